This design comes from an exercise in tuning for small area on the open sky130 flow, not from production work.
Only simulation tests tie the RTL to the original design; equivalence was not proved.
The runs stand in the order in which they began. Some may have run side by side, so a run need not build on the results above it, and the first need not be the original design.
Not every run is shown, and edits may drop behaviour that the tests do not exercise.
Power is estimated from default activity; no workload was simulated.

===== flow/design.v =====
`default_nettype none
module fp_add (
    input  var logic        clk,
    input  var logic        rst,
    input  var logic        valid_i,
    input  var logic [31:0] num_a_i,
    input  var logic [31:0] num_b_i,
    output var logic [31:0] num_o,
    output var logic        valid_o
);
localparam int unsigned W_MANT     = 23;
localparam int unsigned W_MANT_EXT = W_MANT + 1;
localparam int unsigned W_EXP      = 8;
localparam int unsigned W_MANT_IDX = $clog2(W_MANT_EXT + 1);
logic                  sign_a;
logic                  sign_b;
logic [W_EXP-1:0]      exponent_a;
logic [W_EXP-1:0]      exponent_b;
logic [W_MANT-1:0]     mantissa_a;
logic [W_MANT-1:0]     mantissa_b;
logic [W_MANT_EXT-1:0] mantissa_ext_a;
logic [W_MANT_EXT-1:0] mantissa_ext_b;
logic [W_MANT_EXT-1:0] mantissa_aligned_a;
logic [W_MANT_EXT-1:0] mantissa_aligned_b;
logic [W_EXP-1:0]      exponent_diff;
logic                  shift_align_num;
logic                  valid_p1;
logic                  sign_a_p1;
logic                  sign_b_p1;
logic                  overflow;
logic                  res_sign;
logic [W_MANT_EXT-1:0] add_result;
logic [W_EXP-1:0]      exponent_a_p1;
logic [W_EXP-1:0]      exponent_b_p1;
logic [W_MANT_EXT-1:0] mantissa_aligned_a_p1;
logic [W_MANT_EXT-1:0] mantissa_aligned_b_p1;
logic                  shift_align_num_p1;
logic                  valid_p2;
logic [W_MANT_EXT-1:0] add_result_p2;
logic                  overflow_p2;
logic                  res_sign_p2;
logic [W_EXP-1:0]      exponent_a_p2;
logic [W_EXP-1:0]      exponent_b_p2;
logic                  shift_align_num_p2;
logic [W_MANT_EXT-1:0] pri_onehot;
logic                  prev_ones;
logic [W_MANT_IDX-1:0] normalize_shamt;
logic [W_MANT_EXT-1:0] add_result_p3;
logic                  overflow_p3;
logic                  res_sign_p3;
logic [W_EXP-1:0]      exponent_a_p3;
logic [W_EXP-1:0]      exponent_b_p3;
logic [W_EXP-1:0]      res_exponent;
logic [W_EXP-1:0]      higher_exponent;
logic [W_MANT-1:0]     mantissa_normalized;
logic                  shift_align_num_p3;
logic [W_MANT_IDX-1:0] normalize_shamt_p3;
always_comb begin
    { sign_a, exponent_a, mantissa_a } = num_a_i;
    { sign_b, exponent_b, mantissa_b } = num_b_i;
    if (exponent_a != '0)
        mantissa_ext_a = { 1'b1, mantissa_a };
    else
        mantissa_ext_a = { 1'b0, mantissa_a };
    if (exponent_b != '0)
        mantissa_ext_b = { 1'b1, mantissa_b };
    else
        mantissa_ext_b = { 1'b0, mantissa_b };
    if (exponent_a == '0)
        exponent_a = 8'd1;
    if (exponent_b == '0)
        exponent_b = 8'd1;
    if (exponent_a > exponent_b) begin
        exponent_diff   = exponent_a - exponent_b;
        shift_align_num = '0;
    end else begin
        exponent_diff   = exponent_b - exponent_a;
        shift_align_num = '1;
    end
    if (shift_align_num) begin
        mantissa_aligned_a = mantissa_ext_a >> exponent_diff;
        mantissa_aligned_b = mantissa_ext_b;
    end else begin
        mantissa_aligned_a = mantissa_ext_a;
        mantissa_aligned_b = mantissa_ext_b >> exponent_diff;
    end
end
always_ff @(posedge clk) begin
    sign_a_p1             <= sign_a;
    sign_b_p1             <= sign_b;
    mantissa_aligned_a_p1 <= mantissa_aligned_a;
    mantissa_aligned_b_p1 <= mantissa_aligned_b;
    exponent_a_p1         <= exponent_a;
    exponent_b_p1         <= exponent_b;
    shift_align_num_p1    <= shift_align_num;
end
always_ff @(posedge clk)
    if (rst)
        valid_p1 <= '0;
    else
        valid_p1 <= valid_i;
always_comb begin
    if (sign_a_p1 != sign_b_p1) begin
        overflow = '0;
        if (sign_a_p1)
            { res_sign, add_result } = mantissa_aligned_b_p1 - mantissa_aligned_a_p1;
        else
            { res_sign, add_result } = mantissa_aligned_a_p1 - mantissa_aligned_b_p1;
        if (res_sign)
            add_result = -add_result;
    end else begin
        { overflow, add_result } = mantissa_aligned_a_p1 + mantissa_aligned_b_p1;
        res_sign = sign_a_p1;
    end
end
always_ff @(posedge clk) begin
    add_result_p2      <= add_result;
    overflow_p2        <= overflow;
    res_sign_p2        <= res_sign;
    exponent_a_p2      <= exponent_a_p1;
    exponent_b_p2      <= exponent_b_p1;
    shift_align_num_p2 <= shift_align_num_p1;
end
always_ff @(posedge clk)
    if (rst)
        valid_p2 <= '0;
    else
        valid_p2 <= valid_p1;
always_comb begin
    for (int i = W_MANT_EXT-1; i >= 0; i--) begin
        prev_ones = '0;
        for (int j = W_MANT_EXT-1; j > i; j--)
            prev_ones |= add_result_p2[j];
        pri_onehot[i] = add_result_p2[i] && !prev_ones;
    end
    normalize_shamt = '0;
    for (int unsigned i = 0; i < W_MANT_EXT; i++)
        if (pri_onehot[W_MANT_EXT-1-i])
            normalize_shamt |= W_MANT_IDX'(i);
end
always_ff @(posedge clk) begin
    add_result_p3      <= add_result_p2;
    overflow_p3        <= overflow_p2;
    res_sign_p3        <= res_sign_p2;
    exponent_a_p3      <= exponent_a_p2;
    exponent_b_p3      <= exponent_b_p2;
    shift_align_num_p3 <= shift_align_num_p2;
    normalize_shamt_p3 <= normalize_shamt;
end
always_ff @(posedge clk)
    if (rst)
        valid_o <= '0;
    else
        valid_o <= valid_p2;
always_comb begin
    if (shift_align_num_p3)
        higher_exponent = exponent_b_p3;
    else
        higher_exponent = exponent_a_p3;
    if (overflow_p3) begin
        if (higher_exponent != 8'b11111110) begin
            res_exponent        = higher_exponent + 1'b1;
            mantissa_normalized = W_MANT'(add_result_p3 >> 1);
        end else begin
            res_exponent        = higher_exponent;
            mantissa_normalized = '1;
        end
    end else begin
        if (add_result_p3 == '0)
            res_exponent = '0;
        else
            res_exponent = higher_exponent - 8'(normalize_shamt_p3);
        mantissa_normalized = W_MANT'(add_result_p3 << normalize_shamt_p3);
    end
    num_o = { res_sign_p3, res_exponent, mantissa_normalized };
end
endmodule
`resetall

===== flow/run.sh =====
#!/bin/bash
# synth_recipe.tcl (not shown) runs the flow's synth.tcl, then flattens the netlist and writes it again
# the make line also repeats each setting of config.mk as NAME=value (left out here)
make -C /OpenROAD-flow-scripts/flow DESIGN_CONFIG=/design/flow/config.mk WORK_HOME=/design/flow/orfs CLKGATE_MAP_FILE= SYNTH_SCRIPT=/design/flow/synth_recipe.tcl finish

===== flow/config.mk =====
export PLATFORM = sky130hd
export DESIGN_NAME = fp_add
export DESIGN_NICKNAME = fp_add
export VERILOG_FILES = /design/flow/design.v
export SDC_FILE = /design/flow/constraint.sdc
export NUM_CORES = 4
export LEC_CHECK = 0
export CAP_MARGIN = 20
export CORE_MARGIN = 2
export CORE_UTILIZATION = 40
export SLEW_MARGIN = 20

===== flow/constraint.sdc =====
create_clock -name core_clock -period 4.7 [get_ports {clk}]
set_input_delay 0.9400 -clock core_clock [delete_from_list [all_inputs] [get_ports {clk}]]
set_output_delay 0.9400 -clock core_clock [all_outputs]
set_load 0.01 [all_outputs]

==> results.cfg, run 1 <==
[routing]
antenna_left = 0
wl_met3_um = 1940
post_drt_wl_per_cell_um = 18.5
drt-pass1-iter-count = 5
wirelength_um = 40900
drc = 0
vias = 12600
top_layer_used = met4
met2_length_um = 19400
wl_met1_um = 18300
drt_iter0_drc = 860
routed_via_density = 5.68

[synthesis]
synth_seq_cells = 161
netlist.area_leader.share_pct = 24.5
syn_inst = 1618
synth_area_sq_mm = 0.0132
ys_seq_area_share_pct = 24.5
synth_area_per_cell_sq_um = 8.14
synth-edff-count = 0
yosys.area.top_type = dfxtp_1
ys_top_cells_by_area = dfxtp_1 24%, ha_1 9.0%, mux4_2 6.8%, mux2i_1 5.2%, a21oi_1 4.4%
synth_warnings = 1
postSynth.asyncResetShare_pct = 0
synth_nets = 1786
synth_ff_type = dfxtp_1
synth_cell_type_count = 87

[global_route]
grt_pass1_wl_um = 64600
grt_usage_pct = 23.8
grt.overflow.total = 0
grt_pass1_vias = 12000
grt_max_degree = 56
antenna_found_initial = 0

[critical_path]
reg2reg_depth = 12
path_max_fanout = 9
crit_path_cell_trace = clkdlybuf4s50_1 > nor4_1 > nand2_1 > nand2b_1 > ha_2 > inv_1 > fa_2 > a21o_1 > a21oi_2 > o211a_4 > o21ai_1 > a311o_1 > a22oi_2 > xor2_2 > and3_4 > buf_6 > buf_12 > a32o_1 > or3_1
worstSetupEndpointType = flop
rrSetupSlack_ns = 0.62
cp.arrival_ns = 4.90
r2r_start = mantissa_aligned_a_p1[1]
slowest_delay_ns = 0.42
start_kind = input pin
reg2reg_to = add_result_p2[19]
worstSetupPathType = input pin to flop
crit_required_ns = 5.02
critPathSlowestCell = clkdlybuf4s50_1

[sta]
finalHoldViolCount = 0
period_share_pct = 97.5
max_clock_freq_mhz = 218
relSlewSlack_pct = 43.6
rsz0062_at_grt = yes
skew_ns = 0.00872
drv_slew = 0
period_needed_ns = 4.58
worstMarginPinSlew_ns = 0.846
setup_violations = 0
worst_hold_slack_ns = 0.325
setup_slack_ns = 0.119

[floorplanning]
coreArea_sq_mm = 0.0325
die_h_um = 185
dieArea_sq_mm = 0.0344
die_x_um = 185
start_util_pct = 40.6
num_io_pins = 100
rows = 66

[clocking]
cts.sinks = 161
ctsRootBufferMaster = clkbuf_16
h-tree-depth = 4
cts_hold_buf = 0
clk_pin_slew_worst_paths_ns = 0.07
cts_tree = done
clk_path_buf_depth = 2
cts_buffers = 17
clock_latency_ns = 0.44

[pwr]
ir_drop_mv = 0.285
p_per_area_mw_per_mm2 = 501
p_leak_nw = 6.67

[hold_path]
hold_end = exponent_b_p2[3]
worstHoldPathType = flop to flop
holdCritStartpoint = exponent_b_p1[3]
hold_path_depth = 0

[final_layout]
drive_gt1_share_pct = 16.0
instances_no_fill = 2216
layout_commonest_cell = dfxtp_1
insertedDiodeCount = 0
final_net_count = 1930
layout_common_cells = 160 x dfxtp_1, 152 x nand2_1, 130 x nor2_1, 124 x buf_4, 115 x a21oi_1
fin_util_pct = 49.5
area_growth_pct = 21.9
final_cell_area_sq_mm = 0.0161

[status]
outcome = complete, no violations

[placement]
dp_slack_ns = -0.378
place.port_buffers = 99
placedInstanceArea_sq_mm = 0.0153
dpl.hpwl_um = 32900
place_inst = 2179
gp_congestion = 0.947

[run]
maxCapViolCount = 0
-- cells in the mapped netlist (all sizes together), types with 31 or more instances --
| cell type | number |
|---|---|
| a21oi | 119 |
| nor3 | 31 |
| nand3 | 38 |
| ha | 95 |
| o21ai | 116 |
| nor2 | 131 |
| nand2 | 153 |
| dfxtp | 161 |
| inv | 108 |
| clkbuf | 75 |
| mux4 | 40 |
| xnor2 | 42 |
| mux2i | 68 |
| buf | 32 |
-- how the worst max path moves through the flow --
| stage | from | endpoint | slack [ns] | cells past startpoint |
|---|---|---|---|---|
| 2_1_floorplan | num_a_i[23] | mantissa_aligned_a_p1[9] | 0.32 | 17 |
| 3_5_place_dp | num_b_i[28] | mantissa_aligned_b_p1[0] | -0.38 | 19 |
| 4_1_cts | num_b_i[28] | mantissa_aligned_b_p1[0] | 0.07 | 19 |
| 3_3_place_gp | num_b_i[28] | mantissa_aligned_a_p1[6] | -0.24 | 18 |
| 5_1_grt | num_a_i[28] | mantissa_aligned_b_p1[18] | -0.03 | 19 |
| 6_report | num_b_i[30] | mantissa_aligned_a_p1[6] | 0.12 | 19 |
-- kinds of logic after synthesis --
| family | count (synthesis) | synth area share (%) |
|---|---|---|
| xor+xnor | 61 | 4.06 |
| flops | 161 | 24.5 |
| buf+inv | 216 | 6.69 |
| mux | 128 | 13.7 |
| simple gates | 497 | 18.5 |
| compound gates | 454 | 22.7 |
| fa+ha+maj | 101 | 9.93 |
-- registers in the layout, summed over array words and instances (netlist names), 5 cells and up --
signal                 flops
exponent_a_p1              8
mantissa_aligned_b_p1     24
exponent_b_p3              8
exponent_a_p3              8
normalize_shamt_p3         5
exponent_b_p2              8
mantissa_aligned_a_p1     24
add_result_p3             24
add_result_p2             24
exponent_b_p1              8
exponent_a_p2              8
-- power breakdown --
part | leakage (nW) | internal, W | switching, W
Sequential | 1.35 | 0.00168 | 0.000297
Clock | 0.280 | 0.000704 | 0.000622
Combinational | 5.04 | 0.00216 | 0.00258
-- cell type report --
cell class	count	area [sq um]
Tap cell	442	553
Multi-Input combinational cell	1241	9220
Fill cell	3156	16400
Sequential cell	161	3220
Clock inverter	14	145
Inverter	109	409
Timing Repair Buffer	232	2090
Clock buffer	17	425
-- per-layer routing --
metal / track usage [%] / up-vias
li1: - / 6184
met1: 30.9 / 5947
met2: 40.4 / 401
met3: 3.46 / 60
met4: 8.13 / 0
met5: 0 / -
-- per-stage QoR --
step           total power (W)  TNS (ns)
2_1_floorplan          0.00496         0
3_3_place_gp           0.00663     -6.75
3_5_place_dp           0.00665    -11.40
4_1_cts                0.00800         0
5_1_grt                0.00861   -0.0747
6_report               0.00805         0
-- critical path: cells and delay by family --
family,cells,cell delay [ns]
xor gates and xnor gates,1,0.12
adders and majority gates,2,0.55
AOI/OAI and AO/OA,7,1.44
and+or+nand+nor,5,1.10
buffers and inverters,4,0.74
-- what timing repair did --
item | CTS | global route
buffers inserted | 0 | 5
gates resized for setup | 0 | 21
setup endpoints to repair | 0 | 46
==> run 2, diff against run 1 <==
==> flow/design.v (replaced) <==
`default_nettype none
module fp_add (
    input  var logic        clk,
    input  var logic        rst,
    input  var logic        valid_i,
    input  var logic [31:0] num_a_i,
    input  var logic [31:0] num_b_i,
    output var logic [31:0] num_o,
    output var logic        valid_o
);
logic        sa, sb;
logic [7:0]  ea, eb;
logic        a_gt_b;       
logic        sx;
logic [7:0]  ex, ey, xx, xy, d;
logic [22:0] fx, fy;
logic [23:0] mx, my, my_sh;
logic        sub;
logic [24:0] sum;
always_comb begin
    sa = num_a_i[31];
    sb = num_b_i[31];
    ea = num_a_i[30:23];
    eb = num_b_i[30:23];
    a_gt_b = { num_a_i[30:0], ~sa } > { num_b_i[30:0], ~sb };
    sx = a_gt_b ? sa : sb;
    ex = a_gt_b ? ea : eb;
    ey = a_gt_b ? eb : ea;
    fx = a_gt_b ? num_a_i[22:0] : num_b_i[22:0];
    fy = a_gt_b ? num_b_i[22:0] : num_a_i[22:0];
    xx = (ex == '0) ? 8'd1 : ex;
    xy = (ey == '0) ? 8'd1 : ey;
    d  = xx - xy;
    mx = { ex != '0, fx };
    my = { ey != '0, fy };
    my_sh = my >> d;
    sub = sa ^ sb;
    if (sub)
        sum = { 1'b0, mx - my_sh };
    else
        sum = { 1'b0, mx } + { 1'b0, my_sh };
end
logic [23:0] r_q;
logic        c_q;
logic        s_q;
logic [7:0]  h_q;
always_ff @(posedge clk) begin
    r_q <= sum[23:0];
    c_q <= sum[24];
    s_q <= sx;
    h_q <= xx;
end
always_ff @(posedge clk)
    if (rst)
        valid_o <= '0;
    else
        valid_o <= valid_i;
logic [4:0]  lz;
logic [23:0] r_n;
logic [7:0]  e_o;
logic [22:0] m_o;
always_comb begin
    lz = '0;
    for (int i = 0; i < 24; i++)
        if (r_q[i])
            lz = 5'(23 - i);
    r_n = r_q << lz;
    if (c_q) begin
        if (h_q != 8'd254) begin
            e_o = h_q + 8'd1;
            m_o = r_q[23:1];
        end else begin
            e_o = h_q;
            m_o = '1;
        end
    end else begin
        e_o = (r_q == '0) ? 8'd0 : h_q - 8'(lz);
        m_o = r_n[22:0];
    end
    num_o = { s_q, e_o, m_o };
end
endmodule
`resetall
==> results.cfg, run 2 <==
[status]
outcome = complete, but fails checks
violations = setup timing

[sta]
relSlewSlack_pct = 55.1
period_share_pct = 169
worstMarginPinSlew_ns = 0.672
drv_slew = 0
setup_violations = 26
max_clock_freq_mhz = 126
setup_slack_ns = -3.24
period_needed_ns = 7.94
rsz0062_at_grt = yes
fin_setup_tns_ns = -62.61
finalHoldViolCount = 0

[critical_path]
cp.arrival_ns = 8.15
slowest_delay_ns = 0.52
start_kind = input pin
worstSetupEndpointType = flop
critPathSlowestCell = or4b_4
worstSetupPathType = input pin to flop
crit_required_ns = 4.91
path_max_fanout = 5

[global_route]
grt_max_degree = 53
grt.overflow.total = 0
antenna_found_initial = 0
grt_pass1_wl_um = 46900
grt_pass1_vias = 9453
grt_usage_pct = 26.3

[synthesis]
ys_top_cells_by_area = ha_1 14%, mux2i_1 9.7%, dfxtp_1 8.6%, mux4_2 5.8%, mux2_2 5.4%
synth_nets = 1226
netlist.area_leader.share_pct = 14.0
synth_ff_type = dfxtp_1
syn_inst = 1064
synth_most_common_cell = ha_1
ys_top_cells_by_count = 91 x ha_1, 83 x a21oi_1, 83 x inv_1, 82 x nand2_1, 79 x mux2i_1
yosys.area.top_type = ha_1
postSynth.asyncResetShare_pct = 0
synth-edff-count = 0
synth_area_sq_mm = 0.00816
synth_area_per_cell_sq_um = 7.67
synth_seq_cells = 35
synth_warnings = 1
synth_cell_type_count = 85
ys_seq_area_share_pct = 8.59

[routing]
vias = 9572
drt-pass1-iter-count = 5
drc = 0
drt_iter0_drc = 440
antenna_left = 0
post_drt_wl_per_cell_um = 17.1
wirelength_um = 29600
routed_via_density = 5.51

[final_layout]
drive_gt1_share_pct = 46.0
instances_no_fill = 1738
layout_commonest_cell = buf_4
fillCellCount = 1633
insertedDiodeCount = 0
largest_reg_flops = 24
area_growth_pct = 62.8
layout_common_cells = 331 x buf_4, 78 x nand2_1, 69 x nor2_1, 69 x mux2i_1, 58 x a21oi_1
fin_util_pct = 66.1
top_regs = r_q (24), h_q (8)
top_register = r_q
final_net_count = 1630

[clocking]
h-tree-depth = 2
clk_path_buf_depth = 2
cts_hold_buf = 0
ctsRootBufferMaster = clkbuf_16
clk_pin_slew_worst_paths_ns = 0.05
cts_tree = done
cts_buffers = 5
cts.sinks = 35

[hold_path]
hold_path_depth = 2
holdCritStartpoint = num_b_i[31]
worstHoldPathType = input pin to flop
hold_end = s_q

[pwr]
p_per_area_mw_per_mm2 = 386
p_leak_nw = 5.94
ir_drop_mv = 0.188

[run]
maxCapViolCount = 0

[floorplanning]
dieArea_sq_mm = 0.0216
num_io_pins = 100
die_h_um = 147
die_x_um = 147
start_util_pct = 40.6
coreArea_sq_mm = 0.0201
rows = 52

[placement]
gp_congestion = 0.974
dpl.hpwl_um = 23000
place_inst = 1665
place.port_buffers = 99
-- run 2: cell types whose count changed after synthesis, sizes merged, moves of 25 or more --
cell,delta
dfxtp,-126
clkbuf,-41
inv,-25
nor2,-56
nand2,-70
o21ai,-39
a21oi,-36
-- run 2: what timing repair did --
item,CTS,global route
endpoints found under the setup margin,29,36
cloned,1,0
buffers inserted,49,17
pin swaps,107,61
gates resized for setup,370,99
-- run 2: worst max path at each step --
stage           startpoint  endpoint  slack (ns)  cells past startpoint
3_3_place_gp   num_b_i[14]   r_q[23]       -4.07                     38
5_1_grt        num_b_i[28]   r_q[21]       -3.57                     40
4_1_cts         num_b_i[8]   r_q[21]       -3.07                     38
2_1_floorplan  num_b_i[26]   r_q[21]       -3.40                     40
3_5_place_dp   num_b_i[14]   r_q[23]       -4.22                     40
6_report        num_b_i[2]   r_q[21]       -3.24                     39
-- run 2: stage by stage --
| stage | hold slack (ns) | worst slack (ns) | cell area (sq um) | total power (W) |
|---|---|---|---|---|
| finish | 0.925 | -3.24 | 13300 | 0.00513 |
| global route | 0.948 | -3.57 | 13300 | 0.00547 |
| global placement | 1.47 | -4.07 | 11600 | 0.00417 |
| floorplan | 1.01 | -3.40 | 8360 | 0.00258 |
| detailed placement | 1.48 | -4.22 | 11600 | 0.00420 |
| CTS | 1.03 | -3.07 | 12800 | 0.00485 |
-- run 2: routing by layer --
metal,vias to the layer above,GRT usage [%],wire length [um]
met1,4491,34.5,13300
li1,4741,-,-
met3,64,1.46,934
met2,276,45.5,14400
met4,0,10.4,1070
met5,-,0,0
-- run 2: cells by family after synthesis --
group,count (synthesis),synth area share [%]
AO/OA/AOI/OAI,315,25.2
adder cells (fa/ha/maj),96,15.1
buffers and inverters,143,7.27
flip-flops,35,8.58
multiplexers,140,21.1
XOR/XNOR,38,4.31
AND/OR/NAND/NOR,297,18.4
-- run 2: cell type report --
type	instances	area (sq um)	area share, %
clock buffers	6	139	1.05
clock inverters	1	5.00	0.0377
inverters	84	342	2.57
multi-input cells	886	8050	60.6
flip-flops and latches	35	702	5.28
well taps	270	338	2.54
repair buffers	456	3710	27.9
-- run 2: critical path: cells and delay by family --
family	cells	cell delay, ns
and+or+nand+nor	11	2.00
xor gates and xnor gates	1	0.13
buffers and inverters	6	0.75
AOI/OAI and AO/OA	17	3.20
adders and majority gates	4	1.10
-- run 2: where the power goes --
group          total (W)  leakage [nW]  switching, W  internal [W]
Sequential      0.000547         0.295      0.000145      0.000402
Clock           0.000322        0.0727      0.000115      0.000206
Combinational    0.00426          5.57       0.00206       0.00221
==> run 3, diff against run 2 <==
==> flow/design.v (replaced) <==
`default_nettype none
module fp_add (
    input  var logic        clk,
    input  var logic        rst,
    input  var logic        valid_i,
    input  var logic [31:0] num_a_i,
    input  var logic [31:0] num_b_i,
    output var logic [31:0] num_o,
    output var logic        valid_o
);
logic        sa, sb;
logic [7:0]  ea, eb, xa, xb;
logic        a_gt_b;       
logic [8:0]  dab, dba;
logic [7:0]  d;
logic [23:0] ma, mb, my, my_sh;
always_comb begin
    sa = num_a_i[31];
    sb = num_b_i[31];
    ea = num_a_i[30:23];
    eb = num_b_i[30:23];
    xa = (ea == '0) ? 8'd1 : ea;
    xb = (eb == '0) ? 8'd1 : eb;
    ma = { ea != '0, num_a_i[22:0] };
    mb = { eb != '0, num_b_i[22:0] };
    a_gt_b = { num_a_i[30:0], ~sa } > { num_b_i[30:0], ~sb };
    dab = { 1'b0, xa } - { 1'b0, xb };
    dba = { 1'b0, xb } - { 1'b0, xa };
    d   = dab[8] ? dba[7:0] : dab[7:0];
    my    = a_gt_b ? mb : ma;
    my_sh = my >> d;
end
logic        valid_p1;
logic        sx_p1;
logic        sub_p1;
logic [7:0]  h_p1;
logic [23:0] mx_p1;
logic [23:0] my_p1;
always_ff @(posedge clk) begin
    sx_p1  <= a_gt_b ? sa : sb;
    sub_p1 <= sa ^ sb;
    h_p1   <= a_gt_b ? xa : xb;
    mx_p1  <= a_gt_b ? ma : mb;
    my_p1  <= my_sh;
end
always_ff @(posedge clk)
    if (rst)
        valid_p1 <= '0;
    else
        valid_p1 <= valid_i;
logic [24:0] sum;
always_comb begin
    if (sub_p1)
        sum = { 1'b0, mx_p1 - my_p1 };
    else
        sum = { 1'b0, mx_p1 } + { 1'b0, my_p1 };
end
logic [23:0] r_p2;
logic        c_p2;
logic        s_p2;
logic [7:0]  h_p2;
always_ff @(posedge clk) begin
    r_p2 <= sum[23:0];
    c_p2 <= sum[24];
    s_p2 <= sx_p1;
    h_p2 <= h_p1;
end
always_ff @(posedge clk)
    if (rst)
        valid_o <= '0;
    else
        valid_o <= valid_p1;
logic [4:0]  lz;
logic [23:0] r_n;
logic [7:0]  e_o;
logic [22:0] m_o;
always_comb begin
    lz = '0;
    for (int i = 0; i < 24; i++)
        if (r_p2[i])
            lz = 5'(23 - i);
    r_n = r_p2 << lz;
    if (c_p2) begin
        if (h_p2 != 8'd254) begin
            e_o = h_p2 + 8'd1;
            m_o = r_p2[23:1];
        end else begin
            e_o = h_p2;
            m_o = '1;
        end
    end else begin
        e_o = (r_p2 == '0) ? 8'd0 : h_p2 - 8'(lz);
        m_o = r_n[22:0];
    end
    num_o = { s_p2, e_o, m_o };
end
endmodule
`resetall
--- a/flow/config.mk
+++ b/flow/config.mk
@@ -5,6 +5,7 @@
 export SDC_FILE = /design/flow/constraint.sdc
 export NUM_CORES = 4
 export LEC_CHECK = 0
+export ABC_AREA = 1
 export CAP_MARGIN = 20
 export CORE_MARGIN = 2
 export CORE_UTILIZATION = 40
==> results.cfg, run 3 <==
[critical_path]
reg2reg_to = r_p2[22]
worstSetupEndpointType = primary output
rrSetupSlack_ns = 1.25
slowest_delay_ns = 0.57
r2r_start = mx_p1[0]
cp.depth = 30
cp.arrival_ns = 3.47
critPathSlowestCell = clkdlybuf4s50_1
cpMostUsedCell = nand2_1
crit_required_ns = 3.76
crit_buf_inv = 3
path_max_fanout = 22
start_kind = flop
cp_top_family = simple AND/OR/NAND/NOR gates
reg2reg_depth = 16
worstSetupPathType = flop to primary output

[synthesis]
ys_top_cells_by_area = dfxtp_1 20%, nand2_1 16%, ha_1 14%, nand3_1 11%, inv_1 7.6%
netlist.area_leader.share_pct = 19.9
postSynth.asyncResetShare_pct = 0
synth_seq_cells = 94
synth_cell_type_count = 47
synth_warnings = 1
synth_nets = 1715
ys_top_cells_by_count = 392 x nand2_1, 203 x nand3_1, 193 x inv_1, 139 x o21ai_0, 103 x ha_1
synth_area_sq_mm = 0.00947
ys_seq_area_share_pct = 19.9
synth_ff_type = dfxtp_1
synth-edff-count = 0
syn_inst = 1540
synth_most_common_cell = nand2_1
synth_area_per_cell_sq_um = 6.15
yosys.area.top_type = dfxtp_1

[run]
maxCapViolCount = 0

[placement]
place.port_buffers = 99
placedInstanceArea_sq_mm = 0.0110
gp_congestion = 0.954
dpl.hpwl_um = 22400

[pwr]
power.switching_w = 0.00256
p_per_area_mw_per_mm2 = 480
p_seq_share_pct = 22.6
combPwrFrac_pct = 64.3
ir_drop_mv = 0.206
p_clk_share_pct = 13.1
power_w = 0.00544
power.internal_w = 0.00289
p_leak_nw = 5.64
netSwitchingFraction_pct = 47.0

[sta]
worstMarginPinSlew_ns = 0.714
period_share_pct = 93.8
period_needed_ns = 4.41
relSlewSlack_pct = 52.4
finalHoldViolCount = 0
drv_slew = 0
setup_violations = 0
max_clock_freq_mhz = 227
skew_ns = 0.00725
rsz0062_at_grt = yes

[global_route]
grt_max_degree = 40
grt_pass1_wl_um = 44600
grt.overflow.total = 0
grt_pass1_vias = 9257
grt_usage_pct = 21.8
antenna_found_initial = 0

[final_layout]
insertedDiodeCount = 0
final_cell_area_sq_mm = 0.0113
final_net_count = 1801
regArea_sq_mm = 0.00189
layout_common_cells = 391 x nand2_1, 203 x nand3_1, 193 x inv_1, 137 x o21ai_0, 103 x ha_1
top_regs = mx_p1 (24), my_p1 (24), r_p2 (24)
multiInputGateArea_sq_mm = 0.00654
drive_gt1_share_pct = 6.13
layout_commonest_cell = nand2_1
area_growth_pct = 19.6
fillCellCount = 2450

[routing]
wirelength_um = 26800
drt_iter0_drc = 520
drc = 0
post_drt_wl_per_cell_um = 13.7
drt-pass1-iter-count = 5
routed_via_density = 5.08
vias = 9911
antenna_left = 0

[clocking]
cts.sinks = 94
clk_pin_slew_worst_paths_ns = 0.06
h-tree-depth = 3
clk_path_buf_depth = 2
cts_setup_buffers = 0
cts_buffers = 9
clock_latency_ns = 0.34
ctsRootBufferMaster = clkbuf_16
cts_tree = done

[floorplanning]
dieArea_sq_mm = 0.0249
num_io_pins = 100
die_x_um = 158
start_util_pct = 40.6
die_h_um = 158
rows = 56
coreArea_sq_mm = 0.0233

[hold_path]
hold_path_depth = 0
holdCritStartpoint = h_p1[1]
worstHoldPathType = flop to flop
hold_end = h_p2[1]

[status]
outcome = complete, no violations
[run 3: cell count changes after synthesis, sizes merged, moves of 16 or more]
| cell | before | now |
|---|---|---|
| xnor2 | 27 | 5 |
| mux4 | 21 | 0 |
| mux2i | 80 | 2 |
| inv | 83 | 198 |
| nand2 | 83 | 397 |
| dfxtp | 35 | 94 |
| xor2 | 11 | 32 |
| o21ai | 77 | 164 |
| nand3 | 21 | 203 |
| clkbuf | 34 | 58 |
| mux2 | 39 | 0 |
| a21o | 21 | 5 |
[run 3: power by group through the flow]
| stage | Combinational (W) | Sequential (W) | Clock [W] |
|---|---|---|---|
| 2_1_floorplan | 0.00230 | 0.00115 | 0 |
| 3_3_place_gp | 0.00343 | 0.00124 | 0 |
| 3_5_place_dp | 0.00344 | 0.00125 | 0 |
| 4_1_cts | 0.00346 | 0.00123 | 0.000731 |
| 5_1_grt | 0.00394 | 0.00126 | 0.000763 |
| 6_report | 0.00350 | 0.00123 | 0.000713 |
[run 3: metal layers]
layer	vias to the layer above	GRT usage, %	share of wire (%)	routed length (um)
li1	5254	-	-	-
met3	44	1.92	3.4	921
met1	4380	29.3	48	12900
met5	-	0	0	0
met2	233	36.8	46	12300
met4	0	7.14	2.6	695
[run 3: worst register-to-register path: cells and delay by family (launching register included)]
family	cells	cell delay (ns)
fa+ha+maj	2	0.61
compound gates	11	2.11
flops	1	0.33
buf+inv	1	0.04
xor+xnor	1	0.15
simple gates	1	0.08
[run 3: metrics by stage]
stage,hold WS [ns],cells,TNS (ns),worst slack [ns],utilization (%)
2_1_floorplan,0.310,1540,0,0.863,-
3_3_place_gp,0.313,1934,0,0.0700,47.0
3_5_place_dp,0.312,1934,0,0.0245,47.0
4_1_cts,0.327,1950,0,0.0673,48.3
5_1_grt,0.332,1950,-0.0558,-0.0216,48.6
6_report,0.326,1950,0,0.289,48.6
[run 3: cells by family after synthesis]
family	after synthesis	synth area share [%]
AO/OA/AOI/OAI	316	18.4
XOR/XNOR	37	3.50
adder cells (fa/ha/maj)	108	14.7
buffers and inverters	280	11.6
flip-flops	94	19.9
multiplexers	2	0.211
AND/OR/NAND/NOR	703	31.7
[run 3: timing repair]
| action | in CTS | in global routing |
|---|---|---|
| gates cloned | 0 | 0 |
| hold buffers | 0 | 0 |
| gates resized for setup | 7 | 20 |
| endpoints found under the setup margin | 3 | 25 |
[run 3: worst max path at each step]
stage,startpoint,endpoint,slack [ns]
finish,r_p2[1],num_o[6],0.29
global route,r_p2[1],num_o[19],-0.02
CTS,r_p2[1],num_o[27],0.07
detailed placement,num_b_i[28],my_p1[4],0.02
global placement,num_a_i[23],my_p1[4],0.07
floorplan,r_p2[1],num_o[29],0.86
[run 3: final cells by class]
class | count | area share (%)
clock buffer | 11 | 2.05
inverter | 201 | 6.66
clock inverter | 5 | 0.574
tap | 319 | 3.52
sequential | 94 | 16.6
timing repair buffer | 154 | 12.9
multi-input combinational | 1166 | 57.7
==> run 4, diff against run 3 <==
--- a/flow/config.mk
+++ b/flow/config.mk
@@ -5,7 +5,6 @@
 export SDC_FILE = /design/flow/constraint.sdc
 export NUM_CORES = 4
 export LEC_CHECK = 0
-export ABC_AREA = 1
 export CAP_MARGIN = 20
 export CORE_MARGIN = 2
 export CORE_UTILIZATION = 40
==> results.cfg, run 4 <==
[status]
outcome = complete, no violations

[placement]
dpl.hpwl_um = 25900
place.port_buffers = 99
gp_congestion = 0.973
place_inst = 1736
placedInstanceArea_sq_mm = 0.0120

[sta]
skew_ns = 0.00620
worstMarginPinSlew_ns = 0.782
setup_violations = 0
period_needed_ns = 4.62
drv_slew = 0
period_share_pct = 98.3
relSlewSlack_pct = 47.8
finalHoldViolCount = 0
worst_hold_slack_ns = 0.327
max_clock_freq_mhz = 217
rsz0062_at_grt = yes

[final_layout]
top_regs = mx_p1 (24), my_p1 (24), r_p2 (24)
area_growth_pct = 27.3
drive_gt1_share_pct = 17.2
insertedDiodeCount = 0
layout_commonest_cell = buf_4
layout_common_cells = 132 x buf_4, 117 x nand2_1, 115 x inv_1, 110 x o21ai_0, 103 x ha_1
fin_util_pct = 51.9
final_cell_area_sq_mm = 0.0127
final_net_count = 1618
instances_no_fill = 1772

[clocking]
cts_buffers = 9
clk_pin_slew_worst_paths_ns = 0.07
clk_path_buf_depth = 2
clock_latency_ns = 0.34
cts.sinks = 94
ctsRootBufferMaster = clkbuf_16
cts_tree = done
h-tree-depth = 3

[global_route]
grt_pass1_vias = 9632
grt_pass1_wl_um = 50000
antenna_found_initial = 0
grt_usage_pct = 23.8
grt.overflow.total = 0
grt_max_degree = 49

[synthesis]
synth_ff_type = dfxtp_1
synth_cell_type_count = 82
ys_seq_area_share_pct = 18.9
synth_warnings = 1
synth_most_common_cell = nand2_1
yosys.area.top_type = dfxtp_1
synth_area_per_cell_sq_um = 7.86
syn_inst = 1266
netlist.area_leader.share_pct = 18.9
synth_seq_cells = 94
synth-edff-count = 0
ys_top_cells_by_count = 117 x nand2_1, 115 x inv_1, 113 x o21ai_0, 103 x ha_1, 94 x dfxtp_1
ys_top_cells_by_area = dfxtp_1 19%, ha_1 13%, mux2i_1 7.0%, o21ai_0 5.7%, mux4_2 5.4%
synth_nets = 1441
synth_area_sq_mm = 0.00995
postSynth.asyncResetShare_pct = 0

[pwr]
ir_drop_mv = 0.237
p_leak_nw = 5.59
p_per_area_mw_per_mm2 = 384
power_w = 0.00487

[floorplanning]
num_io_pins = 100
dieArea_sq_mm = 0.0262
die_x_um = 162
rows = 57
start_util_pct = 40.8
coreArea_sq_mm = 0.0244
die_h_um = 162

[hold_path]
worstHoldPathType = flop to flop

[routing]
post_drt_wl_per_cell_um = 17.9
drc = 0
antenna_left = 0
drt-pass1-iter-count = 8
vias = 10100
wirelength_um = 31600
routed_via_density = 5.71
drt_iter0_drc = 893

[critical_path]
slowest_delay_ns = 0.60
cp.arrival_ns = 3.68
crit_path_cell_trace = or3_1 > a221oi_4 > o31ai_4 > buf_4 > mux2i_1 > mux2_2 > o22ai_1 > a2111oi_0 > a221oi_1 > clkdlybuf4s50_1
critPathSlowestCell = clkdlybuf4s50_1
crit_required_ns = 3.76
path_max_fanout = 7
crit_buf_inv = 2
start_kind = flop
worstSetupEndpointType = primary output
cp_top_family = compound AO/OA/AOI/OAI gates
worstSetupPathType = flop to primary output

[run]
maxCapViolCount = 0
run 4: repair_timing:
action | CTS | global route
gates cloned | 0 | 1
resized for setup | 16 | 55
endpoints found under the setup margin | 25 | 40
pin swaps | 7 | 16
buffers inserted | 5 | 14
hold buffers | 0 | 0
run 4: path summary, 6_finish.rpt:
kind,depth (start not counted),to,slack (ns),start
worst max-delay path,10,num_o[21],0.08,r_p2[11]
worst min-delay path,0,h_p2[4],0.33,h_p1[4]
worst max register to register,12,r_p2[22],1.63,my_p1[0]
worst min register to register,0,h_p2[4],0.33,h_p1[4]
run 4: routing by layer:
layer  GRT usage, %  share of wire, %
met1           30.9                45
met2           40.4                46
met3           2.30               4.3
met4           10.1               4.4
met5              0                 0
run 4: report_power, final:
| group | switching, W | total (W) | internal, W |
|---|---|---|---|
| Clock | 0.000314 | 0.000744 | 0.000429 |
| Sequential | 0.000230 | 0.00119 | 0.000958 |
| Combinational | 0.00151 | 0.00293 | 0.00143 |
| Total | 0.00205 | 0.00487 | 0.00281 |
run 4: area by class of cell:
type / count / area [sq um]
clock buffer: 10 / 239
multi-input combinational: 981 / 7510
tap: 324 / 405
fill: 2395 / 11700
sequential: 94 / 1890
inverter: 120 / 450
clock inverter: 6 / 70.1
timing repair buffer: 237 / 2100
run 4: kinds of logic after synthesis:
kind of cell / count (synthesis) / synth area share (%)
mux: 102 / 13.4
compound gates: 378 / 25.5
fa+ha+maj: 108 / 14.0
xor+xnor: 36 / 3.51
flops: 94 / 18.9
simple gates: 357 / 17.0
buf+inv: 191 / 7.72
run 4: stage by stage:
stage	worst slack, ns	TNS (ns)
4_1_cts	-0.0179	-0.0233
3_5_place_dp	-0.595	-8.88
5_1_grt	-0.0512	-0.0881
2_1_floorplan	0.377	0
3_3_place_gp	-0.526	-8.27
6_report	0.0821	0
run 4: worst register-to-register path: cells and delay by family, from the launching register on:
| kind | cells | cell delay, ns |
|---|---|---|
| adders and majority gates | 2 | 0.60 |
| buffers and inverters | 1 | 0.06 |
| xor gates and xnor gates | 1 | 0.20 |
| and+or+nand+nor | 1 | 0.19 |
| DFF | 1 | 0.38 |
| AOI/OAI and AO/OA | 7 | 1.57 |
==> run 5, diff against run 4 <==
--- a/flow/design.v
+++ b/flow/design.v
@@ -8,10 +8,37 @@
     output var logic [31:0] num_o,
     output var logic        valid_o
 );
+function automatic logic [24:0] add24(input logic [23:0] a, input logic [23:0] b, input logic ci);
+    logic [24:0] c;
+    logic [23:0] s;
+    c[0] = ci;
+    for (int i = 0; i < 24; i++) begin
+        s[i]   = a[i] ^ b[i] ^ c[i];
+        c[i+1] = (a[i] & b[i]) | ((a[i] ^ b[i]) & c[i]);
+    end
+    add24 = { c[24], s };
+endfunction
+function automatic logic [8:0] add8(input logic [7:0] a, input logic [7:0] b, input logic ci);
+    logic [8:0] c;
+    logic [7:0] s;
+    c[0] = ci;
+    for (int i = 0; i < 8; i++) begin
+        s[i]   = a[i] ^ b[i] ^ c[i];
+        c[i+1] = (a[i] & b[i]) | ((a[i] ^ b[i]) & c[i]);
+    end
+    add8 = { c[8], s };
+endfunction
+function automatic logic gt32(input logic [31:0] a, input logic [31:0] b);
+    logic g;
+    g = 1'b0;
+    for (int i = 0; i < 32; i++)
+        g = (a[i] & ~b[i]) | (~(a[i] ^ b[i]) & g);
+    gt32 = g;
+endfunction
 logic        sa, sb;
-logic [7:0]  ea, eb, xa, xb;
+logic [7:0]  ea, eb, xa, xb, xx, xy;
 logic        a_gt_b;       
-logic [8:0]  dab, dba;
+logic [8:0]  dd;
 logic [7:0]  d;
 logic [23:0] ma, mb, my, my_sh;
 always_comb begin
@@ -23,10 +50,11 @@
     xb = (eb == '0) ? 8'd1 : eb;
     ma = { ea != '0, num_a_i[22:0] };
     mb = { eb != '0, num_b_i[22:0] };
-    a_gt_b = { num_a_i[30:0], ~sa } > { num_b_i[30:0], ~sb };
-    dab = { 1'b0, xa } - { 1'b0, xb };
-    dba = { 1'b0, xb } - { 1'b0, xa };
-    d   = dab[8] ? dba[7:0] : dab[7:0];
+    a_gt_b = gt32({ num_a_i[30:0], ~sa }, { num_b_i[30:0], ~sb });
+    xx = a_gt_b ? xa : xb;
+    xy = a_gt_b ? xb : xa;
+    dd = add8(xx, ~xy, 1'b1);
+    d  = dd[7:0];
     my    = a_gt_b ? mb : ma;
     my_sh = my >> d;
 end
@@ -39,7 +67,7 @@
 always_ff @(posedge clk) begin
     sx_p1  <= a_gt_b ? sa : sb;
     sub_p1 <= sa ^ sb;
-    h_p1   <= a_gt_b ? xa : xb;
+    h_p1   <= xx;
     mx_p1  <= a_gt_b ? ma : mb;
     my_p1  <= my_sh;
 end
@@ -50,10 +78,8 @@
         valid_p1 <= valid_i;
 logic [24:0] sum;
 always_comb begin
-    if (sub_p1)
-        sum = { 1'b0, mx_p1 - my_p1 };
-    else
-        sum = { 1'b0, mx_p1 } + { 1'b0, my_p1 };
+    sum = add24(mx_p1, my_p1 ^ {24{sub_p1}}, sub_p1);
+    sum[24] = sum[24] & ~sub_p1;
 end
 logic [23:0] r_p2;
 logic        c_p2;
@@ -72,6 +98,7 @@
         valid_o <= valid_p1;
 logic [4:0]  lz;
 logic [23:0] r_n;
+logic [8:0]  hm;
 logic [7:0]  e_o;
 logic [22:0] m_o;
 always_comb begin
@@ -80,16 +107,17 @@
         if (r_p2[i])
             lz = 5'(23 - i);
     r_n = r_p2 << lz;
+    hm  = add8(h_p2, ~{3'b000, lz}, 1'b1);
     if (c_p2) begin
         if (h_p2 != 8'd254) begin
-            e_o = h_p2 + 8'd1;
+            e_o = add8(h_p2, 8'd0, 1'b1);
             m_o = r_p2[23:1];
         end else begin
             e_o = h_p2;
             m_o = '1;
         end
     end else begin
-        e_o = (r_p2 == '0) ? 8'd0 : h_p2 - 8'(lz);
+        e_o = (r_p2 == '0) ? 8'd0 : hm[7:0];
         m_o = r_n[22:0];
     end
     num_o = { s_p2, e_o, m_o };
--- a/flow/config.mk
+++ b/flow/config.mk
@@ -5,6 +5,7 @@
 export SDC_FILE = /design/flow/constraint.sdc
 export NUM_CORES = 4
 export LEC_CHECK = 0
+export ABC_AREA = 1
 export CAP_MARGIN = 20
 export CORE_MARGIN = 2
 export CORE_UTILIZATION = 40
==> results.cfg, run 5 <==
[status]
outcome = complete, but fails checks
violations = setup timing

[final_layout]
layout_common_cells = 255 x nand2_1, 184 x inv_1, 140 x buf_4, 91 x dfxtp_1, 61 x clkdlybuf4s50_1
final_net_count = 1604
insertedDiodeCount = 0
layout_commonest_cell = nand2_1
fin_util_pct = 66.2
drive_gt1_share_pct = 36.5
instances_no_fill = 1731
top_regs = mx_p1 (24), my_p1 (24), r_p2 (24)
area_growth_pct = 63.1

[pwr]
p_leak_nw = 6.14
ir_drop_mv = 0.245
p_per_area_mw_per_mm2 = 593

[synthesis]
synth_compound_area_share_pct = 12.5
yosys.area_share.xor_xnor_pct = 3.13
synth_nets = 1364
synth_cell_type_count = 39
syn_inst = 1221
synth_area_sq_mm = 0.00785
synth_seq_cells = 94
postSynth.asyncResetShare_pct = 0
synth_top_family_by_area = simple AND/OR/NAND/NOR gates
synth_warnings = 1
ys_seq_area_share_pct = 24.0
synthAdderAreaFrac_pct = 15.3
ys_top_cells_by_count = 326 x nand2_1, 200 x inv_1, 144 x nand3_1, 131 x o21ai_0, 94 x dfxtp_1
yosys.area.top_type = dfxtp_1
synth.area.mux_share_pct = 0.128
synth_most_common_cell = nand2_1
ys_top_cells_by_area = dfxtp_1 24%, nand2_1 16%, inv_1 9.6%, nand3_1 9.2%, fa_1 8.4%
synth_area_per_cell_sq_um = 6.43
yosys.area_share.simple_pct = 31.9
synth-edff-count = 0
synth_ff_type = dfxtp_1
netlist.area_leader.share_pct = 24.0

[placement]
dpl.hpwl_um = 18400
place_inst = 1674
gp_congestion = 0.936
place.port_buffers = 99

[hold_path]
worstHoldPathType = flop to flop
hold_path_depth = 0

[global_route]
grt.overflow.total = 0
grt_pass1_vias = 7743
grt_pass1_wl_um = 37100
grt_max_degree = 70
antenna_found_initial = 0
grt_usage_pct = 22.3

[sta]
rsz0062_at_grt = yes
max_clock_freq_mhz = 106
worst_hold_slack_ns = 0.327
period_needed_ns = 9.39
setup_violations = 75
fin_setup_tns_ns = -137.90
skew_ns = 0.00545
period_share_pct = 200
setup_slack_ns = -4.69
worstMarginPinSlew_ns = 0.826
finalHoldViolCount = 0
drv_slew = 0
relSlewSlack_pct = 44.7

[critical_path]
start_kind = flop
path_max_fanout = 2
crit_required_ns = 4.93
reg2reg_depth = 25
worstSetupPathType = flop to flop
cp.arrival_ns = 9.63
worstSetupEndpointType = flop

[routing]
post_drt_wl_per_cell_um = 15.2
drt_iter0_drc = 475
vias = 8830
wirelength_um = 26300
top_layer_used = met4
drc = 0
wl_met3_um = 1050
routed_via_density = 5.10
antenna_left = 0
drt-pass1-iter-count = 7
wl_met1_um = 10900
met2_length_um = 13300

[floorplanning]
dieArea_sq_mm = 0.0207
num_io_pins = 100
start_util_pct = 40.6
rows = 51
coreArea_sq_mm = 0.0193
die_x_um = 144
die_h_um = 144

[clocking]
clock_latency_ns = 0.33
ctsRootBufferMaster = clkbuf_16
cts.sinks = 94
cts_buffers = 9
clk_path_buf_depth = 2
clk_pin_slew_worst_paths_ns = 0.06
cts_tree = done
h-tree-depth = 3

[run]
maxCapViolCount = 0
[run 5: changes by cell type after synthesis, moves of 16 or more]
| cell | before | now |
|---|---|---|
| o21ai_0 | 113 | 131 |
| fa_1 | 5 | 33 |
| mux2i_1 | 70 | 1 |
| nor2_1 | 81 | 54 |
| nor3_1 | 29 | 3 |
| inv_1 | 115 | 200 |
| mux4_2 | 24 | 0 |
| a21oi_1 | 71 | 24 |
| nor2b_1 | 21 | 0 |
| ha_1 | 103 | 43 |
| nand3_1 | 27 | 144 |
| o22ai_1 | 16 | 0 |
| nand2_1 | 117 | 326 |
[run 5: critical path, cell delays in order (launching register included)]
cell	delay, ns
dfxtp_2	0.33
mux2i_2	0.16
fa_2	0.38
fa_2	0.37
fa_2	0.38
fa_2	0.38
fa_2	0.38
fa_2	0.37
fa_2	0.37
fa_2	0.37
fa_2	0.38
fa_2	0.39
fa_2	0.38
fa_2	0.37
fa_2	0.37
fa_2	0.38
fa_2	0.37
fa_2	0.37
fa_2	0.37
fa_2	0.37
fa_2	0.37
fa_2	0.37
fa_2	0.37
fa_2	0.37
fa_1	0.50
inv_1	0.04
[run 5: cell type report]
| type | count | area, sq um |
|---|---|---|
| Clock buffer | 9 | 225 |
| Timing Repair Buffer | 290 | 2830 |
| Multi-Input combinational cell | 860 | 6630 |
| Fill cell | 1653 | 6540 |
| Sequential cell | 94 | 1890 |
| Inverter | 206 | 795 |
| Tap cell | 265 | 332 |
| Clock inverter | 7 | 95.1 |
[run 5: repair_timing]
item,CTS,global route
hold endpoints to repair,0,0
gates resized for setup,171,357
gates cloned,3,8
hold buffers,0,0
buffers inserted,6,29
pin swaps,55,121
setup endpoints to repair,99,99
[run 5: cells by family after synthesis]
group	Yosys count
adders and majority gates	76
xor gates and xnor gates	28
DFF	94
muxes	1
and+or+nand+nor	575
buffers and inverters	267
AOI/OAI and AO/OA	180
[run 5: routing by layer]
metal	vias up	global-route usage (%)
met3	98	1.46
met2	291	39.7
met1	4052	28.5
met4	0	8.20
met5	-	0
li1	4389	-
[run 5: metrics by stage]
| stage | instance area (sq um) | setup slack [ns] | total power, W |
|---|---|---|---|
| floorplan | 8180 | -4.72 | 0.00382 |
| global placement | 10400 | -4.69 | 0.00558 |
| detailed placement | 10400 | -4.75 | 0.00561 |
| CTS | 11300 | -4.76 | 0.00674 |
| global route | 12800 | -4.97 | 0.00820 |
| finish | 12800 | -4.69 | 0.00758 |
[run 5: power by group]
group | total [W] | leakage, nW | internal [W] | switching [W]
registers | 0.00115 | 0.787 | 0.00104 | 0.000113
clock network | 0.000753 | 0.156 | 0.000467 | 0.000286
logic | 0.00568 | 5.20 | 0.00245 | 0.00323
[run 5: final timing paths]
check	from	endpoint	slack, ns
max reg2reg	my_p1[0]	r_p2[23]	-4.69
max	my_p1[0]	r_p2[23]	-4.69
min reg2reg	h_p1[7]	h_p2[7]	0.33
min	h_p1[7]	h_p2[7]	0.33
==> run 6, diff against run 5 <==
==> flow/design.v (replaced) <==
`default_nettype none
module fp_add (
    input  var logic        clk,
    input  var logic        rst,
    input  var logic        valid_i,
    input  var logic [31:0] num_a_i,
    input  var logic [31:0] num_b_i,
    output var logic [31:0] num_o,
    output var logic        valid_o
);
function automatic logic [24:0] add24(input logic [23:0] a, input logic [23:0] b, input logic ci);
    logic [23:0] g, p, gg, pp;
    logic [24:0] c;
    g  = a & b;
    p  = a ^ b;
    gg = g;
    pp = p;
    gg[0] = g[0] | (p[0] & ci);
    for (int d = 1; d < 24; d = d * 2)
        for (int i = 2 * d - 1; i < 24; i = i + 2 * d) begin
            gg[i] = gg[i] | (pp[i] & gg[i-d]);
            pp[i] = pp[i] & pp[i-d];
        end
    for (int d = 8; d >= 1; d = d / 2)
        for (int i = 3 * d - 1; i < 24; i = i + 2 * d) begin
            gg[i] = gg[i] | (pp[i] & gg[i-d]);
            pp[i] = pp[i] & pp[i-d];
        end
    c[0] = ci;
    for (int i = 0; i < 24; i++)
        c[i+1] = gg[i];
    add24 = { c[24], p ^ c[23:0] };
endfunction
logic        sa, sb;
logic [7:0]  ea, eb, xa, xb;
logic        za, zb;
logic        a_big;        
logic [8:0]  dab;
logic [7:0]  dba, d;
logic        sat;
logic [23:0] ma, mb, my, my_sh;
always_comb begin
    sa = num_a_i[31];
    sb = num_b_i[31];
    ea = num_a_i[30:23];
    eb = num_b_i[30:23];
    za = ea == '0;
    zb = eb == '0;
    xa = { ea[7:1], ea[0] | za };
    xb = { eb[7:1], eb[0] | zb };
    ma = { ~za, num_a_i[22:0] };
    mb = { ~zb, num_b_i[22:0] };
    a_big = { xa, sb } > { xb, 1'b0 };
    dab = { 1'b0, xa } - { 1'b0, xb };
    dba = xb - xa;
    d   = dab[8] ? dba : dab[7:0];
    sat = (d[7:5] != '0) || (d[4:3] == 2'b11);
    my    = a_big ? mb : ma;
    my_sh = sat ? '0 : my >> d[4:0];
end
logic        valid_p1;
logic        sx_p1;
logic        sub_p1;
logic [7:0]  h_p1;
logic [23:0] mx_p1;
logic [23:0] my_p1;
always_ff @(posedge clk) begin
    sx_p1  <= a_big ? sa : sb;
    sub_p1 <= sa ^ sb;
    h_p1   <= a_big ? xa : xb;
    mx_p1  <= a_big ? ma : mb;
    my_p1  <= my_sh;
end
always_ff @(posedge clk)
    if (rst)
        valid_p1 <= '0;
    else
        valid_p1 <= valid_i;
logic [24:0] sum;
logic        neg;          
logic [23:0] below;        
logic [23:0] r;
always_comb begin
    sum = add24(mx_p1, my_p1 ^ {24{sub_p1}}, sub_p1);
    neg = sub_p1 & ~sum[24];
    below[0] = 1'b0;
    for (int i = 1; i < 24; i++)
        below[i] = below[i-1] | sum[i-1];
    r = sum[23:0] ^ (below & {24{neg}});
end
logic [23:0] r_p2;
logic        c_p2;
logic        s_p2;
logic [7:0]  h_p2;
always_ff @(posedge clk) begin
    r_p2 <= r;
    c_p2 <= sum[24] & ~sub_p1;
    s_p2 <= sx_p1 ^ neg;
    h_p2 <= h_p1;
end
always_ff @(posedge clk)
    if (rst)
        valid_o <= '0;
    else
        valid_o <= valid_p1;
logic [4:0]  lz;
logic [23:0] r_n;
logic [7:0]  e_o;
logic [22:0] m_o;
always_comb begin
    lz = '0;
    for (int i = 0; i < 24; i++)
        if (r_p2[i])
            lz = 5'(23 - i);
    r_n = r_p2 << lz;
    if (c_p2) begin
        if (h_p2 != 8'd254) begin
            e_o = h_p2 + 8'd1;
            m_o = r_p2[23:1];
        end else begin
            e_o = h_p2;
            m_o = '1;
        end
    end else begin
        e_o = (r_p2 == '0) ? 8'd0 : h_p2 - 8'(lz);
        m_o = r_n[22:0];
    end
    num_o = { s_p2, e_o, m_o };
end
endmodule
`resetall
==> results.cfg, run 6 <==
[global_route]
grt_pass1_vias = 7892
grt_usage_pct = 21.4
grt.overflow.total = 0
antenna_found_initial = 0
grt_max_degree = 32
grt_pass1_wl_um = 38500

[clocking]
h-tree-depth = 3
ctsRootBufferMaster = clkbuf_16
cts.sinks = 94
clk_pin_slew_worst_paths_ns = 0.06
clock_latency_ns = 0.34
cts_hold_buf = 0
cts_buffers = 9
clk_path_buf_depth = 2
cts_tree = done

[final_layout]
area_growth_pct = 25.2
instances_no_fill = 1672
final_net_count = 1525
layout_common_cells = 308 x nand2_1, 150 x inv_1, 145 x nand3_1, 111 x o21ai_0, 92 x dfxtp_1
fillCellCount = 2068
layout_commonest_cell = nand2_1
regArea_sq_mm = 0.00189
insertedDiodeCount = 0
multiInputGateArea_sq_mm = 0.00560
top_regs = mx_p1 (24), my_p1 (24), r_p2 (24)
drive_gt1_share_pct = 11.8
fin_util_pct = 51.2

[pwr]
ir_drop_mv = 0.242
p_leak_nw = 5.03
power_w = 0.00586
power.internal_w = 0.00309
power.switching_w = 0.00277
p_clk_share_pct = 12.3
p_per_area_mw_per_mm2 = 563
p_seq_share_pct = 20.2
netSwitchingFraction_pct = 47.3
combPwrFrac_pct = 67.5

[critical_path]
crit_required_ns = 4.98
r2r_start = sub_p1
worstSetupPathType = input pin to flop
cp.depth = 26
worstSetupEndpointType = flop
reg2reg_to = r_p2[23]
cp.arrival_ns = 4.72
cp_top_family = buffers and inverters
start_kind = input pin
slowest_delay_ns = 0.44
path_max_fanout = 21
cpMostUsedCell = inv_1
reg2reg_depth = 21
rrSetupSlack_ns = 0.85
crit_buf_inv = 9
critPathSlowestCell = clkdlybuf4s50_1

[synthesis]
ys_top_cells_by_count = 308 x nand2_1, 151 x inv_1, 148 x nand3_1, 119 x o21ai_0, 94 x dfxtp_1
synth_ff_type = dfxtp_1
synth_nets = 1398
synth_area_per_cell_sq_um = 6.54
synth_area_sq_mm = 0.00831
synth_seq_cells = 94
synth_most_common_cell = nand2_1
syn_inst = 1270
ys_top_cells_by_area = dfxtp_1 23%, nand2_1 14%, nand3_1 8.9%, o21ai_0 7.2%, ha_1 6.9%
synth_cell_type_count = 52
synth_warnings = 1
postSynth.asyncResetShare_pct = 0
yosys.area.top_type = dfxtp_1
netlist.area_leader.share_pct = 22.7
ys_seq_area_share_pct = 22.7
synth-edff-count = 0

[sta]
period_share_pct = 94.5
rsz0062_at_grt = no
finalHoldViolCount = 0
worstMarginPinSlew_ns = 0.623
skew_ns = 0.0114
period_needed_ns = 4.44
max_clock_freq_mhz = 225
fin_setup_tns_ns = 0
setup_violations = 0
relSlewSlack_pct = 58.3
drv_slew = 0

[run]
maxCapViolCount = 0

[floorplanning]
start_util_pct = 40.9
coreArea_sq_mm = 0.0203
die_x_um = 148
dieArea_sq_mm = 0.0219
die_h_um = 148
rows = 52
num_io_pins = 100

[routing]
drt-pass1-iter-count = 5
vias = 8409
drt_iter0_drc = 518
antenna_left = 0
routed_via_density = 5.03
post_drt_wl_per_cell_um = 14.1
wirelength_um = 23600
drc = 0

[hold_path]
worstHoldPathType = flop to flop
hold_path_depth = 0
hold_end = h_p2[1]
holdCritStartpoint = h_p1[1]

[placement]
gp_congestion = 0.960
place_inst = 1656
dpl.hpwl_um = 19400
place.port_buffers = 99

[status]
outcome = complete, no violations
[run 6: cell types whose count changed in the layout (fill, tap and decap cells not counted), sizes merged, moves of 10 or more]
cell,previous run,this run
a21oi,24,41
buf,197,75
clkdlybuf4s50,61,89
fa,33,15
inv,203,161
nand2,331,317
nand4,22,11
nor2,56,66
nor3,3,13
o21ai,131,161
xor2,3,45
[run 6: repair_timing]
action / 4_1_cts / 5_1_grt
gates resized for setup: 5 / 46
buffers inserted: 0 / 0
pin swaps: 0 / 5
setup endpoints to repair: 4 / 50
[run 6: worst max-delay path by stage]
stage	startpoint	to	slack [ns]
3_3_place_gp	num_b_i[25]	my_p1[2]	0.01
2_1_floorplan	num_b_i[25]	my_p1[12]	0.76
6_report	num_b_i[29]	my_p1[4]	0.26
3_5_place_dp	num_b_i[25]	my_p1[2]	-0.09
4_1_cts	r_p2[1]	num_o[27]	0.04
5_1_grt	r_p2[1]	num_o[29]	0.02
[run 6: metal layers]
metal,vias up,wire length (um),global-route usage [%]
li1,4390,-,-
met1,3758,10800,27.8
met2,219,11300,37.7
met3,42,792,1.60
met4,0,687,7.38
met5,-,0,0
[run 6: worst reg2reg max path: cells and delay by family (launching register included)]
kind / cells / cell delay (ns)
AO/OA/AOI/OAI: 2 / 0.31
adder cells (fa/ha/maj): 2 / 0.82
flip-flops: 1 / 0.47
XOR/XNOR: 1 / 0.14
buffers and inverters: 3 / 0.47
AND/OR/NAND/NOR: 13 / 1.58
[run 6: logic make-up (layout without fill, tap and decap cells)]
logic type	count (synthesis)	after routing	synth area share [%]
buf+inv	221	353	10.7
xor+xnor	75	75	8.32
compound gates	244	244	16.6
flops	94	94	22.7
fa+ha+maj	61	61	10.5
mux	8	8	0.964
simple gates	567	567	30.2
[run 6: power groups by stage]
stage | registers (W) | clock network (W) | logic (W)
after floorplan | 0.00111 | 0 | 0.00257
after global placement | 0.00119 | 0 | 0.00387
after detailed placement | 0.00119 | 0 | 0.00388
after CTS | 0.00118 | 0.000740 | 0.00389
after global routing | 0.00121 | 0.000768 | 0.00441
final | 0.00119 | 0.000719 | 0.00395
[run 6: per-stage QoR]
stage / hold WS (ns) / cell area (sq um) / setup slack, ns
after floorplan: 0.310 / 8310 / 0.756
after global routing: 0.330 / 10400 / 0.0163
after global placement: 0.311 / 9970 / 0.0104
after detailed placement: 0.312 / 9970 / -0.0873
final: 0.327 / 10400 / 0.260
after CTS: 0.328 / 10300 / 0.0428
[run 6: layout make-up]
type	instances	share of cell area (%)
multi-input combinational	955	53.9
sequential	94	18.1
timing repair buffer	174	16.0
inverter	163	5.88
tap	270	3.25
clock buffer	11	2.33
clock inverter	5	0.553
==> run 7, diff against run 6 <==
==> flow/flow/run.sh (new file) <==
#!/bin/bash
# Standard ORFS layout, with plain buf_1 cells as the port buffers.
set -euo pipefail
export BUFFER_PORTS_ARGS="-buffer_cell sky130_fd_sc_hd__buf_1"
bash standard.sh > standard.log 2>&1
==> flow/standard.sh (new file) <==
#!/bin/bash
# synth_recipe.tcl (not shown) runs the flow's synth.tcl, then flattens the netlist and writes it again
# the make line also repeats each setting of config.mk as NAME=value (left out here)
make -C /OpenROAD-flow-scripts/flow DESIGN_CONFIG=/design/flow/config.mk WORK_HOME=/design/flow/orfs CLKGATE_MAP_FILE= SYNTH_SCRIPT=/design/flow/synth_recipe.tcl "${@:-finish}"
removed: flow/run.sh
==> results.cfg, run 7 <==
[status]
outcome = complete, no violations

[critical_path]
cp.arrival_ns = 3.44
rrSetupSlack_ns = 0.84
cp_top_family = simple AND/OR/NAND/NOR gates
cpMostUsedCell = nand2_1
reg2reg_depth = 17
reg2reg_to = r_p2[23]
critPathSlowestCell = fa_1
crit_required_ns = 3.76
start_kind = flop
worstSetupPathType = flop to primary output
slowest_delay_ns = 0.43
crit_buf_inv = 3
worstSetupEndpointType = primary output
path_max_fanout = 3
r2r_start = sub_p1

[sta]
drv_slew = 0
relSlewSlack_pct = 49.4
period_share_pct = 93.2
worstMarginPinSlew_ns = 0.758
max_clock_freq_mhz = 228
setup_violations = 0
period_needed_ns = 4.38
fin_setup_tns_ns = 0
rsz0062_at_grt = no
skew_ns = 0.00645
finalHoldViolCount = 0

[synthesis]
synth_most_common_cell = nand2_1
synth_area_per_cell_sq_um = 6.54
synth_ff_type = dfxtp_1
syn_inst = 1270
synth_warnings = 1
synth_compound_area_share_pct = 16.6
yosys.area_share.simple_pct = 30.3
yosys.area_share.xor_xnor_pct = 8.32
synthAdderAreaFrac_pct = 10.5
synth_top_family_by_area = simple AND/OR/NAND/NOR gates
ys_top_cells_by_area = dfxtp_1 23%, nand2_1 14%, nand3_1 8.9%, o21ai_0 7.2%, ha_1 6.9%
synth_nets = 1398
synth-edff-count = 0
ys_top_cells_by_count = 308 x nand2_1, 151 x inv_1, 148 x nand3_1, 119 x o21ai_0, 94 x dfxtp_1
synth_cell_type_count = 52
synth_area_sq_mm = 0.00831
yosys.area.top_type = dfxtp_1
ys_seq_area_share_pct = 22.7
netlist.area_leader.share_pct = 22.7
synth_seq_cells = 94
postSynth.asyncResetShare_pct = 0
synth.area.mux_share_pct = 0.964

[floorplanning]
rows = 52
start_util_pct = 40.9
num_io_pins = 100
coreArea_sq_mm = 0.0203
die_h_um = 148
dieArea_sq_mm = 0.0219
die_x_um = 148

[clocking]
ctsRootBufferMaster = clkbuf_16
cts_setup_buffers = 0
clk_path_buf_depth = 2
cts.sinks = 94
cts_tree = done
clock_latency_ns = 0.34
clk_pin_slew_worst_paths_ns = 0.07
cts_buffers = 9
h-tree-depth = 3

[placement]
place.port_buffers = 99
dpl.hpwl_um = 18300
gp_congestion = 0.917
placedInstanceArea_sq_mm = 0.00899

[hold_path]
worstHoldPathType = flop to flop
hold_end = h_p2[2]
hold_path_depth = 0
holdCritStartpoint = h_p1[2]

[final_layout]
layout_commonest_cell = nand2_1
area_growth_pct = 12.0
top_regs = mx_p1 (24), my_p1 (24), r_p2 (24)
layout_common_cells = 308 x nand2_1, 151 x inv_1, 148 x nand3_1, 116 x o21ai_0, 99 x buf_1
final_net_count = 1478
insertedDiodeCount = 0
drive_gt1_share_pct = 7.60
final_cell_area_sq_mm = 0.00930

[global_route]
grt_pass1_vias = 7583
grt_max_degree = 33
grt_usage_pct = 20.3
grt.overflow.total = 0
grt_pass1_wl_um = 36600
antenna_found_initial = 0

[pwr]
p_per_area_mw_per_mm2 = 573
p_leak_nw = 4.40
ir_drop_mv = 0.262
power_w = 0.00533

[routing]
antenna_left = 0
vias = 8280
routed_via_density = 5.10
wirelength_um = 22300
drt-pass1-iter-count = 5
drt_iter0_drc = 582
post_drt_wl_per_cell_um = 13.7
drc = 0

[run]
maxCapViolCount = 0
-- run 7: cell counts after synthesis --
No cell type changed its count.
-- run 7: repair_timing --
item / 4_1_cts / 5_1_grt
endpoints found under the setup margin: 0 / 2
hold buffers: 0 / 0
gates resized for setup: 0 / 3
hold endpoints to repair: 0 / 0
-- run 7: how the worst max path moves through the flow --
stage / from / endpoint / slack (ns) / depth (start not counted)
final: r_p2[1] / num_o[29] / 0.32 / 31
after floorplan: num_b_i[25] / my_p1[12] / 0.76 / 27
after CTS: r_p2[1] / num_o[30] / 0.24 / 32
after detailed placement: num_a_i[27] / my_p1[1] / 0.08 / 26
after global routing: r_p2[1] / num_o[29] / 0.001 / 31
after global placement: num_b_i[28] / my_p1[1] / 0.05 / 28
-- run 7: routing by layer --
layer	GRT usage, %	vias to the layer above	wire length [um]
met3	2.09	37	1130
met4	6.62	0	573
met2	34.7	242	10500
li1	-	4311	-
met5	0	-	0
met1	27.0	3690	10100
-- run 7: through the flow --
stage	worst slack (ns)	hold WS [ns]	std cells	util, %
final	0.320	0.321	1625	45.8
after global routing	0.000965	0.321	1625	45.8
after CTS	0.241	0.321	1625	45.8
after detailed placement	0.0812	0.314	1609	44.3
after global placement	0.0547	0.311	1609	44.3
after floorplan	0.756	0.310	1270	-
-- run 7: cells by family (layout without fill, tap and decap cells) --
family / count (synthesis) / in the layout
adders and majority gates: 61 / 61
buffers and inverters: 221 / 306
and+or+nand+nor: 567 / 567
DFF: 94 / 94
AOI/OAI and AO/OA: 244 / 244
muxes: 8 / 8
xor gates and xnor gates: 75 / 75
-- run 7: cell type report --
| type | count | area [sq um] |
|---|---|---|
| Inverter | 163 | 612 |
| Tap cell | 270 | 338 |
| Fill cell | 2193 | 11000 |
| Clock buffer | 10 | 239 |
| Multi-Input combinational cell | 955 | 5540 |
| Sequential cell | 94 | 1880 |
| Timing Repair Buffer | 127 | 619 |
| Clock inverter | 6 | 67.6 |
-- run 7: report_power, final --
part / switching, W / leakage [nW] / internal, W
sequential: 0.000203 / 0.784 / 0.000985
combinational: 0.00220 / 3.47 / 0.00119
clock: 0.000311 / 0.145 / 0.000429
total: 0.00272 / 4.40 / 0.00261
==> run 8, diff against run 7 <==
--- a/flow/config.mk
+++ b/flow/config.mk
@@ -9,4 +9,5 @@
 export CAP_MARGIN = 20
 export CORE_MARGIN = 2
 export CORE_UTILIZATION = 40
+export CTS_BUF_LIST = sky130_fd_sc_hd__clkbuf_8
 export SLEW_MARGIN = 20
==> results.cfg, run 8 <==
[run]
maxCapViolCount = 0

[pwr]
p_per_area_mw_per_mm2 = 558
p_clk_share_pct = 10.8
p_leak_nw = 4.36
netSwitchingFraction_pct = 52.4
ir_drop_mv = 0.257
p_seq_share_pct = 23.1
power_w = 0.00513
power.switching_w = 0.00269
combPwrFrac_pct = 66.1
power.internal_w = 0.00244

[synthesis]
postSynth.asyncResetShare_pct = 0
yosys.area.top_type = dfxtp_1
syn_inst = 1270
synth_area_per_cell_sq_um = 6.54
synth_ff_type = dfxtp_1
synth_cell_type_count = 52
ys_seq_area_share_pct = 22.7
synth-edff-count = 0
netlist.area_leader.share_pct = 22.7
synth_warnings = 1
synth_seq_cells = 94
synth_nets = 1398
ys_top_cells_by_count = 308 x nand2_1, 151 x inv_1, 148 x nand3_1, 119 x o21ai_0, 94 x dfxtp_1
synth_most_common_cell = nand2_1
ys_top_cells_by_area = dfxtp_1 23%, nand2_1 14%, nand3_1 8.9%, o21ai_0 7.2%, ha_1 6.9%
synth_area_sq_mm = 0.00831

[sta]
period_needed_ns = 4.42
drv_slew = 0
worstMarginPinSlew_ns = 0.753
setup_slack_ns = 0.284
max_clock_freq_mhz = 226
fin_setup_tns_ns = 0
finalHoldViolCount = 0
skew_ns = 0.0141
rsz0062_at_grt = no
relSlewSlack_pct = 49.8
period_share_pct = 94.0
setup_violations = 0
worst_hold_slack_ns = 0.319

[critical_path]
crit_buf_inv = 3
worstSetupEndpointType = primary output
start_kind = flop
cp_top_family = simple AND/OR/NAND/NOR gates
critPathSlowestCell = fa_1
cp.arrival_ns = 3.48
cpMostUsedCell = nand2_1
path_max_fanout = 5
slowest_delay_ns = 0.42
worstSetupPathType = flop to primary output
crit_required_ns = 3.76

[routing]
drt-pass1-iter-count = 5
vias = 8262
routed_via_density = 5.08
drc = 0
antenna_left = 0
drt_iter0_drc = 482
post_drt_wl_per_cell_um = 13.7
wirelength_um = 22300

[clocking]
clk_path_buf_depth = 2
clock_latency_ns = 0.37
ctsRootBufferMaster = clkbuf_8
cts_tree = done
cts.sinks = 94
clk_pin_slew_worst_paths_ns = 0.10
h-tree-depth = 3
cts_buffers = 9

[global_route]
grt_usage_pct = 20.4
grt.overflow.total = 0
grt_pass1_vias = 7541
grt_pass1_wl_um = 36600
antenna_found_initial = 0
grt_max_degree = 33

[floorplanning]
dieArea_sq_mm = 0.0219
die_h_um = 148
die_x_um = 148
start_util_pct = 40.9
rows = 52
coreArea_sq_mm = 0.0203
num_io_pins = 100

[final_layout]
insertedDiodeCount = 0
instances_no_fill = 1625
final_net_count = 1478
area_growth_pct = 10.8
layout_commonest_cell = nand2_1
drive_gt1_share_pct = 7.68
top_regs = mx_p1 (24), my_p1 (24), r_p2 (24)
layout_common_cells = 308 x nand2_1, 151 x inv_1, 148 x nand3_1, 116 x o21ai_0, 99 x buf_1

[placement]
gp_congestion = 0.917
place_inst = 1609
dp_slack_ns = 0.0812
dpl.hpwl_um = 18300
place.port_buffers = 99

[status]
outcome = complete, no violations

[hold_path]
worstHoldPathType = flop to flop
run 8: through the flow:
stage / utilization, % / instance area [sq um]
3_3_place_gp: 44.3 / 8990
6_report: 45.3 / 9200
2_1_floorplan: - / 8310
5_1_grt: 45.3 / 9200
3_5_place_dp: 44.3 / 8990
4_1_cts: 45.3 / 9200
run 8: worst reg2reg max path, stage by stage (launching register included):
cell and delay, ns:
dfxtp_1 0.62, buf_4 0.26, xnor2_1 0.20, inv_1 0.08, ha_1 0.28, nand2_1 0.09
inv_1 0.05, a221oi_2 0.37, nor3_1 0.08, nor2_1 0.20, o21a_1 0.19, o21a_2 0.17
inv_1 0.06, a21oi_1 0.21, o31ai_1 0.12, fa_1 0.54, o21ai_2 0.08, xor2_1 0.15
run 8: final timing paths:
kind	start	endpoint	slack, ns	cells past startpoint
worst max-delay path	r_p2[2]	num_o[29]	0.28	30
worst min-delay path	h_p1[4]	h_p2[4]	0.32	0
worst max register to register	sub_p1	r_p2[23]	0.85	17
worst min register to register	h_p1[4]	h_p2[4]	0.32	0
run 8: final cells by class:
class	instances	area [sq um]
fill	2203	11100
multi-input combinational	955	5540
sequential	94	1880
timing repair buffer	127	619
inverter	163	612
tap	270	338
clock buffer	10	138
clock inverter	6	67.6
run 8: per-layer routing:
layer  part of all wire [%]  GRT usage [%]  up-vias
met1                     46           27.2     3680
met2                     47           34.7      238
met4                    2.5           6.57        0
met5                      0              0        -
met3                    4.7           1.93       37
li1                       -              -     4307
run 8: what timing repair did:
| item | 4_1_cts | 5_1_grt |
|---|---|---|
| setup endpoints to repair | 0 | 2 |
| gates resized for setup | 0 | 4 |
| hold buffers | 0 | 0 |
| setup buffers | 0 | 0 |
| endpoints found under the hold margin | 0 | 0 |
run 8: kinds of logic (layout without fill, tap and decap cells):
logic type / count (synthesis) / after routing / share of synthesized area (%)
AND/OR/NAND/NOR: 567 / 567 / 30.2
AO/OA/AOI/OAI: 244 / 244 / 16.6
buffers and inverters: 221 / 306 / 10.7
flip-flops: 94 / 94 / 22.7
XOR/XNOR: 75 / 75 / 8.32
adder cells (fa/ha/maj): 61 / 61 / 10.5
multiplexers: 8 / 8 / 0.964
run 8: power groups by stage:
stage / Combinational (W) / Clock (W) / Sequential [W]
global route: 0.00385 / 0.000604 / 0.00121
detailed placement: 0.00338 / 0 / 0.00120
CTS: 0.00339 / 0.000570 / 0.00118
finish: 0.00339 / 0.000553 / 0.00119
global placement: 0.00336 / 0 / 0.00120
floorplan: 0.00257 / 0 / 0.00111
==> run 9, diff against run 8 <==
--- a/flow/design.v
+++ b/flow/design.v
@@ -30,6 +30,17 @@
     for (int i = 0; i < 24; i++)
         c[i+1] = gg[i];
     add24 = { c[24], p ^ c[23:0] };
+endfunction
+function automatic logic [23:0] or_below(input logic [23:0] v);
+    logic [23:0] o;
+    o = v;
+    for (int d = 1; d < 24; d = d * 2)
+        for (int i = 2 * d - 1; i < 24; i = i + 2 * d)
+            o[i] = o[i] | o[i-d];
+    for (int d = 8; d >= 1; d = d / 2)
+        for (int i = 3 * d - 1; i < 24; i = i + 2 * d)
+            o[i] = o[i] | o[i-d];
+    or_below = { o[22:0], 1'b0 };
 endfunction
 logic        sa, sb;
 logic [7:0]  ea, eb, xa, xb;
@@ -80,52 +91,45 @@
 logic        neg;          
 logic [23:0] below;        
 logic [23:0] r;
+logic        cout;
+logic        top;          
 always_comb begin
-    sum = add24(mx_p1, my_p1 ^ {24{sub_p1}}, sub_p1);
-    neg = sub_p1 & ~sum[24];
-    below[0] = 1'b0;
-    for (int i = 1; i < 24; i++)
-        below[i] = below[i-1] | sum[i-1];
+    sum  = add24(mx_p1, my_p1 ^ {24{sub_p1}}, sub_p1);
+    neg  = sub_p1 & ~sum[24];
+    cout = sum[24] & ~sub_p1;
+    top  = cout & (h_p1 == 8'd254);
+    below = or_below(mx_p1 ^ my_p1);
     r = sum[23:0] ^ (below & {24{neg}});
 end
 logic [23:0] r_p2;
 logic        c_p2;
 logic        s_p2;
-logic [7:0]  h_p2;
+logic [7:0]  h1_p2;        
 always_ff @(posedge clk) begin
-    r_p2 <= r;
-    c_p2 <= sum[24] & ~sub_p1;
-    s_p2 <= sx_p1 ^ neg;
-    h_p2 <= h_p1;
+    r_p2  <= r | {24{top}};
+    c_p2  <= cout & ~top;
+    s_p2  <= sx_p1 ^ neg;
+    h1_p2 <= h_p1 + 8'd1;
 end
 always_ff @(posedge clk)
     if (rst)
         valid_o <= '0;
     else
         valid_o <= valid_p1;
+logic [24:0] w, w_n;
 logic [4:0]  lz;
-logic [23:0] r_n;
+logic        zero;
 logic [7:0]  e_o;
-logic [22:0] m_o;
 always_comb begin
+    w = { c_p2, r_p2 };
     lz = '0;
-    for (int i = 0; i < 24; i++)
-        if (r_p2[i])
-            lz = 5'(23 - i);
-    r_n = r_p2 << lz;
-    if (c_p2) begin
-        if (h_p2 != 8'd254) begin
-            e_o = h_p2 + 8'd1;
-            m_o = r_p2[23:1];
-        end else begin
-            e_o = h_p2;
-            m_o = '1;
-        end
-    end else begin
-        e_o = (r_p2 == '0) ? 8'd0 : h_p2 - 8'(lz);
-        m_o = r_n[22:0];
-    end
-    num_o = { s_p2, e_o, m_o };
+    for (int i = 0; i < 25; i++)
+        if (w[i])
+            lz = 5'(24 - i);
+    zero = w == '0;
+    w_n  = w << lz;
+    e_o  = zero ? 8'd0 : h1_p2 - 8'(lz);
+    num_o = { s_p2, e_o, w_n[23:1] };
 end
 endmodule
 `resetall
==> flow/flow/run.sh (replaced) <==
#!/bin/bash
# Layout flow: the standard synthesis, then the combinational logic is
# re-mapped by ABC with an area-recovering script (flip-flops are kept as
# blackboxes, so every register keeps its name and cell), then the standard
# ORFS layout with plain buf_1 cells as the port buffers.
set -euo pipefail
here=$(pwd)
res=$here/orfs/results/$FLOW_PLATFORM/fp_add/base
log=$here/orfs/logs/$FLOW_PLATFORM/fp_add/base
lib=$FLOW_HOME/platforms/$FLOW_PLATFORM/lib/sky130_fd_sc_hd__tt_025C_1v80.lib

bash standard.sh synth > standard_synth.log 2>&1

# the same don't-use list the standard synthesis gave abc
dont_use=$(grep -o -- '-dont_use [A-Za-z0-9_]*' $log/1_2_yosys.log | sort -u | tr '\n' ' ')
cp $res/1_2_yosys.v $here/standard_1_2_yosys.v
cat > $here/remap.ys <<EOT
read_liberty -ignore_miss_func $lib
read_verilog $here/standard_1_2_yosys.v
hierarchy -top $FLOW_TOP
blackbox sky130_fd_sc_hd__df* sky130_fd_sc_hd__dl* sky130_fd_sc_hd__sdf* sky130_fd_sc_hd__edf*
flatten
opt_clean
techmap
opt -fast
abc -script $here/flow/remap.abc -liberty $lib $dont_use
opt_clean -purge
stat -liberty $lib
write_verilog -noattr -noexpr -nohex -nodec $res/1_2_yosys.v
EOT
yosys -l $here/remap.log -q $here/remap.ys > /dev/null 2>&1
rm -f $res/1_synth.odb $res/1_synth.sdc

export BUFFER_PORTS_ARGS="-buffer_cell sky130_fd_sc_hd__buf_1"
bash standard.sh > standard_finish.log 2>&1
==> flow/flow/remap.abc (new file) <==
&get -n
&st
&dch
&nf -p {D}
&put
buffer -c
topo
upsize -c
dnsize -c
==> results.cfg, run 9 <==
[global_route]
grt_usage_pct = 17.6
grt_pass1_wl_um = 28900
antenna_found_initial = 0
grt_max_degree = 48
grt.overflow.total = 0
grt_pass1_vias = 6089

[sta]
rsz0062_at_grt = yes
max_clock_freq_mhz = 222
period_share_pct = 95.7
setup_violations = 0
worstMarginPinSlew_ns = 0.753
finalHoldViolCount = 0
setup_slack_ns = 0.200
drv_slew = 0
relSlewSlack_pct = 49.8
skew_ns = 0.0107
period_needed_ns = 4.50

[clocking]
cts_buffers = 9
h-tree-depth = 3
clock_latency_ns = 0.36
clk_pin_slew_worst_paths_ns = 0.08
cts.sinks = 94
ctsRootBufferMaster = clkbuf_8
cts_tree = done
clk_path_buf_depth = 2
cts_hold_buf = 0

[critical_path]
worstSetupEndpointType = primary output
reg2reg_depth = 15
worstSetupPathType = flop to primary output
start_kind = flop
cp.arrival_ns = 3.56
path_max_fanout = 31
crit_required_ns = 3.76
rrSetupSlack_ns = 0.46

[floorplanning]
start_util_pct = 40.5
rows = 50
die_h_um = 141
dieArea_sq_mm = 0.0199
coreArea_sq_mm = 0.0185
die_x_um = 141
num_io_pins = 100

[hold_path]
worstHoldPathType = flop to flop
hold_path_depth = 1

[pwr]
p_per_area_mw_per_mm2 = 572
ir_drop_mv = 0.208
p_leak_nw = 3.46

[final_layout]
area_growth_pct = 13.1
final_cell_area_sq_mm = 0.00848
layout_commonest_cell = buf_1
insertedDiodeCount = 0
fillCellCount = 1942
top_regs = mx_p1 (24), my_p1 (24), r_p2 (24)
final_net_count = 1096
drive_gt1_share_pct = 10.7
layout_common_cells = 98 x buf_1, 97 x nand2_1, 97 x mux2i_1, 90 x dfxtp_1, 75 x nor2_1

[placement]
dpl.hpwl_um = 14700
gp_congestion = 0.870
placedInstanceArea_sq_mm = 0.00821
dp_slack_ns = 0.127
place.port_buffers = 99

[synthesis]
synth_nets = 1001
syn_inst = 934
synth_warnings = 1
synth_area_sq_mm = 0.00750
synth_area_per_cell_sq_um = 8.03

[routing]
wirelength_um = 17700
routed_via_density = 5.22
antenna_left = 0
drt_iter0_drc = 249
drc = 0
post_drt_wl_per_cell_um = 14.0
drt-pass1-iter-count = 4
vias = 6618

[run]
maxCapViolCount = 0

[status]
outcome = complete, no violations
-- run 9: timing repair --
item,in CTS,in global routing
endpoints found under the hold margin,0,0
setup endpoints to repair,1,22
setup buffers,0,2
pin swaps,0,3
gates resized for setup,2,24
-- run 9: metal layers --
metal,global-route usage [%],vias to the layer above,wire length (um)
met5,0,-,0
met4,5.84,0,331
met3,2.00,22,596
met2,29.0,137,7910
met1,24.1,2901,8860
li1,-,3558,-
-- run 9: worst max-delay path, stage by stage, from the launching register on --
cell and delay [ns]:
dfxtp_4 0.37, nand2b_1 0.10, a21oi_1 0.07, o21bai_1 0.12, a21oi_1 0.08, o21bai_1 0.14, a21oi_1 0.09, o21bai_1 0.14
a21oi_1 0.08, o21bai_1 0.18, a21oi_2 0.10, o31ai_4 0.31, buf_12 0.25, mux2i_2 0.28, mux2i_1 0.14, mux2_2 0.30
a221o_1 0.31, buf_1 0.13
-- run 9: final timing paths --
| kind | startpoint | end |
|---|---|---|
| max | r_p2[2] | num_o[19] |
| min | sx_p1 | s_p2 |
| max reg2reg | sub_p1 | r_p2[23] |
| min reg2reg | sx_p1 | s_p2 |
-- run 9: report_power, final --
group          switching (W)  internal (W)  total (W)
logic                0.00180       0.00135    0.00315
clock network       0.000263      0.000204   0.000468
registers           0.000235      0.000997    0.00123
-- run 9: final cells by class --
class                   instances  area [sq um]  area share [%]
repair buffers                123           578            6.82
flip-flops and latches         94          1890            22.3
inverters                      14          52.6           0.620
clock inverters                 5          33.8           0.399
multi-input cells             787          5490            64.8
clock buffers                  10           138            1.62
well taps                     234           293            3.45
-- run 9: stage by stage --
stage | power (W) | std cells | util (%) | setup TNS (ns) | hold WS [ns]
2_1_floorplan | 0.00345 | 934 | - | 0 | 0.414
6_report | 0.00485 | 1267 | 45.8 | 0 | 0.436
3_3_place_gp | 0.00423 | 1250 | 44.3 | 0 | 0.418
3_5_place_dp | 0.00425 | 1250 | 44.3 | 0 | 0.429
5_1_grt | 0.00529 | 1267 | 45.8 | -0.0522 | 0.460
4_1_cts | 0.00473 | 1265 | 45.3 | 0 | 0.441
==> run 10, diff against run 9 <==
==> flow/flow/run.sh (replaced) <==
#!/bin/bash
# Standard ORFS layout, with plain buf_1 cells as the port buffers.
set -euo pipefail
export BUFFER_PORTS_ARGS="-buffer_cell sky130_fd_sc_hd__buf_1"
bash standard.sh > standard.log 2>&1
removed: flow/flow/remap.abc
==> results.cfg, run 10 <==
[critical_path]
critPathSlowestCell = fa_2
cp_top_family = simple AND/OR/NAND/NOR gates
crit_buf_inv = 2
cp.arrival_ns = 3.34
start_kind = flop
rrSetupSlack_ns = 0.84
worstSetupEndpointType = primary output
r2r_start = sub_p1
reg2reg_depth = 15
crit_required_ns = 3.76
worstSetupPathType = flop to primary output
cpMostUsedCell = nand2_1
path_max_fanout = 3
slowest_delay_ns = 0.37
reg2reg_to = r_p2[14]

[routing]
wirelength_um = 20400
post_drt_wl_per_cell_um = 12.3
drc = 0
routed_via_density = 4.83
vias = 8021
drt-pass1-iter-count = 5
antenna_left = 0
drt_iter0_drc = 390

[hold_path]
worstHoldPathType = flop to flop
holdCritStartpoint = valid_p1
hold_end = valid_o
hold_path_depth = 2

[floorplanning]
dieArea_sq_mm = 0.0219
rows = 52
die_x_um = 148
num_io_pins = 100
die_h_um = 148
start_util_pct = 40.9
coreArea_sq_mm = 0.0203

[final_layout]
final_net_count = 1512
insertedDiodeCount = 0
drive_gt1_share_pct = 6.61
top_regs = mx_p1 (24), my_p1 (24), r_p2 (24)
layout_commonest_cell = nand2_1
layout_common_cells = 343 x nand2_1, 170 x inv_1, 137 x nand3_1, 115 x o21ai_0, 98 x buf_1
fillCellCount = 2225
area_growth_pct = 11.3
instances_no_fill = 1661

[pwr]
p_per_area_mw_per_mm2 = 556
ir_drop_mv = 0.153
p_leak_nw = 4.47

[run]
maxCapViolCount = 0

[synthesis]
ys_top_cells_by_count = 343 x nand2_1, 169 x inv_1, 137 x nand3_1, 116 x o21ai_0, 94 x dfxtp_1
synth_area_sq_mm = 0.00831
synth_most_common_cell = nand2_1
synth_cell_type_count = 49
ys_seq_area_share_pct = 22.7
synth_nets = 1428
synth-edff-count = 0
synth_ff_type = dfxtp_1
synth_seq_cells = 94
syn_inst = 1302
yosys.area.top_type = dfxtp_1
netlist.area_leader.share_pct = 22.7
postSynth.asyncResetShare_pct = 0
synth_area_per_cell_sq_um = 6.38
ys_top_cells_by_area = dfxtp_1 23%, nand2_1 16%, nand3_1 8.3%, inv_1 7.6%, o21ai_0 7.0%
synth_warnings = 1

[sta]
period_needed_ns = 4.28
rsz0062_at_grt = no
worstMarginPinSlew_ns = 0.726
max_clock_freq_mhz = 234
period_share_pct = 91.0
drv_slew = 0
setup_violations = 0
setup_slack_ns = 0.424
skew_ns = 0.0147
finalHoldViolCount = 0
relSlewSlack_pct = 51.5
fin_setup_tns_ns = 0

[placement]
dp_slack_ns = 0.218
place.port_buffers = 99
dpl.hpwl_um = 17300
place_inst = 1645
gp_congestion = 0.932

[clocking]
cts_tree = done
h-tree-depth = 3
cts.sinks = 94
clk_path_buf_depth = 2
cts_setup_buffers = 0
clock_latency_ns = 0.37
clk_pin_slew_worst_paths_ns = 0.08
cts_buffers = 9
ctsRootBufferMaster = clkbuf_8

[global_route]
grt_pass1_vias = 7424
grt.overflow.total = 0
grt_max_degree = 73
antenna_found_initial = 0
grt_pass1_wl_um = 34700
grt_usage_pct = 19.0

[status]
outcome = complete, no violations
==> run 10: worst max path at each step <==
stage | slack [ns] | to | start | cells after the start
final | 0.42 | num_o[29] | r_p2[2] | 32
after global routing | 0.008 | num_o[29] | r_p2[2] | 32
after CTS | 0.1 | num_o[30] | r_p2[1] | 20
after detailed placement | 0.22 | my_p1[15] | num_b_i[23] | 25
after global placement | 0.23 | my_p1[8] | num_b_i[23] | 25
after floorplan | 0.63 | num_o[29] | r_p2[2] | 32
==> run 10: cell type report <==
class / instances / area, sq um / area share, %
sequential: 94 / 1880 / 20.4
multi-input combinational: 978 / 5580 / 60.4
inverter: 175 / 657 / 7.11
tap: 270 / 338 / 3.66
clock buffer: 10 / 138 / 1.49
clock inverter: 6 / 45.0 / 0.487
timing repair buffer: 128 / 603 / 6.53
==> run 10: per-layer routing <==
metal  wire length (um)  track usage (%)  vias to the layer above
met5                  0                0                        -
met3                757             1.78                       18
met2               9380             32.2                      180
li1                   -                -                     4377
met4                355             5.19                        0
met1               9950             25.8                     3446
==> run 10: kinds of logic after synthesis <==
group           count (synthesis)  synth area share [%]
simple gates                  629                  33.5
buf+inv                       230                  10.6
compound gates                210                  14.3
flops                          94                  22.7
xor+xnor                       73                  7.79
fa+ha+maj                      59                  10.2
mux                             7                 0.844
==> run 10: per-stage QoR <==
step | instance area [sq um] | util (%) | total power (W) | hold slack (ns)
3_3_place_gp | 9020 | 44.4 | 0.00462 | 0.389
3_5_place_dp | 9020 | 44.4 | 0.00465 | 0.400
6_report | 9240 | 45.5 | 0.00513 | 0.406
5_1_grt | 9240 | 45.5 | 0.00574 | 0.434
4_1_cts | 9210 | 45.4 | 0.00515 | 0.412
2_1_floorplan | 8310 | - | 0.00372 | 0.388
==> run 10: repair_timing <==
item                                    in CTS  in global routing
cloned                                       0                  0
hold buffers                                 0                  0
endpoints found under the setup margin       1                  3
gates resized for setup                      1                 10
pin swaps                                    0                  1
==> run 10: worst reg2reg max path, stage by stage, from the launching register on <==
cell     delay [ns]
dfxtp_1        0.52
xor2_1         0.19
ha_1           0.28
nand2_1        0.08
nand2_1        0.05
a31oi_1        0.29
inv_1          0.11
a221o_1        0.35
a21oi_1        0.26
o21a_1         0.21
o21ai_0        0.19
nand3_1        0.13
and3_1         0.53
o21ai_0        0.21
or2_2          0.31
nand3_1        0.06
==> run 10: power by group <==
group	switching [W]	leakage [nW]	internal (W)
combinational	0.00219	3.59	0.00127
clock	0.000283	0.0907	0.000209
sequential	0.000185	0.784	0.000995
total	0.00266	4.47	0.00247
==> run 11, diff against run 10 <==
==> flow/flow/run.sh (replaced) <==
#!/bin/bash
# Layout flow: the standard synthesis, then the combinational logic is
# re-mapped by ABC with an area-recovering script (flip-flops are kept as
# blackboxes, so every register keeps its name and cell), then the standard
# ORFS layout with plain buf_1 cells as the port buffers.
set -euo pipefail
here=$(pwd)
res=$here/orfs/results/$FLOW_PLATFORM/fp_add/base
log=$here/orfs/logs/$FLOW_PLATFORM/fp_add/base
lib=$FLOW_HOME/platforms/$FLOW_PLATFORM/lib/sky130_fd_sc_hd__tt_025C_1v80.lib

bash standard.sh synth > standard_synth.log 2>&1

# the same don't-use list the standard synthesis gave abc
dont_use=$(grep -o -- '-dont_use [A-Za-z0-9_]*' $log/1_2_yosys.log | sort -u | tr '\n' ' ')
cp $res/1_2_yosys.v $here/standard_1_2_yosys.v
cat > $here/remap.ys <<EOT
read_liberty -ignore_miss_func $lib
read_verilog $here/standard_1_2_yosys.v
hierarchy -top $FLOW_TOP
blackbox sky130_fd_sc_hd__df* sky130_fd_sc_hd__dl* sky130_fd_sc_hd__sdf* sky130_fd_sc_hd__edf*
flatten
opt_clean
techmap
opt -fast
abc -script $here/flow/remap.abc -liberty $lib $dont_use
opt_clean -purge
stat -liberty $lib
write_verilog -noattr -noexpr -nohex -nodec $res/1_2_yosys.v
EOT
yosys -l $here/remap.log -q $here/remap.ys > /dev/null 2>&1
rm -f $res/1_synth.odb $res/1_synth.sdc

export BUFFER_PORTS_ARGS="-buffer_cell sky130_fd_sc_hd__buf_1"
bash standard.sh > standard_finish.log 2>&1
==> flow/flow/remap.abc (new file) <==
&get -n
&st
&dch
&nf -p {D}
&put
buffer -c
topo
upsize -c
dnsize -c
--- a/flow/config.mk
+++ b/flow/config.mk
@@ -8,6 +8,6 @@
 export ABC_AREA = 1
 export CAP_MARGIN = 20
 export CORE_MARGIN = 2
-export CORE_UTILIZATION = 40
+export CORE_UTILIZATION = 60
 export CTS_BUF_LIST = sky130_fd_sc_hd__clkbuf_8
 export SLEW_MARGIN = 20
==> results.cfg, run 11 <==
[clocking]
ctsRootBufferMaster = clkbuf_8
clock_latency_ns = 0.39
clk_path_buf_depth = 2
cts_hold_buf = 0
cts_buffers = 9
h-tree-depth = 3
cts.sinks = 94
clk_pin_slew_worst_paths_ns = 0.09
cts_tree = done

[final_layout]
insertedDiodeCount = 0
area_growth_pct = 13.0
final_cell_area_sq_mm = 0.00847
final_net_count = 1106
instances_no_fill = 1212
layout_common_cells = 103 x mux2i_1, 98 x buf_1, 97 x nand2_1, 90 x dfxtp_1, 75 x nor2_1
drive_gt1_share_pct = 10.9
layout_commonest_cell = mux2i_1
top_regs = mx_p1 (24), my_p1 (24), r_p2 (24)

[hold_path]
worstHoldPathType = flop to flop

[sta]
max_clock_freq_mhz = 221
setup_violations = 0
skew_ns = 0.0158
relSlewSlack_pct = 51.9
drv_slew = 0
finalHoldViolCount = 0
worst_hold_slack_ns = 0.448
period_needed_ns = 4.52
setup_slack_ns = 0.178
worstMarginPinSlew_ns = 0.722
period_share_pct = 96.2

[routing]
post_drt_wl_per_cell_um = 15.3
drt_iter0_drc = 344
drt-pass1-iter-count = 5
antenna_left = 0
wirelength_um = 18600
vias = 7095
routed_via_density = 5.85
drc = 0

[critical_path]
worstSetupEndpointType = primary output
worstSetupPathType = flop to primary output
crit_buf_inv = 2
crit_path_cell_trace = nor3_1 > nor3_1 > nor3_1 > nor3_1 > nor3_1 > o31ai_1 > a211oi_1 > nor3_1 > or3_1 > and2_4 > o311ai_2 > buf_4 > a311oi_4 > o31a_1 > a311oi_1 > buf_2
cp.arrival_ns = 3.58
path_max_fanout = 7
cpMostUsedCell = nor3_1
cp_top_family = simple AND/OR/NAND/NOR gates
critPathSlowestCell = or3_1
slowest_delay_ns = 0.38
start_kind = flop
crit_required_ns = 3.76

[placement]
dpl.hpwl_um = 15300
dp_slack_ns = 0.136
placedInstanceArea_sq_mm = 0.00819
place.port_buffers = 99
gp_congestion = 0.990
place_inst = 1191

[floorplanning]
rows = 40
dieArea_sq_mm = 0.0134
die_h_um = 116
start_util_pct = 61.9
die_x_um = 116
num_io_pins = 100
coreArea_sq_mm = 0.0121

[global_route]
antenna_found_initial = 0
grt_pass1_wl_um = 30000
grt_pass1_vias = 6426
grt_max_degree = 35
grt.overflow.total = 0
grt_usage_pct = 28.0

[pwr]
power_w = 0.00488
p_leak_nw = 3.52
ir_drop_mv = 0.237
p_per_area_mw_per_mm2 = 576

[synthesis]
synth_area_sq_mm = 0.00750
synth_warnings = 1
synth_area_per_cell_sq_um = 8.03
synth_nets = 1001
syn_inst = 934

[run]
maxCapViolCount = 0

[status]
outcome = complete, no violations
==> run 11: routing by layer <==
| metal | share of wire [%] | global-route usage (%) | vias up |
|---|---|---|---|
| met2 | 48 | 49.5 | 231 |
| met4 | 2.9 | 10.7 | 0 |
| met1 | 43 | 33.6 | 3221 |
| li1 | - | - | 3598 |
| met5 | 0 | 0 | - |
| met3 | 5.7 | 5.44 | 45 |
==> run 11: final timing paths <==
kind / start / to / slack, ns / depth (start not counted)
setup / recovery: r_p2[4] / num_o[30] / 0.18 / 16
hold / removal: sx_p1 / s_p2 / 0.45 / 1
setup reg to reg: sub_p1 / r_p2[23] / 0.31 / 15
hold reg to reg: sx_p1 / s_p2 / 0.45 / 1
==> run 11: where the power goes <==
group / total (W) / internal [W] / switching, W
Sequential: 0.00121 / 0.000996 / 0.000214
Combinational: 0.00317 / 0.00135 / 0.00182
Clock: 0.000500 / 0.000200 / 0.000300
Total: 0.00488 / 0.00255 / 0.00233
==> run 11: final cells by class <==
type	instances	area [sq um]
Clock buffer	9	124
Inverter	14	52.6
Fill cell	1051	3640
Sequential cell	94	1890
Tap cell	168	210
Clock inverter	7	57.6
Timing Repair Buffer	133	666
Multi-Input combinational cell	787	5470
==> run 11: worst register-to-register path: stages, from the launching register on <==
cell and delay [ns]:
dfxtp_1 0.64, mux2i_1 0.22, maj3_1 0.42, o211ai_1 0.25, a32oi_1 0.17, o211ai_2 0.15
a31oi_1 0.20, a31o_2 0.31, o311a_1 0.39, nor4b_1 0.47, nor2_1 0.15, o21bai_1 0.23
maj3_1 0.23, xor2_1 0.20, o21ai_0 0.13, o311ai_0 0.11
==> run 11: stage by stage <==
stage               util (%)  setup TNS (ns)
floorplan                  -               0
global placement        67.6               0
detailed placement      67.6               0
CTS                     69.3               0
global route            69.9         -0.0980
finish                  69.9               0
==> run 11: what timing repair did <==
action                                 4_1_cts  5_1_grt
pin swaps                                    2        8
setup endpoints to repair                    2       15
buffers inserted                             1        4
endpoints found under the hold margin        0        0
resized for setup                            5       12
==> run 12, diff against run 11 <==
==> flow/flow/remap.abc (replaced) <==
&get -n
&st
&dch -f
&nf -p {D}
&put
buffer -c
topo
upsize -c
dnsize -c
--- a/flow/config.mk
+++ b/flow/config.mk
@@ -8,6 +8,6 @@
 export ABC_AREA = 1
 export CAP_MARGIN = 20
 export CORE_MARGIN = 2
-export CORE_UTILIZATION = 60
+export CORE_UTILIZATION = 40
 export CTS_BUF_LIST = sky130_fd_sc_hd__clkbuf_8
 export SLEW_MARGIN = 20
==> results.cfg, run 12 <==
[critical_path]
reg2reg_to = r_p2[4]
start_kind = flop
worstSetupPathType = flop to primary output
cp.arrival_ns = 3.50
rrSetupSlack_ns = 0.48
r2r_start = my_p1[0]
worstSetupEndpointType = primary output
path_max_fanout = 6
crit_required_ns = 3.76
reg2reg_depth = 12

[pwr]
p_clk_share_pct = 12.2
combPwrFrac_pct = 63.1
power.switching_w = 0.00225
power.internal_w = 0.00260
p_leak_nw = 3.47
netSwitchingFraction_pct = 46.3
p_per_area_mw_per_mm2 = 571
ir_drop_mv = 0.179
p_seq_share_pct = 24.7

[sta]
skew_ns = 0.0171
relSlewSlack_pct = 52.6
setup_violations = 0
max_clock_freq_mhz = 225
drv_slew = 0
finalHoldViolCount = 0
fin_setup_tns_ns = 0
setup_slack_ns = 0.260
period_share_pct = 94.5
worstMarginPinSlew_ns = 0.709
rsz0062_at_grt = yes
period_needed_ns = 4.44

[clocking]
cts_buffers = 9
h-tree-depth = 3
clk_pin_slew_worst_paths_ns = 0.09
cts.sinks = 94
clk_path_buf_depth = 2
cts_tree = done
ctsRootBufferMaster = clkbuf_8
clock_latency_ns = 0.38

[final_layout]
fin_util_pct = 46.8
drive_gt1_share_pct = 10.9
final_net_count = 1088
insertedDiodeCount = 0
layout_common_cells = 106 x mux2i_1, 97 x buf_1, 92 x dfxtp_1, 91 x nand2_1, 78 x nor2_1
top_regs = mx_p1 (24), my_p1 (24), r_p2 (24)
instances_no_fill = 1255
final_cell_area_sq_mm = 0.00850
layout_commonest_cell = mux2i_1
area_growth_pct = 13.7

[synthesis]
synth_area_sq_mm = 0.00748
synth_area_per_cell_sq_um = 8.07
syn_inst = 926
synth_warnings = 1
synth_nets = 993

[floorplanning]
dieArea_sq_mm = 0.0198
die_x_um = 141
rows = 49
start_util_pct = 41.2
die_h_um = 141
coreArea_sq_mm = 0.0181
num_io_pins = 100

[placement]
place_inst = 1236
place.port_buffers = 99
gp_congestion = 0.898
dp_slack_ns = 0.119
placedInstanceArea_sq_mm = 0.00820
dpl.hpwl_um = 14300

[global_route]
grt_pass1_wl_um = 29000
antenna_found_initial = 0
grt.overflow.total = 0
grt_usage_pct = 17.7
grt_pass1_vias = 5958
grt_max_degree = 50

[run]
maxCapViolCount = 0

[hold_path]
hold_end = valid_o
worstHoldPathType = flop to flop
holdCritStartpoint = valid_p1
hold_path_depth = 1

[status]
outcome = complete, no violations

[routing]
drt_iter0_drc = 314
wirelength_um = 17500
routed_via_density = 5.21
antenna_left = 0
post_drt_wl_per_cell_um = 14.0
vias = 6543
drt-pass1-iter-count = 5
drc = 0
==> run 12: worst max-delay path by stage <==
stage                      from        end  slack, ns
floorplan               r_p2[2]  num_o[16]       0.40
global placement    num_a_i[28]   my_p1[8]        0.1
detailed placement  num_a_i[28]   my_p1[8]       0.12
CTS                     r_p2[2]  num_o[30]       0.02
global route            r_p2[2]  num_o[30]      -0.03
finish                  r_p2[2]  num_o[30]       0.26
==> run 12: through the flow <==
step	hold WS [ns]	total power, W
after floorplan	0.414	0.00338
after global placement	0.417	0.00415
after detailed placement	0.433	0.00416
after CTS	0.456	0.00476
after global routing	0.489	0.00528
final	0.448	0.00485
==> run 12: layout make-up <==
cell class              count  area [sq um]
fillers                  1828          9650
multi-input cells         781          5450
flip-flops and latches     94          1880
repair buffers            124           617
well taps                 229           287
clock buffers               9           124
clock inverters             7          97.6
inverters                  11          41.3
==> run 12: worst max-delay path, stage by stage, from the launching register on <==
cell and delay [ns]:
dfxtp_2 0.35, nand2b_1 0.14, a21oi_1 0.13, o21bai_1 0.07
a21oi_1 0.17, o21bai_1 0.08, a21oi_1 0.15, o21bai_1 0.08
a21oi_1 0.16, o21bai_1 0.08, a21oi_1 0.25, o31ai_4 0.13
buf_4 0.19, o311ai_4 0.32, a311oi_4 0.16, or3_1 0.36
a21oi_1 0.15, clkbuf_2 0.15
==> run 12: power groups by stage <==
stage | registers, W | logic, W | clock network, W
floorplan | 0.00116 | 0.00222 | 0
global placement | 0.00121 | 0.00294 | 0
detailed placement | 0.00122 | 0.00294 | 0
CTS | 0.00120 | 0.00295 | 0.000608
global route | 0.00123 | 0.00341 | 0.000637
finish | 0.00120 | 0.00306 | 0.000591
==> run 12: routing by layer <==
layer,vias to the layer above,GRT usage [%],part of all wire [%]
met5,-,0,0
met4,0,5.68,1.7
met3,23,2.28,3.8
met2,141,27.4,42
met1,2862,25.5,52
li1,3517,-,-
==> run 12: what timing repair did <==
item	CTS	global route
gates resized for setup	0	10
endpoints found under the setup margin	0	21
hold buffers	0	0
setup buffers	0	2
==> run 13, diff against run 12 <==
==> flow/flow/remap.abc (replaced) <==
&get -n
&st
&dch
&nf -p -R 50 {D}
&put
buffer -c
topo
upsize -c
dnsize -c
==> results.cfg, run 13 <==
[status]
outcome = complete, but fails checks
violations = setup timing

[routing]
wirelength_um = 18000
vias = 6685
post_drt_wl_per_cell_um = 13.9
routed_via_density = 5.16
antenna_left = 0
drt_iter0_drc = 288
drc = 0
drt-pass1-iter-count = 21

[critical_path]
r2r_start = sub_p1
start_kind = flop
rrSetupSlack_ns = 0.45
cp.depth = 22
crit_required_ns = 3.76
reg2reg_to = r_p2[10]
slowest_delay_ns = 0.33
cp_top_family = compound AO/OA/AOI/OAI gates
critPathSlowestCell = dfxtp_2
critPathCapture = num_o[29]
cp.arrival_ns = 3.92
worstSetupEndpointType = primary output
critPathLaunch = r_p2[2]
worstSetupPathType = flop to primary output
path_max_fanout = 3
reg2reg_depth = 22
crit_buf_inv = 1
crit_path_cell_trace = nand2b_1 > a21oi_2 > o21bai_1 > a21oi_1 > o21bai_1 > a21oi_1 > o21bai_1 > a21oi_1 > o21bai_1 > a21oi_1 > o21a_1 > nor2_2 > or2_4 > maj3_2 > a22o_1 > and2_4 > o21ai_2 > nand2_2 > nor3_4 > nor2_1 > a211oi_1 > buf_2

[floorplanning]
coreArea_sq_mm = 0.0181
start_util_pct = 40.9
num_io_pins = 100
rows = 49
die_x_um = 140
die_h_um = 140
dieArea_sq_mm = 0.0196

[final_layout]
fin_util_pct = 47.9
layout_commonest_cell = nand2_1
drive_gt1_share_pct = 15.7
area_growth_pct = 17.1
instances_no_fill = 1296
regArea_sq_mm = 0.00189
top_regs = mx_p1 (24), my_p1 (24), r_p2 (24)
fillCellCount = 1828
insertedDiodeCount = 0
layout_common_cells = 132 x nand2_1, 95 x buf_1, 90 x dfxtp_1, 87 x nor2_1, 85 x mux2i_1
multiInputGateArea_sq_mm = 0.00544
final_net_count = 1129

[placement]
gp_congestion = 0.872
place.port_buffers = 99
dpl.hpwl_um = 14700
place_inst = 1272

[global_route]
grt-busiest-layer = met2
grt_pass1_vias = 6161
grt_usage_pct = 18.2
antenna_found_initial = 0
grt_use_met2_pct = 29.6
grt_pass1_wl_um = 29500
grt_max_degree = 46
grt.overflow.total = 0
met3_usage_pct = 1.74
grtUsageMet1_pct = 25.2

[sta]
period_share_pct = 103
fin_setup_tns_ns = -0.367
finalHoldViolCount = 0
max_clock_freq_mhz = 206
drv_slew = 0
setup_violations = 3
relSlewSlack_pct = 54.8
rsz0062_at_grt = yes
setup_slack_ns = -0.160
worstMarginPinSlew_ns = 0.679
period_needed_ns = 4.86
skew_ns = 0.0169

[pwr]
power_w = 0.00499
p_leak_nw = 3.53
p_per_area_mw_per_mm2 = 575
ir_drop_mv = 0.211

[clocking]
cts.sinks = 94
cts_buffers = 9
h-tree-depth = 3
clk_path_buf_depth = 2
cts_tree = done
clock_latency_ns = 0.37
clk_pin_slew_worst_paths_ns = 0.10
ctsRootBufferMaster = clkbuf_8

[synthesis]
syn_inst = 942
synth_area_per_cell_sq_um = 7.86
synth_warnings = 1
synth_area_sq_mm = 0.00740
synth_nets = 1009

[hold_path]
worstHoldPathType = flop to flop

[run]
maxCapViolCount = 0
[run 13: cell count changes in the layout (fill, tap and decap cells not counted), sizes merged, moves of 5 or more]
cell	change
nor2	+11
inv	-6
nand2b	-10
nand2	+44
mux2i	-22
o311ai	-5
buf	+26
nor3	+19
o21ai	-9
[run 13: routing by layer]
layer  part of all wire (%)  vias to the layer above  wire (um)
met5                      0                        -          0
li1                       -                     3587          -
met2                     44                      133       7870
met1                     51                     2943       9150
met4                    2.0                        0        353
met3                    3.3                       22        584
[run 13: what timing repair did]
action,4_1_cts,5_1_grt
pin swaps,11,2
setup endpoints to repair,4,30
hold buffers,0,0
cloned,0,0
setup buffers,7,3
resized for setup,19,14
[run 13: where the power goes]
part	internal, W	leakage, nW	total, W	switching [W]
logic	0.00136	2.62	0.00313	0.00177
clock network	0.000371	0.127	0.000658	0.000286
registers	0.000990	0.784	0.00120	0.000207
[run 13: metrics by stage]
stage | worst slack [ns] | hold slack (ns) | cell area, sq um
floorplan | 0.0820 | 0.414 | 7400
global placement | 0.0580 | 0.415 | 8250
detailed placement | 0.0205 | 0.424 | 8250
CTS | -0.0836 | 0.436 | 8620
global route | -0.378 | 0.451 | 8670
finish | -0.160 | 0.426 | 8670
[run 13: how the worst min path moves through the flow]
stage,start,to,slack [ns],cells past startpoint
after global routing,sx_p1,s_p2,0.45,1
final,sx_p1,s_p2,0.43,1
after CTS,sx_p1,s_p2,0.44,1
after floorplan,valid_p1,valid_o,0.41,1
after detailed placement,sx_p1,s_p2,0.42,1
after global placement,valid_p1,valid_o,0.42,1
[run 13: final cells by class]
type	count	share of cell area (%)
clock buffers	10	1.59
well taps	229	3.31
flip-flops and latches	94	21.8
repair buffers	148	8.91
clock inverters	6	1.34
multi-input cells	802	62.8
inverters	7	0.303
==> run 14, diff against run 13 <==
==> flow/flow/remap.abc (replaced) <==
&get -n
&st
&dch
&nf -p {D}
&put
buffer -c
topo
upsize -c
dnsize -c
--- a/flow/config.mk
+++ b/flow/config.mk
@@ -6,8 +6,8 @@
 export NUM_CORES = 4
 export LEC_CHECK = 0
 export ABC_AREA = 1
-export CAP_MARGIN = 20
+export CAP_MARGIN = 0
 export CORE_MARGIN = 2
 export CORE_UTILIZATION = 40
 export CTS_BUF_LIST = sky130_fd_sc_hd__clkbuf_8
-export SLEW_MARGIN = 20
+export SLEW_MARGIN = 0
==> results.cfg, run 14 <==
[sta]
finalHoldViolCount = 0
rsz0062_at_grt = yes
setup_violations = 0
drv_slew = 0
worstMarginPinSlew_ns = 0.753
setup_slack_ns = 0.200
max_clock_freq_mhz = 222
period_share_pct = 95.7
relSlewSlack_pct = 49.8
period_needed_ns = 4.50
skew_ns = 0.0107

[clocking]
clk_path_buf_depth = 2
clock_latency_ns = 0.36
ctsRootBufferMaster = clkbuf_8
cts_buffers = 9
cts.sinks = 94
clk_pin_slew_worst_paths_ns = 0.08
cts_tree = done
h-tree-depth = 3

[synthesis]
synth_warnings = 1
synth_area_sq_mm = 0.00750
synth_area_per_cell_sq_um = 8.03
synth_nets = 1001
syn_inst = 934

[hold_path]
hold_path_depth = 1
worstHoldPathType = flop to flop
holdCritStartpoint = sx_p1
hold_end = s_p2

[pwr]
p_leak_nw = 3.46
p_per_area_mw_per_mm2 = 572
ir_drop_mv = 0.208

[placement]
dpl.hpwl_um = 14700
dp_slack_ns = 0.127
gp_congestion = 0.870
place.port_buffers = 99
place_inst = 1250

[final_layout]
final_net_count = 1096
insertedDiodeCount = 0
drive_gt1_share_pct = 10.7
instances_no_fill = 1267
area_growth_pct = 13.1
layout_commonest_cell = buf_1
top_regs = mx_p1 (24), my_p1 (24), r_p2 (24)
layout_common_cells = 98 x buf_1, 97 x nand2_1, 97 x mux2i_1, 90 x dfxtp_1, 75 x nor2_1

[global_route]
grt_pass1_wl_um = 28900
grt_max_degree = 48
grt_usage_pct = 17.6
antenna_found_initial = 0
grt.overflow.total = 0
grt_pass1_vias = 6089

[routing]
routed_via_density = 5.22
drc = 0
drt_iter0_drc = 249
post_drt_wl_per_cell_um = 14.0
antenna_left = 0
wirelength_um = 17700
vias = 6618
drt-pass1-iter-count = 4

[critical_path]
start_kind = flop
cp.arrival_ns = 3.56
rrSetupSlack_ns = 0.46
path_max_fanout = 31
worstSetupEndpointType = primary output
crit_required_ns = 3.76
worstSetupPathType = flop to primary output
r2r_start = sub_p1
reg2reg_to = r_p2[23]
reg2reg_depth = 15

[run]
maxCapViolCount = 0

[floorplanning]
start_util_pct = 40.5
die_h_um = 141
num_io_pins = 100
die_x_um = 141
coreArea_sq_mm = 0.0185
dieArea_sq_mm = 0.0199
rows = 50

[status]
outcome = complete, no violations
run 14: cell count changes in the layout (fill, tap and decap cells not counted), sizes merged, moves of 7 or more:
cell   previous run  this run
mux2i            86       103
nor2             91        77
buf             147       123
nand2           136        97
nor3             38        25
mux2             40        33
inv               8        17
run 14: worst max path at each step:
stage,startpoint,cells past startpoint,slack (ns),to
detailed placement,num_b_i[24],14,0.13,my_p1[16]
floorplan,sub_p1,14,0.37,r_p2[23]
CTS,r_p2[2],17,0.03,num_o[19]
global route,r_p2[4],16,-0.04,num_o[30]
global placement,num_b_i[24],14,0.21,my_p1[8]
finish,r_p2[2],17,0.20,num_o[19]
run 14: timing repair:
item                                    4_1_cts  5_1_grt
endpoints found under the setup margin        1       22
cloned                                        0        0
gates resized for setup                       2       24
hold buffers                                  0        0
pin swaps                                     0        3
buffers inserted                              0        2
run 14: routing by layer:
layer	up-vias	global-route usage (%)	share of wire [%]
met2	137	29.0	45
met1	2901	24.1	50
met3	22	2.00	3.4
li1	3558	-	-
met4	0	5.84	1.9
met5	-	0	0
run 14: stage by stage:
stage	hold slack [ns]	util, %	total power, W	instance area [sq um]	TNS, ns
4_1_cts	0.441	45.3	0.00473	8380	0
2_1_floorplan	0.414	-	0.00345	7500	0
3_3_place_gp	0.418	44.3	0.00423	8210	0
3_5_place_dp	0.429	44.3	0.00425	8210	0
6_report	0.436	45.8	0.00485	8480	0
5_1_grt	0.460	45.8	0.00529	8480	-0.0522
run 14: final cells by class:
class	instances	area (sq um)
Clock buffer	10	138
Clock inverter	5	33.8
Fill cell	1942	10000
Inverter	14	52.6
Multi-Input combinational cell	787	5490
Sequential cell	94	1890
Tap cell	234	293
Timing Repair Buffer	123	578
run 14: worst max-delay path, stage by stage, from the launching register on:
cell and delay [ns]:
dfxtp_4 0.37, nand2b_1 0.10, a21oi_1 0.07, o21bai_1 0.12, a21oi_1 0.08, o21bai_1 0.14, a21oi_1 0.09, o21bai_1 0.14
a21oi_1 0.08, o21bai_1 0.18, a21oi_2 0.10, o31ai_4 0.31, buf_12 0.25, mux2i_2 0.28, mux2i_1 0.14, mux2_2 0.30
a221o_1 0.31, buf_1 0.13
run 14: report_power, final:
group,internal (W),switching [W]
clock,0.000204,0.000263
sequential,0.000997,0.000235
combinational,0.00135,0.00180
==> run 15, diff against run 14 <==
--- a/flow/config.mk
+++ b/flow/config.mk
@@ -6,8 +6,10 @@
 export NUM_CORES = 4
 export LEC_CHECK = 0
 export ABC_AREA = 1
-export CAP_MARGIN = 0
+export CAP_MARGIN = 20
 export CORE_MARGIN = 2
 export CORE_UTILIZATION = 40
 export CTS_BUF_LIST = sky130_fd_sc_hd__clkbuf_8
-export SLEW_MARGIN = 0
+export CTS_CLUSTER_DIAMETER = 100
+export CTS_CLUSTER_SIZE = 32
+export SLEW_MARGIN = 20
==> results.cfg, run 15 <==
[global_route]
grt_use_met2_pct = 29.0
grt_pass1_vias = 6089
grt_usage_pct = 17.6
met3_usage_pct = 2.00
grt.overflow.total = 0
grt_pass1_wl_um = 28900
grt-busiest-layer = met2
antenna_found_initial = 0
grtUsageMet1_pct = 24.1
grt_max_degree = 48

[critical_path]
worstSetupEndpointType = primary output
r2r_start = sub_p1
start_kind = flop
slowest_delay_ns = 0.37
crit_required_ns = 3.76
reg2reg_depth = 15
path_max_fanout = 31
critPathSlowestCell = dfxtp_4
worstSetupPathType = flop to primary output
cp.arrival_ns = 3.56
rrSetupSlack_ns = 0.46
critPathLaunch = r_p2[2]
crit_path_cell_trace = nand2b_1 > a21oi_1 > o21bai_1 > a21oi_1 > o21bai_1 > a21oi_1 > o21bai_1 > a21oi_1 > o21bai_1 > a21oi_2 > o31ai_4 > buf_12 > mux2i_2 > mux2i_1 > mux2_2 > a221o_1 > buf_1
reg2reg_to = r_p2[23]
critPathCapture = num_o[19]

[placement]
place.port_buffers = 99
dp_slack_ns = 0.127
placedInstanceArea_sq_mm = 0.00821
place_inst = 1250
gp_congestion = 0.870
dpl.hpwl_um = 14700

[floorplanning]
dieArea_sq_mm = 0.0199
coreArea_sq_mm = 0.0185
die_h_um = 141
die_x_um = 141
num_io_pins = 100
rows = 50
start_util_pct = 40.5

[sta]
worstMarginPinSlew_ns = 0.753
period_needed_ns = 4.50
skew_ns = 0.0107
setup_violations = 0
max_clock_freq_mhz = 222
relSlewSlack_pct = 49.8
period_share_pct = 95.7
finalHoldViolCount = 0
setup_slack_ns = 0.200
rsz0062_at_grt = yes
worst_hold_slack_ns = 0.436
drv_slew = 0

[pwr]
ir_drop_mv = 0.208
p_per_area_mw_per_mm2 = 572
p_leak_nw = 3.46

[synthesis]
syn_inst = 934
synth_warnings = 1
synth_area_sq_mm = 0.00750
synth_area_per_cell_sq_um = 8.03
synth_nets = 1001

[routing]
antenna_left = 0
wirelength_um = 17700
routed_via_density = 5.22
drt_iter0_drc = 249
post_drt_wl_per_cell_um = 14.0
drc = 0
vias = 6618
drt-pass1-iter-count = 4

[clocking]
clk_path_buf_depth = 2
cts_tree = done
h-tree-depth = 3
cts_buffers = 9
clk_pin_slew_worst_paths_ns = 0.08
ctsRootBufferMaster = clkbuf_8
clock_latency_ns = 0.36
cts.sinks = 94

[final_layout]
instances_no_fill = 1267
drive_gt1_share_pct = 10.7
regArea_sq_mm = 0.00189
top_regs = mx_p1 (24), my_p1 (24), r_p2 (24)
fin_util_pct = 45.8
layout_commonest_cell = buf_1
final_cell_area_sq_mm = 0.00848
final_net_count = 1096
fillCellCount = 1942
layout_common_cells = 98 x buf_1, 97 x nand2_1, 97 x mux2i_1, 90 x dfxtp_1, 75 x nor2_1
multiInputGateArea_sq_mm = 0.00549
area_growth_pct = 13.1
insertedDiodeCount = 0

[run]
maxCapViolCount = 0

[hold_path]
worstHoldPathType = flop to flop

[status]
outcome = complete, no violations
[run 15: cell counts in the layout (fill, tap and decap cells not counted)]
No cell type changed its count.
[run 15: stage by stage]
| stage | power, W | TNS (ns) |
|---|---|---|
| after floorplan | 0.00345 | 0 |
| after global routing | 0.00529 | -0.0522 |
| after CTS | 0.00473 | 0 |
| final | 0.00485 | 0 |
| after detailed placement | 0.00425 | 0 |
| after global placement | 0.00423 | 0 |
[run 15: worst min-delay path by stage]
stage	startpoint	end	slack, ns	cells after the start
2_1_floorplan	valid_p1	valid_o	0.41	1
6_report	sx_p1	s_p2	0.44	1
5_1_grt	valid_p1	valid_o	0.46	1
3_3_place_gp	valid_p1	valid_o	0.42	1
3_5_place_dp	sx_p1	s_p2	0.43	1
4_1_cts	sx_p1	s_p2	0.44	1
[run 15: where the power goes]
| part | internal, W | leakage, nW | switching [W] | total, W |
|---|---|---|---|---|
| Clock | 0.000204 | 0.0903 | 0.000263 | 0.000468 |
| Sequential | 0.000997 | 0.785 | 0.000235 | 0.00123 |
| Combinational | 0.00135 | 2.58 | 0.00180 | 0.00315 |
[run 15: critical path, delay by kind of cell (launching register included)]
family	cells	cell delay [ns]
DFF	1	0.37
muxes	3	0.72
buffers and inverters	2	0.38
and+or+nand+nor	1	0.10
AOI/OAI and AO/OA	11	1.62
[run 15: final cells by class]
cell class                 instances  share of cell area (%)
clock buffer                      10                    1.62
clock inverter                     5                   0.399
inverter                          14                   0.620
sequential                        94                    22.3
tap                              234                    3.45
multi-input combinational        787                    64.8
timing repair buffer             123                    6.82
[run 15: routing by layer]
metal / up-vias / wire [um]
met1: 2901 / 8860
met3: 22 / 596
met4: 0 / 331
li1: 3558 / -
met5: - / 0
met2: 137 / 7910
[run 15: timing repair]
| item | in CTS | in global routing |
|---|---|---|
| setup endpoints to repair | 1 | 22 |
| hold endpoints to repair | 0 | 0 |
| pin swaps | 0 | 3 |
| hold buffers | 0 | 0 |
| gates cloned | 0 | 0 |
| resized for setup | 2 | 24 |
| setup buffers | 0 | 2 |
==> run 16, diff against run 15 <==
--- a/flow/design.v
+++ b/flow/design.v
@@ -65,9 +65,14 @@
     dab = { 1'b0, xa } - { 1'b0, xb };
     dba = xb - xa;
     d   = dab[8] ? dba : dab[7:0];
-    sat = (d[7:5] != '0) || (d[4:3] == 2'b11);
+    sat = d[7:5] != '0;    
     my    = a_big ? mb : ma;
-    my_sh = sat ? '0 : my >> d[4:0];
+    my_sh = my;
+    if (d[0]) my_sh = { 1'b0, my_sh[23:1] };
+    if (d[1]) my_sh = { 2'b0, my_sh[23:2] };
+    if (d[2]) my_sh = { 4'b0, my_sh[23:4] };
+    if (d[3]) my_sh = { 8'b0, my_sh[23:8] };
+    if (d[4] | sat) my_sh = { 16'b0, my_sh[23:16] & {8{~sat}} };
 end
 logic        valid_p1;
 logic        sx_p1;
@@ -127,7 +132,12 @@
         if (w[i])
             lz = 5'(24 - i);
     zero = w == '0;
-    w_n  = w << lz;
+    w_n  = w;
+    if (lz[4]) w_n = { w_n[8:0], 16'b0 };
+    if (lz[3]) w_n = { w_n[16:0], 8'b0 };
+    if (lz[2]) w_n = { w_n[20:0], 4'b0 };
+    if (lz[1]) w_n = { w_n[22:0], 2'b0 };
+    if (lz[0]) w_n = { w_n[23:0], 1'b0 };
     e_o  = zero ? 8'd0 : h1_p2 - 8'(lz);
     num_o = { s_p2, e_o, w_n[23:1] };
 end
--- a/flow/config.mk
+++ b/flow/config.mk
@@ -10,6 +10,4 @@
 export CORE_MARGIN = 2
 export CORE_UTILIZATION = 40
 export CTS_BUF_LIST = sky130_fd_sc_hd__clkbuf_8
-export CTS_CLUSTER_DIAMETER = 100
-export CTS_CLUSTER_SIZE = 32
 export SLEW_MARGIN = 20
==> results.cfg, run 16 <==
[sta]
drv_slew = 0
worst_hold_slack_ns = 0.458
setup_violations = 0
fin_setup_tns_ns = 0
period_share_pct = 93.8
worstMarginPinSlew_ns = 0.644
finalHoldViolCount = 0
max_clock_freq_mhz = 227
skew_ns = 0.0177
relSlewSlack_pct = 56.7
period_needed_ns = 4.41

[global_route]
grt_pass1_wl_um = 31000
grt_pass1_vias = 6258
grt_max_degree = 41
grt.overflow.total = 0
antenna_found_initial = 0
grt_usage_pct = 19.0

[pwr]
p_leak_nw = 3.37
p_seq_share_pct = 27.9
p_per_area_mw_per_mm2 = 526
power.internal_w = 0.00231
netSwitchingFraction_pct = 47.3
ir_drop_mv = 0.510
combPwrFrac_pct = 60.4
power.switching_w = 0.00207
p_clk_share_pct = 11.7
power_w = 0.00438

[critical_path]
reg2reg_to = r_p2[1]
start_kind = flop
worstSetupEndpointType = primary output
crit_required_ns = 3.76
path_max_fanout = 6
critPathSlowestCell = dfxtp_1
critPathLaunch = r_p2[3]
critPathCapture = num_o[29]
cp_top_family = compound AO/OA/AOI/OAI gates
crit_path_cell_trace = inv_1 > a21oi_1 > o21bai_1 > a21oi_1 > o21bai_1 > a21oi_1 > o21bai_1 > a21oi_1 > o21bai_1 > a21oi_1 > o21bai_1 > a21o_1 > o311ai_2 > a311oi_2 > or2_2 > a21oi_1 > buf_1
worstSetupPathType = flop to primary output
rrSetupSlack_ns = 0.40
cp.arrival_ns = 3.47
crit_buf_inv = 2
slowest_delay_ns = 0.45
cp.depth = 17
r2r_start = sub_p1
reg2reg_depth = 15
cpMostUsedCell = a21oi_1

[clocking]
h-tree-depth = 3
clk_path_buf_depth = 2
ctsRootBufferMaster = clkbuf_8
cts_hold_buf = 0
clk_pin_slew_worst_paths_ns = 0.09
clock_latency_ns = 0.38
cts_buffers = 9
cts_tree = done
cts.sinks = 94

[routing]
drt-pass1-iter-count = 7
antenna_left = 0
post_drt_wl_per_cell_um = 14.5
drt_iter0_drc = 372
vias = 6673
wirelength_um = 18500
drc = 0
routed_via_density = 5.23

[placement]
gp_congestion = 0.955
placedInstanceArea_sq_mm = 0.00813
place_inst = 1260
dpl.hpwl_um = 15300
place.port_buffers = 99

[floorplanning]
dieArea_sq_mm = 0.0196
die_x_um = 140
start_util_pct = 41.0
num_io_pins = 100
rows = 49
coreArea_sq_mm = 0.0180
die_h_um = 140

[final_layout]
layout_commonest_cell = nand2_1
drive_gt1_share_pct = 10.9
fillCellCount = 1901
top_regs = mx_p1 (24), my_p1 (24), r_p2 (24)
regArea_sq_mm = 0.00188
final_net_count = 1109
instances_no_fill = 1276
area_growth_pct = 12.7
layout_common_cells = 104 x nand2_1, 99 x buf_1, 94 x dfxtp_1, 90 x mux2i_1, 88 x nor2_1
multiInputGateArea_sq_mm = 0.00529
final_cell_area_sq_mm = 0.00833
insertedDiodeCount = 0

[synthesis]
synth_area_sq_mm = 0.00739
synth_nets = 1014
synth_warnings = 1
synth_area_per_cell_sq_um = 7.80
syn_inst = 947

[run]
maxCapViolCount = 0

[hold_path]
worstHoldPathType = flop to flop

[status]
outcome = complete, no violations
-- run 16: how the worst min path moves through the flow --
stage | from | endpoint | slack (ns) | cells after the start
floorplan | valid_p1 | valid_o | 0.41 | 1
global placement | valid_p1 | valid_o | 0.42 | 1
detailed placement | valid_p1 | valid_o | 0.45 | 1
finish | valid_p1 | valid_o | 0.46 | 1
global route | valid_p1 | valid_o | 0.49 | 1
CTS | valid_p1 | valid_o | 0.46 | 1
-- run 16: layout make-up --
cell class	instances	share of cell area (%)
clock buffers	9	1.49
repair buffers	129	7.47
multi-input cells	793	63.6
well taps	229	3.44
clock inverters	7	0.736
inverters	15	0.676
flip-flops and latches	94	22.6
-- run 16: metal layers --
layer	track usage, %	vias to the layer above	part of all wire (%)
li1	-	3554	-
met1	26.2	2936	49
met2	31.1	154	45
met3	2.15	29	3.5
met4	6.47	0	2.3
met5	0	-	0
-- run 16: through the flow --
stage	worst slack (ns)	utilization [%]
finish	0.290	46.2
global placement	0.283	45.1
CTS	0.0360	46.1
detailed placement	0.273	45.1
floorplan	0.00123	-
global route	-0.00917	46.2
-- run 16: power by group through the flow --
stage	Clock, W	Combinational (W)	Sequential [W]
3_5_place_dp	0	0.00263	0.00124
4_1_cts	0.000526	0.00264	0.00122
5_1_grt	0.000554	0.00296	0.00125
6_report	0.000512	0.00265	0.00122
2_1_floorplan	0	0.00201	0.00115
3_3_place_gp	0	0.00262	0.00124
-- run 16: what timing repair did --
action                     4_1_cts  5_1_grt
buffers inserted                 0        0
setup endpoints to repair        0        5
gates resized for setup          0        3
==> run 17, diff against run 16 <==
--- a/flow/design.v
+++ b/flow/design.v
@@ -31,21 +31,11 @@
         c[i+1] = gg[i];
     add24 = { c[24], p ^ c[23:0] };
 endfunction
-function automatic logic [23:0] or_below(input logic [23:0] v);
-    logic [23:0] o;
-    o = v;
-    for (int d = 1; d < 24; d = d * 2)
-        for (int i = 2 * d - 1; i < 24; i = i + 2 * d)
-            o[i] = o[i] | o[i-d];
-    for (int d = 8; d >= 1; d = d / 2)
-        for (int i = 3 * d - 1; i < 24; i = i + 2 * d)
-            o[i] = o[i] | o[i-d];
-    or_below = { o[22:0], 1'b0 };
-endfunction
 logic        sa, sb;
 logic [7:0]  ea, eb, xa, xb;
 logic        za, zb;
 logic        a_big;        
+logic        b_first;      
 logic [8:0]  dab;
 logic [7:0]  dba, d;
 logic        sat;
@@ -61,10 +51,11 @@
     xb = { eb[7:1], eb[0] | zb };
     ma = { ~za, num_a_i[22:0] };
     mb = { ~zb, num_b_i[22:0] };
-    a_big = { xa, sb } > { xb, 1'b0 };
     dab = { 1'b0, xa } - { 1'b0, xb };
     dba = xb - xa;
+    a_big = ~dab[8];
     d   = dab[8] ? dba : dab[7:0];
+    b_first = (xa == xb) && ({ ma, ~sa } < { mb, ~sb });
     sat = d[7:5] != '0;    
     my    = a_big ? mb : ma;
     my_sh = my;
@@ -77,12 +68,14 @@
 logic        valid_p1;
 logic        sx_p1;
 logic        sub_p1;
+logic        bf_p1;
 logic [7:0]  h_p1;
 logic [23:0] mx_p1;
 logic [23:0] my_p1;
 always_ff @(posedge clk) begin
     sx_p1  <= a_big ? sa : sb;
     sub_p1 <= sa ^ sb;
+    bf_p1  <= b_first;
     h_p1   <= a_big ? xa : xb;
     mx_p1  <= a_big ? ma : mb;
     my_p1  <= my_sh;
@@ -93,27 +86,21 @@
     else
         valid_p1 <= valid_i;
 logic [24:0] sum;
-logic        neg;          
-logic [23:0] below;        
-logic [23:0] r;
 logic        cout;
 logic        top;          
 always_comb begin
-    sum  = add24(mx_p1, my_p1 ^ {24{sub_p1}}, sub_p1);
-    neg  = sub_p1 & ~sum[24];
+    sum  = add24(mx_p1 ^ {24{sub_p1 & bf_p1}}, my_p1 ^ {24{sub_p1 & ~bf_p1}}, sub_p1);
     cout = sum[24] & ~sub_p1;
     top  = cout & (h_p1 == 8'd254);
-    below = or_below(mx_p1 ^ my_p1);
-    r = sum[23:0] ^ (below & {24{neg}});
 end
 logic [23:0] r_p2;
 logic        c_p2;
 logic        s_p2;
 logic [7:0]  h1_p2;        
 always_ff @(posedge clk) begin
-    r_p2  <= r | {24{top}};
+    r_p2  <= sum[23:0] | {24{top}};
     c_p2  <= cout & ~top;
-    s_p2  <= sx_p1 ^ neg;
+    s_p2  <= sx_p1 ^ (sub_p1 & bf_p1);
     h1_p2 <= h_p1 + 8'd1;
 end
 always_ff @(posedge clk)
==> results.cfg, run 17 <==
[status]
outcome = complete, no violations

[critical_path]
start_kind = flop
critPathSlowestCell = dfxtp_1
slowest_delay_ns = 0.57
crit_path_cell_trace = nor2b_4 > xnor2_1 > a221oi_2 > o2111ai_1 > and2_4 > or3b_4 > o31ai_4 > a41oi_2 > o21ai_2 > a221oi_2 > nor3_2 > a22oi_2 > o21ai_2 > nand2_2 > a211o_4 > nand2b_1
cp_top_family = compound AO/OA/AOI/OAI gates
cp.depth = 16
worstSetupEndpointType = flop
worstSetupPathType = flop to flop
crit_buf_inv = 0
crit_required_ns = 5.01
reg2reg_depth = 16
cp.arrival_ns = 4.63
path_max_fanout = 24

[final_layout]
fillCellCount = 1886
layout_common_cells = 132 x nand2_1, 100 x nor2_1, 99 x buf_1, 94 x dfxtp_1, 88 x mux2i_1
area_growth_pct = 13.1
final_net_count = 1161
drive_gt1_share_pct = 8.92
fin_util_pct = 45.9
instances_no_fill = 1333
final_cell_area_sq_mm = 0.00853
insertedDiodeCount = 0
top_regs = mx_p1 (24), my_p1 (24), r_p2 (24)
layout_commonest_cell = nand2_1

[sta]
max_clock_freq_mhz = 231
skew_ns = 0.0114
period_needed_ns = 4.33
worstMarginPinSlew_ns = 0.807
period_share_pct = 92.0
worst_hold_slack_ns = 0.443
drv_slew = 0
setup_violations = 0
fin_setup_tns_ns = 0
rsz0062_at_grt = no
relSlewSlack_pct = 46.2
finalHoldViolCount = 0

[routing]
drc = 0
post_drt_wl_per_cell_um = 13.4
drt-pass1-iter-count = 5
antenna_left = 0
drt_iter0_drc = 324
routed_via_density = 5.16
wirelength_um = 17900
vias = 6874

[synthesis]
synth_nets = 1066
synth_warnings = 1
syn_inst = 999
synth_area_per_cell_sq_um = 7.55
synth_area_sq_mm = 0.00754

[floorplanning]
die_x_um = 141
rows = 50
start_util_pct = 40.6
coreArea_sq_mm = 0.0186
num_io_pins = 100
dieArea_sq_mm = 0.0200
die_h_um = 141

[pwr]
p_per_area_mw_per_mm2 = 506
p_leak_nw = 3.60
ir_drop_mv = 0.173

[placement]
gp_congestion = 0.893
placedInstanceArea_sq_mm = 0.00828
dpl.hpwl_um = 14800
place_inst = 1316
place.port_buffers = 99

[clocking]
clk_path_buf_depth = 2
cts_tree = done
h-tree-depth = 3
clk_pin_slew_worst_paths_ns = 0.09
cts.sinks = 95
clock_latency_ns = 0.37
ctsRootBufferMaster = clkbuf_8
cts_buffers = 9

[global_route]
grt.overflow.total = 0
grt_pass1_vias = 6124
antenna_found_initial = 0
grt_pass1_wl_um = 29500
grt_max_degree = 38
grt_usage_pct = 17.8

[hold_path]
hold_path_depth = 1
worstHoldPathType = flop to flop

[run]
maxCapViolCount = 0
[run 17: power by group]
group | leakage (nW) | switching, W | internal, W
Clock | 0.122 | 0.000286 | 0.000355
Combinational | 2.69 | 0.00143 | 0.00104
Sequential | 0.792 | 0.000206 | 0.00100
Total | 3.60 | 0.00192 | 0.00240
[run 17: stage by stage]
step                      total power [W]  setup WS (ns)
final                             0.00432          0.374
after global routing              0.00469       0.000368
after CTS                         0.00433          0.224
after detailed placement          0.00369         0.0977
after global placement            0.00368          0.201
after floorplan                   0.00301          0.517
[run 17: area by class of cell]
type | instances | area, sq um | share of cell area (%)
flip-flops and latches | 95 | 1900 | 22.3
clock buffers | 9 | 124 | 1.45
repair buffers | 131 | 637 | 7.47
well taps | 234 | 293 | 3.43
inverters | 29 | 109 | 1.28
multi-input cells | 828 | 5340 | 62.7
clock inverters | 7 | 119 | 1.39
[run 17: worst paths after layout]
kind	startpoint	end	slack (ns)
max	sub_p1	r_p2[2]	0.37
min	valid_p1	valid_o	0.44
max reg2reg	sub_p1	r_p2[2]	0.37
min reg2reg	valid_p1	valid_o	0.44
[run 17: repair_timing]
item / 4_1_cts / 5_1_grt
setup endpoints to repair: 0 / 3
hold buffers: 0 / 0
resized for setup: 0 / 2
setup buffers: 0 / 1
[run 17: per-layer routing]
layer / vias to the layer above / GRT usage [%] / wire length (um)
li1: 3678 / - / -
met1: 3001 / 24.7 / 8720
met2: 174 / 29.5 / 8190
met3: 21 / 2.23 / 740
met4: 0 / 4.47 / 270
met5: - / 0 / 0
==> run 18, diff against run 17 <==
==> flow/flow/remap.abc (replaced) <==
strash
dch
map -D 3500
topo
buffer -c
upsize -c -D 3500
dnsize -c -D 3500
==> results.cfg, run 18 <==
[floorplanning]
rows = 50
coreArea_sq_mm = 0.0188
dieArea_sq_mm = 0.0205
die_h_um = 143
die_x_um = 143
start_util_pct = 41.1
num_io_pins = 100

[global_route]
grt_usage_pct = 21.1
antenna_found_initial = 0
grt_max_degree = 56
grt_pass1_vias = 7203
grt_pass1_wl_um = 34800
grt.overflow.total = 0

[run]
maxCapViolCount = 0

[clocking]
ctsRootBufferMaster = clkbuf_8
clk_pin_slew_worst_paths_ns = 0.11
clk_path_buf_depth = 2
cts_tree = done
clock_latency_ns = 0.38
cts_hold_buf = 0
h-tree-depth = 3
cts_buffers = 9
cts.sinks = 95

[critical_path]
worstSetupEndpointType = primary output
cpMostUsedCell = a21oi_1
crit_required_ns = 3.76
critPathSlowestCell = dfxtp_2
start_kind = flop
slowest_delay_ns = 0.34
reg2reg_depth = 31
cp.arrival_ns = 3.50
path_max_fanout = 3
rrSetupSlack_ns = 0.44
r2r_start = sub_p1
worstSetupPathType = flop to primary output
reg2reg_to = r_p2[0]

[sta]
skew_ns = 0.0190
fin_setup_tns_ns = 0
finalHoldViolCount = 0
max_clock_freq_mhz = 225
drv_slew = 0
rsz0062_at_grt = yes
period_share_pct = 94.5
worstMarginPinSlew_ns = 0.759
relSlewSlack_pct = 49.3
setup_violations = 0
period_needed_ns = 4.44

[routing]
wirelength_um = 21400
routed_via_density = 4.85
post_drt_wl_per_cell_um = 12.8
drt-pass1-iter-count = 8
antenna_left = 0
met2_length_um = 10100
vias = 8086
top_layer_used = met4
drc = 0
wl_met3_um = 939
drt_iter0_drc = 490
wl_met1_um = 9570

[synthesis]
synth_nets = 1373
syn_inst = 1306
synth_area_per_cell_sq_um = 5.93
synth_warnings = 1
synth_area_sq_mm = 0.00774

[pwr]
p_leak_nw = 4.24
power_w = 0.00417
p_per_area_mw_per_mm2 = 474
ir_drop_mv = 0.172

[placement]
gp_congestion = 0.933
dpl.hpwl_um = 17900
place.port_buffers = 99

[hold_path]
holdCritStartpoint = valid_p1
worstHoldPathType = flop to flop
hold_end = valid_o
hold_path_depth = 2

[final_layout]
drive_gt1_share_pct = 8.39
layout_commonest_cell = nand2_1
final_net_count = 1469
layout_common_cells = 263 x nand2_1, 224 x nor2_1, 172 x inv_1, 158 x o21ai_0, 97 x buf_1
fillCellCount = 2048
insertedDiodeCount = 0
fin_util_pct = 46.7
regArea_sq_mm = 0.00191
area_growth_pct = 13.5
multiInputGateArea_sq_mm = 0.00503
top_regs = mx_p1 (24), my_p1 (24), r_p2 (24)

[status]
outcome = complete, no violations
==> run 18: power by group <==
part | internal [W] | switching (W) | leakage (nW)
combinational | 0.000936 | 0.00157 | 3.36
sequential | 0.00100 | 0.000156 | 0.793
clock | 0.000202 | 0.000306 | 0.0888
total | 0.00214 | 0.00203 | 4.24
==> run 18: how the worst max path moves through the flow <==
stage / from / endpoint / depth (start not counted)
after floorplan: r_p2[1] / num_o[30] / 30
after global placement: r_p2[1] / num_o[30] / 31
after detailed placement: r_p2[1] / num_o[30] / 31
after CTS: r_p2[3] / num_o[30] / 31
after global routing: r_p2[1] / num_o[30] / 31
final: r_p2[3] / num_o[30] / 31
==> run 18: routing by layer <==
metal,global-route usage [%],vias to the layer above
met3,2.41,41
met5,0,-
met1,26.4,3453
met4,8.34,0
li1,-,4373
met2,36.8,219
==> run 18: final cells by class <==
type / count / area share (%)
clock buffer: 9 / 1.41
multi-input combinational: 978 / 57.3
inverter: 187 / 8.07
sequential: 95 / 21.7
clock inverter: 7 / 0.697
timing repair buffer: 131 / 7.17
tap: 260 / 3.70
==> run 18: per-stage QoR <==
stage | instances | cell area [sq um] | worst slack (ns) | hold WS [ns]
finish | 1667 | 8790 | 0.257 | 0.411
global route | 1667 | 8790 | -0.198 | 0.438
CTS | 1659 | 8660 | 0.00406 | 0.413
detailed placement | 1642 | 8460 | 0.215 | 0.398
global placement | 1642 | 8460 | 0.286 | 0.391
floorplan | 1306 | 7740 | 0.533 | 0.388
==> run 18: worst max-delay path: cells and delay by family (launching register included) <==
family / cells / cell delay [ns]
AO/OA/AOI/OAI: 15 / 1.65
buffers and inverters: 6 / 0.47
flip-flops: 1 / 0.34
AND/OR/NAND/NOR: 10 / 0.69
==> run 18: what timing repair did <==
action / CTS / global route
gates cloned: 0 / 1
setup buffers: 1 / 7
setup endpoints to repair: 2 / 27
pin swaps: 2 / 12
resized for setup: 6 / 31
==> run 19, diff against run 18 <==
==> flow/flow/remap.abc (replaced) <==
&get -n
&st
&dch
&nf -p -F 6 -A 3 -R 70
&put
buffer -c
topo
upsize -c
dnsize -c
==> results.cfg, run 19 <==
[routing]
routed_via_density = 5.13
post_drt_wl_per_cell_um = 14.0
drt-pass1-iter-count = 5
drc = 0
antenna_left = 0
drt_iter0_drc = 319
wirelength_um = 18300
vias = 6731

[final_layout]
top_regs = mx_p1 (24), my_p1 (24), r_p2 (24)
area_growth_pct = 14.5
drive_gt1_share_pct = 10.5
final_cell_area_sq_mm = 0.00843
layout_common_cells = 130 x nand2_1, 102 x nor2_1, 98 x buf_1, 91 x dfxtp_1, 85 x mux2i_1
layout_commonest_cell = nand2_1
final_net_count = 1146
insertedDiodeCount = 0

[synthesis]
synth_area_sq_mm = 0.00736
synth_area_per_cell_sq_um = 7.46
synth_nets = 1054
synth_warnings = 1
syn_inst = 987

[clocking]
ctsRootBufferMaster = clkbuf_8
clk_path_buf_depth = 2
h-tree-depth = 3
clk_pin_slew_worst_paths_ns = 0.09
cts_hold_buf = 0
clock_latency_ns = 0.37
cts.sinks = 95
cts_buffers = 9
cts_tree = done

[placement]
dpl.hpwl_um = 14900
place.port_buffers = 99
placedInstanceArea_sq_mm = 0.00812
dp_slack_ns = -0.0304
gp_congestion = 0.896

[critical_path]
cp.arrival_ns = 3.52
path_max_fanout = 4
worstSetupPathType = flop to primary output
crit_required_ns = 3.76
start_kind = flop
worstSetupEndpointType = primary output

[sta]
rsz0062_at_grt = yes
fin_setup_tns_ns = 0
setup_violations = 0
skew_ns = 0.0140
worstMarginPinSlew_ns = 1.20
finalHoldViolCount = 0
setup_slack_ns = 0.242
period_share_pct = 94.8
period_needed_ns = 4.46
drv_slew = 0
max_clock_freq_mhz = 224
relSlewSlack_pct = 19.0

[floorplanning]
num_io_pins = 100
die_x_um = 140
rows = 49
coreArea_sq_mm = 0.0180
dieArea_sq_mm = 0.0195
start_util_pct = 40.9
die_h_um = 140

[global_route]
grt_usage_pct = 18.3
antenna_found_initial = 0
grt_pass1_vias = 6052
grt_max_degree = 61
grt_pass1_wl_um = 29700
grt.overflow.total = 0

[hold_path]
worstHoldPathType = flop to flop

[pwr]
p_leak_nw = 3.53
ir_drop_mv = 0.360
power_w = 0.00419
p_per_area_mw_per_mm2 = 497

[run]
maxCapViolCount = 0

[status]
outcome = complete, no violations
-- run 19: repair_timing --
item                       in CTS  in global routing
buffers inserted                0                  1
pin swaps                       1                  2
setup endpoints to repair       2                 24
gates resized for setup         3                 25
cloned                          0                  1
-- run 19: final timing paths --
kind,cells after the start,slack [ns],start,end
setup / recovery,27,0.24,r_p2[2],num_o[30]
hold / removal,1,0.45,valid_p1,valid_o
setup reg to reg,22,0.37,bf_p1,r_p2[1]
hold reg to reg,1,0.45,valid_p1,valid_o
-- run 19: power breakdown --
| part | internal, W | leakage, nW | switching (W) |
|---|---|---|---|
| clock | 0.000264 | 0.108 | 0.000292 |
| combinational | 0.00102 | 2.63 | 0.00140 |
| sequential | 0.00100 | 0.793 | 0.000213 |
-- run 19: worst max-delay path, cell delays in order (launching register included) --
cell      delay (ns)
dfxtp_4         0.37
inv_2           0.04
a21oi_2         0.12
o21bai_1        0.07
a21oi_1         0.15
o21bai_1        0.08
a21oi_1         0.15
nor2_1          0.05
nor2_1          0.09
nor2_1          0.04
nor2_1          0.09
nor2_1          0.05
nor2_1          0.08
nor2_1          0.04
nor2_1          0.09
nor2_1          0.04
nor2_1          0.09
nor2_1          0.06
o21bai_2        0.14
nor2_2          0.06
nor3_2          0.21
o221ai_2        0.14
a21o_1          0.21
a21boi_4        0.15
o21ai_4         0.17
nor3_2          0.06
a21oi_1         0.14
buf_1           0.16
-- run 19: through the flow --
stage,instances,utilization (%),hold slack [ns]
6_report,1313,46.8,0.445
3_3_place_gp,1295,45.1,0.417
3_5_place_dp,1295,45.1,0.427
5_1_grt,1313,46.8,0.460
4_1_cts,1311,46.3,0.455
2_1_floorplan,987,-,0.411
-- run 19: routing by layer --
layer / vias to the layer above / routed length, um / track usage (%)
met1: 2963 / 8980 / 25.5
li1: 3603 / - / -
met3: 15 / 599 / 1.41
met5: - / 0 / 0
met2: 150 / 8550 / 30.5
met4: 0 / 198 / 4.74
-- run 19: area by class of cell --
| cell class | instances | area (sq um) |
|---|---|---|
| Multi-Input combinational cell | 809 | 5250 |
| Clock buffer | 10 | 138 |
| Inverter | 36 | 135 |
| Fill cell | 1889 | 9600 |
| Clock inverter | 6 | 68.8 |
| Tap cell | 229 | 287 |
| Sequential cell | 95 | 1910 |
| Timing Repair Buffer | 128 | 641 |
==> run 20, diff against run 19 <==
--- a/flow/design.v
+++ b/flow/design.v
@@ -31,11 +31,21 @@
         c[i+1] = gg[i];
     add24 = { c[24], p ^ c[23:0] };
 endfunction
+function automatic logic [23:0] or_below(input logic [23:0] v);
+    logic [23:0] o;
+    o = v;
+    for (int d = 1; d < 24; d = d * 2)
+        for (int i = 2 * d - 1; i < 24; i = i + 2 * d)
+            o[i] = o[i] | o[i-d];
+    for (int d = 8; d >= 1; d = d / 2)
+        for (int i = 3 * d - 1; i < 24; i = i + 2 * d)
+            o[i] = o[i] | o[i-d];
+    or_below = { o[22:0], 1'b0 };
+endfunction
 logic        sa, sb;
 logic [7:0]  ea, eb, xa, xb;
 logic        za, zb;
 logic        a_big;        
-logic        b_first;      
 logic [8:0]  dab;
 logic [7:0]  dba, d;
 logic        sat;
@@ -51,11 +61,10 @@
     xb = { eb[7:1], eb[0] | zb };
     ma = { ~za, num_a_i[22:0] };
     mb = { ~zb, num_b_i[22:0] };
+    a_big = { xa, sb } > { xb, 1'b0 };
     dab = { 1'b0, xa } - { 1'b0, xb };
     dba = xb - xa;
-    a_big = ~dab[8];
     d   = dab[8] ? dba : dab[7:0];
-    b_first = (xa == xb) && ({ ma, ~sa } < { mb, ~sb });
     sat = d[7:5] != '0;    
     my    = a_big ? mb : ma;
     my_sh = my;
@@ -68,14 +77,12 @@
 logic        valid_p1;
 logic        sx_p1;
 logic        sub_p1;
-logic        bf_p1;
 logic [7:0]  h_p1;
 logic [23:0] mx_p1;
 logic [23:0] my_p1;
 always_ff @(posedge clk) begin
     sx_p1  <= a_big ? sa : sb;
     sub_p1 <= sa ^ sb;
-    bf_p1  <= b_first;
     h_p1   <= a_big ? xa : xb;
     mx_p1  <= a_big ? ma : mb;
     my_p1  <= my_sh;
@@ -86,21 +93,27 @@
     else
         valid_p1 <= valid_i;
 logic [24:0] sum;
+logic        neg;          
+logic [23:0] below;        
+logic [23:0] r;
 logic        cout;
 logic        top;          
 always_comb begin
-    sum  = add24(mx_p1 ^ {24{sub_p1 & bf_p1}}, my_p1 ^ {24{sub_p1 & ~bf_p1}}, sub_p1);
+    sum  = add24(mx_p1, my_p1 ^ {24{sub_p1}}, sub_p1);
+    neg  = sub_p1 & ~sum[24];
     cout = sum[24] & ~sub_p1;
     top  = cout & (h_p1 == 8'd254);
+    below = or_below(mx_p1 ^ my_p1);
+    r = sum[23:0] ^ (below & {24{neg}});
 end
 logic [23:0] r_p2;
 logic        c_p2;
 logic        s_p2;
 logic [7:0]  h1_p2;        
 always_ff @(posedge clk) begin
-    r_p2  <= sum[23:0] | {24{top}};
+    r_p2  <= r | {24{top}};
     c_p2  <= cout & ~top;
-    s_p2  <= sx_p1 ^ (sub_p1 & bf_p1);
+    s_p2  <= sx_p1 ^ neg;
     h1_p2 <= h_p1 + 8'd1;
 end
 always_ff @(posedge clk)
==> flow/flow/remap.abc (replaced) <==
&get -n
&st
&dch -f
&nf -p {D}
&put
buffer -c
topo
upsize -c
dnsize -c
==> results.cfg, run 20 <==
[status]
outcome = complete, no violations

[pwr]
p_clk_share_pct = 12.1
netSwitchingFraction_pct = 46.9
p_per_area_mw_per_mm2 = 506
power.internal_w = 0.00221
p_leak_nw = 3.30
p_seq_share_pct = 29.1
ir_drop_mv = 0.408
combPwrFrac_pct = 58.8
power.switching_w = 0.00195

[final_layout]
final_net_count = 1092
layout_common_cells = 106 x nor2_1, 99 x buf_1, 90 x dfxtp_1, 88 x nand2_1, 86 x mux2i_1
fin_util_pct = 45.7
area_growth_pct = 11.8
instances_no_fill = 1259
final_cell_area_sq_mm = 0.00823
layout_commonest_cell = nor2_1
fillCellCount = 1923
top_regs = mx_p1 (24), my_p1 (24), r_p2 (24)
drive_gt1_share_pct = 10.2
insertedDiodeCount = 0

[routing]
drc = 0
drt_iter0_drc = 362
antenna_left = 0
drt-pass1-iter-count = 5
vias = 6720
wirelength_um = 18300
post_drt_wl_per_cell_um = 14.5
routed_via_density = 5.34

[sta]
period_share_pct = 91.7
skew_ns = 0.0135
worstMarginPinSlew_ns = 0.948
finalHoldViolCount = 0
max_clock_freq_mhz = 232
worst_hold_slack_ns = 0.450
setup_violations = 0
rsz0062_at_grt = no
period_needed_ns = 4.31
drv_slew = 0
fin_setup_tns_ns = 0
relSlewSlack_pct = 36.5

[floorplanning]
rows = 49
start_util_pct = 40.8
die_x_um = 140
num_io_pins = 100
coreArea_sq_mm = 0.0180
die_h_um = 140
dieArea_sq_mm = 0.0195

[synthesis]
synth_warnings = 1
synth_area_sq_mm = 0.00736
synth_area_per_cell_sq_um = 7.86
syn_inst = 937
synth_nets = 1004

[critical_path]
cp.arrival_ns = 3.37
rrSetupSlack_ns = 0.54
start_kind = flop
crit_required_ns = 3.76
worstSetupEndpointType = primary output
worstSetupPathType = flop to primary output
path_max_fanout = 6

[global_route]
grt_pass1_vias = 6180
grt_max_degree = 43
antenna_found_initial = 0
grt_usage_pct = 18.8
grt_pass1_wl_um = 30600
grt.overflow.total = 0

[run]
maxCapViolCount = 0

[placement]
place_inst = 1243
gp_congestion = 0.923
place.port_buffers = 99
dpl.hpwl_um = 14800
placedInstanceArea_sq_mm = 0.00805

[clocking]
cts_setup_buffers = 0
cts_tree = done
clk_pin_slew_worst_paths_ns = 0.09
clk_path_buf_depth = 2
cts_buffers = 9
ctsRootBufferMaster = clkbuf_8
clock_latency_ns = 0.38
h-tree-depth = 3
cts.sinks = 94

[hold_path]
worstHoldPathType = flop to flop
-- run 20: layout make-up --
class                   count  area (sq um)  share of cell area, %
inverters                  15          56.3                  0.684
repair buffers            122           569                   6.91
well taps                 229           287                   3.48
clock buffers               9           124                   1.50
clock inverters             7          55.1                  0.669
multi-input cells         783          5260                   63.8
flip-flops and latches     94          1890                   22.9
-- run 20: per-layer routing --
layer	vias to the layer above	GRT usage [%]	share of wire, %
met5	-	0	0
met4	0	6.37	2.2
met3	24	2.03	4.5
met2	168	29.9	43
met1	2980	26.7	50
li1	3548	-	-
-- run 20: worst max-delay path, stage by stage, from the launching register on --
cell and delay, ns:
dfxtp_2 0.37, nor2_1 0.11, nor3_1 0.05, nor3_1 0.13, nor3_1 0.06, nor3_1 0.16, nor3_1 0.06, nor3_1 0.13
nor3_1 0.07, o31a_1 0.30, o21ai_2 0.18, and2_1 0.21, o311ai_1 0.11, buf_4 0.16, a311o_1 0.34, a31o_2 0.26
a21oi_1 0.13, buf_1 0.17
-- run 20: path summary, 6_finish.rpt --
path,startpoint,endpoint,cells past startpoint
setup / recovery,r_p2[2],num_o[29],17
hold / removal,valid_p1,valid_o,1
setup reg to reg,sub_p1,r_p2[2],16
hold reg to reg,valid_p1,valid_o,1
-- run 20: through the flow --
step                      worst slack [ns]  total power, W
after floorplan                      0.292         0.00302
after global placement               0.268         0.00365
after detailed placement             0.117         0.00367
after CTS                            0.206         0.00417
after global routing                0.0644         0.00457
final                                0.391         0.00417
-- run 20: timing repair --
item                       4_1_cts  5_1_grt
hold buffers                     0        0
setup endpoints to repair        0        3
resized for setup                0        5
-- run 20: power groups by stage --
stage | registers, W | clock network, W | logic [W]
2_1_floorplan | 0.00114 | 0 | 0.00187
3_3_place_gp | 0.00122 | 0 | 0.00243
3_5_place_dp | 0.00123 | 0 | 0.00244
4_1_cts | 0.00121 | 0.000518 | 0.00245
5_1_grt | 0.00124 | 0.000549 | 0.00278
6_report | 0.00121 | 0.000505 | 0.00245
==> run 21, diff against run 20 <==
--- a/flow/config.mk
+++ b/flow/config.mk
@@ -9,5 +9,5 @@
 export CAP_MARGIN = 20
 export CORE_MARGIN = 2
 export CORE_UTILIZATION = 40
-export CTS_BUF_LIST = sky130_fd_sc_hd__clkbuf_8
+export CTS_BUF_LIST = sky130_fd_sc_hd__clkbuf_4 sky130_fd_sc_hd__clkbuf_8
 export SLEW_MARGIN = 20
==> results.cfg, run 21 <==
[status]
outcome = complete, no violations

[sta]
fin_setup_tns_ns = 0
period_share_pct = 91.6
relSlewSlack_pct = 36.7
drv_slew = 0
worstMarginPinSlew_ns = 0.944
period_needed_ns = 4.30
finalHoldViolCount = 0
rsz0062_at_grt = no
setup_violations = 0
worst_hold_slack_ns = 0.450
skew_ns = 0.0135
max_clock_freq_mhz = 232

[synthesis]
synth_area_per_cell_sq_um = 7.86
syn_inst = 937
synth_area_sq_mm = 0.00736
synth_warnings = 1
synth_nets = 1004

[final_layout]
layout_common_cells = 106 x nor2_1, 99 x buf_1, 90 x dfxtp_1, 88 x nand2_1, 86 x mux2i_1
final_cell_area_sq_mm = 0.00824
insertedDiodeCount = 0
final_net_count = 1092
layout_commonest_cell = nor2_1
drive_gt1_share_pct = 10.3
regArea_sq_mm = 0.00189
multiInputGateArea_sq_mm = 0.00526
area_growth_pct = 11.9
instances_no_fill = 1259
fillCellCount = 1922
top_regs = mx_p1 (24), my_p1 (24), r_p2 (24)

[clocking]
h-tree-depth = 3
clk_pin_slew_worst_paths_ns = 0.09
ctsRootBufferMaster = clkbuf_8
cts_hold_buf = 0
cts_buffers = 9
cts_setup_buffers = 0
cts_tree = done
cts.sinks = 94
clk_path_buf_depth = 2
clock_latency_ns = 0.37

[floorplanning]
rows = 49
coreArea_sq_mm = 0.0180
num_io_pins = 100
die_x_um = 140
dieArea_sq_mm = 0.0195
start_util_pct = 40.8
die_h_um = 140

[routing]
drc = 0
post_drt_wl_per_cell_um = 14.5
vias = 6722
routed_via_density = 5.34
antenna_left = 0
wirelength_um = 18200
drt_iter0_drc = 339
drt-pass1-iter-count = 5

[global_route]
grt-busiest-layer = met2
met3_usage_pct = 2.03
grtUsageMet1_pct = 26.7
grt_use_met2_pct = 29.9
grt_max_degree = 43
grt_pass1_vias = 6180
antenna_found_initial = 0
grt.overflow.total = 0
grt_usage_pct = 18.8
grt_pass1_wl_um = 30600

[pwr]
power_w = 0.00417
p_per_area_mw_per_mm2 = 507
ir_drop_mv = 0.408
p_leak_nw = 3.29

[critical_path]
start_kind = flop
r2r_start = sub_p1
rrSetupSlack_ns = 0.54
cp.arrival_ns = 3.36
reg2reg_depth = 16
path_max_fanout = 6
worstSetupPathType = flop to primary output
critPathLaunch = r_p2[2]
worstSetupEndpointType = primary output
crit_required_ns = 3.76
reg2reg_to = r_p2[2]

[placement]
dpl.hpwl_um = 14800
place_inst = 1243
place.port_buffers = 99
gp_congestion = 0.923
placedInstanceArea_sq_mm = 0.00805

[hold_path]
worstHoldPathType = flop to flop
holdCritStartpoint = valid_p1
hold_path_depth = 1
hold_end = valid_o

[run]
maxCapViolCount = 0
## run 21: worst max path at each step
stage | endpoint | slack, ns | cells past startpoint
floorplan | r_p2[23] | 0.29 | 16
global placement | my_p1[13] | 0.27 | 17
detailed placement | my_p1[23] | 0.12 | 17
CTS | num_o[28] | 0.21 | 17
global route | num_o[29] | 0.06 | 18
finish | num_o[29] | 0.40 | 18
## run 21: cell type report
class                   count  share of cell area (%)
repair buffers            122                    6.91
clock inverters             6                   0.623
multi-input cells         783                    63.8
well taps                 229                    3.48
inverters                  15                   0.684
clock buffers              10                    1.60
flip-flops and latches     94                    22.9
## run 21: per-stage QoR
| step | util [%] | worst slack, ns |
|---|---|---|
| after floorplan | - | 0.292 |
| after CTS | 45.7 | 0.206 |
| after detailed placement | 44.7 | 0.117 |
| after global routing | 45.7 | 0.0644 |
| after global placement | 44.7 | 0.268 |
| final | 45.7 | 0.396 |
## run 21: critical path, cell delays in order, from the launching register on
cell	delay, ns
dfxtp_2	0.37
nand2b_1	0.15
a21oi_1	0.14
o21bai_1	0.07
a21oi_1	0.15
o21bai_1	0.08
a21oi_1	0.15
o21bai_1	0.07
a21oi_1	0.15
o21bai_1	0.07
a21oi_1	0.15
o21bai_1	0.11
a21o_1	0.22
o311ai_1	0.22
buf_4	0.17
a311o_1	0.29
nand2_1	0.10
a21oi_1	0.17
buf_1	0.17
## run 21: report_power, final
part | internal (W) | switching (W)
Combinational | 0.00103 | 0.00142
Clock | 0.000207 | 0.000305
Sequential | 0.000983 | 0.000229
Total | 0.00222 | 0.00195
## run 21: timing repair
| action | 4_1_cts | 5_1_grt |
|---|---|---|
| resized for setup | 0 | 5 |
| hold endpoints to repair | 0 | 0 |
| setup endpoints to repair | 0 | 3 |
## run 21: layer usage
metal,share of wire [%],wire [um]
met5,0,0
met4,2.2,404
met3,4.1,753
met2,44,7920
met1,50,9130
==> run 22, diff against run 21 <==
==> flow/flow/remap.abc (replaced) <==
&get -n
&st
&dch
&nf -p -F 6 -A 3
&put
buffer -c
topo
upsize -c
dnsize -c
--- a/flow/config.mk
+++ b/flow/config.mk
@@ -9,5 +9,5 @@
 export CAP_MARGIN = 20
 export CORE_MARGIN = 2
 export CORE_UTILIZATION = 40
-export CTS_BUF_LIST = sky130_fd_sc_hd__clkbuf_4 sky130_fd_sc_hd__clkbuf_8
+export CTS_BUF_LIST = sky130_fd_sc_hd__clkbuf_8
 export SLEW_MARGIN = 20
==> results.cfg, run 22 <==
[global_route]
grt.overflow.total = 0
grt_usage_pct = 18.5
grt_pass1_vias = 6145
grt_max_degree = 44
antenna_found_initial = 0
grt_pass1_wl_um = 30000

[critical_path]
r2r_start = sub_p1
rrSetupSlack_ns = 0.31
worstSetupEndpointType = primary output
crit_required_ns = 3.76
start_kind = flop
worstSetupPathType = flop to primary output
reg2reg_depth = 15
reg2reg_to = r_p2[9]
path_max_fanout = 6
cp.arrival_ns = 3.49

[synthesis]
synth_area_per_cell_sq_um = 7.88
syn_inst = 936
synth_area_sq_mm = 0.00738
synth_nets = 1003
synth_warnings = 1

[final_layout]
fillCellCount = 1877
top_regs = mx_p1 (24), my_p1 (24), r_p2 (24)
final_net_count = 1095
instances_no_fill = 1262
layout_commonest_cell = buf_1
drive_gt1_share_pct = 12.2
layout_common_cells = 98 x buf_1, 96 x nand2_1, 92 x dfxtp_1, 90 x mux2i_1, 81 x nor2_1
insertedDiodeCount = 0
area_growth_pct = 12.8

[hold_path]
hold_path_depth = 1
holdCritStartpoint = valid_p1
hold_end = valid_o
worstHoldPathType = flop to flop

[clocking]
h-tree-depth = 3
cts_buffers = 9
clock_latency_ns = 0.37
ctsRootBufferMaster = clkbuf_8
clk_path_buf_depth = 2
cts.sinks = 94
clk_pin_slew_worst_paths_ns = 0.09
cts_hold_buf = 0
cts_tree = done

[sta]
worstMarginPinSlew_ns = 0.654
max_clock_freq_mhz = 226
period_share_pct = 94.3
finalHoldViolCount = 0
period_needed_ns = 4.43
rsz0062_at_grt = yes
drv_slew = 0
relSlewSlack_pct = 56.2
skew_ns = 0.0149
setup_violations = 0

[placement]
dpl.hpwl_um = 14900
place_inst = 1246
place.port_buffers = 99
gp_congestion = 0.942

[routing]
drc = 0
drt-pass1-iter-count = 5
routed_via_density = 5.20
post_drt_wl_per_cell_um = 14.3
wirelength_um = 18000
drt_iter0_drc = 462
antenna_left = 0
vias = 6562

[pwr]
p_per_area_mw_per_mm2 = 527
ir_drop_mv = 0.401
power_w = 0.00438
p_leak_nw = 3.40

[run]
maxCapViolCount = 0

[floorplanning]
num_io_pins = 100
coreArea_sq_mm = 0.0180
die_h_um = 140
rows = 49
die_x_um = 140
start_util_pct = 40.9
dieArea_sq_mm = 0.0195

[status]
outcome = complete, no violations
[run 22: per-stage QoR]
stage / setup slack [ns] / util [%] / cell area (sq um) / hold WS (ns) / setup TNS (ns)
after global placement: 0.0992 / 45.0 / 8110 / 0.415 / 0
after detailed placement: 0.0148 / 45.0 / 8110 / 0.435 / 0
final: 0.269 / 46.2 / 8320 / 0.444 / 0
after global routing: -0.0188 / 46.2 / 8320 / 0.468 / -0.0188
after floorplan: 0.0866 / - / 7380 / 0.414 / 0
after CTS: 0.00914 / 46.0 / 8290 / 0.455 / 0
[run 22: worst max path at each step]
stage                           end  slack, ns   startpoint  cells after the start
after CTS                 num_o[30]      0.009      r_p2[2]                     18
after detailed placement   my_p1[3]       0.01  num_a_i[27]                     17
after global routing      num_o[30]      -0.02      r_p2[1]                     18
after floorplan             r_p2[4]       0.09       sub_p1                     16
after global placement     my_p1[8]        0.1  num_a_i[27]                     14
final                     num_o[30]       0.27      r_p2[1]                     18
[run 22: where the power goes]
group / switching [W] / internal, W
Combinational: 0.00154 / 0.00113
Clock: 0.000301 / 0.000200
Sequential: 0.000230 / 0.000989
Total: 0.00207 / 0.00232
[run 22: critical path: stages (launching register included)]
cell      delay [ns]
dfxtp_2         0.40
nor2b_1         0.15
o21bai_1        0.07
a21oi_1         0.15
o21bai_1        0.10
a21oi_1         0.15
o21bai_1        0.08
a21oi_1         0.14
o21bai_1        0.07
a21oi_1         0.19
o21bai_1        0.11
a21oi_2         0.17
o21bai_2        0.09
o311ai_1        0.25
buf_4           0.18
a311oi_2        0.16
o31a_1          0.31
a311oi_1        0.20
clkbuf_2        0.17
[run 22: layout make-up]
class	count	area, sq um	share of cell area (%)
well taps	229	287	3.44
inverters	17	63.8	0.767
clock buffers	9	124	1.49
multi-input cells	780	5300	63.8
flip-flops and latches	94	1880	22.7
clock inverters	7	56.3	0.677
repair buffers	126	601	7.22
[run 22: per-layer routing]
metal  GRT usage (%)  vias up  share of wire (%)
li1                -     3508                  -
met1            25.5     2874                 50
met3            2.48       23                3.2
met4            5.74        0                1.6
met5               0        -                  0
met2            29.9      157                 45
[run 22: timing repair]
action	in CTS	in global routing
setup buffers	0	0
setup endpoints to repair	0	6
gates resized for setup	0	8
==> run 23, diff against run 22 <==
==> flow/flow/remap.abc (replaced) <==
&get -n
&st
&dch -f
&nf -p {D}
&put
buffer -c
topo
upsize -c
dnsize -c
--- a/flow/config.mk
+++ b/flow/config.mk
@@ -5,7 +5,7 @@
 export SDC_FILE = /design/flow/constraint.sdc
 export NUM_CORES = 4
 export LEC_CHECK = 0
-export ABC_AREA = 1
+export ABC_AREA = 0
 export CAP_MARGIN = 20
 export CORE_MARGIN = 2
 export CORE_UTILIZATION = 40
==> results.cfg, run 23 <==
[routing]
top_layer_used = met4
vias = 6973
drt_iter0_drc = 316
routed_via_density = 5.23
met2_length_um = 9210
post_drt_wl_per_cell_um = 14.9
drc = 0
wl_met3_um = 742
antenna_left = 0
wirelength_um = 19900
drt-pass1-iter-count = 5
wl_met1_um = 9660

[sta]
period_needed_ns = 4.36
relSlewSlack_pct = 52.3
setup_violations = 0
skew_ns = 0.0132
drv_slew = 0
max_clock_freq_mhz = 229
fin_setup_tns_ns = 0
period_share_pct = 92.8
worstMarginPinSlew_ns = 0.716
rsz0062_at_grt = no
finalHoldViolCount = 0

[pwr]
power.switching_w = 0.00210
p_per_area_mw_per_mm2 = 505
netSwitchingFraction_pct = 47.5
combPwrFrac_pct = 60.6
p_clk_share_pct = 11.1
p_seq_share_pct = 28.3
ir_drop_mv = 0.148
p_leak_nw = 3.28
power.internal_w = 0.00232

[final_layout]
layout_commonest_cell = nand2_1
top_regs = mx_p1 (24), my_p1 (24), r_p2 (24)
layout_common_cells = 122 x nand2_1, 99 x buf_1, 97 x nor2_1, 93 x dfxtp_1, 65 x xnor2_1
insertedDiodeCount = 0
final_net_count = 1129
area_growth_pct = 12.2
final_cell_area_sq_mm = 0.00875
drive_gt1_share_pct = 12.2

[placement]
place.port_buffers = 99
placedInstanceArea_sq_mm = 0.00855
dpl.hpwl_um = 16600
gp_congestion = 0.941

[clocking]
cts_buffers = 9
cts.sinks = 94
clk_pin_slew_worst_paths_ns = 0.10
h-tree-depth = 3
ctsRootBufferMaster = clkbuf_8
clock_latency_ns = 0.37
cts_tree = done
clk_path_buf_depth = 2

[global_route]
grt_pass1_vias = 6392
antenna_found_initial = 0
grt_usage_pct = 19.3
grt_pass1_wl_um = 32000
grt.overflow.total = 0
grt_max_degree = 60

[floorplanning]
start_util_pct = 40.5
rows = 51
die_h_um = 144
die_x_um = 144
coreArea_sq_mm = 0.0193
dieArea_sq_mm = 0.0206
num_io_pins = 100

[synthesis]
syn_inst = 960
synth_nets = 1027
synth_area_per_cell_sq_um = 8.13
synth_area_sq_mm = 0.00780
synth_warnings = 1

[critical_path]
cp.arrival_ns = 3.42
worstSetupEndpointType = primary output
path_max_fanout = 7
start_kind = flop
crit_required_ns = 3.76
worstSetupPathType = flop to primary output

[run]
maxCapViolCount = 0

[status]
outcome = complete, no violations

[hold_path]
worstHoldPathType = flop to flop
[run 23: timing repair]
| item | in CTS | in global routing |
|---|---|---|
| buffers inserted | 0 | 0 |
| hold buffers | 0 | 0 |
| resized for setup | 0 | 6 |
| endpoints found under the setup margin | 0 | 4 |
[run 23: stage by stage]
stage	power, W	hold slack (ns)	std cells	worst slack [ns]	util [%]
floorplan	0.00319	0.413	960	0.885	-
finish	0.00442	0.423	1332	0.340	45.4
CTS	0.00442	0.422	1332	0.0111	45.3
global route	0.00482	0.467	1332	0.0407	45.4
detailed placement	0.00393	0.421	1316	0.311	44.4
global placement	0.00392	0.419	1316	0.408	44.3
[run 23: power by group through the flow]
| stage | logic [W] | registers, W | clock network (W) |
|---|---|---|---|
| floorplan | 0.00200 | 0.00118 | 0 |
| global placement | 0.00265 | 0.00126 | 0 |
| detailed placement | 0.00267 | 0.00126 | 0 |
| CTS | 0.00268 | 0.00124 | 0.000502 |
| global route | 0.00300 | 0.00128 | 0.000537 |
| finish | 0.00268 | 0.00125 | 0.000490 |
[run 23: cell type report]
class,instances,area [sq um]
inverter,15,56.3
clock inverter,7,56.3
clock buffer,9,124
multi-input combinational,820,5740
timing repair buffer,122,557
sequential,94,1880
fill,2002,10500
tap,265,332
[run 23: critical path, stage by stage, from the launching register on]
cell	delay, ns
dfxtp_1	0.54
a211oi_1	0.13
o311ai_0	0.37
o2111ai_1	0.28
a311oi_4	0.37
nor3_1	0.12
o41ai_2	0.42
maj3_2	0.34
a211oi_1	0.10
xnor2_1	0.14
nor2_1	0.08
buf_1	0.15
[run 23: metal layers]
layer,GRT usage (%),vias up
met2,33.4,146
li1,-,3696
met1,25.8,3113
met5,0,-
met3,2.43,18
met4,4.33,0
[run 23: worst paths after layout]
kind         slack, ns    start  depth (start not counted)         to
max               0.34  r_p2[4]                         11  num_o[29]
min               0.42    sx_p1                          1       s_p2
max reg2reg       0.95   sub_p1                         11   r_p2[22]
min reg2reg       0.42    sx_p1                          1       s_p2
==> run 24, diff against run 23 <==
--- a/flow/design.v
+++ b/flow/design.v
@@ -8,7 +8,8 @@
     output var logic [31:0] num_o,
     output var logic        valid_o
 );
-function automatic logic [24:0] add24(input logic [23:0] a, input logic [23:0] b, input logic ci);
+function automatic logic [24:0] add24(input logic [23:0] a, input logic [23:0] b, input logic ci,
+                                      output logic [23:0] pa);
     logic [23:0] g, p, gg, pp;
     logic [24:0] c;
     g  = a & b;
@@ -29,18 +30,8 @@
     c[0] = ci;
     for (int i = 0; i < 24; i++)
         c[i+1] = gg[i];
+    pa = pp;
     add24 = { c[24], p ^ c[23:0] };
-endfunction
-function automatic logic [23:0] or_below(input logic [23:0] v);
-    logic [23:0] o;
-    o = v;
-    for (int d = 1; d < 24; d = d * 2)
-        for (int i = 2 * d - 1; i < 24; i = i + 2 * d)
-            o[i] = o[i] | o[i-d];
-    for (int d = 8; d >= 1; d = d / 2)
-        for (int i = 3 * d - 1; i < 24; i = i + 2 * d)
-            o[i] = o[i] | o[i-d];
-    or_below = { o[22:0], 1'b0 };
 endfunction
 logic        sa, sb;
 logic [7:0]  ea, eb, xa, xb;
@@ -94,16 +85,17 @@
         valid_p1 <= valid_i;
 logic [24:0] sum;
 logic        neg;          
+logic [23:0] pa;           
 logic [23:0] below;        
 logic [23:0] r;
 logic        cout;
 logic        top;          
 always_comb begin
-    sum  = add24(mx_p1, my_p1 ^ {24{sub_p1}}, sub_p1);
+    sum  = add24(mx_p1, my_p1 ^ {24{sub_p1}}, sub_p1, pa);
     neg  = sub_p1 & ~sum[24];
     cout = sum[24] & ~sub_p1;
     top  = cout & (h_p1 == 8'd254);
-    below = or_below(mx_p1 ^ my_p1);
+    below = ~{ pa[22:0], 1'b1 };
     r = sum[23:0] ^ (below & {24{neg}});
 end
 logic [23:0] r_p2;
--- a/flow/config.mk
+++ b/flow/config.mk
@@ -5,7 +5,7 @@
 export SDC_FILE = /design/flow/constraint.sdc
 export NUM_CORES = 4
 export LEC_CHECK = 0
-export ABC_AREA = 0
+export ABC_AREA = 1
 export CAP_MARGIN = 20
 export CORE_MARGIN = 2
 export CORE_UTILIZATION = 40
==> results.cfg, run 24 <==
[status]
outcome = complete, no violations

[clocking]
cts.sinks = 94
cts_tree = done
cts_hold_buf = 0
clk_path_buf_depth = 2
ctsRootBufferMaster = clkbuf_8
clk_pin_slew_worst_paths_ns = 0.10
cts_buffers = 9
cts_setup_buffers = 0
h-tree-depth = 3
clock_latency_ns = 0.37

[final_layout]
insertedDiodeCount = 0
area_growth_pct = 13.0
final_net_count = 1110
drive_gt1_share_pct = 10.9
final_cell_area_sq_mm = 0.00817
top_regs = mx_p1 (24), my_p1 (24), r_p2 (24)
layout_common_cells = 117 x nor2_1, 108 x nand2_1, 98 x buf_1, 90 x dfxtp_1, 79 x mux2i_1
layout_commonest_cell = nor2_1
instances_no_fill = 1277

[sta]
max_clock_freq_mhz = 227
fin_setup_tns_ns = 0
relSlewSlack_pct = 41.5
finalHoldViolCount = 0
rsz0062_at_grt = no
skew_ns = 0.0150
period_needed_ns = 4.41
drv_slew = 0
worstMarginPinSlew_ns = 0.870
period_share_pct = 93.8
setup_violations = 0

[routing]
vias = 6617
antenna_left = 0
drc = 0
drt_iter0_drc = 363
routed_via_density = 5.18
post_drt_wl_per_cell_um = 14.0
wirelength_um = 17900
drt-pass1-iter-count = 5

[global_route]
grtUsageMet1_pct = 25.8
grt_pass1_vias = 6001
grt_use_met2_pct = 30.1
grt_usage_pct = 18.5
grt_max_degree = 41
grt-busiest-layer = met2
grt.overflow.total = 0
grt_pass1_wl_um = 29600
antenna_found_initial = 0
met3_usage_pct = 2.29

[floorplanning]
die_x_um = 138
coreArea_sq_mm = 0.0178
dieArea_sq_mm = 0.0192
start_util_pct = 40.5
rows = 49
die_h_um = 138
num_io_pins = 100

[pwr]
ir_drop_mv = 0.457
p_per_area_mw_per_mm2 = 543
netSwitchingFraction_pct = 46.9
combPwrFrac_pct = 60.2
p_seq_share_pct = 27.3
p_leak_nw = 3.34
p_clk_share_pct = 12.5
power.switching_w = 0.00208
power.internal_w = 0.00236

[critical_path]
start_kind = flop
cp.arrival_ns = 3.47
crit_required_ns = 3.76
rrSetupSlack_ns = 0.55
worstSetupPathType = flop to primary output
path_max_fanout = 6
worstSetupEndpointType = primary output

[placement]
place_inst = 1261
place.port_buffers = 99
gp_congestion = 0.969
dpl.hpwl_um = 14700
placedInstanceArea_sq_mm = 0.00794

[hold_path]
worstHoldPathType = flop to flop

[run]
maxCapViolCount = 0

[synthesis]
synth_nets = 1014
synth_area_per_cell_sq_um = 7.64
synth_warnings = 1
synth_area_sq_mm = 0.00723
syn_inst = 947
-- run 24: final timing paths --
check | from | endpoint | cells past startpoint
min reg2reg | sx_p1 | s_p2 | 1
min | sx_p1 | s_p2 | 1
max | r_p2[1] | num_o[27] | 15
max reg2reg | sub_p1 | r_p2[3] | 14
-- run 24: power by group through the flow --
stage	registers, W	clock network, W	logic [W]
detailed placement	0.00122	0	0.00266
global placement	0.00122	0	0.00264
global route	0.00124	0.000598	0.00301
finish	0.00121	0.000554	0.00267
CTS	0.00120	0.000566	0.00266
floorplan	0.00114	0	0.00205
-- run 24: final cells by class --
class	instances	area (sq um)
clock buffer	9	124
tap	229	287
multi-input combinational	792	5110
fill	1883	9670
inverter	16	60.1
clock inverter	7	80.1
sequential	94	1890
timing repair buffer	130	613
-- run 24: worst max-delay path, cell delays in order, from the launching register on --
cell      delay [ns]
dfxtp_4         0.39
nor2_1          0.05
nor3_1          0.13
nor3_1          0.06
nor3_1          0.13
nor3_1          0.07
o31ai_1         0.26
a211oi_1        0.11
o31ai_1         0.39
nand2_1         0.17
and2_1          0.22
o311ai_2        0.30
a311o_1         0.35
inv_1           0.07
a311oi_1        0.24
clkbuf_2        0.17
-- run 24: through the flow --
step / power [W] / hold slack (ns) / utilization (%) / worst slack [ns]
after floorplan: 0.00318 / 0.413 / - / 0.230
after global placement: 0.00386 / 0.417 / 44.5 / 0.307
after detailed placement: 0.00388 / 0.423 / 44.5 / 0.199
after CTS: 0.00443 / 0.437 / 45.6 / 0.0350
after global routing: 0.00485 / 0.479 / 45.8 / 0.0277
final: 0.00444 / 0.435 / 45.8 / 0.290
-- run 24: layer usage --
layer,wire length [um],up-vias,share of wire (%)
met2,8190,148,46
met5,0,-,0
met4,347,0,1.9
li1,-,3527,-
met3,636,25,3.6
met1,8700,2917,49
-- run 24: timing repair --
action | CTS | global route
endpoints found under the hold margin | 0 | 0
endpoints found under the setup margin | 0 | 5
resized for setup | 0 | 11
==> run 25, diff against run 24 <==
==> flow/flow/remap.abc (replaced) <==
&get -n
&st
&dch
&nf -p -F 6 -A 3
&put
buffer -c
topo
upsize -c
dnsize -c
==> results.cfg, run 25 <==
[status]
outcome = complete, no violations

[critical_path]
path_max_fanout = 8
cp.arrival_ns = 3.44
start_kind = flop
worstSetupPathType = flop to primary output
reg2reg_depth = 14
worstSetupEndpointType = primary output
crit_required_ns = 3.76

[clocking]
cts_hold_buf = 0
cts_buffers = 9
h-tree-depth = 3
cts_setup_buffers = 0
clk_path_buf_depth = 2
ctsRootBufferMaster = clkbuf_8
cts_tree = done
cts.sinks = 94
clock_latency_ns = 0.37
clk_pin_slew_worst_paths_ns = 0.08

[global_route]
grt.overflow.total = 0
antenna_found_initial = 0
grt_pass1_wl_um = 29400
grt_pass1_vias = 6061
grt_usage_pct = 18.3
grt_max_degree = 41

[hold_path]
hold_path_depth = 1
worstHoldPathType = flop to flop

[routing]
drt_iter0_drc = 245
wirelength_um = 17700
routed_via_density = 5.18
drc = 0
post_drt_wl_per_cell_um = 14.0
vias = 6531
drt-pass1-iter-count = 4
antenna_left = 0

[final_layout]
insertedDiodeCount = 0
final_net_count = 1095
final_cell_area_sq_mm = 0.00818
layout_commonest_cell = nand2_1
area_growth_pct = 13.8
layout_common_cells = 117 x nand2_1, 110 x nor2_1, 99 x buf_1, 93 x dfxtp_1, 80 x mux2i_1
top_regs = mx_p1 (24), my_p1 (24), r_p2 (24)
fin_util_pct = 46.0
drive_gt1_share_pct = 10.7

[sta]
rsz0062_at_grt = no
period_needed_ns = 4.38
worst_hold_slack_ns = 0.454
worstMarginPinSlew_ns = 0.634
relSlewSlack_pct = 57.7
period_share_pct = 93.3
setup_violations = 0
finalHoldViolCount = 0
skew_ns = 0.00898
drv_slew = 0
fin_setup_tns_ns = 0
max_clock_freq_mhz = 228
setup_slack_ns = 0.316

[synthesis]
synth_warnings = 1
synth_area_per_cell_sq_um = 7.73
syn_inst = 931
synth_area_sq_mm = 0.00719
synth_nets = 998

[placement]
dpl.hpwl_um = 14600
place.port_buffers = 99
placedInstanceArea_sq_mm = 0.00793
gp_congestion = 0.915
dp_slack_ns = 0.0113

[pwr]
p_leak_nw = 3.39
p_per_area_mw_per_mm2 = 560
ir_drop_mv = 0.439

[floorplanning]
coreArea_sq_mm = 0.0178
start_util_pct = 40.5
num_io_pins = 100
die_x_um = 138
rows = 49
die_h_um = 138
dieArea_sq_mm = 0.0191

[run]
maxCapViolCount = 0
run 25: stage by stage:
stage / total power, W / cells
after floorplan: 0.00324 / 931
after global placement: 0.00394 / 1246
after detailed placement: 0.00395 / 1246
after CTS: 0.00460 / 1262
after global routing: 0.00497 / 1262
final: 0.00458 / 1262
run 25: what timing repair did:
item	4_1_cts	5_1_grt
endpoints found under the hold margin	0	0
resized for setup	0	2
setup endpoints to repair	0	4
run 25: layout make-up:
cell class | count | area (sq um)
flip-flops and latches | 94 | 1880
repair buffers | 125 | 592
well taps | 229 | 287
inverters | 19 | 71.3
clock buffers | 10 | 138
multi-input cells | 779 | 5100
clock inverters | 6 | 116
fillers | 1826 | 9600
run 25: per-layer routing:
metal | GRT usage [%] | part of all wire, % | wire [um]
met5 | 0 | 0 | 0
met4 | 7.52 | 2.9 | 514
met1 | 24.8 | 47 | 8340
met3 | 2.18 | 3.9 | 688
met2 | 29.9 | 46 | 8160
run 25: worst max-delay path: stages, from the launching register on:
cell,delay (ns)
dfxtp_1,0.36
nor4_1,0.54
nand3_1,0.23
nand2b_1,0.24
nor2b_1,0.52
xnor2_1,0.21
inv_1,0.06
a311o_1,0.40
and3_1,0.21
nor3_1,0.14
buf_1,0.17
run 25: final timing paths:
path              slack [ns]        end     start
setup / recovery        0.32  num_o[28]  r_p2[17]
hold / removal          0.45    valid_o  valid_p1
setup reg to reg        0.44    r_p2[9]    sub_p1
hold reg to reg         0.45    valid_o  valid_p1
run 25: where the power goes:
group	switching, W	internal (W)	total [W]
sequential	0.000211	0.000996	0.00121
clock	0.000272	0.000371	0.000643
combinational	0.00160	0.00114	0.00273
total	0.00208	0.00250	0.00458
==> run 26, diff against run 25 <==
--- a/flow/design.v
+++ b/flow/design.v
@@ -33,12 +33,38 @@
     pa = pp;
     add24 = { c[24], p ^ c[23:0] };
 endfunction
+function automatic logic [8:0] add8(input logic [7:0] a, input logic [7:0] b, input logic ci,
+                                    output logic [7:0] pa);
+    logic [7:0] g, p, gg, pp;
+    logic [8:0] c;
+    g  = a & b;
+    p  = a ^ b;
+    gg = g;
+    pp = p;
+    gg[0] = g[0] | (p[0] & ci);
+    for (int d = 1; d < 8; d = d * 2)
+        for (int i = 2 * d - 1; i < 8; i = i + 2 * d) begin
+            gg[i] = gg[i] | (pp[i] & gg[i-d]);
+            pp[i] = pp[i] & pp[i-d];
+        end
+    for (int d = 2; d >= 1; d = d / 2)
+        for (int i = 3 * d - 1; i < 8; i = i + 2 * d) begin
+            gg[i] = gg[i] | (pp[i] & gg[i-d]);
+            pp[i] = pp[i] & pp[i-d];
+        end
+    c[0] = ci;
+    for (int i = 0; i < 8; i++)
+        c[i+1] = gg[i];
+    pa = pp;
+    add8 = { c[8], p ^ c[7:0] };
+endfunction
 logic        sa, sb;
 logic [7:0]  ea, eb, xa, xb;
 logic        za, zb;
 logic        a_big;        
-logic [8:0]  dab;
-logic [7:0]  dba, d;
+logic [8:0]  dab;          
+logic [7:0]  eq_lo;        
+logic [7:0]  d;
 logic        sat;
 logic [23:0] ma, mb, my, my_sh;
 always_comb begin
@@ -52,10 +78,9 @@
     xb = { eb[7:1], eb[0] | zb };
     ma = { ~za, num_a_i[22:0] };
     mb = { ~zb, num_b_i[22:0] };
-    a_big = { xa, sb } > { xb, 1'b0 };
-    dab = { 1'b0, xa } - { 1'b0, xb };
-    dba = xb - xa;
-    d   = dab[8] ? dba : dab[7:0];
+    dab   = add8(xa, ~xb, 1'b1, eq_lo);
+    a_big = dab[8] & (~eq_lo[7] | sb);
+    d     = dab[7:0] ^ ({ ~eq_lo[6:0], 1'b0 } & {8{~dab[8]}});
     sat = d[7:5] != '0;    
     my    = a_big ? mb : ma;
     my_sh = my;
==> flow/flow/remap.abc (replaced) <==
&get -n
&st
&dch -f
&nf -p {D}
&put
buffer -c
topo
upsize -c
dnsize -c
==> results.cfg, run 26 <==
[floorplanning]
coreArea_sq_mm = 0.0174
dieArea_sq_mm = 0.0189
num_io_pins = 100
die_x_um = 137
die_h_um = 137
rows = 48
start_util_pct = 41.0

[final_layout]
top_regs = mx_p1 (24), my_p1 (24), r_p2 (24)
drive_gt1_share_pct = 9.65
area_growth_pct = 12.4
final_net_count = 1078
layout_commonest_cell = nand2_1
insertedDiodeCount = 0
layout_common_cells = 116 x nand2_1, 106 x nor2_1, 99 x buf_1, 92 x dfxtp_1, 79 x mux2i_1
fillCellCount = 1780
fin_util_pct = 46.0

[placement]
gp_congestion = 0.932
dpl.hpwl_um = 13900
place.port_buffers = 99
dp_slack_ns = 0.414

[pwr]
p_per_area_mw_per_mm2 = 555
p_seq_share_pct = 27.2
p_leak_nw = 3.31
power_w = 0.00443
netSwitchingFraction_pct = 47.5
power.internal_w = 0.00233
ir_drop_mv = 0.402
combPwrFrac_pct = 61.4
p_clk_share_pct = 11.4
power.switching_w = 0.00211

[clocking]
cts.sinks = 94
clock_latency_ns = 0.37
ctsResizeCount = 0
cts_setup_buffers = 0
clk_path_buf_depth = 2
h-tree-depth = 3
ctsRootBufferMaster = clkbuf_8
cts_hold_buf = 0
cts_buffers = 9
cts_tree = done
clk_pin_slew_worst_paths_ns = 0.08

[global_route]
grt_usage_pct = 18.3
antenna_found_initial = 0
grt_max_degree = 47
grt.overflow.total = 0
grt_pass1_wl_um = 27600
grt_pass1_vias = 5611

[critical_path]
reg2reg_to = r_p2[23]
slowest_delay_ns = 0.50
start_kind = flop
worstSetupEndpointType = primary output
path_max_fanout = 6
crit_path_cell_trace = o21bai_1 > a21oi_1 > o21bai_1 > a21oi_1 > o21bai_1 > a21oi_1 > o21bai_1 > a21oi_1 > o21bai_1 > a21oi_2 > o21bai_2 > o311ai_0 > buf_4 > a311o_1 > a21oi_1 > a311oi_1 > buf_1
reg2reg_depth = 16
cp.arrival_ns = 3.48
crit_required_ns = 3.76
worstSetupPathType = flop to primary output
critPathSlowestCell = dfxtp_1
r2r_start = sub_p1
rrSetupSlack_ns = 0.83

[hold_path]
hold_path_depth = 1
holdCritStartpoint = valid_p1
hold_end = valid_o
worstHoldPathType = flop to flop

[synthesis]
synth_area_per_cell_sq_um = 7.74
synth_area_sq_mm = 0.00711
syn_inst = 918
synth_warnings = 1
synth_nets = 985

[sta]
period_share_pct = 94.1
fin_setup_tns_ns = 0
worst_hold_slack_ns = 0.446
rsz0062_at_grt = no
period_needed_ns = 4.42
max_clock_freq_mhz = 226
worstMarginPinSlew_ns = 0.813
finalHoldViolCount = 0
drv_slew = 0
skew_ns = 0.0136
setup_violations = 0
relSlewSlack_pct = 45.4
setup_slack_ns = 0.277

[routing]
wirelength_um = 16900
drt-pass1-iter-count = 5
antenna_left = 0
vias = 6395
post_drt_wl_per_cell_um = 13.6
routed_via_density = 5.15
drt_iter0_drc = 322
drc = 0

[run]
maxCapViolCount = 0

[status]
outcome = complete, no violations
[run 26: per-layer routing]
metal	share of wire (%)	up-vias	GRT usage, %
li1	-	3411	-
met1	48	2788	24.7
met2	46	174	30.4
met3	4.2	22	1.80
met4	1.9	0	6.53
met5	0	-	0
[run 26: per-stage QoR]
stage / std cells / cell area [sq um]
after CTS: 1241 / 7970
after floorplan: 918 / 7110
after global routing: 1241 / 7990
after global placement: 1225 / 7790
final: 1241 / 7990
after detailed placement: 1225 / 7790
[run 26: how the worst max path moves through the flow]
stage	from	endpoint	slack, ns	cells after the start
final	r_p2[3]	num_o[29]	0.28	17
after global routing	r_p2[3]	num_o[30]	0.005	15
after CTS	r_p2[1]	num_o[29]	0.21	18
after detailed placement	num_a_i[29]	my_p1[1]	0.41	17
after global placement	num_a_i[29]	my_p1[1]	0.46	17
after floorplan	sub_p1	r_p2[23]	0.60	16
[run 26: final cells by class]
class / instances / area, sq um / share of cell area [%]
Timing Repair Buffer: 119 / 547 / 6.84
Multi-Input combinational cell: 773 / 5040 / 63.1
Clock inverter: 7 / 61.3 / 0.767
Clock buffer: 9 / 124 / 1.55
Sequential cell: 94 / 1880 / 23.6
Tap cell: 225 / 282 / 3.52
Inverter: 14 / 52.6 / 0.658
[run 26: critical path, delay by kind of cell, from the launching register on]
kind | cells | cell delay, ns
AOI/OAI and AO/OA | 15 | 2.25
buffers and inverters | 2 | 0.36
DFF | 1 | 0.50
[run 26: power groups by stage]
| stage | combinational, W | clock [W] | sequential [W] |
|---|---|---|---|
| detailed placement | 0.00272 | 0 | 0.00122 |
| global placement | 0.00270 | 0 | 0.00122 |
| finish | 0.00272 | 0.000504 | 0.00121 |
| floorplan | 0.00208 | 0 | 0.00114 |
| CTS | 0.00272 | 0.000524 | 0.00120 |
| global route | 0.00307 | 0.000549 | 0.00124 |
==> run 27, diff against run 26 <==
==> flow/flow/remap.abc (replaced) <==
&get -n
&st
&dch
&nf -p {D}
&put
buffer -c
topo
upsize -c
dnsize -c
==> results.cfg, run 27 <==
[routing]
drc = 0
routed_via_density = 5.13
antenna_left = 0
drt_iter0_drc = 350
post_drt_wl_per_cell_um = 14.2
vias = 6496
drt-pass1-iter-count = 5
wirelength_um = 18000

[hold_path]
worstHoldPathType = flop to flop
hold_path_depth = 1

[critical_path]
start_kind = input pin
crit_required_ns = 4.95
worstSetupEndpointType = flop
critPathSlowestCell = or4_4
cp_top_family = simple AND/OR/NAND/NOR gates
worstSetupPathType = input pin to flop
cp.depth = 18
crit_path_cell_trace = buf_1 > or4_4 > o21bai_4 > xor2_2 > nand2_1 > or3_1 > or2_0 > or3b_1 > o21ai_4 > buf_12 > buf_12 > mux2i_2 > mux2i_1 > nor2_1 > nor2_1 > mux2i_2 > o22ai_1 > or2_0
slowest_delay_ns = 0.56
cp.arrival_ns = 4.69
crit_buf_inv = 3
reg2reg_depth = 16
path_max_fanout = 7

[placement]
gp_congestion = 0.925
placedInstanceArea_sq_mm = 0.00796
place_inst = 1245
dpl.hpwl_um = 14800
place.port_buffers = 99

[pwr]
ir_drop_mv = 0.354
p_per_area_mw_per_mm2 = 535
p_leak_nw = 3.45

[clocking]
h-tree-depth = 3
cts_buffers = 9
cts_tree = done
clk_pin_slew_worst_paths_ns = 0.09
clk_path_buf_depth = 2
clock_latency_ns = 0.35
cts.sinks = 94
ctsRootBufferMaster = clkbuf_8

[final_layout]
layout_commonest_cell = nor2_1
final_net_count = 1103
area_growth_pct = 17.9
insertedDiodeCount = 0
instances_no_fill = 1266
top_regs = mx_p1 (24), my_p1 (24), r_p2 (24)
drive_gt1_share_pct = 12.7
fillCellCount = 1724
layout_common_cells = 119 x nor2_1, 99 x buf_1, 93 x dfxtp_1, 91 x nand2_1, 80 x mux2i_1
final_cell_area_sq_mm = 0.00830

[synthesis]
synth_area_sq_mm = 0.00704
syn_inst = 907
synth_area_per_cell_sq_um = 7.76
synth_warnings = 1
synth_nets = 974

[global_route]
antenna_found_initial = 0
grt.overflow.total = 0
grt_usage_pct = 19.1
grt_pass1_vias = 5925
grt_pass1_wl_um = 28600
grt_max_degree = 40

[floorplanning]
start_util_pct = 40.8
rows = 48
die_h_um = 137
dieArea_sq_mm = 0.0187
num_io_pins = 100
die_x_um = 137
coreArea_sq_mm = 0.0172

[sta]
rsz0062_at_grt = no
worstMarginPinSlew_ns = 0.811
period_needed_ns = 4.44
relSlewSlack_pct = 45.7
period_share_pct = 94.5
skew_ns = 0.0174
drv_slew = 0
max_clock_freq_mhz = 225
setup_violations = 0
finalHoldViolCount = 0
fin_setup_tns_ns = 0

[run]
maxCapViolCount = 0

[status]
outcome = complete, no violations
run 27: cell count changes in the layout (fill, tap and decap cells not counted), moves of 4 or more:
cell,before,now
nor2_1,106,119
xnor2_1,54,43
nand3_1,21,17
buf_4,18,49
o21ai_0,74,67
nand2_1,116,91
o211ai_1,11,17
a21oi_1,54,67
o22ai_1,10,6
maj3_1,2,7
run 27: cell type report:
cell class	count	area [sq um]	area share (%)
well taps	225	282	3.39
inverters	13	48.8	0.588
flip-flops and latches	94	1880	22.7
clock inverters	6	92.6	1.12
multi-input cells	764	4990	60.1
clock buffers	10	138	1.66
repair buffers	154	870	10.5
run 27: path summary, 6_finish.rpt:
check,from,to,slack [ns]
worst max-delay path,num_b_i[29],my_p1[1],0.26
worst min-delay path,sx_p1,s_p2,0.45
worst max register to register,my_p1[0],r_p2[17],0.31
worst min register to register,sx_p1,s_p2,0.45
run 27: report_power, final:
part / switching (W) / internal [W]
combinational: 0.00155 / 0.00112
clock: 0.000268 / 0.000319
sequential: 0.000199 / 0.000982
total: 0.00202 / 0.00242
run 27: repair_timing:
item / CTS / global route
endpoints found under the hold margin: 0 / 0
endpoints found under the setup margin: 0 / 19
hold buffers: 0 / 0
buffers inserted: 0 / 3
gates resized for setup: 0 / 8
run 27: through the flow:
step / worst slack [ns] / hold slack [ns] / util (%) / power [W]
final: 0.261 / 0.446 / 48.1 / 0.00444
after global routing: 0.0180 / 0.463 / 48.1 / 0.00484
after CTS: 0.117 / 0.455 / 47.5 / 0.00442
after detailed placement: -0.174 / 0.435 / 46.2 / 0.00383
after global placement: -0.0742 / 0.417 / 46.2 / 0.00382
after floorplan: 0.188 / 0.414 / - / 0.00310
run 27: metal layers:
layer | vias to the layer above | routed length [um] | track usage [%] | share of wire [%]
li1 | 3461 | - | - | -
met1 | 2863 | 8900 | 25.8 | 49
met2 | 151 | 8270 | 32.4 | 46
met3 | 21 | 548 | 1.81 | 3.0
met4 | 0 | 263 | 5.38 | 1.5
met5 | - | 0 | 0 | 0
==> run 28, diff against run 27 <==
==> flow/flow/remap.abc (replaced) <==
&get -n
&st
&dch
&nf -p -R 10
&put
buffer -c
topo
upsize -c
dnsize -c
==> results.cfg, run 28 <==
[status]
outcome = complete, no violations

[routing]
antenna_left = 0
wirelength_um = 17100
drc = 0
vias = 6266
drt-pass1-iter-count = 5
drt_iter0_drc = 303
routed_via_density = 5.08
post_drt_wl_per_cell_um = 13.8

[global_route]
antenna_found_initial = 0
grt_pass1_vias = 5726
grt.overflow.total = 0
grt_usage_pct = 18.6
grt_pass1_wl_um = 28300
grt_max_degree = 40

[floorplanning]
start_util_pct = 41.1
rows = 48
num_io_pins = 100
coreArea_sq_mm = 0.0174
dieArea_sq_mm = 0.0189
die_x_um = 137
die_h_um = 137

[clocking]
clk_path_buf_depth = 2
cts_tree = done
cts.sinks = 94
clock_latency_ns = 0.35
cts_hold_buf = 0
cts_setup_buffers = 0
clk_pin_slew_worst_paths_ns = 0.08
h-tree-depth = 3
cts_buffers = 9
ctsRootBufferMaster = clkbuf_8

[sta]
period_share_pct = 94.4
max_clock_freq_mhz = 225
worstMarginPinSlew_ns = 0.990
rsz0062_at_grt = yes
fin_setup_tns_ns = 0
finalHoldViolCount = 0
period_needed_ns = 4.44
skew_ns = 0.00991
relSlewSlack_pct = 33.5
drv_slew = 0
setup_violations = 0

[critical_path]
start_kind = flop
cp.arrival_ns = 3.50
cp.depth = 18
crit_buf_inv = 1
cp_top_family = compound AO/OA/AOI/OAI gates
crit_path_cell_trace = nand2b_1 > a21oi_2 > o21bai_1 > a21oi_1 > o21bai_1 > a21oi_1 > o21bai_1 > a21oi_1 > o21bai_1 > a21oi_1 > o21bai_1 > a21o_1 > o311a_1 > o221a_4 > a211oi_4 > a21oi_1 > a311oi_1 > buf_2
path_max_fanout = 6
crit_required_ns = 3.76
worstSetupPathType = flop to primary output
critPathSlowestCell = dfxtp_2
slowest_delay_ns = 0.36
worstSetupEndpointType = primary output
reg2reg_depth = 17

[final_layout]
final_net_count = 1072
insertedDiodeCount = 0
final_cell_area_sq_mm = 0.00810
layout_commonest_cell = nor2_1
fillCellCount = 1773
fin_util_pct = 46.7
area_growth_pct = 13.7
top_regs = mx_p1 (24), my_p1 (24), r_p2 (24)
layout_common_cells = 117 x nor2_1, 98 x nand2_1, 97 x buf_1, 90 x dfxtp_1, 80 x mux2i_1
drive_gt1_share_pct = 11.1

[run]
maxCapViolCount = 0

[hold_path]
worstHoldPathType = flop to flop
hold_path_depth = 1

[pwr]
power_w = 0.00451
p_leak_nw = 3.29
p_per_area_mw_per_mm2 = 557
ir_drop_mv = 0.351

[synthesis]
synth_area_sq_mm = 0.00713
syn_inst = 907
synth_nets = 974
synth_warnings = 1
synth_area_per_cell_sq_um = 7.86

[placement]
placedInstanceArea_sq_mm = 0.00783
dpl.hpwl_um = 14000
gp_congestion = 0.937
place.port_buffers = 99
## run 28: what timing repair did
action                                  4_1_cts  5_1_grt
endpoints found under the hold margin         0        0
endpoints found under the setup margin        1        5
pin swaps                                     0       12
gates resized for setup                       1       19
## run 28: final cells by class
class	count	area, sq um	area share, %
multi-input combinational	760	5060	62.4
inverter	15	56.3	0.695
clock inverter	6	86.3	1.07
timing repair buffer	125	606	7.47
clock buffer	9	124	1.53
sequential	94	1890	23.3
tap	225	282	3.47
## run 28: path summary, 6_finish.rpt
path | endpoint | from | slack [ns]
max | num_o[30] | r_p2[2] | 0.26
min | valid_o | valid_p1 | 0.44
max reg2reg | r_p2[7] | my_p1[0] | 0.38
min reg2reg | valid_o | valid_p1 | 0.44
## run 28: through the flow
stage               hold slack (ns)  instances  worst slack [ns]
finish                        0.442       1234             0.263
global placement              0.418       1219           -0.0715
detailed placement            0.429       1219           -0.0570
CTS                           0.448       1234           0.00364
floorplan                     0.414        907             0.420
global route                  0.459       1234            0.0127
## run 28: per-layer routing
layer	wire length [um]	share of wire (%)	GRT usage, %
met4	398	2.3	6.30
met5	0	0	0
met1	8540	50	25.8
met3	693	4.1	2.13
met2	7460	44	30.0
## run 28: where the power goes
| group | leakage [nW] | total, W | internal [W] | switching, W |
|---|---|---|---|---|
| Sequential | 0.784 | 0.00121 | 0.000990 | 0.000216 |
| Combinational | 2.40 | 0.00275 | 0.00114 | 0.00161 |
| Clock | 0.105 | 0.000557 | 0.000296 | 0.000260 |
==> run 29, diff against run 28 <==
==> flow/flow/remap.abc (replaced) <==
&get -n
&st
&dch
&nf -p -F 6 -A 3
&put
buffer -c
topo
upsize -c
dnsize -c
==> results.cfg, run 29 <==
[clocking]
clk_pin_slew_worst_paths_ns = 0.10
clock_latency_ns = 0.36
cts_buffers = 9
clk_path_buf_depth = 2
cts_hold_buf = 0
cts.sinks = 94
h-tree-depth = 3
cts_tree = done
ctsRootBufferMaster = clkbuf_8

[sta]
setup_violations = 0
setup_slack_ns = 0.340
relSlewSlack_pct = 46.2
period_needed_ns = 4.36
finalHoldViolCount = 0
max_clock_freq_mhz = 229
drv_slew = 0
skew_ns = 0.0142
fin_setup_tns_ns = 0
period_share_pct = 92.8
worstMarginPinSlew_ns = 0.800

[pwr]
p_seq_share_pct = 27.8
ir_drop_mv = 0.393
p_clk_share_pct = 11.5
combPwrFrac_pct = 60.7
power.switching_w = 0.00201
netSwitchingFraction_pct = 46.8
power_w = 0.00429
p_per_area_mw_per_mm2 = 536
power.internal_w = 0.00228
p_leak_nw = 3.27

[routing]
drt-pass1-iter-count = 4
routed_via_density = 5.03
drt_iter0_drc = 244
drc = 0
post_drt_wl_per_cell_um = 13.6
wirelength_um = 16600
vias = 6128
antenna_left = 0

[global_route]
grt_use_met2_pct = 29.0
grt_pass1_vias = 5635
antenna_found_initial = 0
met3_usage_pct = 1.95
grt_max_degree = 40
grtUsageMet1_pct = 25.3
grt_usage_pct = 18.1
grt_pass1_wl_um = 27600
grt.overflow.total = 0
grt-busiest-layer = met2

[run]
maxCapViolCount = 0

[final_layout]
final_net_count = 1056
multiInputGateArea_sq_mm = 0.00503
instances_no_fill = 1219
regArea_sq_mm = 0.00189
fillCellCount = 1836
area_growth_pct = 11.9
insertedDiodeCount = 0
drive_gt1_share_pct = 11.2
fin_util_pct = 45.9
layout_common_cells = 103 x nand2_1, 98 x buf_1, 97 x nor2_1, 92 x dfxtp_1, 80 x mux2i_1
top_regs = mx_p1 (24), my_p1 (24), r_p2 (24)
layout_commonest_cell = nand2_1

[critical_path]
critPathSlowestCell = nor4_1
crit_buf_inv = 2
cp_top_family = simple AND/OR/NAND/NOR gates
slowest_delay_ns = 0.58
crit_path_cell_trace = nor4_1 > nand3_1 > nand2b_1 > nor2_1 > xnor2_1 > o311ai_2 > buf_4 > and2_1 > o31ai_1 > clkbuf_2
crit_required_ns = 3.76
start_kind = flop
worstSetupPathType = flop to primary output
cp.arrival_ns = 3.42
worstSetupEndpointType = primary output
path_max_fanout = 9

[floorplanning]
num_io_pins = 100
die_x_um = 138
die_h_um = 138
coreArea_sq_mm = 0.0174
start_util_pct = 41.1
rows = 48
dieArea_sq_mm = 0.0190

[placement]
place_inst = 1203
gp_congestion = 0.931
dpl.hpwl_um = 13600
place.port_buffers = 99
dp_slack_ns = 0.112

[synthesis]
synth_area_per_cell_sq_um = 7.93
synth_nets = 969
syn_inst = 902
synth_warnings = 1
synth_area_sq_mm = 0.00715

[status]
outcome = complete, no violations

[hold_path]
worstHoldPathType = flop to flop
[run 29: per-layer routing]
| metal | part of all wire [%] | vias up |
|---|---|---|
| li1 | - | 3346 |
| met1 | 51 | 2647 |
| met2 | 44 | 119 |
| met3 | 3.4 | 16 |
| met4 | 1.8 | 0 |
| met5 | 0 | - |
[run 29: power groups by stage]
stage	Combinational, W	Sequential [W]	Clock (W)
after floorplan	0.00202	0.00113	0
after global placement	0.00259	0.00120	0
after detailed placement	0.00261	0.00120	0
after CTS	0.00262	0.00118	0.000509
after global routing	0.00297	0.00122	0.000534
final	0.00261	0.00119	0.000493
[run 29: final timing paths]
kind             from  depth (start not counted)        end  slack [ns]
max          r_p2[17]                         10  num_o[28]        0.34
min             sx_p1                          1       s_p2        0.43
max reg2reg  my_p1[0]                         16   r_p2[23]        0.48
min reg2reg     sx_p1                          1       s_p2        0.43
[run 29: metrics by stage]
stage / hold slack [ns] / instance area (sq um)
CTS: 0.434 / 7980
floorplan: 0.414 / 7150
global placement: 0.417 / 7800
finish: 0.432 / 8000
detailed placement: 0.419 / 7800
global route: 0.463 / 8000
[run 29: area by class of cell]
class                      count  area share (%)
multi-input combinational    744            62.9
sequential                    94            23.6
timing repair buffer         117            6.66
tap                          225            3.52
clock buffer                   9            1.55
inverter                      23            1.08
clock inverter                 7           0.704
[run 29: timing repair]
action | CTS | global route
endpoints found under the setup margin | 0 | 4
resized for setup | 0 | 6
buffers inserted | 0 | 0
==> run 30, diff against run 29 <==
==> flow/flow/remap.abc (replaced) <==
&get -n
&st
&dch -f
&nf -p {D}
&put
buffer -c
topo
upsize -c
dnsize -c
--- a/flow/config.mk
+++ b/flow/config.mk
@@ -10,4 +10,5 @@
 export CORE_MARGIN = 2
 export CORE_UTILIZATION = 40
 export CTS_BUF_LIST = sky130_fd_sc_hd__clkbuf_8
+export GPL_TIMING_DRIVEN = 0
 export SLEW_MARGIN = 20
==> results.cfg, run 30 <==
[status]
outcome = complete, no violations

[global_route]
met3_usage_pct = 2.02
grtUsageMet1_pct = 26.0
grt_max_degree = 26
grt_pass1_wl_um = 30600
grt_pass1_vias = 6091
grt.overflow.total = 0
grt-busiest-layer = met2
grt_use_met2_pct = 36.0
antenna_found_initial = 0
grt_usage_pct = 20.5

[hold_path]
worstHoldPathType = flop to flop
hold_path_depth = 1
holdCritStartpoint = sx_p1

[routing]
drc = 0
wirelength_um = 18900
routed_via_density = 5.17
drt-pass1-iter-count = 5
post_drt_wl_per_cell_um = 15.0
drt_iter0_drc = 310
antenna_left = 0
vias = 6505

[floorplanning]
die_h_um = 137
rows = 48
dieArea_sq_mm = 0.0189
coreArea_sq_mm = 0.0174
start_util_pct = 41.0
num_io_pins = 100
die_x_um = 137

[critical_path]
critPathCapture = num_o[29]
start_kind = flop
worstSetupEndpointType = primary output
cp.arrival_ns = 3.54
r2r_start = sub_p1
critPathLaunch = r_p2[4]
rrSetupSlack_ns = 0.83
worstSetupPathType = flop to primary output
path_max_fanout = 6
reg2reg_to = r_p2[23]
crit_required_ns = 3.76
reg2reg_depth = 18

[final_layout]
top_regs = mx_p1 (24), my_p1 (24), r_p2 (24)
layout_commonest_cell = nand2_1
instances_no_fill = 1259
area_growth_pct = 12.7
final_net_count = 1096
regArea_sq_mm = 0.00189
fillCellCount = 1824
insertedDiodeCount = 0
multiInputGateArea_sq_mm = 0.00504
drive_gt1_share_pct = 8.90
layout_common_cells = 115 x nand2_1, 106 x nor2_1, 99 x buf_1, 90 x dfxtp_1, 79 x mux2i_1

[clocking]
cts_buffers = 9
cts_setup_buffers = 0
clock_latency_ns = 0.37
cts.sinks = 94
ctsRootBufferMaster = clkbuf_8
clk_pin_slew_worst_paths_ns = 0.10
clk_path_buf_depth = 2
h-tree-depth = 3
cts_tree = done

[pwr]
ir_drop_mv = 0.463
p_seq_share_pct = 26.8
power.internal_w = 0.00231
p_clk_share_pct = 11.1
p_leak_nw = 3.29
combPwrFrac_pct = 62.1
power_w = 0.00448
power.switching_w = 0.00217
netSwitchingFraction_pct = 48.4
p_per_area_mw_per_mm2 = 560

[synthesis]
synth_area_sq_mm = 0.00711
synth_area_per_cell_sq_um = 7.74
syn_inst = 918
synth_nets = 985
synth_warnings = 1

[placement]
dp_slack_ns = -0.139
gp_congestion = 0.929
dpl.hpwl_um = 15700
place.port_buffers = 99
place_inst = 1243

[sta]
drv_slew = 0
relSlewSlack_pct = 42.2
max_clock_freq_mhz = 223
setup_slack_ns = 0.221
period_share_pct = 95.3
worstMarginPinSlew_ns = 0.860
skew_ns = 0.0143
setup_violations = 0
finalHoldViolCount = 0
period_needed_ns = 4.48

[run]
maxCapViolCount = 0
[run 30: worst min-delay path by stage]
stage	slack [ns]	end
2_1_floorplan	0.41	valid_o
3_3_place_gp	0.42	valid_o
3_5_place_dp	0.42	s_p2
4_1_cts	0.44	s_p2
5_1_grt	0.46	s_p2
6_report	0.43	s_p2
[run 30: power groups by stage]
stage	clock (W)	sequential, W	combinational, W
2_1_floorplan	0	0.00114	0.00208
3_3_place_gp	0	0.00122	0.00272
3_5_place_dp	0	0.00121	0.00274
4_1_cts	0.000516	0.00119	0.00276
5_1_grt	0.000548	0.00123	0.00313
6_report	0.000496	0.00120	0.00278
[run 30: cell type report]
type                       instances  area share, %
multi-input combinational        773           62.9
sequential                        94           23.6
timing repair buffer             100           4.91
tap                              225           3.52
buffer                            37           2.11
clock buffer                       9           1.55
clock inverter                     7          0.734
inverter                          14          0.656
[run 30: per-stage QoR]
step	setup TNS (ns)	utilization (%)	hold slack, ns	cell area, sq um
floorplan	0	-	0.414	7110
global placement	-1.38	44.7	0.417	7760
detailed placement	-0.345	44.8	0.422	7780
CTS	0	46.0	0.439	7980
global route	-0.0150	46.1	0.460	8010
finish	0	46.1	0.434	8010
[run 30: routing by layer]
layer | share of wire (%) | wire (um)
met2 | 48 | 9050
met3 | 3.7 | 707
met1 | 46 | 8670
met5 | 0 | 0
met4 | 2.7 | 514
[run 30: worst max-delay path: stages, from the launching register on]
cell      delay, ns
dfxtp_1        0.38
nor3_1         0.20
nor3_1         0.08
nor3_2         0.23
nor3_1         0.08
o31ai_1        0.21
a211oi_1       0.12
o31ai_1        0.27
nand2_2        0.20
and2_1         0.25
o311ai_4       0.31
a311o_1        0.32
a21oi_1        0.09
a311oi_1       0.25
buf_1          0.18
[run 30: timing repair]
item                                    CTS  global route
resized for setup                         5            11
pin swaps                                 0             2
hold buffers                              0             0
endpoints found under the setup margin   15            29
==> run 31, diff against run 30 <==
--- a/flow/design.v
+++ b/flow/design.v
@@ -131,7 +131,7 @@
     r_p2  <= r | {24{top}};
     c_p2  <= cout & ~top;
     s_p2  <= sx_p1 ^ neg;
-    h1_p2 <= h_p1 + 8'd1;
+    h1_p2 <= (sub_p1 & pa[23]) ? 8'd2 : h_p1 + 8'd1;
 end
 always_ff @(posedge clk)
     if (rst)
@@ -140,22 +140,20 @@
         valid_o <= valid_p1;
 logic [24:0] w, w_n;
 logic [4:0]  lz;
-logic        zero;
 logic [7:0]  e_o;
 always_comb begin
     w = { c_p2, r_p2 };
-    lz = '0;
+    lz = 5'd2;
     for (int i = 0; i < 25; i++)
         if (w[i])
             lz = 5'(24 - i);
-    zero = w == '0;
     w_n  = w;
     if (lz[4]) w_n = { w_n[8:0], 16'b0 };
     if (lz[3]) w_n = { w_n[16:0], 8'b0 };
     if (lz[2]) w_n = { w_n[20:0], 4'b0 };
     if (lz[1]) w_n = { w_n[22:0], 2'b0 };
     if (lz[0]) w_n = { w_n[23:0], 1'b0 };
-    e_o  = zero ? 8'd0 : h1_p2 - 8'(lz);
+    e_o  = h1_p2 - 8'(lz);
     num_o = { s_p2, e_o, w_n[23:1] };
 end
 endmodule
--- a/flow/config.mk
+++ b/flow/config.mk
@@ -10,5 +10,4 @@
 export CORE_MARGIN = 2
 export CORE_UTILIZATION = 40
 export CTS_BUF_LIST = sky130_fd_sc_hd__clkbuf_8
-export GPL_TIMING_DRIVEN = 0
 export SLEW_MARGIN = 20
==> results.cfg, run 31 <==
[status]
outcome = complete, no violations

[sta]
max_clock_freq_mhz = 232
period_needed_ns = 4.31
period_share_pct = 91.8
setup_violations = 0
skew_ns = 0.00944
fin_setup_tns_ns = 0
rsz0062_at_grt = no
drv_slew = 0
worstMarginPinSlew_ns = 0.810
relSlewSlack_pct = 45.6
finalHoldViolCount = 0

[routing]
wirelength_um = 17100
routed_via_density = 5.16
drt-pass1-iter-count = 5
vias = 6313
antenna_left = 0
post_drt_wl_per_cell_um = 14.0
drt_iter0_drc = 271
drc = 0

[critical_path]
worstSetupPathType = flop to primary output
start_kind = flop
slowest_delay_ns = 0.43
crit_required_ns = 3.76
path_max_fanout = 13
critPathSlowestCell = a2111oi_0
crit_path_cell_trace = nor4_2 > inv_1 > o21ai_0 > nand2_1 > nand3_1 > and3_2 > xnor2_1 > o311ai_1 > a2111oi_0 > buf_4 > nor3_1 > xor2_1 > buf_1
worstSetupEndpointType = primary output
cp.arrival_ns = 3.37

[synthesis]
synth_area_sq_mm = 0.00708
synth_warnings = 1
synth_area_per_cell_sq_um = 7.84
syn_inst = 903
synth_nets = 970

[clocking]
clk_path_buf_depth = 2
cts_tree = done
cts_buffers = 9
clock_latency_ns = 0.36
cts_setup_buffers = 0
cts_hold_buf = 0
h-tree-depth = 3
ctsRootBufferMaster = clkbuf_8
clk_pin_slew_worst_paths_ns = 0.09
cts.sinks = 94

[floorplanning]
num_io_pins = 100
rows = 48
dieArea_sq_mm = 0.0188
coreArea_sq_mm = 0.0173
die_h_um = 137
start_util_pct = 40.9
die_x_um = 137

[placement]
place.port_buffers = 99
place_inst = 1207
gp_congestion = 0.923
dpl.hpwl_um = 14100

[pwr]
p_leak_nw = 3.29
ir_drop_mv = 0.408
p_per_area_mw_per_mm2 = 545

[global_route]
grt_pass1_vias = 5801
antenna_found_initial = 0
grt.overflow.total = 0
grt_pass1_wl_um = 28000
grt_usage_pct = 18.5
grt_max_degree = 44

[final_layout]
drive_gt1_share_pct = 9.92
layout_common_cells = 111 x nor2_1, 99 x buf_1, 98 x nand2_1, 92 x dfxtp_1, 83 x mux2i_1
instances_no_fill = 1223
final_net_count = 1060
top_regs = mx_p1 (24), my_p1 (24), r_p2 (24)
insertedDiodeCount = 0
area_growth_pct = 12.9
layout_commonest_cell = nor2_1

[hold_path]
worstHoldPathType = flop to flop

[run]
maxCapViolCount = 0
run 31: layer usage:
metal	vias to the layer above	share of wire, %	track usage, %
met5	-	0	0
met4	0	1.8	6.07
met3	24	3.6	2.37
met2	130	45	30.6
met1	2797	50	25.0
li1	3362	-	-
run 31: layout make-up:
| class | instances | area [sq um] |
|---|---|---|
| multi-input cells | 749 | 4990 |
| well taps | 225 | 282 |
| clock inverters | 6 | 85.1 |
| flip-flops and latches | 94 | 1880 |
| repair buffers | 118 | 531 |
| inverters | 21 | 81.3 |
| clock buffers | 10 | 138 |
| fillers | 1780 | 9300 |
run 31: path summary, 6_finish.rpt:
path | from | endpoint | slack, ns | cells after the start
worst min-delay path | sx_p1 | s_p2 | 0.44 | 1
worst max register to register | sub_p1 | r_p2[11] | 0.62 | 16
worst min register to register | sx_p1 | s_p2 | 0.44 | 1
worst max-delay path | r_p2[6] | num_o[29] | 0.39 | 13
run 31: worst max-delay path, delay by kind of cell, from the launching register on:
family	cells	cell delay, ns
xor+xnor	2	0.34
compound gates	3	0.86
buf+inv	3	0.42
simple gates	5	1.01
flops	1	0.38
run 31: metrics by stage:
stage                     hold WS [ns]  cell area [sq um]  power (W)  setup WS (ns)  utilization [%]
after floorplan                  0.414               7080    0.00310          0.399                -
after global placement           0.417               7740    0.00377          0.321             44.8
after detailed placement         0.430               7740    0.00378          0.219             44.8
after CTS                        0.443               7970    0.00437         0.0926             46.1
after global routing             0.458               7990    0.00475         0.0131             46.2
final                            0.436               7990    0.00436          0.385             46.2
run 31: power by group:
part	total [W]	switching [W]	internal, W	leakage, nW
clock	0.000584	0.000271	0.000313	0.114
combinational	0.00259	0.00151	0.00108	2.40
sequential	0.00119	0.000206	0.000983	0.784
run 31: timing repair:
action	in CTS	in global routing
gates resized for setup	0	8
hold endpoints to repair	0	0
endpoints found under the setup margin	0	4
==> run 32, diff against run 31 <==
--- a/flow/design.v
+++ b/flow/design.v
@@ -131,7 +131,7 @@
     r_p2  <= r | {24{top}};
     c_p2  <= cout & ~top;
     s_p2  <= sx_p1 ^ neg;
-    h1_p2 <= (sub_p1 & pa[23]) ? 8'd2 : h_p1 + 8'd1;
+    h1_p2 <= h_p1 + 8'd1;
 end
 always_ff @(posedge clk)
     if (rst)
@@ -140,20 +140,22 @@
         valid_o <= valid_p1;
 logic [24:0] w, w_n;
 logic [4:0]  lz;
+logic        zero;
 logic [7:0]  e_o;
 always_comb begin
     w = { c_p2, r_p2 };
-    lz = 5'd2;
+    lz = '0;
     for (int i = 0; i < 25; i++)
         if (w[i])
             lz = 5'(24 - i);
+    zero = w == '0;
     w_n  = w;
     if (lz[4]) w_n = { w_n[8:0], 16'b0 };
     if (lz[3]) w_n = { w_n[16:0], 8'b0 };
     if (lz[2]) w_n = { w_n[20:0], 4'b0 };
     if (lz[1]) w_n = { w_n[22:0], 2'b0 };
     if (lz[0]) w_n = { w_n[23:0], 1'b0 };
-    e_o  = h1_p2 - 8'(lz);
+    e_o  = zero ? 8'd0 : h1_p2 - 8'(lz);
     num_o = { s_p2, e_o, w_n[23:1] };
 end
 endmodule
--- a/flow/flow/run.sh
+++ b/flow/flow/run.sh
@@ -32,4 +32,5 @@
 rm -f $res/1_synth.odb $res/1_synth.sdc
 
 export BUFFER_PORTS_ARGS="-buffer_cell sky130_fd_sc_hd__buf_1"
+export CTS_ARGS="-sink_clustering_enable -repair_clock_nets -buf_list sky130_fd_sc_hd__clkbuf_8 -sink_clustering_size 30 -sink_clustering_max_diameter 150"
 bash standard.sh > standard_finish.log 2>&1
==> results.cfg, run 32 <==
[critical_path]
crit_required_ns = 3.76
slowest_delay_ns = 0.50
worstSetupEndpointType = primary output
critPathSlowestCell = dfxtp_1
start_kind = flop
crit_path_cell_trace = o21bai_1 > a21oi_1 > o21bai_1 > a21oi_1 > o21bai_1 > a21oi_1 > o21bai_1 > a21oi_1 > o21bai_1 > a21oi_2 > o21bai_2 > o311ai_0 > buf_4 > a311o_1 > a21oi_1 > a311oi_1 > buf_1
cp.arrival_ns = 3.48
worstSetupPathType = flop to primary output
path_max_fanout = 6

[global_route]
grt_max_degree = 47
grt.overflow.total = 0
grt_pass1_vias = 5611
antenna_found_initial = 0
grt_pass1_wl_um = 27600
grt_usage_pct = 18.3

[clocking]
cts_hold_buf = 0
cts_setup_buffers = 0
cts_tree = done
clk_pin_slew_worst_paths_ns = 0.08
clock_latency_ns = 0.37
ctsRootBufferMaster = clkbuf_8
cts_buffers = 9
cts.sinks = 94
h-tree-depth = 3
clk_path_buf_depth = 2

[final_layout]
area_growth_pct = 12.4
layout_commonest_cell = nand2_1
top_regs = mx_p1 (24), my_p1 (24), r_p2 (24)
insertedDiodeCount = 0
drive_gt1_share_pct = 9.65
layout_common_cells = 116 x nand2_1, 106 x nor2_1, 99 x buf_1, 92 x dfxtp_1, 79 x mux2i_1
final_net_count = 1078
final_cell_area_sq_mm = 0.00799
fillCellCount = 1780

[status]
outcome = complete, no violations

[synthesis]
synth_area_per_cell_sq_um = 7.74
synth_warnings = 1
synth_area_sq_mm = 0.00711
synth_nets = 985
syn_inst = 918

[run]
maxCapViolCount = 0

[routing]
wl_met3_um = 703
drt-pass1-iter-count = 5
post_drt_wl_per_cell_um = 13.6
wirelength_um = 16900
routed_via_density = 5.15
vias = 6395
wl_met1_um = 8170
drc = 0
drt_iter0_drc = 322
top_layer_used = met4
met2_length_um = 7710
antenna_left = 0

[floorplanning]
die_h_um = 137
rows = 48
coreArea_sq_mm = 0.0174
dieArea_sq_mm = 0.0189
num_io_pins = 100
start_util_pct = 41.0
die_x_um = 137

[sta]
period_share_pct = 94.1
worstMarginPinSlew_ns = 0.813
skew_ns = 0.0136
setup_violations = 0
rsz0062_at_grt = no
relSlewSlack_pct = 45.4
fin_setup_tns_ns = 0
drv_slew = 0
period_needed_ns = 4.42
finalHoldViolCount = 0
max_clock_freq_mhz = 226

[placement]
place.port_buffers = 99
placedInstanceArea_sq_mm = 0.00779
dpl.hpwl_um = 13900
gp_congestion = 0.932

[pwr]
ir_drop_mv = 0.402
p_leak_nw = 3.31
p_per_area_mw_per_mm2 = 555

[hold_path]
worstHoldPathType = flop to flop
-- run 32: cell count changes in the layout (fill, tap and decap cells not counted), sizes merged, moves of 4 or more --
| cell | before | now |
|---|---|---|
| nand2 | 99 | 116 |
| o311ai | 7 | 3 |
| maj3 | 8 | 3 |
| xor2 | 40 | 47 |
| nand3 | 10 | 21 |
| and3 | 9 | 5 |
| o21ai | 65 | 78 |
| mux2i | 83 | 79 |
| nor2 | 111 | 106 |
-- run 32: critical path: cells and delay by family, from the launching register on --
family / cells / cell delay, ns
buffers and inverters: 2 / 0.36
DFF: 1 / 0.50
AOI/OAI and AO/OA: 15 / 2.25
-- run 32: through the flow --
step                hold slack, ns  util (%)  worst slack [ns]  total power [W]  cells
floorplan                    0.414         -             0.599          0.00323    918
global placement             0.420      44.9             0.458          0.00392   1225
detailed placement           0.430      44.9             0.414          0.00394   1225
CTS                          0.451      45.9             0.212          0.00445   1241
global route                 0.470      46.0           0.00516          0.00486   1241
finish                       0.446      46.0             0.277          0.00443   1241
-- run 32: area by class of cell --
| class | instances | area (sq um) | area share [%] |
|---|---|---|---|
| Multi-Input combinational cell | 773 | 5040 | 63.1 |
| Timing Repair Buffer | 119 | 547 | 6.84 |
| Tap cell | 225 | 282 | 3.52 |
| Clock buffer | 9 | 124 | 1.55 |
| Clock inverter | 7 | 61.3 | 0.767 |
| Sequential cell | 94 | 1880 | 23.6 |
| Inverter | 14 | 52.6 | 0.658 |
-- run 32: report_power, final --
group	switching (W)	leakage (nW)	internal (W)
Sequential	0.000217	0.784	0.000991
Combinational	0.00159	2.43	0.00113
Clock	0.000300	0.0998	0.000204
Total	0.00211	3.31	0.00233
-- run 32: path summary, 6_finish.rpt --
| path | startpoint | endpoint | slack [ns] | cells after the start |
|---|---|---|---|---|
| setup / recovery | r_p2[3] | num_o[29] | 0.28 | 17 |
| hold / removal | valid_p1 | valid_o | 0.45 | 1 |
| setup reg to reg | sub_p1 | r_p2[23] | 0.83 | 16 |
| hold reg to reg | valid_p1 | valid_o | 0.45 | 1 |
-- run 32: metal layers --
metal	vias up	track usage (%)
met4	0	6.53
li1	3411	-
met1	2788	24.7
met2	174	30.4
met5	-	0
met3	22	1.80
-- run 32: timing repair --
| item | 4_1_cts | 5_1_grt |
|---|---|---|
| gates resized for setup | 0 | 5 |
| setup endpoints to repair | 0 | 4 |
| hold endpoints to repair | 0 | 0 |
==> run 33, diff against run 32 <==
--- a/flow/design.v
+++ b/flow/design.v
@@ -131,7 +131,7 @@
     r_p2  <= r | {24{top}};
     c_p2  <= cout & ~top;
     s_p2  <= sx_p1 ^ neg;
-    h1_p2 <= h_p1 + 8'd1;
+    h1_p2 <= (sub_p1 & pa[23]) ? 8'd2 : h_p1 + 8'd1;
 end
 always_ff @(posedge clk)
     if (rst)
@@ -140,22 +140,20 @@
         valid_o <= valid_p1;
 logic [24:0] w, w_n;
 logic [4:0]  lz;
-logic        zero;
 logic [7:0]  e_o;
 always_comb begin
     w = { c_p2, r_p2 };
-    lz = '0;
+    lz = 5'd2;
     for (int i = 0; i < 25; i++)
         if (w[i])
             lz = 5'(24 - i);
-    zero = w == '0;
     w_n  = w;
     if (lz[4]) w_n = { w_n[8:0], 16'b0 };
     if (lz[3]) w_n = { w_n[16:0], 8'b0 };
     if (lz[2]) w_n = { w_n[20:0], 4'b0 };
     if (lz[1]) w_n = { w_n[22:0], 2'b0 };
     if (lz[0]) w_n = { w_n[23:0], 1'b0 };
-    e_o  = zero ? 8'd0 : h1_p2 - 8'(lz);
+    e_o  = h1_p2 - 8'(lz);
     num_o = { s_p2, e_o, w_n[23:1] };
 end
 endmodule
--- a/flow/flow/run.sh
+++ b/flow/flow/run.sh
@@ -32,5 +32,4 @@
 rm -f $res/1_synth.odb $res/1_synth.sdc
 
 export BUFFER_PORTS_ARGS="-buffer_cell sky130_fd_sc_hd__buf_1"
-export CTS_ARGS="-sink_clustering_enable -repair_clock_nets -buf_list sky130_fd_sc_hd__clkbuf_8 -sink_clustering_size 30 -sink_clustering_max_diameter 150"
 bash standard.sh > standard_finish.log 2>&1
==> flow/flow/remap.abc (replaced) <==
&get -n
&st
&dch -f
&nf -p -R 30
&put
buffer -c
topo
upsize -c
dnsize -c
==> results.cfg, run 33 <==
[sta]
worstMarginPinSlew_ns = 0.840
setup_violations = 0
finalHoldViolCount = 0
drv_slew = 0
worst_hold_slack_ns = 0.436
max_clock_freq_mhz = 226
skew_ns = 0.0140
period_needed_ns = 4.43
period_share_pct = 94.2
relSlewSlack_pct = 43.8

[placement]
gp_congestion = 0.891
dpl.hpwl_um = 14100
place.port_buffers = 99

[clocking]
clock_latency_ns = 0.37
h-tree-depth = 3
cts_tree = done
clk_pin_slew_worst_paths_ns = 0.09
cts_hold_buf = 0
clk_path_buf_depth = 2
cts.sinks = 94
cts_setup_buffers = 0
ctsRootBufferMaster = clkbuf_8
cts_buffers = 9
ctsResizeCount = 1

[pwr]
p_leak_nw = 3.34
power.switching_w = 0.00207
power.internal_w = 0.00237
p_clk_share_pct = 12.5
combPwrFrac_pct = 60.4
ir_drop_mv = 0.363
p_seq_share_pct = 27.1
p_per_area_mw_per_mm2 = 549
netSwitchingFraction_pct = 46.6

[floorplanning]
dieArea_sq_mm = 0.0188
die_h_um = 137
coreArea_sq_mm = 0.0174
start_util_pct = 40.9
die_x_um = 137
rows = 48
num_io_pins = 100

[final_layout]
regArea_sq_mm = 0.00188
insertedDiodeCount = 0
top_regs = mx_p1 (24), my_p1 (24), r_p2 (24)
drive_gt1_share_pct = 12.1
final_net_count = 1060
area_growth_pct = 13.5
layout_commonest_cell = nor2_1
layout_common_cells = 112 x nor2_1, 99 x buf_1, 98 x nand2_1, 92 x dfxtp_1, 88 x mux2i_1
fin_util_pct = 46.5
fillCellCount = 1767
multiInputGateArea_sq_mm = 0.00501

[routing]
drt_iter0_drc = 281
vias = 6268
drt-pass1-iter-count = 5
routed_via_density = 5.13
drc = 0
post_drt_wl_per_cell_um = 14.1
antenna_left = 0
wirelength_um = 17200

[global_route]
grt_max_degree = 31
grt_usage_pct = 18.6
grt.overflow.total = 0
grt_pass1_wl_um = 28200
antenna_found_initial = 0
grt_pass1_vias = 5740

[critical_path]
start_kind = flop
path_max_fanout = 5
worstSetupPathType = flop to primary output
crit_required_ns = 3.76
cp.arrival_ns = 3.49
worstSetupEndpointType = primary output

[synthesis]
syn_inst = 894
synth_nets = 961
synth_area_sq_mm = 0.00711
synth_area_per_cell_sq_um = 7.95
synth_warnings = 1

[status]
outcome = complete, no violations

[hold_path]
worstHoldPathType = flop to flop

[run]
maxCapViolCount = 0
run 33: metrics by stage:
| step | total power [W] | TNS [ns] | cell area (sq um) | worst slack, ns | cells |
|---|---|---|---|---|---|
| 2_1_floorplan | 0.00318 | 0 | 7110 | 0.568 | 894 |
| 3_3_place_gp | 0.00386 | 0 | 7830 | 0.0157 | 1207 |
| 3_5_place_dp | 0.00388 | 0 | 7830 | 0.0464 | 1207 |
| 4_1_cts | 0.00445 | 0 | 8050 | 0.0419 | 1223 |
| 5_1_grt | 0.00486 | -0.000737 | 8070 | -0.000737 | 1223 |
| 6_report | 0.00443 | 0 | 8070 | 0.275 | 1223 |
run 33: final timing paths:
kind / slack, ns / cells past startpoint / endpoint / startpoint
setup / recovery: 0.27 / 16 / num_o[30] / r_p2[2]
hold / removal: 0.44 / 1 / s_p2 / sx_p1
setup reg to reg: 0.87 / 18 / r_p2[11] / my_p1[0]
hold reg to reg: 0.44 / 1 / s_p2 / sx_p1
run 33: critical path, cell delays in order (launching register included):
cell and delay, ns:
dfxtp_1 0.46, nor2_1 0.06, a211oi_1 0.22, nor3_1 0.06
nor3_1 0.14, nor3_1 0.06, nor3_1 0.15, o31ai_1 0.13
a31oi_2 0.28, nor2_1 0.09, maj3_1 0.37, a31oi_2 0.21
o21ai_1 0.15, a221oi_2 0.30, nand2b_1 0.11, xnor2_1 0.14
buf_1 0.16
run 33: area by class of cell:
| class | instances | area share [%] |
|---|---|---|
| repair buffers | 126 | 7.43 |
| well taps | 225 | 3.49 |
| inverters | 21 | 0.977 |
| multi-input cells | 741 | 62.1 |
| flip-flops and latches | 94 | 23.4 |
| clock inverters | 7 | 1.15 |
| clock buffers | 9 | 1.54 |
run 33: layer usage:
| metal | track usage, % | vias to the layer above | part of all wire, % |
|---|---|---|---|
| li1 | - | 3341 | - |
| met1 | 25.2 | 2754 | 49 |
| met2 | 31.5 | 155 | 46 |
| met3 | 1.95 | 18 | 3.5 |
| met4 | 5.27 | 0 | 1.3 |
| met5 | 0 | - | 0 |
run 33: power by group through the flow:
stage | registers (W) | clock network (W) | logic [W]
global route | 0.00123 | 0.000607 | 0.00303
floorplan | 0.00114 | 0 | 0.00205
CTS | 0.00119 | 0.000574 | 0.00268
finish | 0.00120 | 0.000555 | 0.00267
global placement | 0.00121 | 0 | 0.00265
detailed placement | 0.00121 | 0 | 0.00267
==> run 34, diff against run 33 <==
--- a/flow/design.v
+++ b/flow/design.v
@@ -8,9 +8,9 @@
     output var logic [31:0] num_o,
     output var logic        valid_o
 );
-function automatic logic [24:0] add24(input logic [23:0] a, input logic [23:0] b, input logic ci,
-                                      output logic [23:0] pa);
-    logic [23:0] g, p, gg, pp;
+function automatic logic [24:0] carry24(input logic [23:0] a, input logic [23:0] b, input logic ci,
+                                        output logic [23:0] p, output logic [23:0] pa);
+    logic [23:0] g, gg, pp;
     logic [24:0] c;
     g  = a & b;
     p  = a ^ b;
@@ -31,7 +31,7 @@
     for (int i = 0; i < 24; i++)
         c[i+1] = gg[i];
     pa = pp;
-    add24 = { c[24], p ^ c[23:0] };
+    carry24 = c;
 endfunction
 function automatic logic [8:0] add8(input logic [7:0] a, input logic [7:0] b, input logic ci,
                                     output logic [7:0] pa);
@@ -108,20 +108,23 @@
         valid_p1 <= '0;
     else
         valid_p1 <= valid_i;
-logic [24:0] sum;
+logic [24:0] c;            
+logic [23:0] p;            
+logic [23:0] pa;           
+logic [23:0] cn;           
+logic [23:0] r;
 logic        neg;          
-logic [23:0] pa;           
-logic [23:0] below;        
-logic [23:0] r;
 logic        cout;
 logic        top;          
 always_comb begin
-    sum  = add24(mx_p1, my_p1 ^ {24{sub_p1}}, sub_p1, pa);
-    neg  = sub_p1 & ~sum[24];
-    cout = sum[24] & ~sub_p1;
+    c    = carry24(mx_p1, my_p1 ^ {24{sub_p1}}, sub_p1, p, pa);
+    neg  = sub_p1 & ~c[24];
+    cout = c[24] & ~sub_p1;
     top  = cout & (h_p1 == 8'd254);
-    below = ~{ pa[22:0], 1'b1 };
-    r = sum[23:0] ^ (below & {24{neg}});
+    cn[0] = c[0];
+    for (int i = 1; i < 24; i++)
+        cn[i] = neg ? (~c[i] | pa[i-1]) : c[i];
+    r = p ^ cn;
 end
 logic [23:0] r_p2;
 logic        c_p2;
==> results.cfg, run 34 <==
[global_route]
grt_usage_pct = 19.5
grt.overflow.total = 0
antenna_found_initial = 0
grt_pass1_wl_um = 29400
grt_pass1_vias = 6085
grt_max_degree = 43

[pwr]
power.switching_w = 0.00199
power.internal_w = 0.00233
p_per_area_mw_per_mm2 = 528
p_leak_nw = 3.36
p_clk_share_pct = 13.4
netSwitchingFraction_pct = 46.1
ir_drop_mv = 0.399
p_seq_share_pct = 27.6
combPwrFrac_pct = 59.0

[sta]
period_share_pct = 96.9
setup_violations = 0
relSlewSlack_pct = 59.5
finalHoldViolCount = 0
worst_hold_slack_ns = 0.430
drv_slew = 0
rsz0062_at_grt = yes
worstMarginPinSlew_ns = 0.602
skew_ns = 0.0117
max_clock_freq_mhz = 220
period_needed_ns = 4.55

[routing]
vias = 6721
wl_met3_um = 758
wl_met1_um = 8760
antenna_left = 0
drt_iter0_drc = 269
post_drt_wl_per_cell_um = 14.1
drt-pass1-iter-count = 5
top_layer_used = met4
drc = 0
routed_via_density = 5.22
wirelength_um = 18200
met2_length_um = 8360

[critical_path]
worstSetupEndpointType = primary output
crit_path_cell_trace = a211oi_2 > nor3_1 > nor3_1 > nor3_1 > nor3_1 > nor3_1 > nor3_1 > nor3_1 > o31ai_1 > nand2_1 > nor2_2 > o211a_1 > a21oi_2 > maj3_2 > a22o_1 > nor3_2 > xor2_1 > buf_2
slowest_delay_ns = 0.37
path_max_fanout = 6
critPathSlowestCell = dfxtp_2
crit_required_ns = 3.76
cp_top_family = simple AND/OR/NAND/NOR gates
cpMostUsedCell = nor3_1
start_kind = flop
crit_buf_inv = 1
worstSetupPathType = flop to primary output
cp.arrival_ns = 3.61

[synthesis]
syn_inst = 956
synth_area_sq_mm = 0.00715
synth_warnings = 1
synth_area_per_cell_sq_um = 7.47
synth_nets = 1023

[placement]
dpl.hpwl_um = 14900
gp_congestion = 0.908
place.port_buffers = 99

[floorplanning]
start_util_pct = 41.2
num_io_pins = 100
dieArea_sq_mm = 0.0189
coreArea_sq_mm = 0.0174
die_h_um = 138
rows = 48
die_x_um = 138

[clocking]
cts_hold_buf = 0
cts_buffers = 9
clk_path_buf_depth = 2
ctsRootBufferMaster = clkbuf_8
cts_tree = done
h-tree-depth = 3
cts.sinks = 94
clk_pin_slew_worst_paths_ns = 0.08
clock_latency_ns = 0.36

[hold_path]
worstHoldPathType = flop to flop

[final_layout]
fillCellCount = 1830
drive_gt1_share_pct = 11.5
layout_commonest_cell = nor2_1
area_growth_pct = 14.4
final_net_count = 1126
layout_common_cells = 129 x nor2_1, 111 x nand2_1, 96 x buf_1, 90 x dfxtp_1, 80 x a21oi_1
top_regs = mx_p1 (24), my_p1 (24), r_p2 (24)
insertedDiodeCount = 0
fin_util_pct = 47.1

[status]
outcome = complete, no violations

[run]
maxCapViolCount = 0
[run 34: cell type report]
cell class | instances | area, sq um | area share, %
Multi-Input combinational cell | 804 | 5040 | 61.7
Tap cell | 225 | 282 | 3.44
Timing Repair Buffer | 135 | 683 | 8.36
Inverter | 15 | 56.3 | 0.689
Clock inverter | 5 | 82.6 | 1.01
Clock buffer | 10 | 138 | 1.68
Sequential cell | 94 | 1890 | 23.2
[run 34: through the flow]
stage | TNS, ns | instances | cell area, sq um | power (W) | worst slack, ns
2_1_floorplan | 0 | 956 | 7150 | 0.00300 | 0.429
3_3_place_gp | 0 | 1267 | 7870 | 0.00368 | 0.0930
3_5_place_dp | 0 | 1267 | 7870 | 0.00370 | 0.0745
4_1_cts | 0 | 1282 | 8100 | 0.00429 | 0.00191
5_1_grt | -0.401 | 1288 | 8180 | 0.00472 | -0.236
6_report | 0 | 1288 | 8180 | 0.00432 | 0.146
[run 34: final timing paths]
kind / cells after the start / endpoint / slack [ns] / startpoint
max reg2reg: 19 / r_p2[11] / 0.46 / sub_p1
min reg2reg: 1 / s_p2 / 0.43 / sx_p1
min: 1 / s_p2 / 0.43 / sx_p1
max: 18 / num_o[30] / 0.15 / r_p2[4]
[run 34: power groups by stage]
stage / clock network, W / logic, W / registers (W)
6_report: 0.000579 / 0.00255 / 0.00119
5_1_grt: 0.000632 / 0.00287 / 0.00121
4_1_cts: 0.000600 / 0.00250 / 0.00119
3_5_place_dp: 0 / 0.00249 / 0.00121
3_3_place_gp: 0 / 0.00247 / 0.00121
2_1_floorplan: 0 / 0.00187 / 0.00113
[run 34: routing by layer]
layer  vias up  track usage (%)
met4         0             6.30
li1       3571                -
met3        26             2.72
met5         -                0
met1      2944             26.2
met2       180             32.2
[run 34: repair_timing]
| action | in CTS | in global routing |
|---|---|---|
| endpoints found under the setup margin | 2 | 10 |
| buffers inserted | 0 | 6 |
| resized for setup | 3 | 19 |
| pin swaps | 0 | 11 |
==> run 35, diff against run 34 <==
==> flow/design.v: back to that of run 26 <==
==> flow/flow/remap.abc (replaced) <==
&get -n
&st
&dch -f
&nf -p
&put
buffer -c
topo
dnsize -c
==> results.cfg, run 35 <==
[floorplanning]
rows = 48
die_h_um = 136
dieArea_sq_mm = 0.0185
num_io_pins = 100
coreArea_sq_mm = 0.0172
die_x_um = 136
start_util_pct = 40.6

[clocking]
clock_latency_ns = 0.37
cts.sinks = 94
cts_buffers = 9
clk_path_buf_depth = 2
clk_pin_slew_worst_paths_ns = 0.09
cts_hold_buf = 0
ctsRootBufferMaster = clkbuf_8
cts_tree = done
h-tree-depth = 3

[synthesis]
synth_nets = 985
synth_area_per_cell_sq_um = 7.61
synth_warnings = 1
synth_area_sq_mm = 0.00698
syn_inst = 918

[run]
maxCapViolCount = 0

[placement]
placedInstanceArea_sq_mm = 0.00769
gp_congestion = 0.941
dp_slack_ns = 0.264
place.port_buffers = 99
dpl.hpwl_um = 13800

[global_route]
grt_pass1_wl_um = 28000
grt.overflow.total = 0
grt_usage_pct = 18.8
grt_pass1_vias = 5731
grt_use_met2_pct = 30.1
grt_max_degree = 50
grtUsageMet1_pct = 26.1
met3_usage_pct = 2.42
grt-busiest-layer = met2
antenna_found_initial = 0

[routing]
routed_via_density = 5.21
post_drt_wl_per_cell_um = 13.8
drc = 0
vias = 6467
wirelength_um = 17100
antenna_left = 0
drt_iter0_drc = 420
drt-pass1-iter-count = 5

[critical_path]
path_max_fanout = 6
worstSetupEndpointType = primary output
cp.arrival_ns = 3.43
worstSetupPathType = flop to primary output
crit_required_ns = 3.76
start_kind = flop

[final_layout]
drive_gt1_share_pct = 8.26
layout_common_cells = 116 x nand2_1, 106 x nor2_1, 99 x buf_1, 93 x dfxtp_1, 79 x mux2i_1
fin_util_pct = 46.0
final_net_count = 1080
layout_commonest_cell = nand2_1
top_regs = mx_p1 (24), my_p1 (24), r_p2 (24)
area_growth_pct = 13.1
final_cell_area_sq_mm = 0.00789
multiInputGateArea_sq_mm = 0.00492
insertedDiodeCount = 0
regArea_sq_mm = 0.00189
fillCellCount = 1803

[sta]
max_clock_freq_mhz = 229
fin_setup_tns_ns = 0
period_share_pct = 93.0
skew_ns = 0.0151
setup_slack_ns = 0.328
rsz0062_at_grt = no
setup_violations = 0
drv_slew = 0
worstMarginPinSlew_ns = 0.839
finalHoldViolCount = 0
relSlewSlack_pct = 43.6
period_needed_ns = 4.37

[pwr]
power_w = 0.00444
ir_drop_mv = 0.352
p_leak_nw = 3.28
p_per_area_mw_per_mm2 = 562

[status]
outcome = complete, no violations

[hold_path]
worstHoldPathType = flop to flop
run 35: power breakdown:
part	switching, W	leakage [nW]	total (W)	internal (W)
registers	0.000218	0.784	0.00121	0.000991
clock network	0.000291	0.0923	0.000539	0.000248
logic	0.00158	2.41	0.00269	0.00111
run 35: worst max-delay path: stages (launching register included):
cell and delay, ns:
dfxtp_4 0.40, nor2b_1 0.14, o21bai_1 0.08, a21oi_1 0.16, o21bai_1 0.07, a21oi_1 0.15, o21bai_1 0.07, a21oi_1 0.15
o21bai_1 0.07, a21oi_1 0.15, o21bai_1 0.07, a21oi_1 0.22, o21bai_2 0.10, o311ai_1 0.28, buf_4 0.17, a311o_1 0.25
a21oi_1 0.09, a311oi_1 0.26, buf_1 0.18
run 35: what timing repair did:
action | 4_1_cts | 5_1_grt
setup buffers | 0 | 1
gates resized for setup | 0 | 3
endpoints found under the setup margin | 0 | 4
run 35: final cells by class:
class	count	share of cell area, %
tap	225	3.57
clock inverter	6	0.903
clock buffer	9	1.57
inverter	14	0.666
timing repair buffer	121	7.12
sequential	94	23.9
multi-input combinational	773	62.3
run 35: final timing paths:
check	from	cells past startpoint	endpoint	slack, ns
max	r_p2[1]	18	num_o[29]	0.33
min	sx_p1	1	s_p2	0.43
max reg2reg	my_p1[0]	16	r_p2[23]	0.56
min reg2reg	sx_p1	1	s_p2	0.43
run 35: metrics by stage:
step | hold slack (ns) | instances
2_1_floorplan | 0.414 | 918
3_3_place_gp | 0.417 | 1226
5_1_grt | 0.458 | 1242
4_1_cts | 0.437 | 1241
3_5_place_dp | 0.421 | 1226
6_report | 0.434 | 1242
run 35: routing by layer:
layer,up-vias,part of all wire [%]
met5,-,0
met4,0,2.1
met3,24,4.3
met2,177,45
met1,2840,49
li1,3426,-
==> run 36, diff against run 35 <==
--- a/flow/design.v
+++ b/flow/design.v
@@ -131,7 +131,7 @@
     r_p2  <= r | {24{top}};
     c_p2  <= cout & ~top;
     s_p2  <= sx_p1 ^ neg;
-    h1_p2 <= h_p1 + 8'd1;
+    h1_p2 <= (sub_p1 & pa[23]) ? 8'd2 : h_p1 + 8'd1;
 end
 always_ff @(posedge clk)
     if (rst)
@@ -140,22 +140,20 @@
         valid_o <= valid_p1;
 logic [24:0] w, w_n;
 logic [4:0]  lz;
-logic        zero;
 logic [7:0]  e_o;
 always_comb begin
     w = { c_p2, r_p2 };
-    lz = '0;
+    lz = 5'd2;
     for (int i = 0; i < 25; i++)
         if (w[i])
             lz = 5'(24 - i);
-    zero = w == '0;
     w_n  = w;
     if (lz[4]) w_n = { w_n[8:0], 16'b0 };
     if (lz[3]) w_n = { w_n[16:0], 8'b0 };
     if (lz[2]) w_n = { w_n[20:0], 4'b0 };
     if (lz[1]) w_n = { w_n[22:0], 2'b0 };
     if (lz[0]) w_n = { w_n[23:0], 1'b0 };
-    e_o  = zero ? 8'd0 : h1_p2 - 8'(lz);
+    e_o  = h1_p2 - 8'(lz);
     num_o = { s_p2, e_o, w_n[23:1] };
 end
 endmodule
==> results.cfg, run 36 <==
[routing]
post_drt_wl_per_cell_um = 13.7
antenna_left = 0
wirelength_um = 16900
routed_via_density = 5.16
drt_iter0_drc = 297
vias = 6338
drt-pass1-iter-count = 4
drc = 0

[clocking]
h-tree-depth = 3
cts_tree = done
clk_path_buf_depth = 2
cts.sinks = 94
clk_pin_slew_worst_paths_ns = 0.10
cts_buffers = 9
clock_latency_ns = 0.38
ctsRootBufferMaster = clkbuf_8

[synthesis]
synth_area_per_cell_sq_um = 7.72
synth_nets = 970
syn_inst = 903
synth_warnings = 1
synth_area_sq_mm = 0.00697

[critical_path]
worstSetupEndpointType = primary output
worstSetupPathType = flop to primary output
path_max_fanout = 13
rrSetupSlack_ns = 0.34
cp.arrival_ns = 3.51
crit_required_ns = 3.76
reg2reg_to = r_p2[19]
r2r_start = my_p1[0]
reg2reg_depth = 15
start_kind = flop

[floorplanning]
coreArea_sq_mm = 0.0172
die_x_um = 136
num_io_pins = 100
die_h_um = 136
start_util_pct = 40.6
rows = 48
dieArea_sq_mm = 0.0185

[sta]
period_needed_ns = 4.45
max_clock_freq_mhz = 225
setup_violations = 0
drv_slew = 0
worstMarginPinSlew_ns = 0.874
period_share_pct = 94.6
finalHoldViolCount = 0
skew_ns = 0.0109
relSlewSlack_pct = 41.3

[final_layout]
final_cell_area_sq_mm = 0.00792
drive_gt1_share_pct = 9.26
final_net_count = 1066
fillCellCount = 1836
top_regs = mx_p1 (24), my_p1 (24), r_p2 (24)
layout_common_cells = 111 x nor2_1, 99 x buf_1, 98 x nand2_1, 93 x dfxtp_1, 83 x mux2i_1
layout_commonest_cell = nor2_1
instances_no_fill = 1229
insertedDiodeCount = 0
area_growth_pct = 13.7

[hold_path]
worstHoldPathType = flop to flop
hold_path_depth = 1
hold_end = valid_o
holdCritStartpoint = valid_p1

[global_route]
grt_usage_pct = 18.3
antenna_found_initial = 0
grt.overflow.total = 0
grt_pass1_wl_um = 27400
grt_pass1_vias = 5736
grt_max_degree = 44

[status]
outcome = complete, no violations

[pwr]
p_per_area_mw_per_mm2 = 539
p_leak_nw = 3.29
power_w = 0.00427
ir_drop_mv = 0.363

[placement]
place.port_buffers = 99
gp_congestion = 0.948
placedInstanceArea_sq_mm = 0.00771
dpl.hpwl_um = 13900
place_inst = 1213

[run]
maxCapViolCount = 0
-- run 36: final cells by class --
class	instances	area (sq um)	share of cell area, %
inverters	21	78.8	0.995
multi-input cells	749	4890	61.8
well taps	225	282	3.55
flip-flops and latches	94	1880	23.8
clock buffers	10	138	1.74
repair buffers	124	584	7.38
clock inverters	6	62.6	0.790
-- run 36: report_power, final --
group | switching [W] | leakage, nW | internal [W]
Combinational | 0.00151 | 2.40 | 0.00106
Sequential | 0.000189 | 0.784 | 0.000981
Clock | 0.000309 | 0.102 | 0.000220
-- run 36: per-layer routing --
metal / vias to the layer above / global-route usage (%) / routed length [um]
met1: 2816 / 24.3 / 8250
met4: 0 / 6.25 / 323
met3: 24 / 1.75 / 559
met2: 129 / 31.1 / 7730
li1: 3369 / - / -
met5: - / 0 / 0
-- run 36: through the flow --
| step | setup TNS [ns] | hold slack, ns | setup WS, ns | util, % |
|---|---|---|---|---|
| after global placement | 0 | 0.418 | 0.0834 | 44.9 |
| after detailed placement | 0 | 0.426 | 0.0668 | 44.9 |
| final | 0 | 0.445 | 0.252 | 46.1 |
| after CTS | 0 | 0.449 | 0.0308 | 46.0 |
| after floorplan | 0 | 0.414 | 0.281 | - |
| after global routing | -0.0229 | 0.468 | -0.0229 | 46.1 |
-- run 36: repair_timing --
item	4_1_cts	5_1_grt
setup buffers	0	0
endpoints found under the setup margin	0	3
hold buffers	0	0
resized for setup	0	4
-- run 36: worst max-delay path by stage --
stage                      to         from  depth (start not counted)
finish              num_o[29]      r_p2[6]                         14
global route        num_o[29]      r_p2[6]                         14
CTS                 num_o[30]      r_p2[1]                         18
detailed placement   my_p1[7]  num_a_i[26]                         17
global placement     my_p1[3]  num_a_i[26]                         15
floorplan            my_p1[0]  num_b_i[27]                         16
-- run 36: critical path: stages (launching register included) --
cell       delay, ns
dfxtp_1         0.38
nor4_1          0.50
inv_1           0.08
o21ai_0         0.18
nand2_1         0.09
nand3_1         0.13
and3_1          0.16
buf_4           0.18
xnor2_1         0.22
o311ai_2        0.20
a2111oi_1       0.48
buf_4           0.20
nor3_1          0.05
xor2_1          0.13
buf_1           0.17
==> run 37, diff against run 36 <==
--- a/flow/design.v
+++ b/flow/design.v
@@ -131,7 +131,7 @@
     r_p2  <= r | {24{top}};
     c_p2  <= cout & ~top;
     s_p2  <= sx_p1 ^ neg;
-    h1_p2 <= (sub_p1 & pa[23]) ? 8'd2 : h_p1 + 8'd1;
+    h1_p2 <= h_p1 + 8'd1;
 end
 always_ff @(posedge clk)
     if (rst)
@@ -140,20 +140,22 @@
         valid_o <= valid_p1;
 logic [24:0] w, w_n;
 logic [4:0]  lz;
+logic        zero;
 logic [7:0]  e_o;
 always_comb begin
     w = { c_p2, r_p2 };
-    lz = 5'd2;
+    lz = '0;
     for (int i = 0; i < 25; i++)
         if (w[i])
             lz = 5'(24 - i);
+    zero = w == '0;
     w_n  = w;
     if (lz[4]) w_n = { w_n[8:0], 16'b0 };
     if (lz[3]) w_n = { w_n[16:0], 8'b0 };
     if (lz[2]) w_n = { w_n[20:0], 4'b0 };
     if (lz[1]) w_n = { w_n[22:0], 2'b0 };
     if (lz[0]) w_n = { w_n[23:0], 1'b0 };
-    e_o  = h1_p2 - 8'(lz);
+    e_o  = zero ? 8'd0 : h1_p2 - 8'(lz);
     num_o = { s_p2, e_o, w_n[23:1] };
 end
 endmodule
==> flow/flow/remap.abc (replaced) <==
&get -n
&st
&dch -f
&nf -p -F 6 -A 3
&put
buffer -c
topo
dnsize -c
==> results.cfg, run 37 <==
[status]
outcome = complete, no violations

[global_route]
grt_usage_pct = 18.9
grt.overflow.total = 0
grt_pass1_vias = 5762
grt_pass1_wl_um = 28300
grt_max_degree = 41
antenna_found_initial = 0

[clocking]
clock_latency_ns = 0.38
clk_pin_slew_worst_paths_ns = 0.09
cts_tree = done
cts_setup_buffers = 0
ctsRootBufferMaster = clkbuf_8
cts_hold_buf = 0
cts_buffers = 9
h-tree-depth = 3
clk_path_buf_depth = 2
cts.sinks = 94

[critical_path]
cp.arrival_ns = 3.54
reg2reg_depth = 16
r2r_start = sub_p1
cp_top_family = simple AND/OR/NAND/NOR gates
crit_required_ns = 3.76
path_max_fanout = 17
reg2reg_to = r_p2[23]
rrSetupSlack_ns = 0.43
worstSetupPathType = flop to primary output
start_kind = flop
critPathSlowestCell = nor4_1
crit_buf_inv = 1
crit_path_cell_trace = nor4_1 > nand3_1 > nand2b_1 > or2_2 > xnor2_1 > a311o_1 > a31o_2 > a21oi_1 > buf_1
worstSetupEndpointType = primary output
critPathLaunch = r_p2[17]
slowest_delay_ns = 0.66

[sta]
finalHoldViolCount = 0
setup_slack_ns = 0.223
drv_slew = 0
relSlewSlack_pct = 43.3
max_clock_freq_mhz = 223
worstMarginPinSlew_ns = 0.843
skew_ns = 0.0149
setup_violations = 0
period_share_pct = 95.3
fin_setup_tns_ns = 0
period_needed_ns = 4.48

[final_layout]
final_net_count = 1064
layout_commonest_cell = nor2_1
layout_common_cells = 100 x nor2_1, 99 x buf_1, 96 x nand2_1, 91 x dfxtp_1, 81 x mux2i_1
drive_gt1_share_pct = 9.08
fillCellCount = 1795
insertedDiodeCount = 0
instances_no_fill = 1227
top_regs = mx_p1 (24), my_p1 (24), r_p2 (24)
fin_util_pct = 46.1
area_growth_pct = 13.6

[placement]
place.port_buffers = 99
gp_congestion = 0.929
place_inst = 1211
dp_slack_ns = 0.138
dpl.hpwl_um = 14100

[synthesis]
synth_area_sq_mm = 0.00697
synth_area_per_cell_sq_um = 7.70
synth_warnings = 1
syn_inst = 905
synth_nets = 972

[pwr]
combPwrFrac_pct = 61.1
power.switching_w = 0.00213
p_clk_share_pct = 11.5
power.internal_w = 0.00233
p_seq_share_pct = 27.4
p_per_area_mw_per_mm2 = 564
netSwitchingFraction_pct = 47.8
p_leak_nw = 3.29
ir_drop_mv = 0.370

[hold_path]
hold_end = valid_o
hold_path_depth = 1
holdCritStartpoint = valid_p1
worstHoldPathType = flop to flop

[floorplanning]
coreArea_sq_mm = 0.0172
die_h_um = 136
rows = 48
num_io_pins = 100
die_x_um = 136
dieArea_sq_mm = 0.0185
start_util_pct = 40.6

[routing]
drc = 0
post_drt_wl_per_cell_um = 14.2
drt-pass1-iter-count = 4
routed_via_density = 5.16
drt_iter0_drc = 296
vias = 6328
wirelength_um = 17400
antenna_left = 0

[run]
maxCapViolCount = 0
-- run 37: worst max path at each step --
stage	endpoint	slack (ns)	cells past startpoint
2_1_floorplan	r_p2[23]	0.07	16
3_3_place_gp	my_p1[5]	0.20	18
3_5_place_dp	my_p1[5]	0.14	18
4_1_cts	num_o[29]	0.06	16
5_1_grt	r_p2[15]	-0.0005	15
6_report	num_o[29]	0.22	9
-- run 37: layer usage --
metal / vias up / GRT usage (%) / wire length, um
li1: 3372 / - / -
met1: 2790 / 25.6 / 8660
met2: 139 / 31.1 / 7750
met3: 27 / 2.65 / 594
met4: 0 / 5.96 / 399
met5: - / 0 / 0
-- run 37: layout make-up --
| cell class | count | area, sq um | area share, % |
|---|---|---|---|
| clock inverters | 7 | 62.6 | 0.791 |
| well taps | 225 | 282 | 3.56 |
| clock buffers | 9 | 124 | 1.57 |
| inverters | 16 | 60.1 | 0.759 |
| flip-flops and latches | 94 | 1890 | 23.9 |
| multi-input cells | 755 | 4930 | 62.3 |
| repair buffers | 121 | 566 | 7.15 |
-- run 37: what timing repair did --
action                                  4_1_cts  5_1_grt
hold endpoints to repair                      0        0
cloned                                        0        0
endpoints found under the setup margin        3        7
gates resized for setup                       1       12
pin swaps                                     0        1
-- run 37: power by group through the flow --
stage,Combinational (W),Clock (W),Sequential (W)
floorplan,0.00204,0,0.00114
global placement,0.00266,0,0.00123
detailed placement,0.00268,0,0.00123
CTS,0.00269,0.000528,0.00121
global route,0.00305,0.000555,0.00125
finish,0.00272,0.000512,0.00122
-- run 37: metrics by stage --
stage	area, sq um	total power (W)	hold slack, ns
detailed placement	7680	0.00391	0.429
floorplan	6970	0.00318	0.414
global placement	7680	0.00389	0.417
finish	7910	0.00446	0.443
CTS	7860	0.00443	0.451
global route	7910	0.00485	0.463
==> run 38, diff against run 37 <==
==> flow/flow/remap.abc (replaced) <==
&get -n
&st
&dch -f
&nf
&put
buffer -c
topo
dnsize -c
==> results.cfg, run 38 <==
[critical_path]
reg2reg_to = r_p2[23]
cp.arrival_ns = 3.46
critPathSlowestCell = dfxtp_4
crit_required_ns = 3.76
reg2reg_depth = 15
r2r_start = my_p1[0]
slowest_delay_ns = 0.40
cp.depth = 18
crit_buf_inv = 2
rrSetupSlack_ns = 0.56
cpMostUsedCell = a21oi_1
path_max_fanout = 6
start_kind = flop
worstSetupEndpointType = primary output
worstSetupPathType = flop to primary output
cp_top_family = compound AO/OA/AOI/OAI gates
crit_path_cell_trace = nor2b_1 > o21bai_1 > a21oi_1 > o21bai_1 > a21oi_1 > o21bai_1 > a21oi_1 > o21bai_1 > a21oi_1 > o21bai_1 > a21oi_1 > o21bai_2 > o311ai_1 > buf_4 > a311o_1 > a21oi_1 > a311oi_1 > buf_1

[sta]
fin_setup_tns_ns = 0
drv_slew = 0
worstMarginPinSlew_ns = 0.815
relSlewSlack_pct = 45.3
finalHoldViolCount = 0
period_share_pct = 93.5
setup_slack_ns = 0.305
max_clock_freq_mhz = 228
setup_violations = 0
skew_ns = 0.0160
period_needed_ns = 4.40
rsz0062_at_grt = no

[global_route]
grt_usage_pct = 19.0
grt_use_met2_pct = 31.4
grt-busiest-layer = met2
grt.overflow.total = 0
grt_pass1_wl_um = 28500
grt_max_degree = 45
grtUsageMet1_pct = 26.1
antenna_found_initial = 0
met3_usage_pct = 1.60
grt_pass1_vias = 5789

[placement]
dpl.hpwl_um = 14100
place.port_buffers = 99
gp_congestion = 0.969
placedInstanceArea_sq_mm = 0.00770
dp_slack_ns = 0.292

[clocking]
h-tree-depth = 3
ctsResizeCount = 0
clock_latency_ns = 0.37
clk_pin_slew_worst_paths_ns = 0.08
clk_path_buf_depth = 2
cts_tree = done
cts_setup_buffers = 0
cts_buffers = 9
cts.sinks = 94
cts_hold_buf = 0
ctsRootBufferMaster = clkbuf_8

[routing]
drt_iter0_drc = 318
antenna_left = 0
routed_via_density = 5.18
wirelength_um = 17300
post_drt_wl_per_cell_um = 13.9
vias = 6451
drt-pass1-iter-count = 5
drc = 0

[hold_path]
hold_path_depth = 1
holdCritStartpoint = sx_p1
worstHoldPathType = flop to flop
hold_end = s_p2

[synthesis]
syn_inst = 922
synth_area_per_cell_sq_um = 7.60
synth_warnings = 1
synth_area_sq_mm = 0.00701
synth_nets = 989

[pwr]
power_w = 0.00442
ir_drop_mv = 0.408
p_leak_nw = 3.27
p_per_area_mw_per_mm2 = 561

[floorplanning]
start_util_pct = 40.7
dieArea_sq_mm = 0.0186
die_h_um = 136
num_io_pins = 100
die_x_um = 136
rows = 48
coreArea_sq_mm = 0.0172

[final_layout]
drive_gt1_share_pct = 8.33
insertedDiodeCount = 0
layout_common_cells = 111 x nor2_1, 111 x nand2_1, 99 x buf_1, 92 x dfxtp_1
final_cell_area_sq_mm = 0.00789
final_net_count = 1082
fin_util_pct = 45.7
top_regs = mx_p1 (24), my_p1 (24), r_p2 (24)
area_growth_pct = 12.5

[run]
maxCapViolCount = 0

[status]
outcome = complete, no violations
## run 38: power breakdown
part | leakage (nW) | internal (W) | switching (W) | total (W)
sequential | 0.784 | 0.000994 | 0.000227 | 0.00122
combinational | 2.39 | 0.00112 | 0.00160 | 0.00271
clock | 0.0930 | 0.000209 | 0.000281 | 0.000490
total | 3.27 | 0.00232 | 0.00210 | 0.00442
## run 38: worst max path at each step
stage                 from        end
2_1_floorplan       sub_p1   r_p2[23]
3_3_place_gp   num_b_i[25]   my_p1[1]
3_5_place_dp   num_a_i[25]   my_p1[1]
4_1_cts            r_p2[1]  num_o[30]
5_1_grt            r_p2[1]  num_o[30]
6_report           r_p2[1]  num_o[29]
## run 38: cell type report
| class | count | area, sq um |
|---|---|---|
| Fill cell | 1818 | 9350 |
| Multi-Input combinational cell | 772 | 4930 |
| Sequential cell | 94 | 1890 |
| Timing Repair Buffer | 120 | 542 |
| Tap cell | 225 | 282 |
| Clock buffer | 10 | 138 |
| Inverter | 18 | 67.6 |
| Clock inverter | 6 | 43.8 |
## run 38: metrics by stage
stage / hold WS (ns) / cells
global route: 0.444 / 1245
detailed placement: 0.428 / 1229
CTS: 0.427 / 1245
floorplan: 0.414 / 922
global placement: 0.419 / 1229
finish: 0.429 / 1245
## run 38: layer usage
metal	part of all wire (%)	vias to the layer above	routed length (um)
met2	46	164	7940
met4	1.5	0	257
met1	49	2852	8470
met3	3.7	18	644
li1	-	3417	-
met5	0	-	0

[port drivers added, routing unchanged]
Ports are ideal in the flow. The routed layouts listed here were re-timed in OpenROAD.
Step 1 (the two cells are an assumption about what drives the block):
set clk [get_ports {clk}]
set_driving_cell -lib_cell sky130_fd_sc_hd__clkbuf_16 $clk
set_driving_cell -lib_cell sky130_fd_sc_hd__buf_2 [delete_from_list [all_inputs] $clk]
Step 2 adds t to the input delays and takes it off the output delays; t is the mean of the earliest and latest rising clock arrival at the registers after step 1. Input paths then give back, and output paths get back, about the clock's delay inside the block.
Three values: no drivers, after step 1, after step 2; two values: the first two.
| run | t (ns) | setup slack, ns | cell pins on the clock port's net |
|---|---|---|---|
| run 1 | 0.479 | 0.119 / 0.145 / -0.335 | 1 |
| run 2 | 0.310 | -3.240 / -3.240 / -3.550 | 1 |
| run 3 | 0.376 | 0.289 / 0.249 / 0.066 | 1 |
| run 4 | 0.382 | 0.082 / 0.039 / -0.057 | 1 |
| run 5 | 0.369 | -4.693 / -4.693 / -4.693 | 1 |
| run 6 | 0.372 | 0.260 / 0.253 / -0.090 | 1 |
| run 7 | 0.379 | 0.320 / 0.279 / -0.001 | 1 |
| run 8 | 0.400 | 0.284 / 0.242 / 0.012 | 1 |
| run 9 | 0.393 | 0.200 / 0.167 / 0.104 | 1 |
| run 10 | 0.395 | 0.424 / 0.387 / 0.166 | 1 |
| run 11 | 0.414 | 0.178 / 0.145 / 0.064 | 1 |
| run 12 | 0.402 | 0.260 / 0.224 / 0.154 | 1 |
| run 13 | 0.401 | -0.160 / -0.198 / 0.123 | 1 |
| run 14 | 0.393 | 0.200 / 0.167 / 0.104 | 1 |
| run 15 | 0.393 | 0.200 / 0.167 / 0.104 | 1 |
| run 16 | 0.405 | 0.290 / 0.252 / 0.212 | 1 |
| run 17 | 0.394 | 0.374 / 0.374 / 0.073 | 1 |
| run 18 | 0.402 | 0.257 / 0.221 / 0.329 | 1 |
| run 19 | 0.395 | 0.242 / 0.205 / 0.004 | 1 |
| run 20 | 0.403 | 0.391 / 0.357 / 0.070 | 1 |
| run 21 | 0.400 | 0.396 / 0.362 / 0.068 | 1 |
| run 22 | 0.403 | 0.269 / 0.232 / 0.136 | 1 |
| run 23 | 0.398 | 0.340 / 0.306 / 0.275 | 1 |
| run 24 | 0.399 | 0.290 / 0.255 / 0.191 | 1 |
| run 25 | 0.395 | 0.316 / 0.283 / -0.001 | 1 |
| run 26 | 0.404 | 0.277 / 0.241 / 0.421 | 1 |
| run 27 | 0.379 | 0.261 / 0.272 / -0.107 | 1 |
| run 28 | 0.381 | 0.263 / 0.229 / -0.069 | 1 |
| run 29 | 0.390 | 0.340 / 0.307 / 0.099 | 1 |
| run 30 | 0.397 | 0.221 / 0.184 / -0.053 | 1 |
| run 31 | 0.400 | 0.385 / 0.344 / 0.182 | 1 |
| run 32 | 0.404 | 0.277 / 0.241 / 0.421 | 1 |
| run 33 | 0.392 | 0.275 / 0.243 / -0.013 | 1 |
| run 34 | 0.394 | 0.146 / 0.108 / 0.075 | 1 |
| run 35 | 0.396 | 0.328 / 0.293 / 0.230 | 1 |
| run 36 | 0.411 | 0.252 / 0.218 / 0.020 | 1 |
| run 37 | 0.411 | 0.223 / 0.184 / 0.056 | 1 |
| run 38 | 0.397 | 0.305 / 0.271 / 0.270 | 1 |
With both steps, setup timing fails in 9 of these runs, where it was met with ideal ports. The setup slack of run 1, which loses most, moves by +0.026 ns with the drivers and by -0.454 ns with both steps.
